What follows belongs to an exercise in optimizing a design on an open flow for small area; a production flow would make more cautious choices. Where RTL was checked, it was by simulation tests only, not by an equivalence proof against the original. Order is by start time. A run may have started before the one above it ended, and the first run may already hold edits. Not every run is shown, and edits may drop behaviour that the tests do not exercise. No functional check of the RTL was part of runs 1 and 2.

--- design/flow/run.sh ---
#!/bin/bash
# synth_recipe.tcl (not shown) runs the flow's synth.tcl, then flattens the netlist and writes it again
# the make line also repeats each setting of config.mk as NAME=value (left out here)
make -C /OpenROAD-flow-scripts/flow DESIGN_CONFIG=/design/flow/config.mk WORK_HOME=/design/flow/orfs CLKGATE_MAP_FILE= SYNTH_SCRIPT=/design/flow/synth_recipe.tcl finish
--- design/flow/config.mk ---
export PLATFORM = sky130hd
export DESIGN_NAME = radix_4
export DESIGN_NICKNAME = radix_4
export VERILOG_FILES = /design/flow/design.v
export SDC_FILE = /design/flow/constraint.sdc
export NUM_CORES = 4
export LEC_CHECK = 0
export CAP_MARGIN = 20
export CORE_MARGIN = 2
export CORE_UTILIZATION = 40
export PLACE_DENSITY = 0.6
export SLEW_MARGIN = 20
--- design/flow/constraint.sdc ---
create_clock -name core_clock -period 13.0 [get_ports {clk}]
set_input_delay 2.6000 -clock core_clock [delete_from_list [all_inputs] [get_ports {clk}]]
set_output_delay 2.6000 -clock core_clock [all_outputs]
set_load 0.01 [all_outputs]
--- design/flow/design.v ---
module DW02_mult_2_stage #(
    parameter A_width = 8,
    parameter B_width = 8
)(
    input  [A_width-1:0] A,
    input  [B_width-1:0] B,
    input  TC,
    input  CLK,
    output reg [A_width+B_width-1:0] PRODUCT
);
wire signed [A_width+B_width-1:0] prod_s = $signed(A) * $signed(B);
wire        [A_width+B_width-1:0] prod_u = A * B;
always @(posedge CLK)
    PRODUCT <= TC ? prod_s : prod_u;
endmodule
module complex_mult #(
    parameter WIDTH_A=26
)(
input signed [WIDTH_A-1:0] A_r,A_i, 
input signed [15:0] B_r,B_i,
input clk,
output signed [WIDTH_A:0] I,Q);
wire signed [WIDTH_A:0] z0;
wire signed [16:0] z1,z2;
assign z0 = (A_r >>> 0) - (A_i >>> 0);
assign z1 = (B_r >>> 0) - (B_i >>> 0);
assign z2 = (B_r >>> 0) + (B_i >>> 0);
wire signed [WIDTH_A+16:0] y0,y1,y2;
wire signed [WIDTH_A+17:0] w1,w2;
mult #(16,WIDTH_A+1,WIDTH_A+17) A0(.A(B_i >>> 0) ,.B(z0 >>> 0) ,.clk(clk) ,.C(y0));
mult #(WIDTH_A,17,WIDTH_A+17) A1(.A(A_r >>> 0) ,.B(z1 >>> 0) ,.clk(clk) ,.C(y1));
mult #(WIDTH_A,17,WIDTH_A+17) A2(.A(A_i >>> 0) ,.B(z2 >>> 0) ,.clk(clk) ,.C(y2));
assign w1 = y0 + y1;
assign w2 = y0 + y2;
wire signed [WIDTH_A:0] I_tmp, Q_tmp;
wire signed [WIDTH_A+17:0] I_round = w1 + (1 << 13);
wire signed [WIDTH_A+17:0] Q_round = w2 + (1 << 13);
assign I_tmp = I_round[WIDTH_A+17 : 14];
assign Q_tmp = Q_round[WIDTH_A+17 : 14];
assign I = I_tmp;
assign Q = Q_tmp;
endmodule
module mult #(
    parameter WIDTH_A=26,
    parameter WIDTH_B=16,
    parameter WIDTH_C=26
)(
    input [WIDTH_A-1:0] A,
    input [WIDTH_B-1:0] B,
    input clk,
    output reg [WIDTH_C-1:0] C);
wire signed [WIDTH_A+WIDTH_B-1:0] Y0;
DW02_mult_2_stage #(WIDTH_A,WIDTH_B) U0 (.A(A) ,.B(B) ,.TC(1'b1), .CLK(clk) ,.PRODUCT(Y0));
always@(*)
begin
    C = Y0;
end
endmodule
module radix_4#(
    parameter WIDTH=26
)(
    input clk, start, rst_n,
    input signed [WIDTH-1:0] A_r, A_i, B_r, B_i, C_r, C_i, D_r, D_i,
    input signed [15:0] W0_r, W0_i, W1_r, W1_i, W2_r, W2_i,
    output reg done,
    output reg signed [WIDTH+1:0] Q0_r, Q0_i, Q1_r, Q1_i, Q2_r, Q2_i, Q3_r, Q3_i
);
reg [1:0] valid;
reg signed [WIDTH-1:0] A_r_d0,A_i_d0;
wire signed [WIDTH:0] z0_r, z0_i, z1_r, z1_i, z2_r, z2_i;
reg signed [WIDTH+1:0] pipe0, pipe1, pipe2, pipe3, pipe4, pipe5, pipe6, pipe7;
reg signed [WIDTH+1:0] pipe8, pipe9, pipe10, pipe11, pipe12, pipe13, pipe14, pipe15;
complex_mult #(WIDTH) U0(.clk(clk), .A_r(B_r), .A_i(B_i), .B_r(W0_r), .B_i(W0_i), .I(z0_r), .Q(z0_i));
complex_mult #(WIDTH) U1(.clk(clk), .A_r(C_r), .A_i(C_i), .B_r(W1_r), .B_i(W1_i), .I(z1_r), .Q(z1_i));
complex_mult #(WIDTH) U2(.clk(clk), .A_r(D_r), .A_i(D_i), .B_r(W2_r), .B_i(W2_i), .I(z2_r), .Q(z2_i));
always@(posedge clk or negedge rst_n)
begin
    if(!rst_n) begin
        done <= 0;
        valid <= 0;
    end
    else begin
        done <= valid[1];
        valid <= {valid[0], start};
    end
end
always@(posedge clk,negedge rst_n)
begin
    if(!rst_n) begin
        A_r_d0<=0;
        A_i_d0<=0;
    end
    else begin
        A_r_d0<=A_r;
        A_i_d0<=A_i;
    end
end
always@(posedge clk or negedge rst_n)
begin
    if(!rst_n) begin
        pipe0 <= 0; pipe1 <= 0; pipe2 <= 0; pipe3 <= 0;
        pipe4 <= 0; pipe5 <= 0; pipe6 <= 0; pipe7 <= 0;
        pipe8 <= 0; pipe9 <= 0; pipe10 <= 0; pipe11 <= 0;
        pipe12 <= 0; pipe13 <= 0; pipe14 <= 0; pipe15 <= 0;
    end
    else if(valid[0]) begin
        pipe0 <= A_r_d0 + z0_r;
        pipe1 <= z1_r + z2_r;
        pipe2 <= A_r_d0 - z0_r;
        pipe3 <= z2_r - z1_r;
        pipe4 <= A_i_d0  + z0_i ;
        pipe5 <= z1_i  + z2_i;
        pipe6 <= A_i_d0  - z0_i ;
        pipe7 <= z1_i - z2_i ;
        pipe8 <= A_r_d0 + z0_i;
        pipe9 <= z1_r + z2_i ;
        pipe10 <= A_i_d0  - z0_r ;
        pipe11 <= z2_r - z1_i;
        pipe12 <= A_r_d0  - z0_i;
        pipe13 <= z1_r - z2_i;
        pipe14 <= A_i_d0  + z0_r;
        pipe15 <= z2_r + z1_i;
    end
end
always@(posedge clk or negedge rst_n)
begin
    if(!rst_n) begin
        Q0_r <= 0; Q1_r <= 0; Q2_r <= 0; Q3_r <= 0;
        Q0_i <= 0; Q1_i <= 0; Q2_i <= 0; Q3_i <= 0;
    end
    else if(valid[1]) begin
        Q0_r <= ((pipe0 + pipe1) + 2) >>> 2;
        Q0_i <= ((pipe4 + pipe5) + 2) >>> 2;
        Q1_r <= ((pipe8 - pipe9) + 2) >>> 2;
        Q1_i <= ((pipe10 + pipe11) + 2) >>> 2;
        Q2_r <= ((pipe2 - pipe3) + 2) >>> 2;
        Q2_i <= ((pipe6 + pipe7) + 2) >>> 2;
        Q3_r <= ((pipe12 - pipe13) + 2) >>> 2;
        Q3_i <= ((pipe14 - pipe15) + 2) >>> 2;
    end
end
endmodule
==> results of run 1 <==
[worst max-delay path, delay by kind of cell]
kind	cells	cell delay (ps)
AO/OA/AOI/OAI	22	4960
adder cells (fa/ha/maj)	9	3850
buffers and inverters	6	810
AND/OR/NAND/NOR	1	220
multiplexers	1	160
XOR/XNOR	1	130
[cell families (layout without fill, tap and decap cells)]
logic type,Yosys count,in the layout,synth area share
multiplexers,312,312,0.0162
flip-flops,1088,1088,0.117
other,0,33,0
XOR/XNOR,1255,1255,0.0509
adder cells (fa/ha/maj),6147,6147,0.486
AND/OR/NAND/NOR,6466,6466,0.138
AO/OA/AOI/OAI,3080,3080,0.0907
buffers and inverters,5839,6353,0.101
[cell usage after synthesis, drive strengths merged (24+ instances only)]
master and n:
a21oi 1121, and2 988, o21a 168, and3 111, a31o 29, nand2b 211
a21o 339, o21bai 181, fa 3741, a31oi 110, o21ai 536, nor2 1391
nor2b 329, inv 5022, ha 2406, dfxtp 369, o211ai 61, or3 80
nand3 172, nand4 55, or2 55, nor3 231, xor2 260, a211oi 90
xnor2 994, o31ai 57, mux2 294, nand2 2727, a21boi 37, clkbuf 796
a211o 33, dfrtp 719, a2111oi 25, o31a 32, o2111ai 25, o41ai 24
[metrics by stage]
stage	instances	hold slack, ps	cell area, µm²	setup WS [ps]
2_1_floorplan	24200	352	216000	1540
3_3_place_gp	31600	465	233000	336
3_5_place_dp	31600	475	233000	285
4_1_cts	31900	488	238000	1220
5_1_grt	31900	501	238000	564
6_report	31900	483	238000	1030
[registers in the layout (all words and copies together), names as in the netlist, 41 cells and up]
signal            cells
U0.A0.U0.PRODUCT     41
U0.A1.U0.PRODUCT     41
U0.A2.U0.PRODUCT     41
U1.A0.U0.PRODUCT     41
U1.A1.U0.PRODUCT     41
U1.A2.U0.PRODUCT     41
U2.A0.U0.PRODUCT     41
U2.A1.U0.PRODUCT     41
U2.A2.U0.PRODUCT     41
[layout make-up]
| class | instances | area [µm²] | area share |
|---|---|---|---|
| Multi-Input combinational cell | 17300 | 170000 | 0.714 |
| Clock inverter | 71 | 1080 | 0.00452 |
| Clock buffer | 200 | 4290 | 0.0180 |
| Tap cell | 7208 | 9020 | 0.0379 |
| Inverter | 5025 | 18900 | 0.0792 |
| Sequential cell | 1088 | 25400 | 0.107 |
| Timing Repair Buffer | 1057 | 9370 | 0.0394 |
| Antenna cell | 33 | 82.6 | 0.000347 |
[how the worst max path moves through the flow]
stage	end	slack, ps	depth (start not counted)
2_1_floorplan	U1.A0.U0.PRODUCT[39]	1540	41
3_3_place_gp	U1.A0.U0.PRODUCT[39]	340	40
3_5_place_dp	U0.A0.U0.PRODUCT[37]	280	34
4_1_cts	U0.A0.U0.PRODUCT[37]	1220	34
5_1_grt	U0.A1.U0.PRODUCT[39]	560	36
6_report	U1.A0.U0.PRODUCT[39]	1030	40
[routing by layer]
| layer | vias up | GRT usage |
|---|---|---|
| met4 | 40 | 0.121 |
| met3 | 1158 | 0.0509 |
| met5 | - | 0 |
| met1 | 85600 | 0.370 |
| li1 | 75500 | - |
| met2 | 6102 | 0.408 |
==> impl_metrics.csv, run 1 <==
group,metric,value,unit
synthesis,synthArstFlopShare,0.661,
drt,met3WireLength,61.7,mm
clock_tree,clkTransAtPathRegs,60,ps
drt,ant_nets,0,
synthesis,syn_area_per_cell,8.94,µm²
worst_setup_path,max_stage_delay,520,ps
drt,drt-initial-drc-count,13400,
floorplanning,num_rows,270,
drt,wl_met1,316,mm
sta,maxSlewViolCount,0,
clock_tree,postCtsSetupRepairBufs,0,
clock_tree,cts_root_buf,"clkbuf_16",
synthesis,synth.top_cell.area_share,0.346,
cells_and_area,post-route-util,0.441,
placed_design,dp_hpwl,617,mm
synthesis,synthFlopType,"dfrtp_1",
cells_and_area,final_cell_mix,"inv_1, fa_1, nand2_1, ha_1, nor2_1",
sta,finClkSkew,83.7,ps
synthesis,synth_cells,24200,
global_route,grt_pass1_wl,1100,mm
cells_and_area,fillCellCount,53100,
placed_design,port-buffer-count,531,
worst_setup_path,worstPathMaxFanout,6,
min_path,worstHoldStart,"Q3_r[22]",
sta,slew_headroom,0.155,
min_path,hold_end,"Q3_r[22]",
clock_tree,cts_sinks,1088,
worst_setup_path,reg2reg_to,"pipe9[25]",
drt,routed_wl,733,mm
sta,period_share,0.921,
sta,period_needed,11970,ps
synthesis,synth_edf_count,0,
floorplanning,initial_core_util,0.401,
drt,avgRoutedWirePerCell,23.0,µm
cells_and_area,final_common_cell,"inv_1",
outcome,status,"finished clean",
cells_and_area,drive_gt1_frac,0.0545,
clock_tree,numCtsBuffers,151,
floorplanning,die_w,739,µm
synthesis,yosys_register_bits,1088,
drt,wl_met2,316,mm
synthesis,netlist_top_cells_area,"fa_1, ha_1, inv_1, dfrtp_1, nand2_1",
global_route,grt_max_degree,183,
clock_tree,cts_buffer_depth,4,
floorplanning,io_pins,532,
worst_setup_path,reg2reg_setup_slack,4420,ps
clock_tree,hold_buffers,0,
synthesis,synth.distinct_cells,109,
drt,drcViolationCount,0,
clock_tree,clk_latency,900,ps
floorplanning,core_area,540000,µm²
synthesis,yosys.area.top_type,"fa_1",
min_path,hold_path.class,"reg -> reg",
sta,tightest_slew,1260,ps
drt,vias,168000,
global_route,grt_pass1_vias,174000,
worst_setup_path,setup.worst_path.end_class,"register",
sta,grt_setup_unrepaired,"no",
drt,topRoutingLayerUsed,"met5",
worst_setup_path,r2r_start,"U1.A0.U0.PRODUCT[6]",
worst_setup_path,critical_path_required,13800,ps
worst_setup_path,critPathKind,"in -> reg",
synthesis,synth_area,216000,µm²
sta,max_freq,0.0835,GHz
worst_setup_path,reg2regPathDepth,28,
clock_tree,htreeDepth,4,
sta,finalHoldViolCount,0,
worst_setup_path,critPathLaunchType,"input port",
cells_and_area,nets,31000,
sta,finalSetupTns,0,ps
clock_tree,cts_resized,0,
worst_setup_path,worst_path_max_delay_cell,"a221oi_1",
sta,setup_viol,0,
global_route,antenna_found_initial,75,
drt,viasPerCell,5.27,
synthesis,yosys_warnings,5,
synthesis,ys_seq_area_frac,0.117,
flow_run,maxCapViolCount,0,
placed_design,place_congestion,0.978,
cells_and_area,area_delta_synth_final,10.1,%
floorplanning,die_area,547000,µm²
floorplanning,fp.dieH,739,µm
drt,first_pass_iters,8,
clock_tree,cts_tree,"built",
worst_setup_path,crit_start,"C_r[0]",
worst_setup_path,arrival,12770,ps
global_route,grt_overflow_total,0,
min_path,hold_depth,2,
global_route,grt_util_all_layers,0.268,
Power of run 1 is not shown: default switching activity piles up to over one toggle a cycle in this logic, so the estimate is an artifact.
## Run 2: large edit since run 1, in outline
design/flow/design.v: 142 -> 3276 lines; modules unchanged: 0
  benc: new, 7 lines
  bxor: new, 3 lines
  bsel: new, 3 lines
  bsgn: new, 3 lines
  fa1: new, 4 lines
  cmult: new, 2981 lines, shown in part
  radix_4: edited, 84 -> 65 lines
  inc2: new, 12 lines
  bf_add: new, 94 lines
  bf_addq: new, 96 lines
  fa: new, 4 lines
  ha: new, 4 lines
  removed: DW02_mult_2_stage, complex_mult, mult
==> module benc as of run 2 <==
module benc (input b1, input b0, input bm, output one, output two,
             output negp, output negn);
assign one = b0 ^ bm;
assign two = (b1 & ~b0 & ~bm) | (~b1 & b0 & bm);
assign negp = b1 & ~(b0 & bm);
assign negn = ~b1 & (b0 | bm);
endmodule
==> module bxor as of run 2 <==
module bxor (input a, input b, output y);
assign y = a ^ b;
endmodule
==> module bsel as of run 2 <==
module bsel (input one, input a, input two, input b, output y);
assign y = (one & a) | (two & b);
endmodule
==> module bsgn as of run 2 <==
module bsgn (input one, input two, input a, output yn);
assign yn = ~((one | two) & a);
endmodule
==> module fa1 as of run 2 <==
module fa1 (input a, input b, output s, output co);
assign s  = ~(a ^ b);
assign co = a | b;
endmodule
==> module cmult as of run 2, first 21 of 2981 lines <==
module cmult (
    input  [25:0] xr, xi,
    input  [15:0] wr, wi,
    output [26:0] zr, zi);
wire n1, n2, n3, n4, n5, n6, n7, n8, n9, n10, n11, n12, n13, n14, n15, n16;
wire n17, n18, n19, n20, n21, n22, n23, n24, n25, n26, n27, n28, n29, n30, n31, n32;
wire n33, n34, n35, n36, n37, n38, n39, n40, n41, n42, n43, n44, n45, n46, n47, n48;
wire n49, n50, n51, n52, n53, n54, n55, n56, n57, n58, n59, n60, n61, n62, n63, n64;
wire n65, n66, n67, n68, n69, n70, n71, n72, n73, n74, n75, n76, n77, n78, n79, n80;
wire n81, n82, n83, n84, n85, n86, n87, n88, n89, n90, n91, n92, n93, n94, n95, n96;
wire n97, n98, n99, n100, n101, n102, n103, n104, n105, n106, n107, n108, n109, n110, n111, n112;
wire n113, n114, n115, n116, n117, n118, n119, n120, n121, n122, n123, n124, n125, n126, n127, n128;
wire n129, n130, n131, n132, n133, n134, n135, n136, n137, n138, n139, n140, n141, n142, n143, n144;
wire n145, n146, n147, n148, n149, n150, n151, n152, n153, n154, n155, n156, n157, n158, n159, n160;
wire n161, n162, n163, n164, n165, n166, n167, n168, n169, n170, n171, n172, n173, n174, n175, n176;
wire n177, n178, n179, n180, n181, n182, n183, n184, n185, n186, n187, n188, n189, n190, n191, n192;
wire n193, n194, n195, n196, n197, n198, n199, n200, n201, n202, n203, n204, n205, n206, n207, n208;
wire n209, n210, n211, n212, n213, n214, n215, n216, n217, n218, n219, n220, n221, n222, n223, n224;
wire n225, n226, n227, n228, n229, n230, n231, n232, n233, n234, n235, n236, n237, n238, n239, n240;
wire n241, n242, n243, n244, n245, n246, n247, n248, n249, n250, n251, n252, n253, n254, n255, n256;
wire n257, n258, n259, n260, n261, n262, n263, n264, n265, n266, n267, n268, n269, n270, n271, n272;
==> module radix_4 as of run 2 <==
module radix_4#(
    parameter WIDTH=26
)(
    input clk, start, rst_n,
    input signed [WIDTH-1:0] A_r, A_i, B_r, B_i, C_r, C_i, D_r, D_i,
    input signed [15:0] W0_r, W0_i, W1_r, W1_i, W2_r, W2_i,
    output reg done,
    output signed [WIDTH+1:0] Q0_r, Q0_i, Q1_r, Q1_i, Q2_r, Q2_i, Q3_r, Q3_i
);
reg [1:0] valid;
always @(posedge clk or negedge rst_n)
    if (!rst_n) begin
        valid <= 2'b0;
        done  <= 1'b0;
    end else begin
        valid <= {valid[0], start};
        done  <= valid[1];
    end
wire [26:0] m0_r, m0_i, m1_r, m1_i, m2_r, m2_i;
cmult U0(.xr(B_r), .xi(B_i), .wr(W0_r), .wi(W0_i), .zr(m0_r), .zi(m0_i));
cmult U1(.xr(C_r), .xi(C_i), .wr(W1_r), .wi(W1_i), .zr(m1_r), .zi(m1_i));
cmult U2(.xr(D_r), .xi(D_i), .wr(W2_r), .wi(W2_i), .zr(m2_r), .zi(m2_i));
wire [26:0] a2_r, a2_i;
inc2 i0 (.a(A_r), .s(a2_r));
inc2 i1 (.a(A_i), .s(a2_i));
reg [26:0] z0_r, z0_i, z1_r, z1_i, z2_r, z2_i, ap_r, ap_i;
always @(posedge clk) begin
    z0_r <= m0_r; z0_i <= m0_i;
    z1_r <= m1_r; z1_i <= m1_i;
    z2_r <= m2_r; z2_i <= m2_i;
    ap_r <= a2_r; ap_i <= a2_i;
end
wire [27:0] t1_r, t1_i, t2_r, t2_i, t3_r, t3_i, t4_r, t4_i;
bf_add a0 (.a({ap_r[26], ap_r}), .b({z1_r[26], z1_r}),   .cin(1'b0), .s(t1_r));
bf_add a1 (.a({ap_i[26], ap_i}), .b({z1_i[26], z1_i}),   .cin(1'b0), .s(t1_i));
bf_add a2 (.a({ap_r[26], ap_r}), .b(~{z1_r[26], z1_r}),  .cin(1'b1), .s(t3_r));
bf_add a3 (.a({ap_i[26], ap_i}), .b(~{z1_i[26], z1_i}),  .cin(1'b1), .s(t3_i));
bf_add a4 (.a({z0_r[26], z0_r}), .b({z2_r[26], z2_r}),   .cin(1'b0), .s(t2_r));
bf_add a5 (.a({z0_i[26], z0_i}), .b({z2_i[26], z2_i}),   .cin(1'b0), .s(t2_i));
bf_add a6 (.a({z0_r[26], z0_r}), .b(~{z2_r[26], z2_r}),  .cin(1'b1), .s(t4_r));
bf_add a7 (.a({z0_i[26], z0_i}), .b(~{z2_i[26], z2_i}),  .cin(1'b1), .s(t4_i));
reg [27:0] u1_r, u1_i, u2_r, u2_i, u3_r, u3_i, u4_r, u4_i;
always @(posedge clk) begin
    u1_r <= t1_r; u1_i <= t1_i; u2_r <= t2_r; u2_i <= t2_i;
    u3_r <= t3_r; u3_i <= t3_i; u4_r <= t4_r; u4_i <= t4_i;
end
wire [26:0] q0_r, q0_i, q1_r, q1_i, q2_r, q2_i, q3_r, q3_i;
bf_addq b0 (.a({u1_r[27], u1_r}), .b({u2_r[27], u2_r}),   .cin(1'b0), .s(q0_r));
bf_addq b1 (.a({u1_i[27], u1_i}), .b({u2_i[27], u2_i}),   .cin(1'b0), .s(q0_i));
bf_addq b2 (.a({u1_r[27], u1_r}), .b(~{u2_r[27], u2_r}),  .cin(1'b1), .s(q2_r));
bf_addq b3 (.a({u1_i[27], u1_i}), .b(~{u2_i[27], u2_i}),  .cin(1'b1), .s(q2_i));
bf_addq b4 (.a({u3_r[27], u3_r}), .b({u4_i[27], u4_i}),   .cin(1'b0), .s(q1_r));
bf_addq b5 (.a({u3_i[27], u3_i}), .b(~{u4_r[27], u4_r}),  .cin(1'b1), .s(q1_i));
bf_addq b6 (.a({u3_r[27], u3_r}), .b(~{u4_i[27], u4_i}),  .cin(1'b1), .s(q3_r));
bf_addq b7 (.a({u3_i[27], u3_i}), .b({u4_r[27], u4_r}),   .cin(1'b0), .s(q3_i));
reg [26:0] r0_r, r0_i, r1_r, r1_i, r2_r, r2_i, r3_r, r3_i;
always @(posedge clk) begin
    r0_r <= q0_r; r0_i <= q0_i; r1_r <= q1_r; r1_i <= q1_i;
    r2_r <= q2_r; r2_i <= q2_i; r3_r <= q3_r; r3_i <= q3_i;
end
assign Q0_r = {r0_r[26], r0_r}; assign Q0_i = {r0_i[26], r0_i};
assign Q1_r = {r1_r[26], r1_r}; assign Q1_i = {r1_i[26], r1_i};
assign Q2_r = {r2_r[26], r2_r}; assign Q2_i = {r2_i[26], r2_i};
assign Q3_r = {r3_r[26], r3_r}; assign Q3_i = {r3_i[26], r3_i};
endmodule
==> module inc2 as of run 2 <==
module inc2 (input [25:0] a, output [26:0] s);
wire [26:0] c;
assign c[1] = 1'b1;
assign s[0] = a[0];
assign s[1] = ~a[1];
assign c[2] = a[1];
genvar i;
generate for (i = 2; i < 26; i = i + 1) begin : g
    ha h (.a(a[i]), .b(c[i]), .s(s[i]), .co(c[i+1]));
end endgenerate
assign s[26] = a[25] ^ c[26];
endmodule
==> module bf_add as of run 2 <==
module bf_add (input [27:0] a, input [27:0] b, input cin, output [27:0] s);
wire n1, n2, n3, n4, n5, n6, n7, n8, n9, n10, n11, n12, n13, n14, n15, n16;
wire n17, n18, n19, n20, n21, n22, n23, n24, n25, n26, n27, n28, n29, n30, n31, n32;
wire n33, n34, n35, n36, n37, n38, n39, n40, n41, n42, n43, n44, n45, n46, n47, n48;
wire n49, n50, n51, n52, n53, n54, n55, n56, n57, n58, n59, n60, n61, n62, n63, n64;
wire n65, n66, n67, n68, n69, n70, n71, n72, n73, n74, n75, n76, n77, n78, n79, n80;
wire n81, n82, n83, n84, n85, n86;
assign n1 = (a[0] & b[0]) | ((a[0] | b[0]) & 1'b0);
assign n2 = (a[0] | b[0]) & 1'b1;
assign n3 = (a[1] & b[1]) | ((a[1] | b[1]) & n1);
assign n4 = (a[1] | b[1]) & n2;
assign n5 = (a[2] & b[2]) | ((a[2] | b[2]) & n3);
assign n6 = (a[2] | b[2]) & n4;
assign n7 = (a[3] & b[3]) | ((a[3] | b[3]) & n5);
assign n8 = (a[3] | b[3]) & n6;
assign n9 = (a[4] & b[4]) | ((a[4] | b[4]) & n7);
assign n10 = (a[4] | b[4]) & n8;
assign n11 = (a[5] & b[5]) | ((a[5] | b[5]) & n9);
assign n12 = (a[5] | b[5]) & n10;
assign n13 = (a[6] & b[6]) | ((a[6] | b[6]) & n11);
assign n14 = (a[6] | b[6]) & n12;
assign n15 = (a[7] & b[7]) | ((a[7] | b[7]) & n13);
assign n16 = (a[7] | b[7]) & n14;
assign n17 = (a[8] & b[8]) | ((a[8] | b[8]) & n15);
assign n18 = (a[8] | b[8]) & n16;
assign n19 = (a[9] & b[9]) | ((a[9] | b[9]) & n17);
assign n20 = (a[9] | b[9]) & n18;
assign n21 = (a[10] & b[10]) | ((a[10] | b[10]) & n19);
assign n22 = (a[10] | b[10]) & n20;
assign n23 = (a[11] & b[11]) | ((a[11] | b[11]) & n21);
assign n24 = (a[11] | b[11]) & n22;
assign n25 = (a[12] & b[12]) | ((a[12] | b[12]) & n23);
assign n26 = (a[12] | b[12]) & n24;
assign n27 = (a[13] & b[13]) | ((a[13] | b[13]) & n25);
assign n28 = (a[13] | b[13]) & n26;
fa u1 (.a(a[0]), .b(b[0]), .c(cin), .s(s[0]), .co(n29));
fa u2 (.a(a[1]), .b(b[1]), .c(n29), .s(s[1]), .co(n30));
fa u3 (.a(a[2]), .b(b[2]), .c(n30), .s(s[2]), .co(n31));
fa u4 (.a(a[3]), .b(b[3]), .c(n31), .s(s[3]), .co(n32));
fa u5 (.a(a[4]), .b(b[4]), .c(n32), .s(s[4]), .co(n33));
fa u6 (.a(a[5]), .b(b[5]), .c(n33), .s(s[5]), .co(n34));
fa u7 (.a(a[6]), .b(b[6]), .c(n34), .s(s[6]), .co(n35));
fa u8 (.a(a[7]), .b(b[7]), .c(n35), .s(s[7]), .co(n36));
fa u9 (.a(a[8]), .b(b[8]), .c(n36), .s(s[8]), .co(n37));
fa u10 (.a(a[9]), .b(b[9]), .c(n37), .s(s[9]), .co(n38));
fa u11 (.a(a[10]), .b(b[10]), .c(n38), .s(s[10]), .co(n39));
fa u12 (.a(a[11]), .b(b[11]), .c(n39), .s(s[11]), .co(n40));
fa u13 (.a(a[12]), .b(b[12]), .c(n40), .s(s[12]), .co(n41));
fa u14 (.a(a[13]), .b(b[13]), .c(n41), .s(s[13]), .co(n42));
assign n43 = n27 | (n28 & cin);
assign n44 = (a[14] & b[14]) | ((a[14] | b[14]) & 1'b0);
assign n45 = (a[14] | b[14]) & 1'b1;
assign n46 = (a[15] & b[15]) | ((a[15] | b[15]) & n44);
assign n47 = (a[15] | b[15]) & n45;
assign n48 = (a[16] & b[16]) | ((a[16] | b[16]) & n46);
assign n49 = (a[16] | b[16]) & n47;
assign n50 = (a[17] & b[17]) | ((a[17] | b[17]) & n48);
assign n51 = (a[17] | b[17]) & n49;
assign n52 = (a[18] & b[18]) | ((a[18] | b[18]) & n50);
assign n53 = (a[18] | b[18]) & n51;
assign n54 = (a[19] & b[19]) | ((a[19] | b[19]) & n52);
assign n55 = (a[19] | b[19]) & n53;
assign n56 = (a[20] & b[20]) | ((a[20] | b[20]) & n54);
assign n57 = (a[20] | b[20]) & n55;
assign n58 = (a[21] & b[21]) | ((a[21] | b[21]) & n56);
assign n59 = (a[21] | b[21]) & n57;
assign n60 = (a[22] & b[22]) | ((a[22] | b[22]) & n58);
assign n61 = (a[22] | b[22]) & n59;
assign n62 = (a[23] & b[23]) | ((a[23] | b[23]) & n60);
assign n63 = (a[23] | b[23]) & n61;
assign n64 = (a[24] & b[24]) | ((a[24] | b[24]) & n62);
assign n65 = (a[24] | b[24]) & n63;
assign n66 = (a[25] & b[25]) | ((a[25] | b[25]) & n64);
assign n67 = (a[25] | b[25]) & n65;
assign n68 = (a[26] & b[26]) | ((a[26] | b[26]) & n66);
assign n69 = (a[26] | b[26]) & n67;
assign n70 = (a[27] & b[27]) | ((a[27] | b[27]) & n68);
assign n71 = (a[27] | b[27]) & n69;
fa u15 (.a(a[14]), .b(b[14]), .c(n43), .s(s[14]), .co(n72));
fa u16 (.a(a[15]), .b(b[15]), .c(n72), .s(s[15]), .co(n73));
fa u17 (.a(a[16]), .b(b[16]), .c(n73), .s(s[16]), .co(n74));
fa u18 (.a(a[17]), .b(b[17]), .c(n74), .s(s[17]), .co(n75));
fa u19 (.a(a[18]), .b(b[18]), .c(n75), .s(s[18]), .co(n76));
fa u20 (.a(a[19]), .b(b[19]), .c(n76), .s(s[19]), .co(n77));
fa u21 (.a(a[20]), .b(b[20]), .c(n77), .s(s[20]), .co(n78));
fa u22 (.a(a[21]), .b(b[21]), .c(n78), .s(s[21]), .co(n79));
fa u23 (.a(a[22]), .b(b[22]), .c(n79), .s(s[22]), .co(n80));
fa u24 (.a(a[23]), .b(b[23]), .c(n80), .s(s[23]), .co(n81));
fa u25 (.a(a[24]), .b(b[24]), .c(n81), .s(s[24]), .co(n82));
fa u26 (.a(a[25]), .b(b[25]), .c(n82), .s(s[25]), .co(n83));
fa u27 (.a(a[26]), .b(b[26]), .c(n83), .s(s[26]), .co(n84));
fa u28 (.a(a[27]), .b(b[27]), .c(n84), .s(s[27]), .co(n85));
assign n86 = n70 | (n71 & n43);
endmodule
==> module bf_addq as of run 2 <==
module bf_addq (input [28:0] a, input [28:0] b, input cin, output [26:0] s);
wire n1, n2, n3, n4, n5, n6, n7, n8, n9, n10, n11, n12, n13, n14, n15, n16;
wire n17, n18, n19, n20, n21, n22, n23, n24, n25, n26, n27, n28, n29, n30, n31, n32;
wire n33, n34, n35, n36, n37, n38, n39, n40, n41, n42, n43, n44, n45, n46, n47, n48;
wire n49, n50, n51, n52, n53, n54, n55, n56, n57, n58, n59, n60, n61, n62, n63, n64;
wire n65, n66, n67, n68, n69, n70, n71, n72, n73, n74, n75, n76, n77, n78, n79, n80;
wire n81, n82, n83, n84, n85, n86, n87, n88;
assign n1 = (a[0] & b[0]) | ((a[0] | b[0]) & 1'b0);
assign n2 = (a[0] | b[0]) & 1'b1;
assign n3 = (a[1] & b[1]) | ((a[1] | b[1]) & n1);
assign n4 = (a[1] | b[1]) & n2;
assign n5 = n3 | (n4 & cin);
assign n6 = (a[2] & b[2]) | ((a[2] | b[2]) & 1'b0);
assign n7 = (a[2] | b[2]) & 1'b1;
assign n8 = (a[3] & b[3]) | ((a[3] | b[3]) & n6);
assign n9 = (a[3] | b[3]) & n7;
assign n10 = (a[4] & b[4]) | ((a[4] | b[4]) & n8);
assign n11 = (a[4] | b[4]) & n9;
assign n12 = (a[5] & b[5]) | ((a[5] | b[5]) & n10);
assign n13 = (a[5] | b[5]) & n11;
assign n14 = (a[6] & b[6]) | ((a[6] | b[6]) & n12);
assign n15 = (a[6] | b[6]) & n13;
assign n16 = (a[7] & b[7]) | ((a[7] | b[7]) & n14);
assign n17 = (a[7] | b[7]) & n15;
assign n18 = (a[8] & b[8]) | ((a[8] | b[8]) & n16);
assign n19 = (a[8] | b[8]) & n17;
assign n20 = (a[9] & b[9]) | ((a[9] | b[9]) & n18);
assign n21 = (a[9] | b[9]) & n19;
assign n22 = (a[10] & b[10]) | ((a[10] | b[10]) & n20);
assign n23 = (a[10] | b[10]) & n21;
assign n24 = (a[11] & b[11]) | ((a[11] | b[11]) & n22);
assign n25 = (a[11] | b[11]) & n23;
assign n26 = (a[12] & b[12]) | ((a[12] | b[12]) & n24);
assign n27 = (a[12] | b[12]) & n25;
assign n28 = (a[13] & b[13]) | ((a[13] | b[13]) & n26);
assign n29 = (a[13] | b[13]) & n27;
assign n30 = (a[14] & b[14]) | ((a[14] | b[14]) & n28);
assign n31 = (a[14] | b[14]) & n29;
assign n32 = (a[15] & b[15]) | ((a[15] | b[15]) & n30);
assign n33 = (a[15] | b[15]) & n31;
fa u1 (.a(a[2]), .b(b[2]), .c(n5), .s(s[0]), .co(n34));
fa u2 (.a(a[3]), .b(b[3]), .c(n34), .s(s[1]), .co(n35));
fa u3 (.a(a[4]), .b(b[4]), .c(n35), .s(s[2]), .co(n36));
fa u4 (.a(a[5]), .b(b[5]), .c(n36), .s(s[3]), .co(n37));
fa u5 (.a(a[6]), .b(b[6]), .c(n37), .s(s[4]), .co(n38));
fa u6 (.a(a[7]), .b(b[7]), .c(n38), .s(s[5]), .co(n39));
fa u7 (.a(a[8]), .b(b[8]), .c(n39), .s(s[6]), .co(n40));
fa u8 (.a(a[9]), .b(b[9]), .c(n40), .s(s[7]), .co(n41));
fa u9 (.a(a[10]), .b(b[10]), .c(n41), .s(s[8]), .co(n42));
fa u10 (.a(a[11]), .b(b[11]), .c(n42), .s(s[9]), .co(n43));
fa u11 (.a(a[12]), .b(b[12]), .c(n43), .s(s[10]), .co(n44));
fa u12 (.a(a[13]), .b(b[13]), .c(n44), .s(s[11]), .co(n45));
fa u13 (.a(a[14]), .b(b[14]), .c(n45), .s(s[12]), .co(n46));
fa u14 (.a(a[15]), .b(b[15]), .c(n46), .s(s[13]), .co(n47));
assign n48 = n32 | (n33 & n5);
assign n49 = (a[16] & b[16]) | ((a[16] | b[16]) & 1'b0);
assign n50 = (a[16] | b[16]) & 1'b1;
assign n51 = (a[17] & b[17]) | ((a[17] | b[17]) & n49);
assign n52 = (a[17] | b[17]) & n50;
assign n53 = (a[18] & b[18]) | ((a[18] | b[18]) & n51);
assign n54 = (a[18] | b[18]) & n52;
assign n55 = (a[19] & b[19]) | ((a[19] | b[19]) & n53);
assign n56 = (a[19] | b[19]) & n54;
assign n57 = (a[20] & b[20]) | ((a[20] | b[20]) & n55);
assign n58 = (a[20] | b[20]) & n56;
assign n59 = (a[21] & b[21]) | ((a[21] | b[21]) & n57);
assign n60 = (a[21] | b[21]) & n58;
assign n61 = (a[22] & b[22]) | ((a[22] | b[22]) & n59);
assign n62 = (a[22] | b[22]) & n60;
assign n63 = (a[23] & b[23]) | ((a[23] | b[23]) & n61);
assign n64 = (a[23] | b[23]) & n62;
assign n65 = (a[24] & b[24]) | ((a[24] | b[24]) & n63);
assign n66 = (a[24] | b[24]) & n64;
assign n67 = (a[25] & b[25]) | ((a[25] | b[25]) & n65);
assign n68 = (a[25] | b[25]) & n66;
assign n69 = (a[26] & b[26]) | ((a[26] | b[26]) & n67);
assign n70 = (a[26] | b[26]) & n68;
assign n71 = (a[27] & b[27]) | ((a[27] | b[27]) & n69);
assign n72 = (a[27] | b[27]) & n70;
assign n73 = (a[28] & b[28]) | ((a[28] | b[28]) & n71);
assign n74 = (a[28] | b[28]) & n72;
fa u15 (.a(a[16]), .b(b[16]), .c(n48), .s(s[14]), .co(n75));
fa u16 (.a(a[17]), .b(b[17]), .c(n75), .s(s[15]), .co(n76));
fa u17 (.a(a[18]), .b(b[18]), .c(n76), .s(s[16]), .co(n77));
fa u18 (.a(a[19]), .b(b[19]), .c(n77), .s(s[17]), .co(n78));
fa u19 (.a(a[20]), .b(b[20]), .c(n78), .s(s[18]), .co(n79));
fa u20 (.a(a[21]), .b(b[21]), .c(n79), .s(s[19]), .co(n80));
fa u21 (.a(a[22]), .b(b[22]), .c(n80), .s(s[20]), .co(n81));
fa u22 (.a(a[23]), .b(b[23]), .c(n81), .s(s[21]), .co(n82));
fa u23 (.a(a[24]), .b(b[24]), .c(n82), .s(s[22]), .co(n83));
fa u24 (.a(a[25]), .b(b[25]), .c(n83), .s(s[23]), .co(n84));
fa u25 (.a(a[26]), .b(b[26]), .c(n84), .s(s[24]), .co(n85));
fa u26 (.a(a[27]), .b(b[27]), .c(n85), .s(s[25]), .co(n86));
fa u27 (.a(a[28]), .b(b[28]), .c(n86), .s(s[26]), .co(n87));
assign n88 = n73 | (n74 & n48);
endmodule
==> module fa as of run 2 <==
module fa (input a, input b, input c, output s, output co);
assign s  = a ^ b ^ c;
assign co = (a & b) | (a & c) | (b & c);
endmodule
==> module ha as of run 2 <==
module ha (input a, input b, output s, output co);
assign s  = a ^ b;
assign co = a & b;
endmodule
--- a/design/flow/config.mk
+++ b/design/flow/config.mk
@@ -10,3 +10,5 @@
 export CORE_UTILIZATION = 40
 export PLACE_DENSITY = 0.6
 export SLEW_MARGIN = 20
+export SYNTH_HIERARCHICAL = 1
+export SYNTH_MINIMUM_KEEP_SIZE = 0
==> run 2 against run 1 <==
Compared with the run above:
- still clean on timing, DRC and antenna
- core utilization increased by 1.6 points
- final cell count decreased by 49%
- critical path depth decreased by 15
- first-iteration DRC count decreased by 28%
- setup slack improved by 680 ps
- non-clock buffer count decreased by 101
- count of clock-buffer cells in the layout decreased by 112
- via count decreased by 40%
- wire length decreased by 30%
==> impl_metrics.csv, run 2 <==
group,metric,value,unit
outcome,status,"finished clean",
drt,drt-initial-drc-count,9706,
clock_tree,clkTransAtPathRegs,60,ps
drt,avgRoutedWirePerCell,31.6,µm
synthesis,yosys_warnings,7,
cells_and_area,nets,15300,
min_path,hold_path.class,"reg -> reg",
cells_and_area,post-route-util,0.457,
worst_setup_path,reg2reg_setup_slack,5160,ps
floorplanning,core_area,321000,µm²
clock_tree,cts_buffer_depth,3,
cells_and_area,final_common_cell,"fa_1",
cells_and_area,final_cell_mix,"fa_1, a22o_1, xor2_1, dfxtp_1, inv_1",
floorplanning,io_pins,532,
worst_setup_path,crit_end,"z1_i[20]",
drt,drcViolationCount,0,
sta,slew_headroom,0.172,
synthesis,synth_cells,10800,
drt,routed_wl,514,mm
sta,tightest_slew,1240,ps
sta,finClkSkew,82.1,ps
floorplanning,num_rows,208,
floorplanning,fp.dieH,572,µm
sta,period_share,0.868,
worst_setup_path,arrival,11860,ps
placed_design,place_congestion,1.01,
clock_tree,cts_tree,"built",
worst_setup_path,crit_start,"W1_i[5]",
placed_design,port-buffer-count,531,
global_route,grt_overflow_total,0,
clock_tree,clk_latency,750,ps
sta,maxSlewViolCount,0,
clock_tree,numCtsBuffers,74,
sta,setup_viol,0,
placed_design,dp_hpwl,423,mm
synthesis,syn_area_per_cell,11.9,µm²
sta,finalHoldViolCount,0,
clock_tree,hold_buffers,0,
clock_tree,cts_root_buf,"clkbuf_16",
clock_tree,postCtsSetupRepairBufs,0,
worst_setup_path,r2r_start,"z1_i[10]",
global_route,grt_util_all_layers,0.313,
drt,viasPerCell,6.25,
drt,vias,102000,
floorplanning,initial_core_util,0.402,
sta,grt_setup_unrepaired,"no",
drt,ant_nets,0,
worst_setup_path,setup.worst_path.end_class,"register",
cells_and_area,drive_gt1_frac,0.0719,
clock_tree,cts_resized,0,
flow_run,maxCapViolCount,0,
worst_setup_path,critPathKind,"in -> reg",
cells_and_area,fillCellCount,29500,
global_route,grt_pass1_wl,753,mm
global_route,grt_max_degree,57,
sta,period_needed,11290,ps
synthesis,synth_area,129000,µm²
floorplanning,die_area,327000,µm²
worst_setup_path,reg2regPathDepth,20,
floorplanning,die_w,572,µm
sta,max_freq,0.0886,GHz
clock_tree,cts_sinks,659,
drt,first_pass_iters,7,
global_route,grt_pass1_vias,110000,
worst_setup_path,critical_path_required,13580,ps
worst_setup_path,critPathLaunchType,"input port",
cells_and_area,area_delta_synth_final,13.8,%
worst_setup_path,worstPathMaxFanout,12,
clock_tree,htreeDepth,3,
global_route,antenna_found_initial,66,
worst_setup_path,reg2reg_to,"u3_i[27]",
run 2: worst max-delay path: stages:
cell             delay, ps
clkdlybuf4s50_1        540
ha_1                   280
nor2b_4                540
buf_4                  360
xor2_1                 130
a22o_1                 290
fa_1                   510
fa_1                   490
fa_1                   450
fa_1                   410
fa_1                   570
fa_1                   470
or2_2                  340
maj3_1                 350
a222oi_1               280
nand2_1                170
nand2_1                100
nand2_1                 60
fa_1                   380
fa_1                   420
fa_1                   420
fa_1                   410
fa_1                   410
fa_1                   400
fa_1                   460
run 2: worst min-delay path by stage:
stage                   from  endpoint  slack, ps  cells after the start
finish              valid[1]      done        360                      0
global route        valid[1]      done        360                      0
CTS                 valid[1]      done        360                      0
detailed placement  valid[1]      done        340                      0
global placement    valid[0]  valid[1]        340                      0
floorplan           valid[1]      done        330                      0
run 2: layer usage:
metal  global-route usage  up-vias  wire length, µm
met5                    0        -              374
met4                0.182       58            35300
met3               0.0812     1478            49100
met2                0.500     5628           235000
met1                0.383    53400           194000
li1                     -    41100                -
run 2: cell type report:
| cell class | count | area, µm² | area share |
|---|---|---|---|
| clock inverter | 49 | 624 | 0.00426 |
| sequential | 659 | 13200 | 0.0901 |
| inverter | 556 | 2090 | 0.0142 |
| clock buffer | 88 | 1950 | 0.0133 |
| multi-input combinational | 9615 | 115000 | 0.782 |
| tap | 4305 | 5390 | 0.0367 |
| timing repair buffer | 956 | 8640 | 0.0589 |
| antenna | 35 | 87.6 | 0.000597 |
run 2: per-stage QoR:
step           worst slack, ps  instance area (µm²)  hold slack, ps  cells  setup TNS [ps]
4_1_cts                   1800               147000             361  16200               0
3_5_place_dp               963               144000             339  16100               0
5_1_grt                   1450               147000             362  16200               0
2_1_floorplan            -52.5               129000             331  10800           -52.5
6_report                  1710               147000             358  16300               0
3_3_place_gp              1080               144000             343  16100               0
Power of run 2 is left out for the same reason.
==> run 3: changes to the inputs <==
==> design/flow/design.v (replaced) <==
module benc2 (input b1, input b0, input bm, output one, output two,
              output negp, output negn);
assign one = b0 ^ bm;
assign two = (b1 & ~b0 & ~bm) | (~b1 & b0 & bm);
assign negp = b1 & ~(b0 & bm);
assign negn = ~b1 & (b0 | bm);
endmodule
module benc (input b1, input b0, input bm, output one, output two, output negp);
assign one = b0 ^ bm;
assign two = (b1 & ~b0 & ~bm) | (~b1 & b0 & bm);
assign negp = b1 & ~(b0 & bm);
endmodule
module brow (input [25:0] x, input one, input two, input neg, output [26:0] p);
wire [25:0] xv;
bxorv ux (.a(x), .n({26{neg}}), .y(xv));
bselv us (.one({26{one}}), .a(xv[25:0]), .two({26{two}}), .b({xv[24:0], neg}), .y(p[25:0]));
bsgn ug (.one(one), .two(two), .a(xv[25]), .yn(p[26]));
endmodule
module bxorv (input [25:0] a, input [25:0] n, output [25:0] y);
assign y = a ^ n;
endmodule
module bselv (input [25:0] one, input [25:0] a, input [25:0] two, input [25:0] b, output [25:0] y);
assign y = (one & a) | (two & b);
endmodule
module bsgn (input one, input two, input a, output yn);
assign yn = ~((one | two) & a);
endmodule
module xnr (input a, input b, output y);
assign y = ~(a ^ b);
endmodule
module orr (input a, input b, output y);
assign y = a | b;
endmodule
module cmult (
    input  [25:0] xr, xi,
    input  [15:0] wr, wi,
    output [26:0] zr, zi);
wire [26:0] nv57;
wire [26:0] nv58;
wire [26:0] nv59;
wire [26:0] nv60;
wire [26:0] nv61;
wire [26:0] nv62;
wire [26:0] nv63;
wire [26:0] nv64;
wire [26:0] nv65;
wire [26:0] nv66;
wire [26:0] nv67;
wire [26:0] nv68;
wire [26:0] nv69;
wire [26:0] nv70;
wire [26:0] nv71;
wire [26:0] nv72;
wire [60:0] nv81;
wire [60:0] nv82;
wire [93:0] nv87;
wire [93:0] nv88;
wire [68:0] nv91;
wire [68:0] nv92;
wire [21:0] nv93;
wire [21:0] nv94;
wire [65:0] nv97;
wire [65:0] nv98;
wire [4:0] nv99;
wire [4:0] nv100;
wire [38:0] nv103;
wire [38:0] nv104;
wire [35:0] nv105;
wire [35:0] nv106;
wire [3:0] nv107;
wire [3:0] nv108;
wire [26:0] nv222;
wire [26:0] nv223;
wire [26:0] nv224;
wire [26:0] nv225;
wire [26:0] nv226;
wire [26:0] nv227;
wire [26:0] nv228;
wire [26:0] nv229;
wire [26:0] nv230;
wire [26:0] nv231;
wire [26:0] nv232;
wire [26:0] nv233;
wire [26:0] nv234;
wire [26:0] nv235;
wire [26:0] nv236;
wire [26:0] nv237;
wire [60:0] nv246;
wire [60:0] nv247;
wire [93:0] nv252;
wire [93:0] nv253;
wire [68:0] nv256;
wire [68:0] nv257;
wire [21:0] nv258;
wire [21:0] nv259;
wire [65:0] nv262;
wire [65:0] nv263;
wire [4:0] nv264;
wire [4:0] nv265;
wire [38:0] nv268;
wire [38:0] nv269;
wire [35:0] nv270;
wire [35:0] nv271;
wire [3:0] nv272;
wire [3:0] nv273;
wire n1, n2, n3, n4, n5, n6, n7, n8, n9, n10, n11, n12, n13, n14, n15, n16;
wire n17, n18, n19, n20, n21, n22, n23, n24, n25, n26, n27, n28, n29, n30, n31, n32;
wire n33, n34, n35, n36, n37, n38, n39, n40, n41, n42, n43, n44, n45, n46, n47, n48;
wire n49, n50, n51, n52, n53, n54, n55, n56, n73, n74, n75, n76, n77, n78, n79, n80;
wire n83, n84, n85, n86, n89, n90, n95, n96, n101, n102, n109, n110, n111, n112, n113, n114;
wire n115, n116, n117, n118, n119, n120, n121, n122, n123, n124, n125, n126, n127, n128, n129, n130;
wire n131, n132, n133, n134, n135, n136, n137, n138, n139, n140, n141, n142, n143, n144, n145, n146;
wire n147, n148, n149, n150, n151, n152, n153, n154, n155, n156, n157, n158, n159, n160, n161, n162;
wire n163, n164, n165, n166, n167, n168, n169, n170, n171, n172, n173, n174, n175, n176, n177, n178;
wire n179, n180, n181, n182, n183, n184, n185, n186, n187, n188, n189, n190, n191, n192, n193, n194;
wire n195, n196, n197, n198, n199, n200, n201, n202, n203, n204, n205, n206, n207, n208, n209, n210;
wire n211, n212, n213, n214, n215, n216, n217, n218, n219, n220, n221, n238, n239, n240, n241, n242;
wire n243, n244, n245, n248, n249, n250, n251, n254, n255, n260, n261, n266, n267, n274, n275, n276;
wire n277, n278, n279, n280, n281, n282, n283, n284, n285, n286, n287, n288, n289, n290, n291, n292;
wire n293, n294, n295, n296, n297, n298, n299, n300, n301, n302, n303, n304, n305, n306, n307, n308;
wire n309, n310, n311, n312, n313, n314, n315, n316, n317, n318, n319, n320, n321, n322, n323, n324;
wire n325, n326, n327, n328, n329, n330, n331, n332, n333, n334, n335, n336, n337, n338, n339, n340;
wire n341, n342, n343, n344, n345, n346, n347, n348, n349, n350, n351, n352, n353, n354, n355, n356;
wire n357, n358, n359, n360, n361, n362, n363, n364, n365, n366, n367, n368, n369, n370, n371, n372;
wire n373, n374, n375, n376, n377, n378, n379, n380, n381, n382, n383, n384, n385, n386;
benc u1 (.b1(wr[1]), .b0(wr[0]), .bm(1'b0), .one(n1), .two(n2), .negp(n3));
benc u2 (.b1(wr[3]), .b0(wr[2]), .bm(wr[1]), .one(n4), .two(n5), .negp(n6));
benc u3 (.b1(wr[5]), .b0(wr[4]), .bm(wr[3]), .one(n7), .two(n8), .negp(n9));
benc u4 (.b1(wr[7]), .b0(wr[6]), .bm(wr[5]), .one(n10), .two(n11), .negp(n12));
benc u5 (.b1(wr[9]), .b0(wr[8]), .bm(wr[7]), .one(n13), .two(n14), .negp(n15));
benc u6 (.b1(wr[11]), .b0(wr[10]), .bm(wr[9]), .one(n16), .two(n17), .negp(n18));
benc u7 (.b1(wr[13]), .b0(wr[12]), .bm(wr[11]), .one(n19), .two(n20), .negp(n21));
benc u8 (.b1(wr[15]), .b0(wr[14]), .bm(wr[13]), .one(n22), .two(n23), .negp(n24));
benc2 u9 (.b1(wi[1]), .b0(wi[0]), .bm(1'b0), .one(n25), .two(n26), .negp(n27), .negn(n28));
benc2 u10 (.b1(wi[3]), .b0(wi[2]), .bm(wi[1]), .one(n29), .two(n30), .negp(n31), .negn(n32));
benc2 u11 (.b1(wi[5]), .b0(wi[4]), .bm(wi[3]), .one(n33), .two(n34), .negp(n35), .negn(n36));
benc2 u12 (.b1(wi[7]), .b0(wi[6]), .bm(wi[5]), .one(n37), .two(n38), .negp(n39), .negn(n40));
benc2 u13 (.b1(wi[9]), .b0(wi[8]), .bm(wi[7]), .one(n41), .two(n42), .negp(n43), .negn(n44));
benc2 u14 (.b1(wi[11]), .b0(wi[10]), .bm(wi[9]), .one(n45), .two(n46), .negp(n47), .negn(n48));
benc2 u15 (.b1(wi[13]), .b0(wi[12]), .bm(wi[11]), .one(n49), .two(n50), .negp(n51), .negn(n52));
benc2 u16 (.b1(wi[15]), .b0(wi[14]), .bm(wi[13]), .one(n53), .two(n54), .negp(n55), .negn(n56));
brow u_rnv57 (.x(xr), .one(n1), .two(n2), .neg(n3), .p(nv57));
brow u_rnv58 (.x(xr), .one(n4), .two(n5), .neg(n6), .p(nv58));
brow u_rnv59 (.x(xr), .one(n7), .two(n8), .neg(n9), .p(nv59));
brow u_rnv60 (.x(xr), .one(n10), .two(n11), .neg(n12), .p(nv60));
brow u_rnv61 (.x(xr), .one(n13), .two(n14), .neg(n15), .p(nv61));
brow u_rnv62 (.x(xr), .one(n16), .two(n17), .neg(n18), .p(nv62));
brow u_rnv63 (.x(xr), .one(n19), .two(n20), .neg(n21), .p(nv63));
brow u_rnv64 (.x(xr), .one(n22), .two(n23), .neg(n24), .p(nv64));
brow u_rnv65 (.x(xi), .one(n25), .two(n26), .neg(n28), .p(nv65));
brow u_rnv66 (.x(xi), .one(n29), .two(n30), .neg(n32), .p(nv66));
brow u_rnv67 (.x(xi), .one(n33), .two(n34), .neg(n36), .p(nv67));
brow u_rnv68 (.x(xi), .one(n37), .two(n38), .neg(n40), .p(nv68));
brow u_rnv69 (.x(xi), .one(n41), .two(n42), .neg(n44), .p(nv69));
brow u_rnv70 (.x(xi), .one(n45), .two(n46), .neg(n48), .p(nv70));
brow u_rnv71 (.x(xi), .one(n49), .two(n50), .neg(n52), .p(nv71));
brow u_rnv72 (.x(xi), .one(n53), .two(n54), .neg(n56), .p(nv72));
xnr u17 (.a(nv57[13]), .b(nv58[11]), .y(n73));
orr u18 (.a(nv57[13]), .b(nv58[11]), .y(n74));
xnr u19 (.a(nv58[25]), .b(nv59[23]), .y(n75));
orr u20 (.a(nv58[25]), .b(nv59[23]), .y(n76));
xnr u21 (.a(nv58[26]), .b(nv59[24]), .y(n77));
orr u22 (.a(nv58[26]), .b(nv59[24]), .y(n78));
xnr u23 (.a(nv59[26]), .b(nv60[24]), .y(n79));
orr u24 (.a(nv59[26]), .b(nv60[24]), .y(n80));
fav #(61) u_fanv81 (.a({nv59[25], nv63[16], nv60[22], nv63[15], nv60[21], nv66[24], nv63[14], nv60[20], nv57[26], nv66[23], nv63[13], nv60[19], nv57[25], nv66[22], nv63[12], nv60[18], nv57[24], nv66[21], nv63[11], nv60[17], nv57[23], nv66[20], nv63[10], nv60[16], nv57[22], nv66[19], nv63[9], nv60[15], nv57[21], nv66[18], nv63[8], nv60[14], nv57[20], nv66[17], nv63[7], nv60[13], nv57[19], nv66[16], nv63[6], nv60[12], nv57[18], nv66[15], nv63[5], nv60[11], nv57[17], nv66[14], nv63[4], nv60[10], nv57[16], nv66[13], nv63[3], nv60[9], nv57[15], nv65[14], nv63[2], nv60[8], nv57[14], nv59[9], nv60[6], nv57[12], nv57[10]}), .b({nv60[23], nv64[14], nv61[20], nv64[13], nv61[19], nv67[22], nv64[12], nv61[18], nv58[24], nv67[21], nv64[11], nv61[17], nv58[23], nv67[20], nv64[10], nv61[16], nv58[22], nv67[19], nv64[9], nv61[15], nv58[21], nv67[18], nv64[8], nv61[14], nv58[20], nv67[17], nv64[7], nv61[13], nv58[19], nv67[16], nv64[6], nv61[12], nv58[18], nv67[15], nv64[5], nv61[11], nv58[17], nv67[14], nv64[4], nv61[10], nv58[16], nv67[13], nv64[3], nv61[9], nv58[15], nv67[12], nv64[2], nv61[8], nv58[14], nv67[11], nv64[1], nv61[7], nv58[13], nv66[12], nv64[0], nv61[6], nv58[12], nv60[7], nv61[4], nv58[10], nv58[8]}), .c({nv61[21], nv66[26], nv62[18], nv66[25], nv62[17], nv68[20], nv65[26], nv62[16], nv59[22], nv68[19], nv65[25], nv62[15], nv59[21], nv68[18], nv65[24], nv62[14], nv59[20], nv68[17], nv65[23], nv62[13], nv59[19], nv68[16], nv65[22], nv62[12], nv59[18], nv68[15], nv65[21], nv62[11], nv59[17], nv68[14], nv65[20], nv62[10], nv59[16], nv68[13], nv65[19], nv62[9], nv59[15], nv68[12], nv65[18], nv62[8], nv59[14], nv68[11], nv65[17], nv62[7], nv59[13], nv68[10], nv65[16], nv62[6], nv59[12], nv68[9], nv65[15], nv62[5], nv59[11], nv67[10], n24, nv62[4], nv59[10], nv61[5], nv62[2], nv59[8], nv59[6]}), .s(nv81), .co(nv82));
xnr u25 (.a(nv60[26]), .b(nv61[24]), .y(n83));
orr u26 (.a(nv60[26]), .b(nv61[24]), .y(n84));
xnr u27 (.a(nv61[26]), .b(nv62[24]), .y(n85));
orr u28 (.a(nv61[26]), .b(nv62[24]), .y(n86));
fav #(94) u_fanv87 (.a({nv61[25], nv68[26], nv62[22], nv69[23], nv63[19], nv60[25], nv72[16], nv69[22], nv64[16], nv61[22], n78, nv70[19], nv67[25], nv62[19], n77, n76, nv70[18], nv67[24], nv82[55], nv82[52], nv70[17], nv67[23], nv81[53], nv82[50], nv72[12], nv69[18], nv81[49], nv82[46], nv72[11], nv69[17], nv81[45], nv82[42], nv72[10], nv69[16], nv81[41], nv82[38], nv72[9], nv69[15], nv81[37], nv82[34], nv72[8], nv69[14], nv81[33], nv82[30], nv72[7], nv69[13], nv81[29], nv82[26], nv72[6], nv69[12], nv81[25], nv82[22], nv72[5], nv69[11], nv81[21], nv82[18], nv72[4], nv69[10], nv81[17], nv82[14], nv72[3], nv69[9], nv81[13], nv82[10], nv72[2], nv69[8], nv81[9], nv82[6], nv72[1], nv69[7], nv81[5], n74, nv71[2], nv68[8], nv82[1], nv69[5], nv66[11], nv62[3], n52, nv69[4], nv66[10], nv63[0], nv68[5], nv65[11], nv60[5], nv57[11], nv67[6], n18, nv60[4], nv60[3], nv57[9], nv60[2], nv57[8], nv57[6]}), .b({nv62[23], nv69[24], nv63[20], nv70[21], nv64[17], nv61[23], nv82[60], nv70[20], nv67[26], nv62[20], nv82[58], nv71[17], nv68[23], nv63[17], nv81[58], nv82[56], nv71[16], nv68[22], n75, nv82[53], nv71[15], nv68[21], nv81[54], nv82[51], nv82[48], nv70[16], nv81[50], nv82[47], nv82[44], nv70[15], nv81[46], nv82[43], nv82[40], nv70[14], nv81[42], nv82[39], nv82[36], nv70[13], nv81[38], nv82[35], nv82[32], nv70[12], nv81[34], nv82[31], nv82[28], nv70[11], nv81[30], nv82[27], nv82[24], nv70[10], nv81[26], nv82[23], nv82[20], nv70[9], nv81[22], nv82[19], nv82[16], nv70[8], nv81[18], nv82[15], nv82[12], nv70[7], nv81[14], nv82[11], nv82[8], nv70[6], nv81[10], nv82[7], nv82[4], nv70[5], nv81[6], nv82[3], nv72[0], nv69[6], nv82[2], nv70[3], nv67[9], nv63[1], nv81[1], nv70[2], nv67[8], n21, nv69[3], nv66[9], nv61[3], nv58[9], nv68[4], nv65[10], nv61[2], nv61[1], nv58[7], nv61[0], nv58[6], nv58[4]}), .c({nv63[21], nv70[22], nv64[18], nv71[19], nv68[25], nv62[21], n79, nv71[18], nv68[24], nv63[18], nv82[59], nv72[15], nv69[21], nv64[15], nv81[59], nv82[57], nv72[14], nv69[20], nv81[56], nv82[54], nv72[13], nv69[19], nv81[55], nv81[52], nv82[49], nv71[14], nv81[51], nv81[48], nv82[45], nv71[13], nv81[47], nv81[44], nv82[41], nv71[12], nv81[43], nv81[40], nv82[37], nv71[11], nv81[39], nv81[36], nv82[33], nv71[10], nv81[35], nv81[32], nv82[29], nv71[9], nv81[31], nv81[28], nv82[25], nv71[8], nv81[27], nv81[24], nv82[21], nv71[7], nv81[23], nv81[20], nv82[17], nv71[6], nv81[19], nv81[16], nv82[13], nv71[5], nv81[15], nv81[12], nv82[9], nv71[4], nv81[11], nv81[8], nv82[5], nv71[3], nv81[7], nv81[4], n56, nv70[4], n73, nv71[1], nv68[7], nv65[13], nv81[2], nv71[0], nv68[6], nv65[12], nv70[1], nv67[7], nv62[1], nv59[7], nv69[2], nv66[8], nv62[0], nv65[9], nv59[5], n15, nv59[4], nv59[2]}), .s(nv87), .co(nv88));
xnr u29 (.a(nv62[26]), .b(nv63[24]), .y(n89));
orr u30 (.a(nv62[26]), .b(nv63[24]), .y(n90));
fav #(69) u_fanv91 (.a({nv64[22], nv70[25], nv62[25], nv70[24], nv63[22], nv88[91], nv71[21], nv64[19], nv88[89], nv71[20], nv87[89], nv88[85], nv72[17], nv87[84], nv88[80], nv88[78], nv87[80], nv88[76], nv87[77], nv88[72], nv88[71], nv87[73], nv88[68], nv88[66], nv88[64], nv88[62], nv88[60], nv88[58], nv88[56], nv88[54], nv88[52], nv88[50], nv88[48], nv88[46], nv88[44], nv88[42], nv88[40], nv88[38], nv88[36], nv88[34], nv88[32], nv88[30], nv88[28], nv88[26], nv88[24], nv88[22], nv88[20], nv87[20], nv88[16], nv87[18], nv81[3], nv88[12], nv88[11], nv88[8], nv88[7], nv82[0], nv88[4], nv70[0], nv69[1], nv66[7], nv68[2], nv65[8], nv67[3], nv60[1], nv57[7], nv66[4], nv60[0], nv57[5], nv57[4]}), .b({nv70[26], nv71[23], nv63[23], nv71[22], nv64[20], nv88[92], nv72[19], nv69[25], nv88[90], nv72[18], nv87[90], nv88[86], n80, nv87[85], nv88[81], nv88[79], nv87[81], nv88[77], nv88[74], nv88[73], nv87[74], nv88[69], nv81[57], nv88[67], nv87[68], nv88[63], nv87[64], nv88[59], nv87[60], nv88[55], nv87[56], nv88[51], nv87[52], nv88[47], nv87[48], nv88[43], nv87[44], nv88[39], nv87[40], nv88[35], nv87[36], nv88[31], nv87[32], nv88[27], nv87[28], nv88[23], nv88[21], nv87[21], nv88[17], nv88[15], nv87[16], nv88[13], nv87[12], nv88[9], nv87[8], nv88[5], nv81[0], n48, nv88[1], nv67[5], nv69[0], nv66[6], nv68[1], nv65[7], nv58[5], nv67[2], n12, nv58[3], nv58[2]}), .c({nv71[24], nv72[21], nv64[21], nv72[20], nv69[26], nv87[93], n84, nv70[23], n83, nv88[88], nv88[87], nv87[88], nv88[84], nv87[86], nv88[82], nv87[83], nv87[82], nv81[60], nv88[75], nv87[76], nv87[75], nv88[70], nv87[72], nv87[69], nv88[65], nv87[65], nv88[61], nv87[61], nv88[57], nv87[57], nv88[53], nv87[53], nv88[49], nv87[49], nv88[45], nv87[45], nv88[41], nv87[41], nv88[37], nv87[37], nv88[33], nv87[33], nv88[29], nv87[29], nv88[25], nv87[25], nv87[24], nv88[19], nv88[18], nv87[19], nv87[17], nv88[14], nv87[13], nv88[10], nv87[9], nv88[6], nv87[5], nv88[3], nv88[2], nv68[3], n44, nv67[4], nv88[0], nv66[5], nv59[3], nv68[0], nv65[6], nv59[1], nv59[0]}), .s(nv91), .co(nv92));
hav #(22) u_hanv93 (.a({nv88[93], nv87[91], nv88[83], nv87[78], nv87[70], nv87[66], nv87[62], nv87[58], nv87[54], nv87[50], nv87[46], nv87[42], nv87[38], nv87[34], nv87[30], nv87[26], nv87[22], nv87[14], nv87[10], nv87[6], nv87[3], nv87[1]}), .b({n85, nv87[92], nv87[87], nv87[79], nv87[71], nv87[67], nv87[63], nv87[59], nv87[55], nv87[51], nv87[47], nv87[43], nv87[39], nv87[35], nv87[31], nv87[27], nv87[23], nv87[15], nv87[11], nv87[7], nv87[4], nv87[2]}), .s(nv93), .co(nv94));
xnr u31 (.a(nv63[26]), .b(nv64[24]), .y(n95));
orr u32 (.a(nv63[26]), .b(nv64[24]), .y(n96));
fav #(66) u_fanv97 (.a({nv72[23], nv63[25], nv72[22], nv91[66], n86, nv92[62], nv92[61], nv92[60], nv91[61], nv91[59], nv92[56], nv91[57], nv92[54], nv91[55], nv92[51], nv94[18], nv92[49], nv93[18], nv92[46], nv92[45], nv91[46], nv91[44], nv92[42], nv91[42], nv92[40], nv91[40], nv92[38], nv91[38], nv92[36], nv91[36], nv92[34], nv91[34], nv92[32], nv91[32], nv92[30], nv91[30], nv92[28], nv91[28], nv92[26], nv91[26], nv92[24], nv91[24], nv92[22], nv92[21], nv92[20], nv93[5], nv92[17], nv91[18], nv92[15], nv91[15], nv94[3], nv92[12], nv94[2], nv93[2], nv92[9], nv94[0], nv92[7], nv91[8], nv92[4], nv92[2], n40, nv65[5], nv67[0], n9, nv57[3], nv57[2]}), .b({n90, nv64[23], nv92[66], nv91[67], nv92[64], nv93[21], nv91[64], nv91[62], nv94[20], nv91[60], nv93[20], nv94[19], nv92[55], nv92[53], nv92[52], nv92[50], nv91[51], nv92[48], nv91[49], nv91[47], nv92[44], nv93[17], nv94[16], nv93[16], nv94[15], nv93[15], nv94[14], nv93[14], nv94[13], nv93[13], nv94[12], nv93[12], nv94[11], nv93[11], nv94[10], nv93[10], nv94[9], nv93[9], nv94[8], nv93[8], nv94[7], nv93[7], nv94[6], nv93[6], nv91[22], nv92[19], nv92[18], nv94[4], nv92[16], nv91[16], nv92[13], nv91[13], nv92[11], nv91[11], nv94[1], nv93[1], nv92[8], nv92[6], nv92[5], nv92[3], nv92[1], nv66[3], n36, nv65[4], nv58[1], nv58[0]}), .c({nv92[68], nv71[25], nv92[67], nv94[21], nv92[65], nv92[63], nv91[65], nv91[63], nv92[59], nv92[58], nv92[57], nv91[58], nv91[56], nv93[19], nv91[54], nv91[53], nv91[52], nv91[50], nv92[47], nv91[48], nv94[17], nv91[45], nv92[43], nv91[43], nv92[41], nv91[41], nv92[39], nv91[39], nv92[37], nv91[37], nv92[35], nv91[35], nv92[33], nv91[33], nv92[31], nv91[31], nv92[29], nv91[29], nv92[27], nv91[27], nv92[25], nv91[25], nv92[23], nv91[23], nv94[5], nv91[21], nv91[20], nv91[19], nv91[17], nv93[4], nv92[14], nv91[14], nv93[3], nv91[12], nv92[10], nv91[10], nv91[9], nv93[0], nv91[7], nv91[4], nv87[0], nv67[1], nv91[0], nv66[2], nv65[3], n6}), .s(nv97), .co(nv98));
hav #(5) u_hanv99 (.a({nv71[26], n89, nv91[5], nv91[2], nv92[0]}), .b({nv72[24], nv91[68], nv91[6], nv91[3], nv91[1]}), .s(nv99), .co(nv100));
xnr u33 (.a(nv64[26]), .b(nv72[26]), .y(n101));
orr u34 (.a(nv64[26]), .b(nv72[26]), .y(n102));
fav #(39) u_fanv103 (.a({nv64[25], nv99[4], nv97[64], nv98[61], nv98[59], nv97[59], nv98[55], nv98[53], nv98[51], nv98[49], nv97[49], nv98[45], nv98[43], nv98[41], nv98[39], nv98[37], nv98[35], nv98[33], nv98[31], nv98[29], nv98[27], nv98[25], nv98[23], nv98[21], nv98[19], nv98[17], nv98[15], nv98[13], nv98[11], nv98[9], nv98[7], nv98[6], nv100[1], nv98[4], nv98[2], nv98[1], nv66[1], nv65[2], nv57[0]}), .b({nv72[25], nv98[64], nv100[3], nv99[3], nv97[61], nv98[57], nv97[57], nv97[55], nv97[53], nv97[51], nv98[47], nv97[47], nv97[45], nv98[42], nv98[40], nv98[38], nv98[36], nv98[34], nv98[32], nv98[30], nv98[28], nv98[26], nv98[24], nv98[22], nv97[21], nv97[19], nv97[17], nv98[14], nv97[13], nv98[10], nv97[9], nv97[7], nv98[5], nv100[0], nv97[4], nv97[2], nv98[0], nv66[0], n3}), .c({nv100[4], n95, nv98[63], nv97[63], nv97[62], nv98[58], nv97[58], nv98[54], nv98[52], nv98[50], nv98[48], nv98[46], nv98[44], nv97[43], nv97[41], nv97[39], nv97[37], nv97[35], nv97[33], nv97[31], nv97[29], nv97[27], nv97[25], nv97[23], nv98[20], nv98[18], nv98[16], nv97[15], nv98[12], nv97[11], nv98[8], nv100[2], nv97[6], nv99[1], nv99[0], nv97[3], nv97[1], n32, nv65[0]}), .s(nv103), .co(nv104));
fav #(36) u_fanv105 (.a({n96, nv98[65], nv97[65], nv98[62], nv98[60], nv97[60], nv98[56], nv97[56], nv97[54], nv97[52], nv97[50], nv97[48], nv97[46], nv97[44], nv97[42], nv97[40], nv97[38], nv97[36], nv97[34], nv97[32], nv97[30], nv97[28], nv97[26], nv97[24], nv97[22], nv97[20], nv104[11], nv97[16], nv97[14], nv97[12], nv97[10], nv97[8], nv99[2], nv97[5], nv98[3], nv57[1]}), .b({nv103[38], nv103[37], nv104[35], nv103[35], nv103[34], nv104[32], nv103[32], nv104[30], nv104[29], nv104[28], nv103[28], nv104[26], nv104[25], nv104[24], nv104[23], nv104[22], nv104[21], nv104[20], nv104[19], nv104[18], nv104[17], nv104[16], nv104[15], nv104[14], nv103[14], nv104[12], nv97[18], nv104[10], nv104[9], nv104[8], nv104[7], nv104[6], nv104[5], nv104[4], nv103[4], nv65[1]}), .c({nv104[37], nv104[36], nv103[36], nv104[34], nv104[33], nv103[33], nv104[31], nv103[31], nv103[30], nv103[29], nv104[27], nv103[27], nv103[26], nv103[25], nv103[24], nv103[23], nv103[22], nv103[21], nv103[20], nv103[19], nv103[18], nv103[17], nv103[16], nv103[15], nv104[13], nv103[13], nv103[12], nv103[11], nv103[10], nv103[9], nv103[8], nv103[7], nv103[6], nv103[5], nv104[3], nv104[0]}), .s(nv105), .co(nv106));
hav #(4) u_hanv107 (.a({n101, nv104[2], nv104[1], nv97[0]}), .b({nv104[38], nv103[3], nv103[2], nv103[1]}), .s(nv107), .co(nv108));
assign n109 = (n28 & nv103[0]) | ((n28 | nv103[0]) & 1'b0);
assign n110 = (n28 | nv103[0]) & 1'b1;
assign n111 = (nv105[0] & 1'b0) | ((nv105[0] | 1'b0) & n109);
assign n112 = (nv105[0] | 1'b0) & n110;
assign n113 = (nv106[0] & nv107[0]) | ((nv106[0] | nv107[0]) & n111);
assign n114 = (nv106[0] | nv107[0]) & n112;
assign n115 = (nv108[0] & nv107[1]) | ((nv108[0] | nv107[1]) & n113);
assign n116 = (nv108[0] | nv107[1]) & n114;
assign n117 = (nv108[1] & nv107[2]) | ((nv108[1] | nv107[2]) & n115);
assign n118 = (nv108[1] | nv107[2]) & n116;
assign n119 = (nv105[1] & nv108[2]) | ((nv105[1] | nv108[2]) & n117);
assign n120 = (nv105[1] | nv108[2]) & n118;
assign n121 = (nv106[1] & nv105[2]) | ((nv106[1] | nv105[2]) & n119);
assign n122 = (nv106[1] | nv105[2]) & n120;
assign n123 = (nv106[2] & nv105[3]) | ((nv106[2] | nv105[3]) & n121);
assign n124 = (nv106[2] | nv105[3]) & n122;
assign n125 = (nv106[3] & nv105[4]) | ((nv106[3] | nv105[4]) & n123);
assign n126 = (nv106[3] | nv105[4]) & n124;
assign n127 = (nv106[4] & nv105[5]) | ((nv106[4] | nv105[5]) & n125);
assign n128 = (nv106[4] | nv105[5]) & n126;
assign n129 = (nv106[5] & nv105[6]) | ((nv106[5] | nv105[6]) & n127);
assign n130 = (nv106[5] | nv105[6]) & n128;
assign n131 = (nv106[6] & nv105[7]) | ((nv106[6] | nv105[7]) & n129);
assign n132 = (nv106[6] | nv105[7]) & n130;
assign n133 = (nv106[7] & nv105[8]) | ((nv106[7] | nv105[8]) & n131);
assign n134 = (nv106[7] | nv105[8]) & n132;
assign n135 = (nv106[8] & nv105[9]) | ((nv106[8] | nv105[9]) & n133);
assign n136 = (nv106[8] | nv105[9]) & n134;
assign n137 = n135 | (n136 & 1'b0);
assign n138 = (nv106[9] & nv105[10]) | ((nv106[9] | nv105[10]) & 1'b0);
assign n139 = (nv106[9] | nv105[10]) & 1'b1;
assign n140 = (nv106[10] & nv105[11]) | ((nv106[10] | nv105[11]) & n138);
assign n141 = (nv106[10] | nv105[11]) & n139;
assign n142 = (nv106[11] & nv105[12]) | ((nv106[11] | nv105[12]) & n140);
assign n143 = (nv106[11] | nv105[12]) & n141;
assign n144 = (nv106[12] & nv105[13]) | ((nv106[12] | nv105[13]) & n142);
assign n145 = (nv106[12] | nv105[13]) & n143;
assign n146 = (nv106[13] & nv105[14]) | ((nv106[13] | nv105[14]) & n144);
assign n147 = (nv106[13] | nv105[14]) & n145;
assign n148 = (nv106[14] & nv105[15]) | ((nv106[14] | nv105[15]) & n146);
assign n149 = (nv106[14] | nv105[15]) & n147;
assign n150 = (nv106[15] & nv105[16]) | ((nv106[15] | nv105[16]) & n148);
assign n151 = (nv106[15] | nv105[16]) & n149;
assign n152 = (nv106[16] & nv105[17]) | ((nv106[16] | nv105[17]) & n150);
assign n153 = (nv106[16] | nv105[17]) & n151;
assign n154 = (nv106[17] & nv105[18]) | ((nv106[17] | nv105[18]) & n152);
assign n155 = (nv106[17] | nv105[18]) & n153;
fa u35 (.a(nv106[9]), .b(nv105[10]), .c(n137), .s(zr[0]), .co(n156));
fa u36 (.a(nv106[10]), .b(nv105[11]), .c(n156), .s(zr[1]), .co(n157));
fa u37 (.a(nv106[11]), .b(nv105[12]), .c(n157), .s(zr[2]), .co(n158));
fa u38 (.a(nv106[12]), .b(nv105[13]), .c(n158), .s(zr[3]), .co(n159));
fa u39 (.a(nv106[13]), .b(nv105[14]), .c(n159), .s(zr[4]), .co(n160));
fa u40 (.a(nv106[14]), .b(nv105[15]), .c(n160), .s(zr[5]), .co(n161));
fa u41 (.a(nv106[15]), .b(nv105[16]), .c(n161), .s(zr[6]), .co(n162));
fa u42 (.a(nv106[16]), .b(nv105[17]), .c(n162), .s(zr[7]), .co(n163));
fa u43 (.a(nv106[17]), .b(nv105[18]), .c(n163), .s(zr[8]), .co(n164));
assign n165 = n154 | (n155 & n137);
assign n166 = (nv106[18] & nv105[19]) | ((nv106[18] | nv105[19]) & 1'b0);
assign n167 = (nv106[18] | nv105[19]) & 1'b1;
assign n168 = (nv106[19] & nv105[20]) | ((nv106[19] | nv105[20]) & n166);
assign n169 = (nv106[19] | nv105[20]) & n167;
assign n170 = (nv106[20] & nv105[21]) | ((nv106[20] | nv105[21]) & n168);
assign n171 = (nv106[20] | nv105[21]) & n169;
assign n172 = (nv106[21] & nv105[22]) | ((nv106[21] | nv105[22]) & n170);
assign n173 = (nv106[21] | nv105[22]) & n171;
assign n174 = (nv106[22] & nv105[23]) | ((nv106[22] | nv105[23]) & n172);
assign n175 = (nv106[22] | nv105[23]) & n173;
assign n176 = (nv106[23] & nv105[24]) | ((nv106[23] | nv105[24]) & n174);
assign n177 = (nv106[23] | nv105[24]) & n175;
assign n178 = (nv106[24] & nv105[25]) | ((nv106[24] | nv105[25]) & n176);
assign n179 = (nv106[24] | nv105[25]) & n177;
assign n180 = (nv106[25] & nv105[26]) | ((nv106[25] | nv105[26]) & n178);
assign n181 = (nv106[25] | nv105[26]) & n179;
assign n182 = (nv106[26] & nv105[27]) | ((nv106[26] | nv105[27]) & n180);
assign n183 = (nv106[26] | nv105[27]) & n181;
fa u44 (.a(nv106[18]), .b(nv105[19]), .c(n165), .s(zr[9]), .co(n184));
fa u45 (.a(nv106[19]), .b(nv105[20]), .c(n184), .s(zr[10]), .co(n185));
fa u46 (.a(nv106[20]), .b(nv105[21]), .c(n185), .s(zr[11]), .co(n186));
fa u47 (.a(nv106[21]), .b(nv105[22]), .c(n186), .s(zr[12]), .co(n187));
fa u48 (.a(nv106[22]), .b(nv105[23]), .c(n187), .s(zr[13]), .co(n188));
fa u49 (.a(nv106[23]), .b(nv105[24]), .c(n188), .s(zr[14]), .co(n189));
fa u50 (.a(nv106[24]), .b(nv105[25]), .c(n189), .s(zr[15]), .co(n190));
fa u51 (.a(nv106[25]), .b(nv105[26]), .c(n190), .s(zr[16]), .co(n191));
fa u52 (.a(nv106[26]), .b(nv105[27]), .c(n191), .s(zr[17]), .co(n192));
assign n193 = n182 | (n183 & n165);
assign n194 = (nv106[27] & nv105[28]) | ((nv106[27] | nv105[28]) & 1'b0);
assign n195 = (nv106[27] | nv105[28]) & 1'b1;
assign n196 = (nv106[28] & nv105[29]) | ((nv106[28] | nv105[29]) & n194);
assign n197 = (nv106[28] | nv105[29]) & n195;
assign n198 = (nv106[29] & nv105[30]) | ((nv106[29] | nv105[30]) & n196);
assign n199 = (nv106[29] | nv105[30]) & n197;
assign n200 = (nv106[30] & nv105[31]) | ((nv106[30] | nv105[31]) & n198);
assign n201 = (nv106[30] | nv105[31]) & n199;
assign n202 = (nv106[31] & nv105[32]) | ((nv106[31] | nv105[32]) & n200);
assign n203 = (nv106[31] | nv105[32]) & n201;
assign n204 = (nv106[32] & nv105[33]) | ((nv106[32] | nv105[33]) & n202);
assign n205 = (nv106[32] | nv105[33]) & n203;
assign n206 = (nv106[33] & nv105[34]) | ((nv106[33] | nv105[34]) & n204);
assign n207 = (nv106[33] | nv105[34]) & n205;
assign n208 = (nv106[34] & nv105[35]) | ((nv106[34] | nv105[35]) & n206);
assign n209 = (nv106[34] | nv105[35]) & n207;
assign n210 = (nv106[35] & nv107[3]) | ((nv106[35] | nv107[3]) & n208);
assign n211 = (nv106[35] | nv107[3]) & n209;
fa u53 (.a(nv106[27]), .b(nv105[28]), .c(n193), .s(zr[18]), .co(n212));
fa u54 (.a(nv106[28]), .b(nv105[29]), .c(n212), .s(zr[19]), .co(n213));
fa u55 (.a(nv106[29]), .b(nv105[30]), .c(n213), .s(zr[20]), .co(n214));
fa u56 (.a(nv106[30]), .b(nv105[31]), .c(n214), .s(zr[21]), .co(n215));
fa u57 (.a(nv106[31]), .b(nv105[32]), .c(n215), .s(zr[22]), .co(n216));
fa u58 (.a(nv106[32]), .b(nv105[33]), .c(n216), .s(zr[23]), .co(n217));
fa u59 (.a(nv106[33]), .b(nv105[34]), .c(n217), .s(zr[24]), .co(n218));
fa u60 (.a(nv106[34]), .b(nv105[35]), .c(n218), .s(zr[25]), .co(n219));
fa u61 (.a(nv106[35]), .b(nv107[3]), .c(n219), .s(zr[26]), .co(n220));
assign n221 = n210 | (n211 & n193);
brow u_rnv222 (.x(xr), .one(n25), .two(n26), .neg(n27), .p(nv222));
brow u_rnv223 (.x(xr), .one(n29), .two(n30), .neg(n31), .p(nv223));
brow u_rnv224 (.x(xr), .one(n33), .two(n34), .neg(n35), .p(nv224));
brow u_rnv225 (.x(xr), .one(n37), .two(n38), .neg(n39), .p(nv225));
brow u_rnv226 (.x(xr), .one(n41), .two(n42), .neg(n43), .p(nv226));
brow u_rnv227 (.x(xr), .one(n45), .two(n46), .neg(n47), .p(nv227));
brow u_rnv228 (.x(xr), .one(n49), .two(n50), .neg(n51), .p(nv228));
brow u_rnv229 (.x(xr), .one(n53), .two(n54), .neg(n55), .p(nv229));
brow u_rnv230 (.x(xi), .one(n1), .two(n2), .neg(n3), .p(nv230));
brow u_rnv231 (.x(xi), .one(n4), .two(n5), .neg(n6), .p(nv231));
brow u_rnv232 (.x(xi), .one(n7), .two(n8), .neg(n9), .p(nv232));
brow u_rnv233 (.x(xi), .one(n10), .two(n11), .neg(n12), .p(nv233));
brow u_rnv234 (.x(xi), .one(n13), .two(n14), .neg(n15), .p(nv234));
brow u_rnv235 (.x(xi), .one(n16), .two(n17), .neg(n18), .p(nv235));
brow u_rnv236 (.x(xi), .one(n19), .two(n20), .neg(n21), .p(nv236));
brow u_rnv237 (.x(xi), .one(n22), .two(n23), .neg(n24), .p(nv237));
xnr u62 (.a(nv222[13]), .b(nv223[11]), .y(n238));
orr u63 (.a(nv222[13]), .b(nv223[11]), .y(n239));
xnr u64 (.a(nv223[25]), .b(nv224[23]), .y(n240));
orr u65 (.a(nv223[25]), .b(nv224[23]), .y(n241));
xnr u66 (.a(nv223[26]), .b(nv224[24]), .y(n242));
orr u67 (.a(nv223[26]), .b(nv224[24]), .y(n243));
xnr u68 (.a(nv224[26]), .b(nv225[24]), .y(n244));
orr u69 (.a(nv224[26]), .b(nv225[24]), .y(n245));
fav #(61) u_fanv246 (.a({nv224[25], nv228[16], nv225[22], nv228[15], nv225[21], nv231[24], nv228[14], nv225[20], nv222[26], nv231[23], nv228[13], nv225[19], nv222[25], nv231[22], nv228[12], nv225[18], nv222[24], nv231[21], nv228[11], nv225[17], nv222[23], nv231[20], nv228[10], nv225[16], nv222[22], nv231[19], nv228[9], nv225[15], nv222[21], nv231[18], nv228[8], nv225[14], nv222[20], nv231[17], nv228[7], nv225[13], nv222[19], nv231[16], nv228[6], nv225[12], nv222[18], nv231[15], nv228[5], nv225[11], nv222[17], nv231[14], nv228[4], nv225[10], nv222[16], nv231[13], nv228[3], nv225[9], nv222[15], nv230[14], nv228[2], nv225[8], nv222[14], nv224[9], nv225[6], nv222[12], nv222[10]}), .b({nv225[23], nv229[14], nv226[20], nv229[13], nv226[19], nv232[22], nv229[12], nv226[18], nv223[24], nv232[21], nv229[11], nv226[17], nv223[23], nv232[20], nv229[10], nv226[16], nv223[22], nv232[19], nv229[9], nv226[15], nv223[21], nv232[18], nv229[8], nv226[14], nv223[20], nv232[17], nv229[7], nv226[13], nv223[19], nv232[16], nv229[6], nv226[12], nv223[18], nv232[15], nv229[5], nv226[11], nv223[17], nv232[14], nv229[4], nv226[10], nv223[16], nv232[13], nv229[3], nv226[9], nv223[15], nv232[12], nv229[2], nv226[8], nv223[14], nv232[11], nv229[1], nv226[7], nv223[13], nv231[12], nv229[0], nv226[6], nv223[12], nv225[7], nv226[4], nv223[10], nv223[8]}), .c({nv226[21], nv231[26], nv227[18], nv231[25], nv227[17], nv233[20], nv230[26], nv227[16], nv224[22], nv233[19], nv230[25], nv227[15], nv224[21], nv233[18], nv230[24], nv227[14], nv224[20], nv233[17], nv230[23], nv227[13], nv224[19], nv233[16], nv230[22], nv227[12], nv224[18], nv233[15], nv230[21], nv227[11], nv224[17], nv233[14], nv230[20], nv227[10], nv224[16], nv233[13], nv230[19], nv227[9], nv224[15], nv233[12], nv230[18], nv227[8], nv224[14], nv233[11], nv230[17], nv227[7], nv224[13], nv233[10], nv230[16], nv227[6], nv224[12], nv233[9], nv230[15], nv227[5], nv224[11], nv232[10], n55, nv227[4], nv224[10], nv226[5], nv227[2], nv224[8], nv224[6]}), .s(nv246), .co(nv247));
xnr u70 (.a(nv225[26]), .b(nv226[24]), .y(n248));
orr u71 (.a(nv225[26]), .b(nv226[24]), .y(n249));
xnr u72 (.a(nv226[26]), .b(nv227[24]), .y(n250));
orr u73 (.a(nv226[26]), .b(nv227[24]), .y(n251));
fav #(94) u_fanv252 (.a({nv226[25], nv233[26], nv227[22], nv234[23], nv228[19], nv225[25], nv237[16], nv234[22], nv229[16], nv226[22], n243, nv235[19], nv232[25], nv227[19], n242, n241, nv235[18], nv232[24], nv247[55], nv247[52], nv235[17], nv232[23], nv246[53], nv247[50], nv237[12], nv234[18], nv246[49], nv247[46], nv237[11], nv234[17], nv246[45], nv247[42], nv237[10], nv234[16], nv246[41], nv247[38], nv237[9], nv234[15], nv246[37], nv247[34], nv237[8], nv234[14], nv246[33], nv247[30], nv237[7], nv234[13], nv246[29], nv247[26], nv237[6], nv234[12], nv246[25], nv247[22], nv237[5], nv234[11], nv246[21], nv247[18], nv237[4], nv234[10], nv246[17], nv247[14], nv237[3], nv234[9], nv246[13], nv247[10], nv237[2], nv234[8], nv246[9], nv247[6], nv237[1], nv234[7], nv246[5], n239, nv236[2], nv233[8], nv247[1], nv234[5], nv231[11], nv227[3], n21, nv234[4], nv231[10], nv228[0], nv233[5], nv230[11], nv225[5], nv222[11], nv232[6], n47, nv225[4], nv225[3], nv222[9], nv225[2], nv222[8], nv222[6]}), .b({nv227[23], nv234[24], nv228[20], nv235[21], nv229[17], nv226[23], nv247[60], nv235[20], nv232[26], nv227[20], nv247[58], nv236[17], nv233[23], nv228[17], nv246[58], nv247[56], nv236[16], nv233[22], n240, nv247[53], nv236[15], nv233[21], nv246[54], nv247[51], nv247[48], nv235[16], nv246[50], nv247[47], nv247[44], nv235[15], nv246[46], nv247[43], nv247[40], nv235[14], nv246[42], nv247[39], nv247[36], nv235[13], nv246[38], nv247[35], nv247[32], nv235[12], nv246[34], nv247[31], nv247[28], nv235[11], nv246[30], nv247[27], nv247[24], nv235[10], nv246[26], nv247[23], nv247[20], nv235[9], nv246[22], nv247[19], nv247[16], nv235[8], nv246[18], nv247[15], nv247[12], nv235[7], nv246[14], nv247[11], nv247[8], nv235[6], nv246[10], nv247[7], nv247[4], nv235[5], nv246[6], nv247[3], nv237[0], nv234[6], nv247[2], nv235[3], nv232[9], nv228[1], nv246[1], nv235[2], nv232[8], n51, nv234[3], nv231[9], nv226[3], nv223[9], nv233[4], nv230[10], nv226[2], nv226[1], nv223[7], nv226[0], nv223[6], nv223[4]}), .c({nv228[21], nv235[22], nv229[18], nv236[19], nv233[25], nv227[21], n244, nv236[18], nv233[24], nv228[18], nv247[59], nv237[15], nv234[21], nv229[15], nv246[59], nv247[57], nv237[14], nv234[20], nv246[56], nv247[54], nv237[13], nv234[19], nv246[55], nv246[52], nv247[49], nv236[14], nv246[51], nv246[48], nv247[45], nv236[13], nv246[47], nv246[44], nv247[41], nv236[12], nv246[43], nv246[40], nv247[37], nv236[11], nv246[39], nv246[36], nv247[33], nv236[10], nv246[35], nv246[32], nv247[29], nv236[9], nv246[31], nv246[28], nv247[25], nv236[8], nv246[27], nv246[24], nv247[21], nv236[7], nv246[23], nv246[20], nv247[17], nv236[6], nv246[19], nv246[16], nv247[13], nv236[5], nv246[15], nv246[12], nv247[9], nv236[4], nv246[11], nv246[8], nv247[5], nv236[3], nv246[7], nv246[4], n24, nv235[4], n238, nv236[1], nv233[7], nv230[13], nv246[2], nv236[0], nv233[6], nv230[12], nv235[1], nv232[7], nv227[1], nv224[7], nv234[2], nv231[8], nv227[0], nv230[9], nv224[5], n43, nv224[4], nv224[2]}), .s(nv252), .co(nv253));
xnr u74 (.a(nv227[26]), .b(nv228[24]), .y(n254));
orr u75 (.a(nv227[26]), .b(nv228[24]), .y(n255));
fav #(69) u_fanv256 (.a({nv229[22], nv235[25], nv227[25], nv235[24], nv228[22], nv253[91], nv236[21], nv229[19], nv253[89], nv236[20], nv252[89], nv253[85], nv237[17], nv252[84], nv253[80], nv253[78], nv252[80], nv253[76], nv252[77], nv253[72], nv253[71], nv252[73], nv253[68], nv253[66], nv253[64], nv253[62], nv253[60], nv253[58], nv253[56], nv253[54], nv253[52], nv253[50], nv253[48], nv253[46], nv253[44], nv253[42], nv253[40], nv253[38], nv253[36], nv253[34], nv253[32], nv253[30], nv253[28], nv253[26], nv253[24], nv253[22], nv253[20], nv252[20], nv253[16], nv252[18], nv246[3], nv253[12], nv253[11], nv253[8], nv253[7], nv247[0], nv253[4], nv235[0], nv234[1], nv231[7], nv233[2], nv230[8], nv232[3], nv225[1], nv222[7], nv231[4], nv225[0], nv222[5], nv222[4]}), .b({nv235[26], nv236[23], nv228[23], nv236[22], nv229[20], nv253[92], nv237[19], nv234[25], nv253[90], nv237[18], nv252[90], nv253[86], n245, nv252[85], nv253[81], nv253[79], nv252[81], nv253[77], nv253[74], nv253[73], nv252[74], nv253[69], nv246[57], nv253[67], nv252[68], nv253[63], nv252[64], nv253[59], nv252[60], nv253[55], nv252[56], nv253[51], nv252[52], nv253[47], nv252[48], nv253[43], nv252[44], nv253[39], nv252[40], nv253[35], nv252[36], nv253[31], nv252[32], nv253[27], nv252[28], nv253[23], nv253[21], nv252[21], nv253[17], nv253[15], nv252[16], nv253[13], nv252[12], nv253[9], nv252[8], nv253[5], nv246[0], n18, nv253[1], nv232[5], nv234[0], nv231[6], nv233[1], nv230[7], nv223[5], nv232[2], n39, nv223[3], nv223[2]}), .c({nv236[24], nv237[21], nv229[21], nv237[20], nv234[26], nv252[93], n249, nv235[23], n248, nv253[88], nv253[87], nv252[88], nv253[84], nv252[86], nv253[82], nv252[83], nv252[82], nv246[60], nv253[75], nv252[76], nv252[75], nv253[70], nv252[72], nv252[69], nv253[65], nv252[65], nv253[61], nv252[61], nv253[57], nv252[57], nv253[53], nv252[53], nv253[49], nv252[49], nv253[45], nv252[45], nv253[41], nv252[41], nv253[37], nv252[37], nv253[33], nv252[33], nv253[29], nv252[29], nv253[25], nv252[25], nv252[24], nv253[19], nv253[18], nv252[19], nv252[17], nv253[14], nv252[13], nv253[10], nv252[9], nv253[6], nv252[5], nv253[3], nv253[2], nv233[3], n15, nv232[4], nv253[0], nv231[5], nv224[3], nv233[0], nv230[6], nv224[1], nv224[0]}), .s(nv256), .co(nv257));
hav #(22) u_hanv258 (.a({nv253[93], nv252[91], nv253[83], nv252[78], nv252[70], nv252[66], nv252[62], nv252[58], nv252[54], nv252[50], nv252[46], nv252[42], nv252[38], nv252[34], nv252[30], nv252[26], nv252[22], nv252[14], nv252[10], nv252[6], nv252[3], nv252[1]}), .b({n250, nv252[92], nv252[87], nv252[79], nv252[71], nv252[67], nv252[63], nv252[59], nv252[55], nv252[51], nv252[47], nv252[43], nv252[39], nv252[35], nv252[31], nv252[27], nv252[23], nv252[15], nv252[11], nv252[7], nv252[4], nv252[2]}), .s(nv258), .co(nv259));
xnr u76 (.a(nv228[26]), .b(nv229[24]), .y(n260));
orr u77 (.a(nv228[26]), .b(nv229[24]), .y(n261));
fav #(66) u_fanv262 (.a({nv237[23], nv228[25], nv237[22], nv256[66], n251, nv257[62], nv257[61], nv257[60], nv256[61], nv256[59], nv257[56], nv256[57], nv257[54], nv256[55], nv257[51], nv259[18], nv257[49], nv258[18], nv257[46], nv257[45], nv256[46], nv256[44], nv257[42], nv256[42], nv257[40], nv256[40], nv257[38], nv256[38], nv257[36], nv256[36], nv257[34], nv256[34], nv257[32], nv256[32], nv257[30], nv256[30], nv257[28], nv256[28], nv257[26], nv256[26], nv257[24], nv256[24], nv257[22], nv257[21], nv257[20], nv258[5], nv257[17], nv256[18], nv257[15], nv256[15], nv259[3], nv257[12], nv259[2], nv258[2], nv257[9], nv259[0], nv257[7], nv256[8], nv257[4], nv257[2], n12, nv230[5], nv232[0], n35, nv222[3], nv222[2]}), .b({n255, nv229[23], nv257[66], nv256[67], nv257[64], nv258[21], nv256[64], nv256[62], nv259[20], nv256[60], nv258[20], nv259[19], nv257[55], nv257[53], nv257[52], nv257[50], nv256[51], nv257[48], nv256[49], nv256[47], nv257[44], nv258[17], nv259[16], nv258[16], nv259[15], nv258[15], nv259[14], nv258[14], nv259[13], nv258[13], nv259[12], nv258[12], nv259[11], nv258[11], nv259[10], nv258[10], nv259[9], nv258[9], nv259[8], nv258[8], nv259[7], nv258[7], nv259[6], nv258[6], nv256[22], nv257[19], nv257[18], nv259[4], nv257[16], nv256[16], nv257[13], nv256[13], nv257[11], nv256[11], nv259[1], nv258[1], nv257[8], nv257[6], nv257[5], nv257[3], nv257[1], nv231[3], n9, nv230[4], nv223[1], nv223[0]}), .c({nv257[68], nv236[25], nv257[67], nv259[21], nv257[65], nv257[63], nv256[65], nv256[63], nv257[59], nv257[58], nv257[57], nv256[58], nv256[56], nv258[19], nv256[54], nv256[53], nv256[52], nv256[50], nv257[47], nv256[48], nv259[17], nv256[45], nv257[43], nv256[43], nv257[41], nv256[41], nv257[39], nv256[39], nv257[37], nv256[37], nv257[35], nv256[35], nv257[33], nv256[33], nv257[31], nv256[31], nv257[29], nv256[29], nv257[27], nv256[27], nv257[25], nv256[25], nv257[23], nv256[23], nv259[5], nv256[21], nv256[20], nv256[19], nv256[17], nv258[4], nv257[14], nv256[14], nv258[3], nv256[12], nv257[10], nv256[10], nv256[9], nv258[0], nv256[7], nv256[4], nv252[0], nv232[1], nv256[0], nv231[2], nv230[3], n31}), .s(nv262), .co(nv263));
hav #(5) u_hanv264 (.a({nv236[26], n254, nv256[5], nv256[2], nv257[0]}), .b({nv237[24], nv256[68], nv256[6], nv256[3], nv256[1]}), .s(nv264), .co(nv265));
xnr u78 (.a(nv229[26]), .b(nv237[26]), .y(n266));
orr u79 (.a(nv229[26]), .b(nv237[26]), .y(n267));
fav #(39) u_fanv268 (.a({nv229[25], nv264[4], nv262[64], nv263[61], nv263[59], nv262[59], nv263[55], nv263[53], nv263[51], nv263[49], nv262[49], nv263[45], nv263[43], nv263[41], nv263[39], nv263[37], nv263[35], nv263[33], nv263[31], nv263[29], nv263[27], nv263[25], nv263[23], nv263[21], nv263[19], nv263[17], nv263[15], nv263[13], nv263[11], nv263[9], nv263[7], nv263[6], nv265[1], nv263[4], nv263[2], nv263[1], nv231[1], nv230[2], nv222[0]}), .b({nv237[25], nv263[64], nv265[3], nv264[3], nv262[61], nv263[57], nv262[57], nv262[55], nv262[53], nv262[51], nv263[47], nv262[47], nv262[45], nv263[42], nv263[40], nv263[38], nv263[36], nv263[34], nv263[32], nv263[30], nv263[28], nv263[26], nv263[24], nv263[22], nv262[21], nv262[19], nv262[17], nv263[14], nv262[13], nv263[10], nv262[9], nv262[7], nv263[5], nv265[0], nv262[4], nv262[2], nv263[0], nv231[0], n27}), .c({nv265[4], n260, nv263[63], nv262[63], nv262[62], nv263[58], nv262[58], nv263[54], nv263[52], nv263[50], nv263[48], nv263[46], nv263[44], nv262[43], nv262[41], nv262[39], nv262[37], nv262[35], nv262[33], nv262[31], nv262[29], nv262[27], nv262[25], nv262[23], nv263[20], nv263[18], nv263[16], nv262[15], nv263[12], nv262[11], nv263[8], nv265[2], nv262[6], nv264[1], nv264[0], nv262[3], nv262[1], n6, nv230[0]}), .s(nv268), .co(nv269));
fav #(36) u_fanv270 (.a({n261, nv263[65], nv262[65], nv263[62], nv263[60], nv262[60], nv263[56], nv262[56], nv262[54], nv262[52], nv262[50], nv262[48], nv262[46], nv262[44], nv262[42], nv262[40], nv262[38], nv262[36], nv262[34], nv262[32], nv262[30], nv262[28], nv262[26], nv262[24], nv262[22], nv262[20], nv269[11], nv262[16], nv262[14], nv262[12], nv262[10], nv262[8], nv264[2], nv262[5], nv263[3], nv222[1]}), .b({nv268[38], nv268[37], nv269[35], nv268[35], nv268[34], nv269[32], nv268[32], nv269[30], nv269[29], nv269[28], nv268[28], nv269[26], nv269[25], nv269[24], nv269[23], nv269[22], nv269[21], nv269[20], nv269[19], nv269[18], nv269[17], nv269[16], nv269[15], nv269[14], nv268[14], nv269[12], nv262[18], nv269[10], nv269[9], nv269[8], nv269[7], nv269[6], nv269[5], nv269[4], nv268[4], nv230[1]}), .c({nv269[37], nv269[36], nv268[36], nv269[34], nv269[33], nv268[33], nv269[31], nv268[31], nv268[30], nv268[29], nv269[27], nv268[27], nv268[26], nv268[25], nv268[24], nv268[23], nv268[22], nv268[21], nv268[20], nv268[19], nv268[18], nv268[17], nv268[16], nv268[15], nv269[13], nv268[13], nv268[12], nv268[11], nv268[10], nv268[9], nv268[8], nv268[7], nv268[6], nv268[5], nv269[3], nv269[0]}), .s(nv270), .co(nv271));
hav #(4) u_hanv272 (.a({n266, nv269[2], nv269[1], nv262[0]}), .b({nv269[38], nv268[3], nv268[2], nv268[1]}), .s(nv272), .co(nv273));
assign n274 = (n3 & nv268[0]) | ((n3 | nv268[0]) & 1'b0);
assign n275 = (n3 | nv268[0]) & 1'b1;
assign n276 = (nv270[0] & 1'b0) | ((nv270[0] | 1'b0) & n274);
assign n277 = (nv270[0] | 1'b0) & n275;
assign n278 = (nv271[0] & nv272[0]) | ((nv271[0] | nv272[0]) & n276);
assign n279 = (nv271[0] | nv272[0]) & n277;
assign n280 = (nv273[0] & nv272[1]) | ((nv273[0] | nv272[1]) & n278);
assign n281 = (nv273[0] | nv272[1]) & n279;
assign n282 = (nv273[1] & nv272[2]) | ((nv273[1] | nv272[2]) & n280);
assign n283 = (nv273[1] | nv272[2]) & n281;
assign n284 = (nv270[1] & nv273[2]) | ((nv270[1] | nv273[2]) & n282);
assign n285 = (nv270[1] | nv273[2]) & n283;
assign n286 = (nv271[1] & nv270[2]) | ((nv271[1] | nv270[2]) & n284);
assign n287 = (nv271[1] | nv270[2]) & n285;
assign n288 = (nv271[2] & nv270[3]) | ((nv271[2] | nv270[3]) & n286);
assign n289 = (nv271[2] | nv270[3]) & n287;
assign n290 = (nv271[3] & nv270[4]) | ((nv271[3] | nv270[4]) & n288);
assign n291 = (nv271[3] | nv270[4]) & n289;
assign n292 = (nv271[4] & nv270[5]) | ((nv271[4] | nv270[5]) & n290);
assign n293 = (nv271[4] | nv270[5]) & n291;
assign n294 = (nv271[5] & nv270[6]) | ((nv271[5] | nv270[6]) & n292);
assign n295 = (nv271[5] | nv270[6]) & n293;
assign n296 = (nv271[6] & nv270[7]) | ((nv271[6] | nv270[7]) & n294);
assign n297 = (nv271[6] | nv270[7]) & n295;
assign n298 = (nv271[7] & nv270[8]) | ((nv271[7] | nv270[8]) & n296);
assign n299 = (nv271[7] | nv270[8]) & n297;
assign n300 = (nv271[8] & nv270[9]) | ((nv271[8] | nv270[9]) & n298);
assign n301 = (nv271[8] | nv270[9]) & n299;
assign n302 = n300 | (n301 & 1'b0);
assign n303 = (nv271[9] & nv270[10]) | ((nv271[9] | nv270[10]) & 1'b0);
assign n304 = (nv271[9] | nv270[10]) & 1'b1;
assign n305 = (nv271[10] & nv270[11]) | ((nv271[10] | nv270[11]) & n303);
assign n306 = (nv271[10] | nv270[11]) & n304;
assign n307 = (nv271[11] & nv270[12]) | ((nv271[11] | nv270[12]) & n305);
assign n308 = (nv271[11] | nv270[12]) & n306;
assign n309 = (nv271[12] & nv270[13]) | ((nv271[12] | nv270[13]) & n307);
assign n310 = (nv271[12] | nv270[13]) & n308;
assign n311 = (nv271[13] & nv270[14]) | ((nv271[13] | nv270[14]) & n309);
assign n312 = (nv271[13] | nv270[14]) & n310;
assign n313 = (nv271[14] & nv270[15]) | ((nv271[14] | nv270[15]) & n311);
assign n314 = (nv271[14] | nv270[15]) & n312;
assign n315 = (nv271[15] & nv270[16]) | ((nv271[15] | nv270[16]) & n313);
assign n316 = (nv271[15] | nv270[16]) & n314;
assign n317 = (nv271[16] & nv270[17]) | ((nv271[16] | nv270[17]) & n315);
assign n318 = (nv271[16] | nv270[17]) & n316;
assign n319 = (nv271[17] & nv270[18]) | ((nv271[17] | nv270[18]) & n317);
assign n320 = (nv271[17] | nv270[18]) & n318;
fa u80 (.a(nv271[9]), .b(nv270[10]), .c(n302), .s(zi[0]), .co(n321));
fa u81 (.a(nv271[10]), .b(nv270[11]), .c(n321), .s(zi[1]), .co(n322));
fa u82 (.a(nv271[11]), .b(nv270[12]), .c(n322), .s(zi[2]), .co(n323));
fa u83 (.a(nv271[12]), .b(nv270[13]), .c(n323), .s(zi[3]), .co(n324));
fa u84 (.a(nv271[13]), .b(nv270[14]), .c(n324), .s(zi[4]), .co(n325));
fa u85 (.a(nv271[14]), .b(nv270[15]), .c(n325), .s(zi[5]), .co(n326));
fa u86 (.a(nv271[15]), .b(nv270[16]), .c(n326), .s(zi[6]), .co(n327));
fa u87 (.a(nv271[16]), .b(nv270[17]), .c(n327), .s(zi[7]), .co(n328));
fa u88 (.a(nv271[17]), .b(nv270[18]), .c(n328), .s(zi[8]), .co(n329));
assign n330 = n319 | (n320 & n302);
assign n331 = (nv271[18] & nv270[19]) | ((nv271[18] | nv270[19]) & 1'b0);
assign n332 = (nv271[18] | nv270[19]) & 1'b1;
assign n333 = (nv271[19] & nv270[20]) | ((nv271[19] | nv270[20]) & n331);
assign n334 = (nv271[19] | nv270[20]) & n332;
assign n335 = (nv271[20] & nv270[21]) | ((nv271[20] | nv270[21]) & n333);
assign n336 = (nv271[20] | nv270[21]) & n334;
assign n337 = (nv271[21] & nv270[22]) | ((nv271[21] | nv270[22]) & n335);
assign n338 = (nv271[21] | nv270[22]) & n336;
assign n339 = (nv271[22] & nv270[23]) | ((nv271[22] | nv270[23]) & n337);
assign n340 = (nv271[22] | nv270[23]) & n338;
assign n341 = (nv271[23] & nv270[24]) | ((nv271[23] | nv270[24]) & n339);
assign n342 = (nv271[23] | nv270[24]) & n340;
assign n343 = (nv271[24] & nv270[25]) | ((nv271[24] | nv270[25]) & n341);
assign n344 = (nv271[24] | nv270[25]) & n342;
assign n345 = (nv271[25] & nv270[26]) | ((nv271[25] | nv270[26]) & n343);
assign n346 = (nv271[25] | nv270[26]) & n344;
assign n347 = (nv271[26] & nv270[27]) | ((nv271[26] | nv270[27]) & n345);
assign n348 = (nv271[26] | nv270[27]) & n346;
fa u89 (.a(nv271[18]), .b(nv270[19]), .c(n330), .s(zi[9]), .co(n349));
fa u90 (.a(nv271[19]), .b(nv270[20]), .c(n349), .s(zi[10]), .co(n350));
fa u91 (.a(nv271[20]), .b(nv270[21]), .c(n350), .s(zi[11]), .co(n351));
fa u92 (.a(nv271[21]), .b(nv270[22]), .c(n351), .s(zi[12]), .co(n352));
fa u93 (.a(nv271[22]), .b(nv270[23]), .c(n352), .s(zi[13]), .co(n353));
fa u94 (.a(nv271[23]), .b(nv270[24]), .c(n353), .s(zi[14]), .co(n354));
fa u95 (.a(nv271[24]), .b(nv270[25]), .c(n354), .s(zi[15]), .co(n355));
fa u96 (.a(nv271[25]), .b(nv270[26]), .c(n355), .s(zi[16]), .co(n356));
fa u97 (.a(nv271[26]), .b(nv270[27]), .c(n356), .s(zi[17]), .co(n357));
assign n358 = n347 | (n348 & n330);
assign n359 = (nv271[27] & nv270[28]) | ((nv271[27] | nv270[28]) & 1'b0);
assign n360 = (nv271[27] | nv270[28]) & 1'b1;
assign n361 = (nv271[28] & nv270[29]) | ((nv271[28] | nv270[29]) & n359);
assign n362 = (nv271[28] | nv270[29]) & n360;
assign n363 = (nv271[29] & nv270[30]) | ((nv271[29] | nv270[30]) & n361);
assign n364 = (nv271[29] | nv270[30]) & n362;
assign n365 = (nv271[30] & nv270[31]) | ((nv271[30] | nv270[31]) & n363);
assign n366 = (nv271[30] | nv270[31]) & n364;
assign n367 = (nv271[31] & nv270[32]) | ((nv271[31] | nv270[32]) & n365);
assign n368 = (nv271[31] | nv270[32]) & n366;
assign n369 = (nv271[32] & nv270[33]) | ((nv271[32] | nv270[33]) & n367);
assign n370 = (nv271[32] | nv270[33]) & n368;
assign n371 = (nv271[33] & nv270[34]) | ((nv271[33] | nv270[34]) & n369);
assign n372 = (nv271[33] | nv270[34]) & n370;
assign n373 = (nv271[34] & nv270[35]) | ((nv271[34] | nv270[35]) & n371);
assign n374 = (nv271[34] | nv270[35]) & n372;
assign n375 = (nv271[35] & nv272[3]) | ((nv271[35] | nv272[3]) & n373);
assign n376 = (nv271[35] | nv272[3]) & n374;
fa u98 (.a(nv271[27]), .b(nv270[28]), .c(n358), .s(zi[18]), .co(n377));
fa u99 (.a(nv271[28]), .b(nv270[29]), .c(n377), .s(zi[19]), .co(n378));
fa u100 (.a(nv271[29]), .b(nv270[30]), .c(n378), .s(zi[20]), .co(n379));
fa u101 (.a(nv271[30]), .b(nv270[31]), .c(n379), .s(zi[21]), .co(n380));
fa u102 (.a(nv271[31]), .b(nv270[32]), .c(n380), .s(zi[22]), .co(n381));
fa u103 (.a(nv271[32]), .b(nv270[33]), .c(n381), .s(zi[23]), .co(n382));
fa u104 (.a(nv271[33]), .b(nv270[34]), .c(n382), .s(zi[24]), .co(n383));
fa u105 (.a(nv271[34]), .b(nv270[35]), .c(n383), .s(zi[25]), .co(n384));
fa u106 (.a(nv271[35]), .b(nv272[3]), .c(n384), .s(zi[26]), .co(n385));
assign n386 = n375 | (n376 & n358);
endmodule
module radix_4#(
    parameter WIDTH=26
)(
    input clk, start, rst_n,
    input signed [WIDTH-1:0] A_r, A_i, B_r, B_i, C_r, C_i, D_r, D_i,
    input signed [15:0] W0_r, W0_i, W1_r, W1_i, W2_r, W2_i,
    output reg done,
    output signed [WIDTH+1:0] Q0_r, Q0_i, Q1_r, Q1_i, Q2_r, Q2_i, Q3_r, Q3_i
);
reg [1:0] valid;
always @(posedge clk or negedge rst_n)
    if (!rst_n) begin
        valid <= 2'b0;
        done  <= 1'b0;
    end else begin
        valid <= {valid[0], start};
        done  <= valid[1];
    end
wire [26:0] m0_r, m0_i, m1_r, m1_i, m2_r, m2_i;
cmult U0(.xr(B_r), .xi(B_i), .wr(W0_r), .wi(W0_i), .zr(m0_r), .zi(m0_i));
cmult U1(.xr(C_r), .xi(C_i), .wr(W1_r), .wi(W1_i), .zr(m1_r), .zi(m1_i));
cmult U2(.xr(D_r), .xi(D_i), .wr(W2_r), .wi(W2_i), .zr(m2_r), .zi(m2_i));
wire [26:1] a2_r, a2_i;
inc2 i0 (.a(A_r[25:1]), .s(a2_r));
inc2 i1 (.a(A_i[25:1]), .s(a2_i));
reg [26:0] z0_r, z0_i, z1_r, z1_i, z2_r, z2_i, ap_r, ap_i;
always @(posedge clk) begin
    z0_r <= m0_r; z0_i <= m0_i;
    z1_r <= m1_r; z1_i <= m1_i;
    z2_r <= m2_r; z2_i <= m2_i;
    ap_r <= {a2_r, A_r[0]}; ap_i <= {a2_i, A_i[0]};
end
wire [27:0] t1_r, t1_i, t2_r, t2_i, t3_r, t3_i, t4_r, t4_i;
bf_add a0 (.a({ap_r[26], ap_r}), .b({z1_r[26], z1_r}),   .cin(1'b0), .s(t1_r));
bf_add a1 (.a({ap_i[26], ap_i}), .b({z1_i[26], z1_i}),   .cin(1'b0), .s(t1_i));
bf_add a2 (.a({ap_r[26], ap_r}), .b(~{z1_r[26], z1_r}),  .cin(1'b1), .s(t3_r));
bf_add a3 (.a({ap_i[26], ap_i}), .b(~{z1_i[26], z1_i}),  .cin(1'b1), .s(t3_i));
bf_add a4 (.a({z0_r[26], z0_r}), .b({z2_r[26], z2_r}),   .cin(1'b0), .s(t2_r));
bf_add a5 (.a({z0_i[26], z0_i}), .b({z2_i[26], z2_i}),   .cin(1'b0), .s(t2_i));
bf_add a6 (.a({z0_r[26], z0_r}), .b(~{z2_r[26], z2_r}),  .cin(1'b1), .s(t4_r));
bf_add a7 (.a({z0_i[26], z0_i}), .b(~{z2_i[26], z2_i}),  .cin(1'b1), .s(t4_i));
reg [27:0] u1_r, u1_i, u2_r, u2_i, u3_r, u3_i, u4_r, u4_i;
always @(posedge clk) begin
    u1_r <= t1_r; u1_i <= t1_i; u2_r <= t2_r; u2_i <= t2_i;
    u3_r <= t3_r; u3_i <= t3_i; u4_r <= t4_r; u4_i <= t4_i;
end
wire [26:0] q0_r, q0_i, q1_r, q1_i, q2_r, q2_i, q3_r, q3_i;
bf_addq b0 (.a({u1_r[27], u1_r}), .b({u2_r[27], u2_r}),   .cin(1'b0), .s(q0_r));
bf_addq b1 (.a({u1_i[27], u1_i}), .b({u2_i[27], u2_i}),   .cin(1'b0), .s(q0_i));
bf_addq b2 (.a({u1_r[27], u1_r}), .b(~{u2_r[27], u2_r}),  .cin(1'b1), .s(q2_r));
bf_addq b3 (.a({u1_i[27], u1_i}), .b(~{u2_i[27], u2_i}),  .cin(1'b1), .s(q2_i));
bf_addq b4 (.a({u3_r[27], u3_r}), .b({u4_i[27], u4_i}),   .cin(1'b0), .s(q1_r));
bf_addq b5 (.a({u3_i[27], u3_i}), .b(~{u4_r[27], u4_r}),  .cin(1'b1), .s(q1_i));
bf_addq b6 (.a({u3_r[27], u3_r}), .b(~{u4_i[27], u4_i}),  .cin(1'b1), .s(q3_r));
bf_addq b7 (.a({u3_i[27], u3_i}), .b({u4_r[27], u4_r}),   .cin(1'b0), .s(q3_i));
reg [26:0] r0_r, r0_i, r1_r, r1_i, r2_r, r2_i, r3_r, r3_i;
always @(posedge clk) begin
    r0_r <= q0_r; r0_i <= q0_i; r1_r <= q1_r; r1_i <= q1_i;
    r2_r <= q2_r; r2_i <= q2_i; r3_r <= q3_r; r3_i <= q3_i;
end
assign Q0_r = {r0_r[26], r0_r}; assign Q0_i = {r0_i[26], r0_i};
assign Q1_r = {r1_r[26], r1_r}; assign Q1_i = {r1_i[26], r1_i};
assign Q2_r = {r2_r[26], r2_r}; assign Q2_i = {r2_i[26], r2_i};
assign Q3_r = {r3_r[26], r3_r}; assign Q3_i = {r3_i[26], r3_i};
endmodule
module inc2 (input [25:1] a, output [26:1] s);
wire [26:2] c;
assign s[1] = ~a[1];
assign c[2] = a[1];
genvar i;
generate for (i = 2; i < 26; i = i + 1) begin : g
    ha h (.a(a[i]), .b(c[i]), .s(s[i]), .co(c[i+1]));
end endgenerate
assign s[26] = a[25] ^ c[26];
endmodule
module bf_add (input [27:0] a, input [27:0] b, input cin, output [27:0] s);
wire n1, n2, n3, n4, n5, n6, n7, n8, n9, n10, n11, n12, n13, n14, n15, n16;
wire n17, n18, n19, n20, n21, n22, n23, n24, n25, n26, n27, n28, n29, n30, n31, n32;
wire n33, n34, n35, n36, n37, n38, n39, n40, n41, n42, n43, n44, n45, n46, n47, n48;
wire n49, n50, n51, n52, n53, n54, n55, n56, n57, n58, n59, n60, n61, n62, n63, n64;
wire n65, n66, n67, n68, n69, n70, n71, n72, n73, n74, n75, n76, n77, n78, n79, n80;
wire n81, n82, n83, n84, n85;
assign n1 = (a[0] & b[0]) | ((a[0] | b[0]) & 1'b0);
assign n2 = (a[0] | b[0]) & 1'b1;
assign n3 = (a[1] & b[1]) | ((a[1] | b[1]) & n1);
assign n4 = (a[1] | b[1]) & n2;
assign n5 = (a[2] & b[2]) | ((a[2] | b[2]) & n3);
assign n6 = (a[2] | b[2]) & n4;
assign n7 = (a[3] & b[3]) | ((a[3] | b[3]) & n5);
assign n8 = (a[3] | b[3]) & n6;
assign n9 = (a[4] & b[4]) | ((a[4] | b[4]) & n7);
assign n10 = (a[4] | b[4]) & n8;
assign n11 = (a[5] & b[5]) | ((a[5] | b[5]) & n9);
assign n12 = (a[5] | b[5]) & n10;
assign n13 = (a[6] & b[6]) | ((a[6] | b[6]) & n11);
assign n14 = (a[6] | b[6]) & n12;
assign n15 = (a[7] & b[7]) | ((a[7] | b[7]) & n13);
assign n16 = (a[7] | b[7]) & n14;
assign n17 = (a[8] & b[8]) | ((a[8] | b[8]) & n15);
assign n18 = (a[8] | b[8]) & n16;
assign n19 = (a[9] & b[9]) | ((a[9] | b[9]) & n17);
assign n20 = (a[9] | b[9]) & n18;
assign n21 = (a[10] & b[10]) | ((a[10] | b[10]) & n19);
assign n22 = (a[10] | b[10]) & n20;
assign n23 = (a[11] & b[11]) | ((a[11] | b[11]) & n21);
assign n24 = (a[11] | b[11]) & n22;
assign n25 = (a[12] & b[12]) | ((a[12] | b[12]) & n23);
assign n26 = (a[12] | b[12]) & n24;
assign n27 = (a[13] & b[13]) | ((a[13] | b[13]) & n25);
assign n28 = (a[13] | b[13]) & n26;
assign n29 = (a[14] & b[14]) | ((a[14] | b[14]) & n27);
assign n30 = (a[14] | b[14]) & n28;
assign n31 = (a[15] & b[15]) | ((a[15] | b[15]) & n29);
assign n32 = (a[15] | b[15]) & n30;
assign n33 = (a[16] & b[16]) | ((a[16] | b[16]) & n31);
assign n34 = (a[16] | b[16]) & n32;
assign n35 = (a[17] & b[17]) | ((a[17] | b[17]) & n33);
assign n36 = (a[17] | b[17]) & n34;
assign n37 = (a[18] & b[18]) | ((a[18] | b[18]) & n35);
assign n38 = (a[18] | b[18]) & n36;
assign n39 = (a[19] & b[19]) | ((a[19] | b[19]) & n37);
assign n40 = (a[19] | b[19]) & n38;
assign n41 = (a[20] & b[20]) | ((a[20] | b[20]) & n39);
assign n42 = (a[20] | b[20]) & n40;
assign n43 = (a[21] & b[21]) | ((a[21] | b[21]) & n41);
assign n44 = (a[21] | b[21]) & n42;
assign n45 = (a[22] & b[22]) | ((a[22] | b[22]) & n43);
assign n46 = (a[22] | b[22]) & n44;
assign n47 = (a[23] & b[23]) | ((a[23] | b[23]) & n45);
assign n48 = (a[23] | b[23]) & n46;
assign n49 = (a[24] & b[24]) | ((a[24] | b[24]) & n47);
assign n50 = (a[24] | b[24]) & n48;
assign n51 = (a[25] & b[25]) | ((a[25] | b[25]) & n49);
assign n52 = (a[25] | b[25]) & n50;
assign n53 = (a[26] & b[26]) | ((a[26] | b[26]) & n51);
assign n54 = (a[26] | b[26]) & n52;
assign n55 = (a[27] & b[27]) | ((a[27] | b[27]) & n53);
assign n56 = (a[27] | b[27]) & n54;
fa u1 (.a(a[0]), .b(b[0]), .c(cin), .s(s[0]), .co(n57));
fa u2 (.a(a[1]), .b(b[1]), .c(n57), .s(s[1]), .co(n58));
fa u3 (.a(a[2]), .b(b[2]), .c(n58), .s(s[2]), .co(n59));
fa u4 (.a(a[3]), .b(b[3]), .c(n59), .s(s[3]), .co(n60));
fa u5 (.a(a[4]), .b(b[4]), .c(n60), .s(s[4]), .co(n61));
fa u6 (.a(a[5]), .b(b[5]), .c(n61), .s(s[5]), .co(n62));
fa u7 (.a(a[6]), .b(b[6]), .c(n62), .s(s[6]), .co(n63));
fa u8 (.a(a[7]), .b(b[7]), .c(n63), .s(s[7]), .co(n64));
fa u9 (.a(a[8]), .b(b[8]), .c(n64), .s(s[8]), .co(n65));
fa u10 (.a(a[9]), .b(b[9]), .c(n65), .s(s[9]), .co(n66));
fa u11 (.a(a[10]), .b(b[10]), .c(n66), .s(s[10]), .co(n67));
fa u12 (.a(a[11]), .b(b[11]), .c(n67), .s(s[11]), .co(n68));
fa u13 (.a(a[12]), .b(b[12]), .c(n68), .s(s[12]), .co(n69));
fa u14 (.a(a[13]), .b(b[13]), .c(n69), .s(s[13]), .co(n70));
fa u15 (.a(a[14]), .b(b[14]), .c(n70), .s(s[14]), .co(n71));
fa u16 (.a(a[15]), .b(b[15]), .c(n71), .s(s[15]), .co(n72));
fa u17 (.a(a[16]), .b(b[16]), .c(n72), .s(s[16]), .co(n73));
fa u18 (.a(a[17]), .b(b[17]), .c(n73), .s(s[17]), .co(n74));
fa u19 (.a(a[18]), .b(b[18]), .c(n74), .s(s[18]), .co(n75));
fa u20 (.a(a[19]), .b(b[19]), .c(n75), .s(s[19]), .co(n76));
fa u21 (.a(a[20]), .b(b[20]), .c(n76), .s(s[20]), .co(n77));
fa u22 (.a(a[21]), .b(b[21]), .c(n77), .s(s[21]), .co(n78));
fa u23 (.a(a[22]), .b(b[22]), .c(n78), .s(s[22]), .co(n79));
fa u24 (.a(a[23]), .b(b[23]), .c(n79), .s(s[23]), .co(n80));
fa u25 (.a(a[24]), .b(b[24]), .c(n80), .s(s[24]), .co(n81));
fa u26 (.a(a[25]), .b(b[25]), .c(n81), .s(s[25]), .co(n82));
fa u27 (.a(a[26]), .b(b[26]), .c(n82), .s(s[26]), .co(n83));
fa u28 (.a(a[27]), .b(b[27]), .c(n83), .s(s[27]), .co(n84));
assign n85 = n55 | (n56 & cin);
endmodule
module bf_addq (input [28:0] a, input [28:0] b, input cin, output [26:0] s);
wire n1, n2, n3, n4, n5, n6, n7, n8, n9, n10, n11, n12, n13, n14, n15, n16;
wire n17, n18, n19, n20, n21, n22, n23, n24, n25, n26, n27, n28, n29, n30, n31, n32;
wire n33, n34, n35, n36, n37, n38, n39, n40, n41, n42, n43, n44, n45, n46, n47, n48;
wire n49, n50, n51, n52, n53, n54, n55, n56, n57, n58, n59, n60, n61, n62, n63, n64;
wire n65, n66, n67, n68, n69, n70, n71, n72, n73, n74, n75, n76, n77, n78, n79, n80;
wire n81, n82, n83, n84, n85, n86, n87;
assign n1 = (a[0] & b[0]) | ((a[0] | b[0]) & 1'b0);
assign n2 = (a[0] | b[0]) & 1'b1;
assign n3 = (a[1] & b[1]) | ((a[1] | b[1]) & n1);
assign n4 = (a[1] | b[1]) & n2;
assign n5 = n3 | (n4 & cin);
assign n6 = (a[2] & b[2]) | ((a[2] | b[2]) & 1'b0);
assign n7 = (a[2] | b[2]) & 1'b1;
assign n8 = (a[3] & b[3]) | ((a[3] | b[3]) & n6);
assign n9 = (a[3] | b[3]) & n7;
assign n10 = (a[4] & b[4]) | ((a[4] | b[4]) & n8);
assign n11 = (a[4] | b[4]) & n9;
assign n12 = (a[5] & b[5]) | ((a[5] | b[5]) & n10);
assign n13 = (a[5] | b[5]) & n11;
assign n14 = (a[6] & b[6]) | ((a[6] | b[6]) & n12);
assign n15 = (a[6] | b[6]) & n13;
assign n16 = (a[7] & b[7]) | ((a[7] | b[7]) & n14);
assign n17 = (a[7] | b[7]) & n15;
assign n18 = (a[8] & b[8]) | ((a[8] | b[8]) & n16);
assign n19 = (a[8] | b[8]) & n17;
assign n20 = (a[9] & b[9]) | ((a[9] | b[9]) & n18);
assign n21 = (a[9] | b[9]) & n19;
assign n22 = (a[10] & b[10]) | ((a[10] | b[10]) & n20);
assign n23 = (a[10] | b[10]) & n21;
assign n24 = (a[11] & b[11]) | ((a[11] | b[11]) & n22);
assign n25 = (a[11] | b[11]) & n23;
assign n26 = (a[12] & b[12]) | ((a[12] | b[12]) & n24);
assign n27 = (a[12] | b[12]) & n25;
assign n28 = (a[13] & b[13]) | ((a[13] | b[13]) & n26);
assign n29 = (a[13] | b[13]) & n27;
assign n30 = (a[14] & b[14]) | ((a[14] | b[14]) & n28);
assign n31 = (a[14] | b[14]) & n29;
assign n32 = (a[15] & b[15]) | ((a[15] | b[15]) & n30);
assign n33 = (a[15] | b[15]) & n31;
assign n34 = (a[16] & b[16]) | ((a[16] | b[16]) & n32);
assign n35 = (a[16] | b[16]) & n33;
assign n36 = (a[17] & b[17]) | ((a[17] | b[17]) & n34);
assign n37 = (a[17] | b[17]) & n35;
assign n38 = (a[18] & b[18]) | ((a[18] | b[18]) & n36);
assign n39 = (a[18] | b[18]) & n37;
assign n40 = (a[19] & b[19]) | ((a[19] | b[19]) & n38);
assign n41 = (a[19] | b[19]) & n39;
assign n42 = (a[20] & b[20]) | ((a[20] | b[20]) & n40);
assign n43 = (a[20] | b[20]) & n41;
assign n44 = (a[21] & b[21]) | ((a[21] | b[21]) & n42);
assign n45 = (a[21] | b[21]) & n43;
assign n46 = (a[22] & b[22]) | ((a[22] | b[22]) & n44);
assign n47 = (a[22] | b[22]) & n45;
assign n48 = (a[23] & b[23]) | ((a[23] | b[23]) & n46);
assign n49 = (a[23] | b[23]) & n47;
assign n50 = (a[24] & b[24]) | ((a[24] | b[24]) & n48);
assign n51 = (a[24] | b[24]) & n49;
assign n52 = (a[25] & b[25]) | ((a[25] | b[25]) & n50);
assign n53 = (a[25] | b[25]) & n51;
assign n54 = (a[26] & b[26]) | ((a[26] | b[26]) & n52);
assign n55 = (a[26] | b[26]) & n53;
assign n56 = (a[27] & b[27]) | ((a[27] | b[27]) & n54);
assign n57 = (a[27] | b[27]) & n55;
assign n58 = (a[28] & b[28]) | ((a[28] | b[28]) & n56);
assign n59 = (a[28] | b[28]) & n57;
fa u1 (.a(a[2]), .b(b[2]), .c(n5), .s(s[0]), .co(n60));
fa u2 (.a(a[3]), .b(b[3]), .c(n60), .s(s[1]), .co(n61));
fa u3 (.a(a[4]), .b(b[4]), .c(n61), .s(s[2]), .co(n62));
fa u4 (.a(a[5]), .b(b[5]), .c(n62), .s(s[3]), .co(n63));
fa u5 (.a(a[6]), .b(b[6]), .c(n63), .s(s[4]), .co(n64));
fa u6 (.a(a[7]), .b(b[7]), .c(n64), .s(s[5]), .co(n65));
fa u7 (.a(a[8]), .b(b[8]), .c(n65), .s(s[6]), .co(n66));
fa u8 (.a(a[9]), .b(b[9]), .c(n66), .s(s[7]), .co(n67));
fa u9 (.a(a[10]), .b(b[10]), .c(n67), .s(s[8]), .co(n68));
fa u10 (.a(a[11]), .b(b[11]), .c(n68), .s(s[9]), .co(n69));
fa u11 (.a(a[12]), .b(b[12]), .c(n69), .s(s[10]), .co(n70));
fa u12 (.a(a[13]), .b(b[13]), .c(n70), .s(s[11]), .co(n71));
fa u13 (.a(a[14]), .b(b[14]), .c(n71), .s(s[12]), .co(n72));
fa u14 (.a(a[15]), .b(b[15]), .c(n72), .s(s[13]), .co(n73));
fa u15 (.a(a[16]), .b(b[16]), .c(n73), .s(s[14]), .co(n74));
fa u16 (.a(a[17]), .b(b[17]), .c(n74), .s(s[15]), .co(n75));
fa u17 (.a(a[18]), .b(b[18]), .c(n75), .s(s[16]), .co(n76));
fa u18 (.a(a[19]), .b(b[19]), .c(n76), .s(s[17]), .co(n77));
fa u19 (.a(a[20]), .b(b[20]), .c(n77), .s(s[18]), .co(n78));
fa u20 (.a(a[21]), .b(b[21]), .c(n78), .s(s[19]), .co(n79));
fa u21 (.a(a[22]), .b(b[22]), .c(n79), .s(s[20]), .co(n80));
fa u22 (.a(a[23]), .b(b[23]), .c(n80), .s(s[21]), .co(n81));
fa u23 (.a(a[24]), .b(b[24]), .c(n81), .s(s[22]), .co(n82));
fa u24 (.a(a[25]), .b(b[25]), .c(n82), .s(s[23]), .co(n83));
fa u25 (.a(a[26]), .b(b[26]), .c(n83), .s(s[24]), .co(n84));
fa u26 (.a(a[27]), .b(b[27]), .c(n84), .s(s[25]), .co(n85));
fa u27 (.a(a[28]), .b(b[28]), .c(n85), .s(s[26]), .co(n86));
assign n87 = n58 | (n59 & n5);
endmodule
module fa (input a, input b, input c, output s, output co);
assign s  = a ^ b ^ c;
assign co = (a & b) | (a & c) | (b & c);
endmodule
module ha (input a, input b, output s, output co);
assign s  = a ^ b;
assign co = a & b;
endmodule
module fav #(parameter W = 1) (input [W-1:0] a, input [W-1:0] b, input [W-1:0] c,
                               output [W-1:0] s, output [W-1:0] co);
assign s  = a ^ b ^ c;
assign co = (a & b) | (a & c) | (b & c);
endmodule
module hav #(parameter W = 1) (input [W-1:0] a, input [W-1:0] b,
                               output [W-1:0] s, output [W-1:0] co);
assign s  = a ^ b;
assign co = a & b;
endmodule
--- a/design/flow/config.mk
+++ b/design/flow/config.mk
@@ -7,8 +7,9 @@
 export LEC_CHECK = 0
 export CAP_MARGIN = 20
 export CORE_MARGIN = 2
-export CORE_UTILIZATION = 40
-export PLACE_DENSITY = 0.6
+export CORE_UTILIZATION = 55
+export CTS_BUF_LIST = sky130_fd_sc_hd__clkbuf_4
+export PLACE_DENSITY = 0.7
 export SLEW_MARGIN = 20
 export SYNTH_HIERARCHICAL = 1
 export SYNTH_MINIMUM_KEEP_SIZE = 0
==> run 3 against run 2 <==
Compared with the run above:
- still clean
- count of clock-buffer cells in the layout increased by 146
- hold slack about the same
- synthesized area decreased by 4.2%
- core utilization increased by 18 points
- clock skew increased by 100 ps
- sequential share of layout area increased by 0.35 points
- setup slack got worse by 930 ps
- flip-flop and latch count unchanged
- critical endpoint is now u3_i[27]
==> impl_metrics.csv, run 3 <==
group,metric,value,unit
outcome,status,"finished clean",
synthesis,syn_area_per_cell,12.4,µm²
cells_and_area,drive_gt1_frac,0.0906,
synthesis,synth_common_cells,"fa_1, a22o_1, xor2_1",
global_route,grt_util_all_layers,0.409,
worst_setup_path,critical_path_required,14000,ps
global_route,grt_max_degree,57,
clock_tree,numCtsBuffers,167,
cells_and_area,area_delta_synth_final,14.3,%
synthesis,synthSimpleGateAreaFrac,0.0146,
clock_tree,clkTransAtPathRegs,70,ps
floorplanning,die_area,228000,µm²
synthesis,synth.top_cell.area_share,0.453,
clock_tree,cts_sinks,659,
worst_setup_path,reg2reg_setup_slack,780,ps
drt,vias,97000,
drt,avgRoutedWirePerCell,32.3,µm
drt,first_pass_iters,8,
clock_tree,hold_buffers,0,
cells_and_area,nets,14700,
floorplanning,initial_core_util,0.554,
drt,viasPerCell,6.74,
sta,tightest_slew,1160,ps
synthesis,synth_compound_area_frac,0.204,
clock_tree,postCtsSetupRepairBufs,0,
worst_setup_path,max_stage_delay,510,ps
synthesis,synth_cells,9936,
drt,routed_wl,465,mm
synthesis,yosys_warnings,7,
clock_tree,cts_resized,0,
flow_run,maxCapViolCount,0,
synthesis,synth.distinct_cells,45,
worst_setup_path,critPathLaunchType,"register",
synthesis,synthFlopType,"dfxtp_1",
drt,ant_nets,0,
clock_tree,cts_tree,"built",
global_route,grt_overflow_total,0,
synthesis,synth_area,123000,µm²
worst_setup_path,reg2regPathDepth,29,
synthesis,synthArstFlopShare,0.00455,
worst_setup_path,worst_path_max_delay_cell,"fa_1",
synthesis,netlist_top_cells_area,"fa_1, a22o_1, xor2_1, dfxtp_1, ha_1",
clock_tree,cts_buffer_depth,3,
synthesis,synthMuxAreaShare,0,
global_route,grt_pass1_vias,106000,
worst_setup_path,setup.worst_path.end_class,"register",
synthesis,synth_xor_area_frac,0.181,
worst_setup_path,timing.critical_path.mode_cell,"fa_1",
min_path,hold_path.class,"reg -> reg",
floorplanning,die_w,478,µm
sta,finalSetupTns,0,ps
drt,drt-initial-drc-count,10400,
worst_setup_path,crit_start,"z1_i[0]",
placed_design,port-buffer-count,531,
worst_setup_path,arrival,13220,ps
placed_design,place_congestion,1.02,
clock_tree,clk_latency,1220,ps
worst_setup_path,crit_end,"u3_i[27]",
synthesis,synth_adder_area_share,0.484,
sta,period_needed,12220,ps
sta,max_freq,0.0818,GHz
worst_setup_path,worstPathMaxFanout,2,
sta,period_share,0.940,
clock_tree,cts_root_buf,"clkbuf_4",
sta,maxSlewViolCount,0,
worst_setup_path,r2r_start,"z1_i[0]",
sta,finalHoldViolCount,0,
sta,slew_headroom,0.223,
synthesis,synth_edf_count,0,
global_route,antenna_found_initial,30,
synthesis,synth_top_family_by_area,"adder cells",
synthesis,yosys_register_bits,659,
clock_tree,htreeDepth,4,
worst_setup_path,critPathKind,"reg -> reg",
sta,setup_viol,0,
cells_and_area,final_cell_mix,"fa_1, a22o_1, xor2_1, dfxtp_1",
global_route,grt_pass1_wl,690,mm
synthesis,yosys.area.top_type,"fa_1",
floorplanning,io_pins,532,
floorplanning,core_area,223000,µm²
placed_design,dp_hpwl,379,mm
floorplanning,fp.dieH,478,µm
floorplanning,num_rows,173,
cells_and_area,final_common_cell,"fa_1",
worst_setup_path,reg2reg_to,"u3_i[27]",
sta,grt_setup_unrepaired,"no",
synthesis,synth_most_common_cell,"fa_1",
sta,finClkSkew,185,ps
synthesis,ys_seq_area_frac,0.107,
sta,whs,358,ps
drt,drcViolationCount,0,
-- run 3: changes by cell type in the layout (fill, tap and decap cells not counted), sizes merged, moves of 62 or more --
cell / before / now
clkbuf: 89 / 234
inv: 570 / 283
ha: 384 / 306
buf: 481 / 599
nor2: 190 / 63
a22oi: 90 / 21
a21oi: 121 / 59
-- run 3: cell type report --
type                            count  area, µm²
Timing Repair Buffer             1130      10700
Tap cell                         2975       3720
Antenna cell                       24       60.1
Multi-Input combinational cell   9025     110000
Inverter                          276       1040
Clock buffer                      234       1760
Clock inverter                     55        378
Sequential cell                   659      13200
Fill cell                       17600      81700
-- run 3: per-layer routing --
layer,GRT usage,part of all wire
met1,0.501,0.36
met2,0.632,0.45
met3,0.0829,0.093
met4,0.327,0.10
met5,0,0.00038
-- run 3: Yosys stat by module, one instance, submodules excluded, a selection --
module	times used	area (µm²)	cells inside	flip-flops and latches
xnr	54	8.76	1	0
benc	24	41.3	5	0
benc2	24	65.1	9	0
bxorv	96	228	26	0
bsgn	96	5.00	1	0
ha	48	12.5	1	0
orr	48	6.26	1	0
fa	602	20.0	1	0
bf_addq	8	20.0	4	0
radix_4	1	14100	889	659
inc2	2	12.5	2	0
bselv	96	228	26	0
cmult	3	925	153	0
-- run 3: kinds of logic (layout without fill, tap and decap cells) --
| kind of cell | after synthesis | in the layout |
|---|---|---|
| buffers and inverters | 284 | 1695 |
| flip-flops | 659 | 659 |
| adder cells (fa/ha/maj) | 3104 | 3104 |
| other | 5 | 61 |
| AO/OA/AOI/OAI | 2985 | 2985 |
| XOR/XNOR | 2552 | 2552 |
| AND/OR/NAND/NOR | 347 | 347 |
-- run 3: worst min path at each step --
stage / start / to / cells after the start
finish: valid[1] / done / 0
global route: valid[0] / valid[1] / 0
CTS: valid[0] / valid[1] / 0
detailed placement: valid[0] / valid[1] / 0
global placement: valid[1] / done / 0
floorplan: valid[1] / done / 0
-- run 3: critical path: cells and delay by family, from the launching register on --
kind                     cells  cell delay, ps
adder cells (fa/ha/maj)     28           11670
buffers and inverters        1              90
flip-flops                   1             400
-- run 3: through the flow --
step	cells	setup slack, ps	area (µm²)	util
global placement	14100	294	139000	0.623
CTS	14400	704	141000	0.633
finish	14400	780	141000	0.633
global route	14400	539	141000	0.633
floorplan	9968	223	124000	-
detailed placement	14100	132	139000	0.624
Power of run 3 is left out for the same reason.
==> run 4: changes to the inputs <==
==> design/flow/flow/run.sh (new file) <==
#!/bin/bash
# The standard layout (standard.sh, unchanged synthesis and steps),
# with the plain sky130_fd_sc_hd__buf_1 as the buffer on every input and
# output port instead of the cell buffer_ports picks by default.
set -e
cp standard.sh standard_sh_copy.log
export BUFFER_PORTS_ARGS="-buffer_cell sky130_fd_sc_hd__buf_1"
bash standard.sh > standard.log 2>&1
==> design/flow/standard.sh (new file) <==
#!/bin/bash
# synth_recipe.tcl (not shown) runs the flow's synth.tcl, then flattens the netlist and writes it again
# the make line also repeats each setting of config.mk as NAME=value (left out here)
make -C /OpenROAD-flow-scripts/flow DESIGN_CONFIG=/design/flow/config.mk WORK_HOME=/design/flow/orfs CLKGATE_MAP_FILE= SYNTH_SCRIPT=/design/flow/synth_recipe.tcl "${@:-finish}"
removed: design/flow/run.sh
==> run 4 against run 3 <==
Compared with the run above:
- still clean on timing, DRC and antenna
- synthesized area is the same
- non-clock buffer count is 82 lower
- critical path depth grew 1
- first-iteration DRC count shrank 3.1%
- final cell count down 0.43%
- design area is 3.0% lower
- synthesized cell count stayed put
- count of clock-buffer cells in the layout down 6
- setup slack worse by 21 ps
- die area unchanged
- maximum frequency decreased by 0.17%
- clock skew down 63 ps
- critical path type unchanged
- largest cell class unchanged
==> impl_metrics.csv, run 4 <==
group,metric,value,unit
outcome,status,"finished clean",
floorplanning,die_area,228000,µm²
sta,tightest_slew,1210,ps
cells_and_area,nets,14600,
worst_setup_path,setup.worst_path.end_class,"register",
sta,slew_headroom,0.196,
floorplanning,fp.dieH,478,µm
worst_setup_path,worstPathMaxFanout,3,
sta,finalSetupTns,0,ps
sta,setup_viol,0,
floorplanning,core_area,223000,µm²
drt,ant_nets,0,
sta,maxSlewViolCount,0,
flow_run,maxCapViolCount,0,
synthesis,synthArstFlopShare,0.00455,
synthesis,syn_area_per_cell,12.4,µm²
synthesis,synth_common_cells,"fa_1, a22o_1, xor2_1",
sta,finalHoldViolCount,0,
clock_tree,cts_resized,0,
cells_and_area,final_common_cell,"fa_1",
global_route,antenna_found_initial,21,
clock_tree,cts_sinks,659,
synthesis,synthFlopType,"dfxtp_1",
clock_tree,postCtsSetupRepairBufs,0,
synthesis,netlist_top_cells_area,"fa_1, a22o_1, xor2_1, dfxtp_1, ha_1",
synthesis,synth.distinct_cells,45,
placed_design,place_congestion,1.04,
sta,grt_setup_unrepaired,"no",
drt,avgRoutedWirePerCell,32.4,µm
global_route,grt_util_all_layers,0.407,
drt,drcViolationCount,0,
sta,max_freq,0.0817,GHz
clock_tree,htreeDepth,4,
clock_tree,cts_root_buf,"clkbuf_4",
clock_tree,clkTransAtPathRegs,70,ps
sta,period_share,0.942,
synthesis,yosys_warnings,7,
drt,drt-initial-drc-count,10100,
drt,vias,96300,
global_route,grt_overflow_total,0,
clock_tree,clk_latency,1120,ps
drt,routed_wl,463,mm
min_path,hold_path.class,"reg -> reg",
synthesis,synth_cells,9936,
worst_setup_path,arrival,13210,ps
synthesis,synth_most_common_cell,"fa_1",
drt,viasPerCell,6.73,
worst_setup_path,max_stage_delay,580,ps
clock_tree,numCtsBuffers,166,
worst_setup_path,critPathLaunchType,"register",
global_route,grt_max_degree,57,
cells_and_area,final_cell_mix,"fa_1, a22o_1, xor2_1, dfxtp_1, buf_1",
placed_design,dp_hpwl,379,mm
synthesis,yosys_register_bits,659,
floorplanning,initial_core_util,0.554,
worst_setup_path,worst_path_max_delay_cell,"fa_1",
cells_and_area,drive_gt1_frac,0.0840,
synthesis,synth.top_cell.area_share,0.453,
synthesis,yosys.area.top_type,"fa_1",
sta,period_needed,12240,ps
clock_tree,cts_tree,"built",
worst_setup_path,critical_path_required,13970,ps
drt,first_pass_iters,6,
floorplanning,num_rows,173,
floorplanning,die_w,478,µm
synthesis,ys_seq_area_frac,0.107,
worst_setup_path,critPathKind,"reg -> reg",
clock_tree,hold_buffers,0,
synthesis,synth_area,123000,µm²
global_route,grt_pass1_wl,688,mm
worst_setup_path,timing.critical_path.mode_cell,"fa_1",
sta,finClkSkew,122,ps
synthesis,synth_edf_count,0,
placed_design,port-buffer-count,531,
global_route,grt_pass1_vias,105000,
floorplanning,io_pins,532,
cells_and_area,area_delta_synth_final,10.9,%
clock_tree,cts_buffer_depth,3,
worst_setup_path,reg2reg_setup_slack,760,ps
-- run 4: cell counts after synthesis --
Identical to the previous run, type by type.
-- run 4: kinds of logic (layout without fill, tap and decap cells) --
kind of cell / after synthesis / count (layout) / synth area share
other cells: 5 / 82 / 0.000152
buf+inv: 284 / 1612 / 0.00888
flops: 659 / 659 / 0.107
xor+xnor: 2552 / 2552 / 0.181
compound gates: 2985 / 2985 / 0.204
simple gates: 347 / 347 / 0.0146
fa+ha+maj: 3104 / 3104 / 0.484
-- run 4: worst paths after layout --
kind	start	endpoint	cells past startpoint
setup / recovery	u4_r[1]	r1_i[26]	30
hold / removal	valid[0]	valid[1]	0
setup reg to reg	u4_r[1]	r1_i[26]	30
hold reg to reg	valid[0]	valid[1]	0
max in group asynchronous	rst_n	done	1
min in group asynchronous	rst_n	valid[1]	1
-- run 4: cell type report --
| type | count | area (µm²) |
|---|---|---|
| antenna | 45 | 113 |
| timing repair buffer | 1048 | 6390 |
| multi-input combinational | 9025 | 110000 |
| clock inverter | 60 | 413 |
| tap | 2975 | 3720 |
| fill | 17900 | 85900 |
| inverter | 276 | 1040 |
| clock buffer | 228 | 1710 |
| sequential | 659 | 13200 |
-- run 4: through the flow --
stage	hold slack (ps)	instance area, µm²	instances	worst slack [ps]	utilization
4_1_cts	373	137000	14300	780	0.614
2_1_floorplan	331	124000	9968	223	-
3_3_place_gp	346	135000	14000	299	0.604
3_5_place_dp	343	135000	14000	165	0.604
6_report	364	137000	14300	759	0.614
5_1_grt	384	137000	14300	547	0.614
-- run 4: metal layers --
layer | part of all wire | routed length [µm] | GRT usage
met1 | 0.37 | 170000 | 0.510
met2 | 0.45 | 208000 | 0.628
met3 | 0.088 | 40900 | 0.0731
met4 | 0.095 | 44100 | 0.315
met5 | 0.00079 | 365 | 0
-- run 4: worst max-delay path: cells and delay by family (launching register included) --
family,cells,cell delay [ps]
AO/OA/AOI/OAI,2,270
adder cells (fa/ha/maj),27,11410
buffers and inverters,1,70
flip-flops,1,380
-- run 4: Yosys stat by module, one instance, submodules excluded, a selection --
module   cell area (µm²)  flip-flops and latches  copies in the design
cmult                925                       0                     3
bselv                228                       0                    96
bf_addq             20.0                       0                     8
radix_4            14100                     659                     1
bsgn                5.00                       0                    96
ha                  12.5                       0                    48
benc2               65.1                       0                    24
inc2                12.5                       0                     2
orr                 6.26                       0                    48
xnr                 8.76                       0                    54
Power of run 4 is left out for the same reason.
==> run 5: changes to the inputs <==
==> design/flow/design.v (replaced) <==
module benc2 (input b1, input b0, input bm, output one, output two,
              output negp, output negn);
assign one = b0 ^ bm;
assign two = (b1 & ~b0 & ~bm) | (~b1 & b0 & bm);
assign negp = b1 & ~(b0 & bm);
assign negn = ~b1 & (b0 | bm);
endmodule
module benc0 (input b1, input b0, output two);
assign two = b1 & ~b0;
endmodule
module benc0n (input b1, input b0, output two, output negn);
assign two = b1 & ~b0;
assign negn = ~b1 & b0;
endmodule
module benc (input b1, input b0, input bm, output one, output two, output negp);
assign one = b0 ^ bm;
assign two = (b1 & ~b0 & ~bm) | (~b1 & b0 & bm);
assign negp = b1 & ~(b0 & bm);
endmodule
module brow (input [25:0] x, input one, input two, input neg, output [26:0] p);
wire [25:0] xv;
bxorv ux (.a(x), .n({26{neg}}), .y(xv));
bselv us (.one({26{one}}), .a(xv[25:0]), .two({26{two}}), .b({xv[24:0], neg}), .y(p[25:0]));
bsgn ug (.one(one), .two(two), .a(xv[25]), .yn(p[26]));
endmodule
module bxorv (input [25:0] a, input [25:0] n, output [25:0] y);
assign y = a ^ n;
endmodule
module bselv (input [25:0] one, input [25:0] a, input [25:0] two, input [25:0] b, output [25:0] y);
assign y = (one & a) | (two & b);
endmodule
module bsgn (input one, input two, input a, output yn);
assign yn = ~((one | two) & a);
endmodule
module xnr (input a, input b, output y);
assign y = ~(a ^ b);
endmodule
module orr (input a, input b, output y);
assign y = a | b;
endmodule
module cmult (
    input  [25:0] xr, xi,
    input  [15:0] wr, wi,
    output [26:0] zr, zi);
wire [26:0] nv53;
wire [26:0] nv54;
wire [26:0] nv55;
wire [26:0] nv56;
wire [26:0] nv57;
wire [26:0] nv58;
wire [26:0] nv59;
wire [26:0] nv60;
wire [26:0] nv61;
wire [26:0] nv62;
wire [26:0] nv63;
wire [26:0] nv64;
wire [26:0] nv65;
wire [26:0] nv66;
wire [26:0] nv67;
wire [26:0] nv68;
wire [130:0] nv87;
wire [130:0] nv88;
wire [86:0] nv89;
wire [86:0] nv90;
wire [59:0] nv91;
wire [59:0] nv92;
wire [9:0] nv93;
wire [9:0] nv94;
wire [43:0] nv95;
wire [43:0] nv96;
wire [2:0] nv97;
wire [2:0] nv98;
wire [27:0] nv99;
wire [27:0] nv100;
wire [20:0] nv101;
wire [20:0] nv102;
wire [11:0] nv103;
wire [11:0] nv104;
wire [26:0] nv218;
wire [26:0] nv219;
wire [26:0] nv220;
wire [26:0] nv221;
wire [26:0] nv222;
wire [26:0] nv223;
wire [26:0] nv224;
wire [26:0] nv225;
wire [26:0] nv226;
wire [26:0] nv227;
wire [26:0] nv228;
wire [26:0] nv229;
wire [26:0] nv230;
wire [26:0] nv231;
wire [26:0] nv232;
wire [26:0] nv233;
wire [130:0] nv252;
wire [130:0] nv253;
wire [86:0] nv254;
wire [86:0] nv255;
wire [59:0] nv256;
wire [59:0] nv257;
wire [9:0] nv258;
wire [9:0] nv259;
wire [43:0] nv260;
wire [43:0] nv261;
wire [2:0] nv262;
wire [2:0] nv263;
wire [27:0] nv264;
wire [27:0] nv265;
wire [20:0] nv266;
wire [20:0] nv267;
wire [11:0] nv268;
wire [11:0] nv269;
wire n1, n2, n3, n4, n5, n6, n7, n8, n9, n10, n11, n12, n13, n14, n15, n16;
wire n17, n18, n19, n20, n21, n22, n23, n24, n25, n26, n27, n28, n29, n30, n31, n32;
wire n33, n34, n35, n36, n37, n38, n39, n40, n41, n42, n43, n44, n45, n46, n47, n48;
wire n49, n50, n51, n52, n69, n70, n71, n72, n73, n74, n75, n76, n77, n78, n79, n80;
wire n81, n82, n83, n84, n85, n86, n105, n106, n107, n108, n109, n110, n111, n112, n113, n114;
wire n115, n116, n117, n118, n119, n120, n121, n122, n123, n124, n125, n126, n127, n128, n129, n130;
wire n131, n132, n133, n134, n135, n136, n137, n138, n139, n140, n141, n142, n143, n144, n145, n146;
wire n147, n148, n149, n150, n151, n152, n153, n154, n155, n156, n157, n158, n159, n160, n161, n162;
wire n163, n164, n165, n166, n167, n168, n169, n170, n171, n172, n173, n174, n175, n176, n177, n178;
wire n179, n180, n181, n182, n183, n184, n185, n186, n187, n188, n189, n190, n191, n192, n193, n194;
wire n195, n196, n197, n198, n199, n200, n201, n202, n203, n204, n205, n206, n207, n208, n209, n210;
wire n211, n212, n213, n214, n215, n216, n217, n234, n235, n236, n237, n238, n239, n240, n241, n242;
wire n243, n244, n245, n246, n247, n248, n249, n250, n251, n270, n271, n272, n273, n274, n275, n276;
wire n277, n278, n279, n280, n281, n282, n283, n284, n285, n286, n287, n288, n289, n290, n291, n292;
wire n293, n294, n295, n296, n297, n298, n299, n300, n301, n302, n303, n304, n305, n306, n307, n308;
wire n309, n310, n311, n312, n313, n314, n315, n316, n317, n318, n319, n320, n321, n322, n323, n324;
wire n325, n326, n327, n328, n329, n330, n331, n332, n333, n334, n335, n336, n337, n338, n339, n340;
wire n341, n342, n343, n344, n345, n346, n347, n348, n349, n350, n351, n352, n353, n354, n355, n356;
wire n357, n358, n359, n360, n361, n362, n363, n364, n365, n366, n367, n368, n369, n370, n371, n372;
wire n373, n374, n375, n376, n377, n378, n379, n380, n381, n382;
benc0 u1 (.b1(wr[1]), .b0(wr[0]), .two(n1));
benc u2 (.b1(wr[3]), .b0(wr[2]), .bm(wr[1]), .one(n2), .two(n3), .negp(n4));
benc u3 (.b1(wr[5]), .b0(wr[4]), .bm(wr[3]), .one(n5), .two(n6), .negp(n7));
benc u4 (.b1(wr[7]), .b0(wr[6]), .bm(wr[5]), .one(n8), .two(n9), .negp(n10));
benc u5 (.b1(wr[9]), .b0(wr[8]), .bm(wr[7]), .one(n11), .two(n12), .negp(n13));
benc u6 (.b1(wr[11]), .b0(wr[10]), .bm(wr[9]), .one(n14), .two(n15), .negp(n16));
benc u7 (.b1(wr[13]), .b0(wr[12]), .bm(wr[11]), .one(n17), .two(n18), .negp(n19));
benc u8 (.b1(wr[15]), .b0(wr[14]), .bm(wr[13]), .one(n20), .two(n21), .negp(n22));
benc0n u9 (.b1(wi[1]), .b0(wi[0]), .two(n23), .negn(n24));
benc2 u10 (.b1(wi[3]), .b0(wi[2]), .bm(wi[1]), .one(n25), .two(n26), .negp(n27), .negn(n28));
benc2 u11 (.b1(wi[5]), .b0(wi[4]), .bm(wi[3]), .one(n29), .two(n30), .negp(n31), .negn(n32));
benc2 u12 (.b1(wi[7]), .b0(wi[6]), .bm(wi[5]), .one(n33), .two(n34), .negp(n35), .negn(n36));
benc2 u13 (.b1(wi[9]), .b0(wi[8]), .bm(wi[7]), .one(n37), .two(n38), .negp(n39), .negn(n40));
benc2 u14 (.b1(wi[11]), .b0(wi[10]), .bm(wi[9]), .one(n41), .two(n42), .negp(n43), .negn(n44));
benc2 u15 (.b1(wi[13]), .b0(wi[12]), .bm(wi[11]), .one(n45), .two(n46), .negp(n47), .negn(n48));
benc2 u16 (.b1(wi[15]), .b0(wi[14]), .bm(wi[13]), .one(n49), .two(n50), .negp(n51), .negn(n52));
brow u_rnv53 (.x(xr), .one(wr[0]), .two(n1), .neg(wr[1]), .p(nv53));
brow u_rnv54 (.x(xr), .one(n2), .two(n3), .neg(n4), .p(nv54));
brow u_rnv55 (.x(xr), .one(n5), .two(n6), .neg(n7), .p(nv55));
brow u_rnv56 (.x(xr), .one(n8), .two(n9), .neg(n10), .p(nv56));
brow u_rnv57 (.x(xr), .one(n11), .two(n12), .neg(n13), .p(nv57));
brow u_rnv58 (.x(xr), .one(n14), .two(n15), .neg(n16), .p(nv58));
brow u_rnv59 (.x(xr), .one(n17), .two(n18), .neg(n19), .p(nv59));
brow u_rnv60 (.x(xr), .one(n20), .two(n21), .neg(n22), .p(nv60));
brow u_rnv61 (.x(xi), .one(wi[0]), .two(n23), .neg(n24), .p(nv61));
brow u_rnv62 (.x(xi), .one(n25), .two(n26), .neg(n28), .p(nv62));
brow u_rnv63 (.x(xi), .one(n29), .two(n30), .neg(n32), .p(nv63));
brow u_rnv64 (.x(xi), .one(n33), .two(n34), .neg(n36), .p(nv64));
brow u_rnv65 (.x(xi), .one(n37), .two(n38), .neg(n40), .p(nv65));
brow u_rnv66 (.x(xi), .one(n41), .two(n42), .neg(n44), .p(nv66));
brow u_rnv67 (.x(xi), .one(n45), .two(n46), .neg(n48), .p(nv67));
brow u_rnv68 (.x(xi), .one(n49), .two(n50), .neg(n52), .p(nv68));
xnr u17 (.a(nv53[13]), .b(nv54[11]), .y(n69));
orr u18 (.a(nv53[13]), .b(nv54[11]), .y(n70));
xnr u19 (.a(nv54[25]), .b(nv55[23]), .y(n71));
orr u20 (.a(nv54[25]), .b(nv55[23]), .y(n72));
xnr u21 (.a(nv54[26]), .b(nv55[24]), .y(n73));
orr u22 (.a(nv54[26]), .b(nv55[24]), .y(n74));
xnr u23 (.a(nv55[26]), .b(nv56[24]), .y(n75));
orr u24 (.a(nv55[26]), .b(nv56[24]), .y(n76));
xnr u25 (.a(nv56[26]), .b(nv57[24]), .y(n77));
orr u26 (.a(nv56[26]), .b(nv57[24]), .y(n78));
xnr u27 (.a(nv57[26]), .b(nv58[24]), .y(n79));
orr u28 (.a(nv57[26]), .b(nv58[24]), .y(n80));
xnr u29 (.a(nv58[26]), .b(nv59[24]), .y(n81));
orr u30 (.a(nv58[26]), .b(nv59[24]), .y(n82));
xnr u31 (.a(nv59[26]), .b(nv60[24]), .y(n83));
orr u32 (.a(nv59[26]), .b(nv60[24]), .y(n84));
xnr u33 (.a(nv60[26]), .b(nv68[26]), .y(n85));
orr u34 (.a(nv60[26]), .b(nv68[26]), .y(n86));
fav #(131) u_fanv87 (.a({nv59[25], nv60[22], nv66[25], nv58[25], nv66[24], nv59[22], nv60[19], nv57[25], nv64[26], nv58[22], nv65[23], nv59[19], nv56[25], nv65[22], nv60[16], nv57[22], nv66[19], nv63[25], nv58[19], nv55[25], nv66[18], nv63[24], nv59[16], nv56[22], nv66[17], nv63[23], nv59[15], nv56[21], nv65[18], nv62[24], nv59[14], nv56[20], nv53[26], nv65[17], nv62[23], nv59[13], nv56[19], nv53[25], nv65[16], nv62[22], nv59[12], nv56[18], nv53[24], nv65[15], nv62[21], nv59[11], nv56[17], nv53[23], nv65[14], nv62[20], nv59[10], nv56[16], nv53[22], nv65[13], nv62[19], nv59[9], nv56[15], nv53[21], nv65[12], nv62[18], nv59[8], nv56[14], nv53[20], nv65[11], nv62[17], nv59[7], nv56[13], nv53[19], nv65[10], nv62[16], nv59[6], nv56[12], nv53[18], nv65[9], nv62[15], nv59[5], nv56[11], nv53[17], nv65[8], nv62[14], nv59[4], nv56[10], nv53[16], nv65[7], nv62[13], nv59[3], nv56[9], nv53[15], nv67[2], nv64[8], nv61[14], nv59[2], nv56[8], nv53[14], nv65[5], nv62[11], nv58[3], nv55[9], nv65[4], nv62[10], nv59[0], nv56[6], nv53[12], nv64[5], nv61[11], nv56[5], nv53[11], nv63[6], n16, nv56[4], nv53[10], nv62[7], nv56[3], nv53[9], nv64[2], nv61[8], nv56[2], nv53[8], nv56[1], nv53[7], nv62[4], nv56[0], nv53[6], nv61[5], nv53[5], n7, nv53[4], nv53[3], nv61[2], nv53[2], nv53[0]}), .b({nv60[23], nv66[26], nv67[23], nv59[23], nv67[22], nv60[20], nv65[25], nv58[23], nv65[24], nv59[20], nv66[21], nv60[17], nv57[23], nv66[20], nv63[26], nv58[20], nv67[17], nv64[23], nv59[17], nv56[23], nv67[16], nv64[22], nv60[14], nv57[20], nv67[15], nv64[21], nv60[13], nv57[19], nv66[16], nv63[22], nv60[12], nv57[18], nv54[24], nv66[15], nv63[21], nv60[11], nv57[17], nv54[23], nv66[14], nv63[20], nv60[10], nv57[16], nv54[22], nv66[13], nv63[19], nv60[9], nv57[15], nv54[21], nv66[12], nv63[18], nv60[8], nv57[14], nv54[20], nv66[11], nv63[17], nv60[7], nv57[13], nv54[19], nv66[10], nv63[16], nv60[6], nv57[12], nv54[18], nv66[9], nv63[15], nv60[5], nv57[11], nv54[17], nv66[8], nv63[14], nv60[4], nv57[10], nv54[16], nv66[7], nv63[13], nv60[3], nv57[9], nv54[15], nv66[6], nv63[12], nv60[2], nv57[8], nv54[14], nv66[5], nv63[11], nv60[1], nv57[7], nv54[13], nv68[0], nv65[6], nv62[12], nv60[0], nv57[6], nv54[12], nv66[3], nv63[9], nv59[1], nv56[7], nv66[2], nv63[8], n19, nv57[4], nv54[10], nv65[3], nv62[9], nv57[3], nv54[9], nv64[4], nv61[10], nv57[2], nv54[8], nv63[5], nv57[1], nv54[7], nv65[0], nv62[6], nv57[0], nv54[6], nv61[7], nv54[5], nv63[2], n10, nv54[4], nv62[3], nv54[3], nv61[4], nv54[2], nv54[1], nv62[0], nv54[0], wr[1]}), .c({nv67[25], nv67[24], nv68[21], nv60[21], nv68[20], nv65[26], nv66[23], nv59[21], nv66[22], nv60[18], nv67[19], nv64[25], nv58[21], nv67[18], nv64[24], nv59[18], nv68[15], nv65[21], nv60[15], nv57[21], nv68[14], nv65[20], nv62[26], nv58[18], nv68[13], nv65[19], nv62[25], nv58[17], nv67[14], nv64[20], nv61[26], nv58[16], nv55[22], nv67[13], nv64[19], nv61[25], nv58[15], nv55[21], nv67[12], nv64[18], nv61[24], nv58[14], nv55[20], nv67[11], nv64[17], nv61[23], nv58[13], nv55[19], nv67[10], nv64[16], nv61[22], nv58[12], nv55[18], nv67[9], nv64[15], nv61[21], nv58[11], nv55[17], nv67[8], nv64[14], nv61[20], nv58[10], nv55[16], nv67[7], nv64[13], nv61[19], nv58[9], nv55[15], nv67[6], nv64[12], nv61[18], nv58[8], nv55[14], nv67[5], nv64[11], nv61[17], nv58[7], nv55[13], nv67[4], nv64[10], nv61[16], nv58[6], nv55[12], nv67[3], nv64[9], nv61[15], nv58[5], nv55[11], n52, nv66[4], nv63[10], n22, nv58[4], nv55[10], nv67[1], nv64[7], nv61[13], nv57[5], nv67[0], nv64[6], nv61[12], nv58[2], nv55[8], nv66[1], nv63[7], nv58[1], nv55[7], nv65[2], nv62[8], nv58[0], nv55[6], nv64[3], nv61[9], nv55[5], n40, nv63[4], n13, nv55[4], nv62[5], nv55[3], nv64[0], nv61[6], nv55[2], nv63[1], nv55[1], nv62[2], nv55[0], nv61[3], n28, n4, nv61[0]}), .s(nv87), .co(nv88));
fav #(87) u_fanv89 (.a({nv60[25], nv67[26], nv68[23], nv68[22], n80, nv88[123], nv88[121], nv67[21], nv88[119], nv67[20], nv88[116], nv68[17], nv87[115], nv88[113], nv68[16], nv87[112], nv88[109], n74, nv87[107], nv88[105], n72, nv87[103], nv88[101], nv88[98], nv87[98], nv88[95], nv68[12], nv87[93], nv88[90], nv68[11], nv87[88], nv88[85], nv68[10], nv87[83], nv88[80], nv68[9], nv87[78], nv88[75], nv68[8], nv87[73], nv88[70], nv68[7], nv87[68], nv88[65], nv68[6], nv87[63], nv88[60], nv68[5], nv87[58], nv88[55], nv68[4], nv87[53], nv88[50], nv68[3], nv87[48], nv88[45], nv68[2], nv87[45], nv88[42], nv88[39], nv68[1], nv87[38], nv88[35], n70, nv87[33], nv88[31], nv88[28], nv87[29], nv88[26], n48, nv88[23], nv88[20], nv87[21], nv88[18], nv66[0], nv88[15], nv65[1], nv87[14], nv88[11], nv88[9], nv63[3], nv87[8], n36, nv88[4], nv63[0], nv62[1], nv53[1]}), .b({nv68[25], nv68[24], n82, nv88[127], nv88[125], nv88[124], nv88[122], nv68[19], nv88[120], nv68[18], nv88[117], n76, nv87[116], nv88[114], nv88[111], nv87[113], nv88[110], nv88[107], nv87[108], nv88[106], nv88[103], nv87[104], nv88[102], nv88[99], nv87[99], nv88[96], nv88[93], nv87[94], nv88[91], nv88[88], nv87[89], nv88[86], nv88[83], nv87[84], nv88[81], nv88[78], nv87[79], nv88[76], nv88[73], nv87[74], nv88[71], nv88[68], nv87[69], nv88[66], nv88[63], nv87[64], nv88[61], nv88[58], nv87[59], nv88[56], nv88[53], nv87[54], nv88[51], nv88[48], nv87[49], nv88[46], nv88[43], nv87[46], nv87[43], nv88[40], nv88[37], nv87[39], nv88[36], nv88[33], nv87[34], nv88[32], nv88[29], nv87[30], nv88[27], nv88[24], nv87[24], nv88[21], nv87[22], nv88[19], n44, nv88[16], nv88[13], nv87[15], nv88[12], nv88[10], nv64[1], nv87[9], nv88[6], nv88[5], n32, nv88[1], nv61[1]}), .c({n84, nv88[130], nv88[129], nv88[128], nv88[126], n79, nv87[123], n78, n77, nv88[118], nv87[118], nv88[115], nv87[117], n75, nv88[112], nv87[114], nv87[111], nv88[108], nv87[109], n73, nv88[104], nv87[105], n71, nv88[100], nv87[100], nv88[97], nv88[94], nv87[95], nv88[92], nv88[89], nv87[90], nv88[87], nv88[84], nv87[85], nv88[82], nv88[79], nv87[80], nv88[77], nv88[74], nv87[75], nv88[72], nv88[69], nv87[70], nv88[67], nv88[64], nv87[65], nv88[62], nv88[59], nv87[60], nv88[57], nv88[54], nv87[55], nv88[52], nv88[49], nv87[50], nv88[47], nv88[44], nv87[47], nv87[44], nv88[41], nv88[38], nv87[40], nv87[37], nv88[34], nv87[35], n69, nv88[30], nv87[31], nv87[28], nv88[25], nv87[25], nv88[22], nv87[23], nv87[20], nv88[17], nv87[17], nv88[14], nv87[16], nv87[13], nv87[11], nv88[8], nv87[10], nv88[7], nv87[6], nv88[3], nv88[2], nv88[0]}), .s(nv89), .co(nv90));
fav #(60) u_fanv91 (.a({n83, nv87[130], n81, nv87[127], nv87[125], nv87[124], nv90[76], nv87[121], nv90[73], nv87[119], nv89[72], nv90[69], nv89[69], nv90[66], nv90[65], nv87[110], nv90[62], nv87[106], nv90[58], nv87[101], nv90[55], nv87[96], nv90[52], nv87[91], nv90[49], nv87[86], nv90[46], nv87[81], nv90[43], nv87[76], nv90[40], nv87[71], nv90[37], nv87[66], nv90[34], nv87[61], nv90[31], nv87[56], nv89[30], nv90[27], nv87[51], nv89[26], nv90[23], nv90[21], nv87[41], nv90[19], nv87[36], nv89[17], nv87[32], nv90[13], nv87[26], nv90[10], nv90[9], nv87[18], nv90[6], nv87[12], nv90[3], nv87[7], nv87[4], nv87[1]}), .b({nv90[84], nv90[83], nv87[129], nv87[128], nv87[126], nv90[77], nv89[77], nv87[122], nv90[74], nv87[120], nv89[73], nv90[70], nv89[70], nv90[67], nv89[66], nv90[63], nv89[63], nv90[60], nv90[59], nv87[102], nv90[56], nv87[97], nv90[53], nv87[92], nv90[50], nv87[87], nv90[47], nv87[82], nv90[44], nv87[77], nv90[41], nv87[72], nv90[38], nv87[67], nv90[35], nv87[62], nv90[32], nv87[57], nv89[31], nv90[28], nv87[52], nv89[27], nv90[24], nv90[22], nv87[42], nv89[20], nv90[17], nv89[18], nv90[15], nv90[14], nv87[27], nv90[11], nv89[10], nv87[19], nv90[7], nv90[4], nv89[4], nv90[2], nv87[5], nv87[2]}), .c({nv89[85], nv89[84], nv90[82], nv90[81], nv90[79], nv90[78], nv89[78], nv90[75], nv89[75], nv90[72], nv89[74], nv90[71], nv89[71], nv90[68], nv89[67], nv90[64], nv89[64], nv90[61], nv89[60], nv90[57], nv89[57], nv90[54], nv89[54], nv90[51], nv89[51], nv90[48], nv89[48], nv90[45], nv89[45], nv90[42], nv89[42], nv90[39], nv89[39], nv90[36], nv89[36], nv90[33], nv89[33], nv90[30], nv89[32], nv90[29], nv90[26], nv89[28], nv90[25], nv89[23], nv90[20], nv89[21], nv90[18], nv89[19], nv90[16], nv89[15], nv90[12], nv89[12], nv89[11], nv90[8], nv89[8], nv90[5], nv89[5], nv89[3], nv90[1], nv90[0]}), .s(nv91), .co(nv92));
hav #(10) u_hanv93 (.a({nv89[61], nv89[58], nv89[55], nv89[52], nv89[49], nv89[46], nv89[43], nv89[40], nv89[37], nv89[34]}), .b({nv89[62], nv89[59], nv89[56], nv89[53], nv89[50], nv89[47], nv89[44], nv89[41], nv89[38], nv89[35]}), .s(nv93), .co(nv94));
fav #(44) u_fanv95 (.a({nv90[85], nv89[83], nv89[82], nv90[80], nv89[79], nv92[50], nv89[76], nv92[46], nv92[44], nv89[68], nv92[41], nv89[65], nv91[40], nv92[38], nv91[38], nv92[36], nv91[36], nv92[34], nv91[34], nv92[32], nv91[32], nv92[30], nv91[30], nv92[28], nv91[28], nv92[26], nv91[26], nv92[24], nv91[24], nv92[22], nv93[0], nv92[19], nv92[17], nv89[29], nv91[15], nv89[24], nv89[22], nv92[9], nv89[16], nv89[13], nv92[5], nv89[9], nv89[6], nv87[3]}), .b({nv89[86], nv92[56], nv92[55], nv89[81], nv89[80], nv92[51], nv92[48], nv92[47], nv92[45], nv92[42], nv91[42], nv92[40], nv93[9], nv94[8], nv93[8], nv94[7], nv93[7], nv94[6], nv93[6], nv94[5], nv93[5], nv94[4], nv93[4], nv94[3], nv93[3], nv94[2], nv93[2], nv94[1], nv93[1], nv94[0], nv92[21], nv92[20], nv91[19], nv92[15], nv92[14], nv89[25], nv92[11], nv92[10], nv92[8], nv89[14], nv91[6], nv92[4], nv89[7], nv89[1]}), .c({nv92[59], nv91[57], nv91[56], nv92[54], nv92[52], nv91[52], nv91[50], nv91[48], nv91[46], nv92[43], nv91[43], nv94[9], nv91[41], nv92[39], nv91[39], nv92[37], nv91[37], nv92[35], nv91[35], nv92[33], nv91[33], nv92[31], nv91[31], nv92[29], nv91[29], nv92[27], nv91[27], nv92[25], nv91[25], nv92[23], nv91[23], nv91[22], nv92[18], nv92[16], nv91[16], nv92[13], nv92[12], nv91[11], nv91[9], nv92[6], nv91[7], nv91[5], nv92[3], nv92[0]}), .s(nv95), .co(nv96));
hav #(3) u_hanv97 (.a({nv91[44], nv91[20], nv91[17]}), .b({nv91[45], nv91[21], nv91[18]}), .s(nv97), .co(nv98));
fav #(28) u_fanv99 (.a({n85, nv92[57], nv91[55], nv92[53], nv91[53], nv92[49], nv91[49], nv91[47], nv96[32], nv96[30], nv96[28], nv96[26], nv96[24], nv96[22], nv96[20], nv96[18], nv96[16], nv96[14], nv96[12], nv98[1], nv96[10], nv96[8], nv96[7], nv91[13], nv91[12], nv91[10], nv92[7], nv89[2]}), .b({nv90[86], nv91[58], nv96[39], nv91[54], nv96[37], nv91[51], nv96[35], nv98[2], nv97[2], nv95[32], nv96[29], nv96[27], nv96[25], nv96[23], nv96[21], nv96[19], nv96[17], nv96[15], nv96[13], nv96[11], nv98[0], nv96[9], nv95[8], nv91[14], nv96[5], nv96[4], nv91[8], nv91[1]}), .c({nv96[43], nv96[42], nv95[40], nv96[38], nv95[38], nv96[36], nv95[36], nv96[34], nv96[33], nv96[31], nv95[30], nv95[28], nv95[26], nv95[24], nv95[22], nv95[20], nv95[18], nv95[16], nv95[14], nv95[12], nv97[1], nv95[10], nv95[9], nv96[6], nv95[6], nv95[5], nv95[4], nv96[0]}), .s(nv99), .co(nv100));
fav #(21) u_fanv101 (.a({nv92[58], nv96[40], nv95[39], nv95[37], nv95[35], nv95[34], nv95[33], nv95[31], nv95[29], nv95[27], nv95[25], nv95[23], nv95[21], nv95[19], nv95[17], nv95[15], nv95[13], nv95[11], nv97[0], nv95[7], nv92[1]}), .b({nv91[59], nv95[41], nv100[23], nv99[22], nv99[20], nv100[18], nv100[17], nv100[16], nv100[15], nv100[14], nv100[13], nv100[12], nv100[11], nv100[10], nv100[9], nv100[8], nv100[7], nv100[6], nv99[6], nv99[4], nv91[2]}), .c({nv100[26], nv100[25], nv99[24], nv100[21], nv100[19], nv99[19], nv99[18], nv99[17], nv99[16], nv99[15], nv99[14], nv99[13], nv99[12], nv99[11], nv99[10], nv99[9], nv99[8], nv99[7], nv100[5], nv100[3], nv100[0]}), .s(nv101), .co(nv102));
hav #(12) u_hanv103 (.a({nv96[41], nv100[24], nv100[22], nv100[20], nv100[4], nv100[2], nv100[1], nv96[3], nv96[2], nv96[1], nv91[4], nv92[2]}), .b({nv95[42], nv99[25], nv99[23], nv99[21], nv99[5], nv99[3], nv99[2], nv99[1], nv95[3], nv95[2], nv95[1], nv91[3]}), .s(nv103), .co(nv104));
assign n105 = (n24 & nv87[0]) | ((n24 | nv87[0]) & 1'b0);
assign n106 = (n24 | nv87[0]) & 1'b1;
assign n107 = (nv89[0] & 1'b0) | ((nv89[0] | 1'b0) & n105);
assign n108 = (nv89[0] | 1'b0) & n106;
assign n109 = (nv91[0] & 1'b0) | ((nv91[0] | 1'b0) & n107);
assign n110 = (nv91[0] | 1'b0) & n108;
assign n111 = (nv95[0] & 1'b0) | ((nv95[0] | 1'b0) & n109);
assign n112 = (nv95[0] | 1'b0) & n110;
assign n113 = (nv99[0] & 1'b0) | ((nv99[0] | 1'b0) & n111);
assign n114 = (nv99[0] | 1'b0) & n112;
assign n115 = (nv101[0] & 1'b0) | ((nv101[0] | 1'b0) & n113);
assign n116 = (nv101[0] | 1'b0) & n114;
assign n117 = (nv102[0] & nv103[0]) | ((nv102[0] | nv103[0]) & n115);
assign n118 = (nv102[0] | nv103[0]) & n116;
assign n119 = (nv104[0] & nv103[1]) | ((nv104[0] | nv103[1]) & n117);
assign n120 = (nv104[0] | nv103[1]) & n118;
assign n121 = (nv104[1] & nv103[2]) | ((nv104[1] | nv103[2]) & n119);
assign n122 = (nv104[1] | nv103[2]) & n120;
assign n123 = (nv104[2] & nv103[3]) | ((nv104[2] | nv103[3]) & n121);
assign n124 = (nv104[2] | nv103[3]) & n122;
assign n125 = (nv104[3] & nv103[4]) | ((nv104[3] | nv103[4]) & n123);
assign n126 = (nv104[3] | nv103[4]) & n124;
assign n127 = (nv104[4] & nv103[5]) | ((nv104[4] | nv103[5]) & n125);
assign n128 = (nv104[4] | nv103[5]) & n126;
assign n129 = (nv104[5] & nv103[6]) | ((nv104[5] | nv103[6]) & n127);
assign n130 = (nv104[5] | nv103[6]) & n128;
assign n131 = (nv101[1] & nv104[6]) | ((nv101[1] | nv104[6]) & n129);
assign n132 = (nv101[1] | nv104[6]) & n130;
assign n133 = n131 | (n132 & 1'b0);
assign n134 = (nv102[1] & nv103[7]) | ((nv102[1] | nv103[7]) & 1'b0);
assign n135 = (nv102[1] | nv103[7]) & 1'b1;
assign n136 = (nv101[2] & nv104[7]) | ((nv101[2] | nv104[7]) & n134);
assign n137 = (nv101[2] | nv104[7]) & n135;
assign n138 = (nv102[2] & nv101[3]) | ((nv102[2] | nv101[3]) & n136);
assign n139 = (nv102[2] | nv101[3]) & n137;
assign n140 = (nv102[3] & nv101[4]) | ((nv102[3] | nv101[4]) & n138);
assign n141 = (nv102[3] | nv101[4]) & n139;
assign n142 = (nv102[4] & nv101[5]) | ((nv102[4] | nv101[5]) & n140);
assign n143 = (nv102[4] | nv101[5]) & n141;
assign n144 = (nv102[5] & nv101[6]) | ((nv102[5] | nv101[6]) & n142);
assign n145 = (nv102[5] | nv101[6]) & n143;
assign n146 = (nv102[6] & nv101[7]) | ((nv102[6] | nv101[7]) & n144);
assign n147 = (nv102[6] | nv101[7]) & n145;
assign n148 = (nv102[7] & nv101[8]) | ((nv102[7] | nv101[8]) & n146);
assign n149 = (nv102[7] | nv101[8]) & n147;
assign n150 = (nv102[8] & nv101[9]) | ((nv102[8] | nv101[9]) & n148);
assign n151 = (nv102[8] | nv101[9]) & n149;
fa u35 (.a(nv102[1]), .b(nv103[7]), .c(n133), .s(zr[0]), .co(n152));
fa u36 (.a(nv101[2]), .b(nv104[7]), .c(n152), .s(zr[1]), .co(n153));
fa u37 (.a(nv102[2]), .b(nv101[3]), .c(n153), .s(zr[2]), .co(n154));
fa u38 (.a(nv102[3]), .b(nv101[4]), .c(n154), .s(zr[3]), .co(n155));
fa u39 (.a(nv102[4]), .b(nv101[5]), .c(n155), .s(zr[4]), .co(n156));
fa u40 (.a(nv102[5]), .b(nv101[6]), .c(n156), .s(zr[5]), .co(n157));
fa u41 (.a(nv102[6]), .b(nv101[7]), .c(n157), .s(zr[6]), .co(n158));
fa u42 (.a(nv102[7]), .b(nv101[8]), .c(n158), .s(zr[7]), .co(n159));
fa u43 (.a(nv102[8]), .b(nv101[9]), .c(n159), .s(zr[8]), .co(n160));
assign n161 = n150 | (n151 & n133);
assign n162 = (nv102[9] & nv101[10]) | ((nv102[9] | nv101[10]) & 1'b0);
assign n163 = (nv102[9] | nv101[10]) & 1'b1;
assign n164 = (nv102[10] & nv101[11]) | ((nv102[10] | nv101[11]) & n162);
assign n165 = (nv102[10] | nv101[11]) & n163;
assign n166 = (nv102[11] & nv101[12]) | ((nv102[11] | nv101[12]) & n164);
assign n167 = (nv102[11] | nv101[12]) & n165;
assign n168 = (nv102[12] & nv101[13]) | ((nv102[12] | nv101[13]) & n166);
assign n169 = (nv102[12] | nv101[13]) & n167;
assign n170 = (nv102[13] & nv101[14]) | ((nv102[13] | nv101[14]) & n168);
assign n171 = (nv102[13] | nv101[14]) & n169;
assign n172 = (nv102[14] & nv101[15]) | ((nv102[14] | nv101[15]) & n170);
assign n173 = (nv102[14] | nv101[15]) & n171;
assign n174 = (nv102[15] & nv101[16]) | ((nv102[15] | nv101[16]) & n172);
assign n175 = (nv102[15] | nv101[16]) & n173;
assign n176 = (nv102[16] & nv103[8]) | ((nv102[16] | nv103[8]) & n174);
assign n177 = (nv102[16] | nv103[8]) & n175;
assign n178 = (nv101[17] & nv104[8]) | ((nv101[17] | nv104[8]) & n176);
assign n179 = (nv101[17] | nv104[8]) & n177;
fa u44 (.a(nv102[9]), .b(nv101[10]), .c(n161), .s(zr[9]), .co(n180));
fa u45 (.a(nv102[10]), .b(nv101[11]), .c(n180), .s(zr[10]), .co(n181));
fa u46 (.a(nv102[11]), .b(nv101[12]), .c(n181), .s(zr[11]), .co(n182));
fa u47 (.a(nv102[12]), .b(nv101[13]), .c(n182), .s(zr[12]), .co(n183));
fa u48 (.a(nv102[13]), .b(nv101[14]), .c(n183), .s(zr[13]), .co(n184));
fa u49 (.a(nv102[14]), .b(nv101[15]), .c(n184), .s(zr[14]), .co(n185));
fa u50 (.a(nv102[15]), .b(nv101[16]), .c(n185), .s(zr[15]), .co(n186));
fa u51 (.a(nv102[16]), .b(nv103[8]), .c(n186), .s(zr[16]), .co(n187));
fa u52 (.a(nv101[17]), .b(nv104[8]), .c(n187), .s(zr[17]), .co(n188));
assign n189 = n178 | (n179 & n161);
assign n190 = (nv102[17] & nv103[9]) | ((nv102[17] | nv103[9]) & 1'b0);
assign n191 = (nv102[17] | nv103[9]) & 1'b1;
assign n192 = (nv101[18] & nv104[9]) | ((nv101[18] | nv104[9]) & n190);
assign n193 = (nv101[18] | nv104[9]) & n191;
assign n194 = (nv102[18] & nv103[10]) | ((nv102[18] | nv103[10]) & n192);
assign n195 = (nv102[18] | nv103[10]) & n193;
assign n196 = (nv101[19] & nv104[10]) | ((nv101[19] | nv104[10]) & n194);
assign n197 = (nv101[19] | nv104[10]) & n195;
assign n198 = (nv102[19] & nv103[11]) | ((nv102[19] | nv103[11]) & n196);
assign n199 = (nv102[19] | nv103[11]) & n197;
assign n200 = (nv99[26] & nv104[11]) | ((nv99[26] | nv104[11]) & n198);
assign n201 = (nv99[26] | nv104[11]) & n199;
assign n202 = (nv101[20] & 1'b0) | ((nv101[20] | 1'b0) & n200);
assign n203 = (nv101[20] | 1'b0) & n201;
assign n204 = (nv95[43] & nv102[20]) | ((nv95[43] | nv102[20]) & n202);
assign n205 = (nv95[43] | nv102[20]) & n203;
assign n206 = (nv99[27] & 1'b0) | ((nv99[27] | 1'b0) & n204);
assign n207 = (nv99[27] | 1'b0) & n205;
fa u53 (.a(nv102[17]), .b(nv103[9]), .c(n189), .s(zr[18]), .co(n208));
fa u54 (.a(nv101[18]), .b(nv104[9]), .c(n208), .s(zr[19]), .co(n209));
fa u55 (.a(nv102[18]), .b(nv103[10]), .c(n209), .s(zr[20]), .co(n210));
fa u56 (.a(nv101[19]), .b(nv104[10]), .c(n210), .s(zr[21]), .co(n211));
fa u57 (.a(nv102[19]), .b(nv103[11]), .c(n211), .s(zr[22]), .co(n212));
fa u58 (.a(nv99[26]), .b(nv104[11]), .c(n212), .s(zr[23]), .co(n213));
assign zr[24] = nv101[20] ^ 1'b0 ^ n213;
assign n214 = (nv101[20] & 1'b0) | (nv101[20] & n213) | (1'b0 & n213);
fa u59 (.a(nv95[43]), .b(nv102[20]), .c(n214), .s(zr[25]), .co(n215));
assign zr[26] = nv99[27] ^ 1'b0 ^ n215;
assign n216 = (nv99[27] & 1'b0) | (nv99[27] & n215) | (1'b0 & n215);
assign n217 = n206 | (n207 & n189);
brow u_rnv218 (.x(xr), .one(wi[0]), .two(n23), .neg(wi[1]), .p(nv218));
brow u_rnv219 (.x(xr), .one(n25), .two(n26), .neg(n27), .p(nv219));
brow u_rnv220 (.x(xr), .one(n29), .two(n30), .neg(n31), .p(nv220));
brow u_rnv221 (.x(xr), .one(n33), .two(n34), .neg(n35), .p(nv221));
brow u_rnv222 (.x(xr), .one(n37), .two(n38), .neg(n39), .p(nv222));
brow u_rnv223 (.x(xr), .one(n41), .two(n42), .neg(n43), .p(nv223));
brow u_rnv224 (.x(xr), .one(n45), .two(n46), .neg(n47), .p(nv224));
brow u_rnv225 (.x(xr), .one(n49), .two(n50), .neg(n51), .p(nv225));
brow u_rnv226 (.x(xi), .one(wr[0]), .two(n1), .neg(wr[1]), .p(nv226));
brow u_rnv227 (.x(xi), .one(n2), .two(n3), .neg(n4), .p(nv227));
brow u_rnv228 (.x(xi), .one(n5), .two(n6), .neg(n7), .p(nv228));
brow u_rnv229 (.x(xi), .one(n8), .two(n9), .neg(n10), .p(nv229));
brow u_rnv230 (.x(xi), .one(n11), .two(n12), .neg(n13), .p(nv230));
brow u_rnv231 (.x(xi), .one(n14), .two(n15), .neg(n16), .p(nv231));
brow u_rnv232 (.x(xi), .one(n17), .two(n18), .neg(n19), .p(nv232));
brow u_rnv233 (.x(xi), .one(n20), .two(n21), .neg(n22), .p(nv233));
xnr u60 (.a(nv218[13]), .b(nv219[11]), .y(n234));
orr u61 (.a(nv218[13]), .b(nv219[11]), .y(n235));
xnr u62 (.a(nv219[25]), .b(nv220[23]), .y(n236));
orr u63 (.a(nv219[25]), .b(nv220[23]), .y(n237));
xnr u64 (.a(nv219[26]), .b(nv220[24]), .y(n238));
orr u65 (.a(nv219[26]), .b(nv220[24]), .y(n239));
xnr u66 (.a(nv220[26]), .b(nv221[24]), .y(n240));
orr u67 (.a(nv220[26]), .b(nv221[24]), .y(n241));
xnr u68 (.a(nv221[26]), .b(nv222[24]), .y(n242));
orr u69 (.a(nv221[26]), .b(nv222[24]), .y(n243));
xnr u70 (.a(nv222[26]), .b(nv223[24]), .y(n244));
orr u71 (.a(nv222[26]), .b(nv223[24]), .y(n245));
xnr u72 (.a(nv223[26]), .b(nv224[24]), .y(n246));
orr u73 (.a(nv223[26]), .b(nv224[24]), .y(n247));
xnr u74 (.a(nv224[26]), .b(nv225[24]), .y(n248));
orr u75 (.a(nv224[26]), .b(nv225[24]), .y(n249));
xnr u76 (.a(nv225[26]), .b(nv233[26]), .y(n250));
orr u77 (.a(nv225[26]), .b(nv233[26]), .y(n251));
fav #(131) u_fanv252 (.a({nv224[25], nv225[22], nv231[25], nv223[25], nv231[24], nv224[22], nv225[19], nv222[25], nv229[26], nv223[22], nv230[23], nv224[19], nv221[25], nv230[22], nv225[16], nv222[22], nv231[19], nv228[25], nv223[19], nv220[25], nv231[18], nv228[24], nv224[16], nv221[22], nv231[17], nv228[23], nv224[15], nv221[21], nv230[18], nv227[24], nv224[14], nv221[20], nv218[26], nv230[17], nv227[23], nv224[13], nv221[19], nv218[25], nv230[16], nv227[22], nv224[12], nv221[18], nv218[24], nv230[15], nv227[21], nv224[11], nv221[17], nv218[23], nv230[14], nv227[20], nv224[10], nv221[16], nv218[22], nv230[13], nv227[19], nv224[9], nv221[15], nv218[21], nv230[12], nv227[18], nv224[8], nv221[14], nv218[20], nv230[11], nv227[17], nv224[7], nv221[13], nv218[19], nv230[10], nv227[16], nv224[6], nv221[12], nv218[18], nv230[9], nv227[15], nv224[5], nv221[11], nv218[17], nv230[8], nv227[14], nv224[4], nv221[10], nv218[16], nv230[7], nv227[13], nv224[3], nv221[9], nv218[15], nv232[2], nv229[8], nv226[14], nv224[2], nv221[8], nv218[14], nv230[5], nv227[11], nv223[3], nv220[9], nv230[4], nv227[10], nv224[0], nv221[6], nv218[12], nv229[5], nv226[11], nv221[5], nv218[11], nv228[6], n43, nv221[4], nv218[10], nv227[7], nv221[3], nv218[9], nv229[2], nv226[8], nv221[2], nv218[8], nv221[1], nv218[7], nv227[4], nv221[0], nv218[6], nv226[5], nv218[5], n31, nv218[4], nv218[3], nv226[2], nv218[2], nv218[0]}), .b({nv225[23], nv231[26], nv232[23], nv224[23], nv232[22], nv225[20], nv230[25], nv223[23], nv230[24], nv224[20], nv231[21], nv225[17], nv222[23], nv231[20], nv228[26], nv223[20], nv232[17], nv229[23], nv224[17], nv221[23], nv232[16], nv229[22], nv225[14], nv222[20], nv232[15], nv229[21], nv225[13], nv222[19], nv231[16], nv228[22], nv225[12], nv222[18], nv219[24], nv231[15], nv228[21], nv225[11], nv222[17], nv219[23], nv231[14], nv228[20], nv225[10], nv222[16], nv219[22], nv231[13], nv228[19], nv225[9], nv222[15], nv219[21], nv231[12], nv228[18], nv225[8], nv222[14], nv219[20], nv231[11], nv228[17], nv225[7], nv222[13], nv219[19], nv231[10], nv228[16], nv225[6], nv222[12], nv219[18], nv231[9], nv228[15], nv225[5], nv222[11], nv219[17], nv231[8], nv228[14], nv225[4], nv222[10], nv219[16], nv231[7], nv228[13], nv225[3], nv222[9], nv219[15], nv231[6], nv228[12], nv225[2], nv222[8], nv219[14], nv231[5], nv228[11], nv225[1], nv222[7], nv219[13], nv233[0], nv230[6], nv227[12], nv225[0], nv222[6], nv219[12], nv231[3], nv228[9], nv224[1], nv221[7], nv231[2], nv228[8], n47, nv222[4], nv219[10], nv230[3], nv227[9], nv222[3], nv219[9], nv229[4], nv226[10], nv222[2], nv219[8], nv228[5], nv222[1], nv219[7], nv230[0], nv227[6], nv222[0], nv219[6], nv226[7], nv219[5], nv228[2], n35, nv219[4], nv227[3], nv219[3], nv226[4], nv219[2], nv219[1], nv227[0], nv219[0], wi[1]}), .c({nv232[25], nv232[24], nv233[21], nv225[21], nv233[20], nv230[26], nv231[23], nv224[21], nv231[22], nv225[18], nv232[19], nv229[25], nv223[21], nv232[18], nv229[24], nv224[18], nv233[15], nv230[21], nv225[15], nv222[21], nv233[14], nv230[20], nv227[26], nv223[18], nv233[13], nv230[19], nv227[25], nv223[17], nv232[14], nv229[20], nv226[26], nv223[16], nv220[22], nv232[13], nv229[19], nv226[25], nv223[15], nv220[21], nv232[12], nv229[18], nv226[24], nv223[14], nv220[20], nv232[11], nv229[17], nv226[23], nv223[13], nv220[19], nv232[10], nv229[16], nv226[22], nv223[12], nv220[18], nv232[9], nv229[15], nv226[21], nv223[11], nv220[17], nv232[8], nv229[14], nv226[20], nv223[10], nv220[16], nv232[7], nv229[13], nv226[19], nv223[9], nv220[15], nv232[6], nv229[12], nv226[18], nv223[8], nv220[14], nv232[5], nv229[11], nv226[17], nv223[7], nv220[13], nv232[4], nv229[10], nv226[16], nv223[6], nv220[12], nv232[3], nv229[9], nv226[15], nv223[5], nv220[11], n22, nv231[4], nv228[10], n51, nv223[4], nv220[10], nv232[1], nv229[7], nv226[13], nv222[5], nv232[0], nv229[6], nv226[12], nv223[2], nv220[8], nv231[1], nv228[7], nv223[1], nv220[7], nv230[2], nv227[8], nv223[0], nv220[6], nv229[3], nv226[9], nv220[5], n13, nv228[4], n39, nv220[4], nv227[5], nv220[3], nv229[0], nv226[6], nv220[2], nv228[1], nv220[1], nv227[2], nv220[0], nv226[3], n4, n27, nv226[0]}), .s(nv252), .co(nv253));
fav #(87) u_fanv254 (.a({nv225[25], nv232[26], nv233[23], nv233[22], n245, nv253[123], nv253[121], nv232[21], nv253[119], nv232[20], nv253[116], nv233[17], nv252[115], nv253[113], nv233[16], nv252[112], nv253[109], n239, nv252[107], nv253[105], n237, nv252[103], nv253[101], nv253[98], nv252[98], nv253[95], nv233[12], nv252[93], nv253[90], nv233[11], nv252[88], nv253[85], nv233[10], nv252[83], nv253[80], nv233[9], nv252[78], nv253[75], nv233[8], nv252[73], nv253[70], nv233[7], nv252[68], nv253[65], nv233[6], nv252[63], nv253[60], nv233[5], nv252[58], nv253[55], nv233[4], nv252[53], nv253[50], nv233[3], nv252[48], nv253[45], nv233[2], nv252[45], nv253[42], nv253[39], nv233[1], nv252[38], nv253[35], n235, nv252[33], nv253[31], nv253[28], nv252[29], nv253[26], n19, nv253[23], nv253[20], nv252[21], nv253[18], nv231[0], nv253[15], nv230[1], nv252[14], nv253[11], nv253[9], nv228[3], nv252[8], n10, nv253[4], nv228[0], nv227[1], nv218[1]}), .b({nv233[25], nv233[24], n247, nv253[127], nv253[125], nv253[124], nv253[122], nv233[19], nv253[120], nv233[18], nv253[117], n241, nv252[116], nv253[114], nv253[111], nv252[113], nv253[110], nv253[107], nv252[108], nv253[106], nv253[103], nv252[104], nv253[102], nv253[99], nv252[99], nv253[96], nv253[93], nv252[94], nv253[91], nv253[88], nv252[89], nv253[86], nv253[83], nv252[84], nv253[81], nv253[78], nv252[79], nv253[76], nv253[73], nv252[74], nv253[71], nv253[68], nv252[69], nv253[66], nv253[63], nv252[64], nv253[61], nv253[58], nv252[59], nv253[56], nv253[53], nv252[54], nv253[51], nv253[48], nv252[49], nv253[46], nv253[43], nv252[46], nv252[43], nv253[40], nv253[37], nv252[39], nv253[36], nv253[33], nv252[34], nv253[32], nv253[29], nv252[30], nv253[27], nv253[24], nv252[24], nv253[21], nv252[22], nv253[19], n16, nv253[16], nv253[13], nv252[15], nv253[12], nv253[10], nv229[1], nv252[9], nv253[6], nv253[5], n7, nv253[1], nv226[1]}), .c({n249, nv253[130], nv253[129], nv253[128], nv253[126], n244, nv252[123], n243, n242, nv253[118], nv252[118], nv253[115], nv252[117], n240, nv253[112], nv252[114], nv252[111], nv253[108], nv252[109], n238, nv253[104], nv252[105], n236, nv253[100], nv252[100], nv253[97], nv253[94], nv252[95], nv253[92], nv253[89], nv252[90], nv253[87], nv253[84], nv252[85], nv253[82], nv253[79], nv252[80], nv253[77], nv253[74], nv252[75], nv253[72], nv253[69], nv252[70], nv253[67], nv253[64], nv252[65], nv253[62], nv253[59], nv252[60], nv253[57], nv253[54], nv252[55], nv253[52], nv253[49], nv252[50], nv253[47], nv253[44], nv252[47], nv252[44], nv253[41], nv253[38], nv252[40], nv252[37], nv253[34], nv252[35], n234, nv253[30], nv252[31], nv252[28], nv253[25], nv252[25], nv253[22], nv252[23], nv252[20], nv253[17], nv252[17], nv253[14], nv252[16], nv252[13], nv252[11], nv253[8], nv252[10], nv253[7], nv252[6], nv253[3], nv253[2], nv253[0]}), .s(nv254), .co(nv255));
fav #(60) u_fanv256 (.a({n248, nv252[130], n246, nv252[127], nv252[125], nv252[124], nv255[76], nv252[121], nv255[73], nv252[119], nv254[72], nv255[69], nv254[69], nv255[66], nv255[65], nv252[110], nv255[62], nv252[106], nv255[58], nv252[101], nv255[55], nv252[96], nv255[52], nv252[91], nv255[49], nv252[86], nv255[46], nv252[81], nv255[43], nv252[76], nv255[40], nv252[71], nv255[37], nv252[66], nv255[34], nv252[61], nv255[31], nv252[56], nv254[30], nv255[27], nv252[51], nv254[26], nv255[23], nv255[21], nv252[41], nv255[19], nv252[36], nv254[17], nv252[32], nv255[13], nv252[26], nv255[10], nv255[9], nv252[18], nv255[6], nv252[12], nv255[3], nv252[7], nv252[4], nv252[1]}), .b({nv255[84], nv255[83], nv252[129], nv252[128], nv252[126], nv255[77], nv254[77], nv252[122], nv255[74], nv252[120], nv254[73], nv255[70], nv254[70], nv255[67], nv254[66], nv255[63], nv254[63], nv255[60], nv255[59], nv252[102], nv255[56], nv252[97], nv255[53], nv252[92], nv255[50], nv252[87], nv255[47], nv252[82], nv255[44], nv252[77], nv255[41], nv252[72], nv255[38], nv252[67], nv255[35], nv252[62], nv255[32], nv252[57], nv254[31], nv255[28], nv252[52], nv254[27], nv255[24], nv255[22], nv252[42], nv254[20], nv255[17], nv254[18], nv255[15], nv255[14], nv252[27], nv255[11], nv254[10], nv252[19], nv255[7], nv255[4], nv254[4], nv255[2], nv252[5], nv252[2]}), .c({nv254[85], nv254[84], nv255[82], nv255[81], nv255[79], nv255[78], nv254[78], nv255[75], nv254[75], nv255[72], nv254[74], nv255[71], nv254[71], nv255[68], nv254[67], nv255[64], nv254[64], nv255[61], nv254[60], nv255[57], nv254[57], nv255[54], nv254[54], nv255[51], nv254[51], nv255[48], nv254[48], nv255[45], nv254[45], nv255[42], nv254[42], nv255[39], nv254[39], nv255[36], nv254[36], nv255[33], nv254[33], nv255[30], nv254[32], nv255[29], nv255[26], nv254[28], nv255[25], nv254[23], nv255[20], nv254[21], nv255[18], nv254[19], nv255[16], nv254[15], nv255[12], nv254[12], nv254[11], nv255[8], nv254[8], nv255[5], nv254[5], nv254[3], nv255[1], nv255[0]}), .s(nv256), .co(nv257));
hav #(10) u_hanv258 (.a({nv254[61], nv254[58], nv254[55], nv254[52], nv254[49], nv254[46], nv254[43], nv254[40], nv254[37], nv254[34]}), .b({nv254[62], nv254[59], nv254[56], nv254[53], nv254[50], nv254[47], nv254[44], nv254[41], nv254[38], nv254[35]}), .s(nv258), .co(nv259));
fav #(44) u_fanv260 (.a({nv255[85], nv254[83], nv254[82], nv255[80], nv254[79], nv257[50], nv254[76], nv257[46], nv257[44], nv254[68], nv257[41], nv254[65], nv256[40], nv257[38], nv256[38], nv257[36], nv256[36], nv257[34], nv256[34], nv257[32], nv256[32], nv257[30], nv256[30], nv257[28], nv256[28], nv257[26], nv256[26], nv257[24], nv256[24], nv257[22], nv258[0], nv257[19], nv257[17], nv254[29], nv256[15], nv254[24], nv254[22], nv257[9], nv254[16], nv254[13], nv257[5], nv254[9], nv254[6], nv252[3]}), .b({nv254[86], nv257[56], nv257[55], nv254[81], nv254[80], nv257[51], nv257[48], nv257[47], nv257[45], nv257[42], nv256[42], nv257[40], nv258[9], nv259[8], nv258[8], nv259[7], nv258[7], nv259[6], nv258[6], nv259[5], nv258[5], nv259[4], nv258[4], nv259[3], nv258[3], nv259[2], nv258[2], nv259[1], nv258[1], nv259[0], nv257[21], nv257[20], nv256[19], nv257[15], nv257[14], nv254[25], nv257[11], nv257[10], nv257[8], nv254[14], nv256[6], nv257[4], nv254[7], nv254[1]}), .c({nv257[59], nv256[57], nv256[56], nv257[54], nv257[52], nv256[52], nv256[50], nv256[48], nv256[46], nv257[43], nv256[43], nv259[9], nv256[41], nv257[39], nv256[39], nv257[37], nv256[37], nv257[35], nv256[35], nv257[33], nv256[33], nv257[31], nv256[31], nv257[29], nv256[29], nv257[27], nv256[27], nv257[25], nv256[25], nv257[23], nv256[23], nv256[22], nv257[18], nv257[16], nv256[16], nv257[13], nv257[12], nv256[11], nv256[9], nv257[6], nv256[7], nv256[5], nv257[3], nv257[0]}), .s(nv260), .co(nv261));
hav #(3) u_hanv262 (.a({nv256[44], nv256[20], nv256[17]}), .b({nv256[45], nv256[21], nv256[18]}), .s(nv262), .co(nv263));
fav #(28) u_fanv264 (.a({n250, nv257[57], nv256[55], nv257[53], nv256[53], nv257[49], nv256[49], nv256[47], nv261[32], nv261[30], nv261[28], nv261[26], nv261[24], nv261[22], nv261[20], nv261[18], nv261[16], nv261[14], nv261[12], nv263[1], nv261[10], nv261[8], nv261[7], nv256[13], nv256[12], nv256[10], nv257[7], nv254[2]}), .b({nv255[86], nv256[58], nv261[39], nv256[54], nv261[37], nv256[51], nv261[35], nv263[2], nv262[2], nv260[32], nv261[29], nv261[27], nv261[25], nv261[23], nv261[21], nv261[19], nv261[17], nv261[15], nv261[13], nv261[11], nv263[0], nv261[9], nv260[8], nv256[14], nv261[5], nv261[4], nv256[8], nv256[1]}), .c({nv261[43], nv261[42], nv260[40], nv261[38], nv260[38], nv261[36], nv260[36], nv261[34], nv261[33], nv261[31], nv260[30], nv260[28], nv260[26], nv260[24], nv260[22], nv260[20], nv260[18], nv260[16], nv260[14], nv260[12], nv262[1], nv260[10], nv260[9], nv261[6], nv260[6], nv260[5], nv260[4], nv261[0]}), .s(nv264), .co(nv265));
fav #(21) u_fanv266 (.a({nv257[58], nv261[40], nv260[39], nv260[37], nv260[35], nv260[34], nv260[33], nv260[31], nv260[29], nv260[27], nv260[25], nv260[23], nv260[21], nv260[19], nv260[17], nv260[15], nv260[13], nv260[11], nv262[0], nv260[7], nv257[1]}), .b({nv256[59], nv260[41], nv265[23], nv264[22], nv264[20], nv265[18], nv265[17], nv265[16], nv265[15], nv265[14], nv265[13], nv265[12], nv265[11], nv265[10], nv265[9], nv265[8], nv265[7], nv265[6], nv264[6], nv264[4], nv256[2]}), .c({nv265[26], nv265[25], nv264[24], nv265[21], nv265[19], nv264[19], nv264[18], nv264[17], nv264[16], nv264[15], nv264[14], nv264[13], nv264[12], nv264[11], nv264[10], nv264[9], nv264[8], nv264[7], nv265[5], nv265[3], nv265[0]}), .s(nv266), .co(nv267));
hav #(12) u_hanv268 (.a({nv261[41], nv265[24], nv265[22], nv265[20], nv265[4], nv265[2], nv265[1], nv261[3], nv261[2], nv261[1], nv256[4], nv257[2]}), .b({nv260[42], nv264[25], nv264[23], nv264[21], nv264[5], nv264[3], nv264[2], nv264[1], nv260[3], nv260[2], nv260[1], nv256[3]}), .s(nv268), .co(nv269));
assign n270 = (wr[1] & nv252[0]) | ((wr[1] | nv252[0]) & 1'b0);
assign n271 = (wr[1] | nv252[0]) & 1'b1;
assign n272 = (nv254[0] & 1'b0) | ((nv254[0] | 1'b0) & n270);
assign n273 = (nv254[0] | 1'b0) & n271;
assign n274 = (nv256[0] & 1'b0) | ((nv256[0] | 1'b0) & n272);
assign n275 = (nv256[0] | 1'b0) & n273;
assign n276 = (nv260[0] & 1'b0) | ((nv260[0] | 1'b0) & n274);
assign n277 = (nv260[0] | 1'b0) & n275;
assign n278 = (nv264[0] & 1'b0) | ((nv264[0] | 1'b0) & n276);
assign n279 = (nv264[0] | 1'b0) & n277;
assign n280 = (nv266[0] & 1'b0) | ((nv266[0] | 1'b0) & n278);
assign n281 = (nv266[0] | 1'b0) & n279;
assign n282 = (nv267[0] & nv268[0]) | ((nv267[0] | nv268[0]) & n280);
assign n283 = (nv267[0] | nv268[0]) & n281;
assign n284 = (nv269[0] & nv268[1]) | ((nv269[0] | nv268[1]) & n282);
assign n285 = (nv269[0] | nv268[1]) & n283;
assign n286 = (nv269[1] & nv268[2]) | ((nv269[1] | nv268[2]) & n284);
assign n287 = (nv269[1] | nv268[2]) & n285;
assign n288 = (nv269[2] & nv268[3]) | ((nv269[2] | nv268[3]) & n286);
assign n289 = (nv269[2] | nv268[3]) & n287;
assign n290 = (nv269[3] & nv268[4]) | ((nv269[3] | nv268[4]) & n288);
assign n291 = (nv269[3] | nv268[4]) & n289;
assign n292 = (nv269[4] & nv268[5]) | ((nv269[4] | nv268[5]) & n290);
assign n293 = (nv269[4] | nv268[5]) & n291;
assign n294 = (nv269[5] & nv268[6]) | ((nv269[5] | nv268[6]) & n292);
assign n295 = (nv269[5] | nv268[6]) & n293;
assign n296 = (nv266[1] & nv269[6]) | ((nv266[1] | nv269[6]) & n294);
assign n297 = (nv266[1] | nv269[6]) & n295;
assign n298 = n296 | (n297 & 1'b0);
assign n299 = (nv267[1] & nv268[7]) | ((nv267[1] | nv268[7]) & 1'b0);
assign n300 = (nv267[1] | nv268[7]) & 1'b1;
assign n301 = (nv266[2] & nv269[7]) | ((nv266[2] | nv269[7]) & n299);
assign n302 = (nv266[2] | nv269[7]) & n300;
assign n303 = (nv267[2] & nv266[3]) | ((nv267[2] | nv266[3]) & n301);
assign n304 = (nv267[2] | nv266[3]) & n302;
assign n305 = (nv267[3] & nv266[4]) | ((nv267[3] | nv266[4]) & n303);
assign n306 = (nv267[3] | nv266[4]) & n304;
assign n307 = (nv267[4] & nv266[5]) | ((nv267[4] | nv266[5]) & n305);
assign n308 = (nv267[4] | nv266[5]) & n306;
assign n309 = (nv267[5] & nv266[6]) | ((nv267[5] | nv266[6]) & n307);
assign n310 = (nv267[5] | nv266[6]) & n308;
assign n311 = (nv267[6] & nv266[7]) | ((nv267[6] | nv266[7]) & n309);
assign n312 = (nv267[6] | nv266[7]) & n310;
assign n313 = (nv267[7] & nv266[8]) | ((nv267[7] | nv266[8]) & n311);
assign n314 = (nv267[7] | nv266[8]) & n312;
assign n315 = (nv267[8] & nv266[9]) | ((nv267[8] | nv266[9]) & n313);
assign n316 = (nv267[8] | nv266[9]) & n314;
fa u78 (.a(nv267[1]), .b(nv268[7]), .c(n298), .s(zi[0]), .co(n317));
fa u79 (.a(nv266[2]), .b(nv269[7]), .c(n317), .s(zi[1]), .co(n318));
fa u80 (.a(nv267[2]), .b(nv266[3]), .c(n318), .s(zi[2]), .co(n319));
fa u81 (.a(nv267[3]), .b(nv266[4]), .c(n319), .s(zi[3]), .co(n320));
fa u82 (.a(nv267[4]), .b(nv266[5]), .c(n320), .s(zi[4]), .co(n321));
fa u83 (.a(nv267[5]), .b(nv266[6]), .c(n321), .s(zi[5]), .co(n322));
fa u84 (.a(nv267[6]), .b(nv266[7]), .c(n322), .s(zi[6]), .co(n323));
fa u85 (.a(nv267[7]), .b(nv266[8]), .c(n323), .s(zi[7]), .co(n324));
fa u86 (.a(nv267[8]), .b(nv266[9]), .c(n324), .s(zi[8]), .co(n325));
assign n326 = n315 | (n316 & n298);
assign n327 = (nv267[9] & nv266[10]) | ((nv267[9] | nv266[10]) & 1'b0);
assign n328 = (nv267[9] | nv266[10]) & 1'b1;
assign n329 = (nv267[10] & nv266[11]) | ((nv267[10] | nv266[11]) & n327);
assign n330 = (nv267[10] | nv266[11]) & n328;
assign n331 = (nv267[11] & nv266[12]) | ((nv267[11] | nv266[12]) & n329);
assign n332 = (nv267[11] | nv266[12]) & n330;
assign n333 = (nv267[12] & nv266[13]) | ((nv267[12] | nv266[13]) & n331);
assign n334 = (nv267[12] | nv266[13]) & n332;
assign n335 = (nv267[13] & nv266[14]) | ((nv267[13] | nv266[14]) & n333);
assign n336 = (nv267[13] | nv266[14]) & n334;
assign n337 = (nv267[14] & nv266[15]) | ((nv267[14] | nv266[15]) & n335);
assign n338 = (nv267[14] | nv266[15]) & n336;
assign n339 = (nv267[15] & nv266[16]) | ((nv267[15] | nv266[16]) & n337);
assign n340 = (nv267[15] | nv266[16]) & n338;
assign n341 = (nv267[16] & nv268[8]) | ((nv267[16] | nv268[8]) & n339);
assign n342 = (nv267[16] | nv268[8]) & n340;
assign n343 = (nv266[17] & nv269[8]) | ((nv266[17] | nv269[8]) & n341);
assign n344 = (nv266[17] | nv269[8]) & n342;
fa u87 (.a(nv267[9]), .b(nv266[10]), .c(n326), .s(zi[9]), .co(n345));
fa u88 (.a(nv267[10]), .b(nv266[11]), .c(n345), .s(zi[10]), .co(n346));
fa u89 (.a(nv267[11]), .b(nv266[12]), .c(n346), .s(zi[11]), .co(n347));
fa u90 (.a(nv267[12]), .b(nv266[13]), .c(n347), .s(zi[12]), .co(n348));
fa u91 (.a(nv267[13]), .b(nv266[14]), .c(n348), .s(zi[13]), .co(n349));
fa u92 (.a(nv267[14]), .b(nv266[15]), .c(n349), .s(zi[14]), .co(n350));
fa u93 (.a(nv267[15]), .b(nv266[16]), .c(n350), .s(zi[15]), .co(n351));
fa u94 (.a(nv267[16]), .b(nv268[8]), .c(n351), .s(zi[16]), .co(n352));
fa u95 (.a(nv266[17]), .b(nv269[8]), .c(n352), .s(zi[17]), .co(n353));
assign n354 = n343 | (n344 & n326);
assign n355 = (nv267[17] & nv268[9]) | ((nv267[17] | nv268[9]) & 1'b0);
assign n356 = (nv267[17] | nv268[9]) & 1'b1;
assign n357 = (nv266[18] & nv269[9]) | ((nv266[18] | nv269[9]) & n355);
assign n358 = (nv266[18] | nv269[9]) & n356;
assign n359 = (nv267[18] & nv268[10]) | ((nv267[18] | nv268[10]) & n357);
assign n360 = (nv267[18] | nv268[10]) & n358;
assign n361 = (nv266[19] & nv269[10]) | ((nv266[19] | nv269[10]) & n359);
assign n362 = (nv266[19] | nv269[10]) & n360;
assign n363 = (nv267[19] & nv268[11]) | ((nv267[19] | nv268[11]) & n361);
assign n364 = (nv267[19] | nv268[11]) & n362;
assign n365 = (nv264[26] & nv269[11]) | ((nv264[26] | nv269[11]) & n363);
assign n366 = (nv264[26] | nv269[11]) & n364;
assign n367 = (nv266[20] & 1'b0) | ((nv266[20] | 1'b0) & n365);
assign n368 = (nv266[20] | 1'b0) & n366;
assign n369 = (nv260[43] & nv267[20]) | ((nv260[43] | nv267[20]) & n367);
assign n370 = (nv260[43] | nv267[20]) & n368;
assign n371 = (nv264[27] & 1'b0) | ((nv264[27] | 1'b0) & n369);
assign n372 = (nv264[27] | 1'b0) & n370;
fa u96 (.a(nv267[17]), .b(nv268[9]), .c(n354), .s(zi[18]), .co(n373));
fa u97 (.a(nv266[18]), .b(nv269[9]), .c(n373), .s(zi[19]), .co(n374));
fa u98 (.a(nv267[18]), .b(nv268[10]), .c(n374), .s(zi[20]), .co(n375));
fa u99 (.a(nv266[19]), .b(nv269[10]), .c(n375), .s(zi[21]), .co(n376));
fa u100 (.a(nv267[19]), .b(nv268[11]), .c(n376), .s(zi[22]), .co(n377));
fa u101 (.a(nv264[26]), .b(nv269[11]), .c(n377), .s(zi[23]), .co(n378));
assign zi[24] = nv266[20] ^ 1'b0 ^ n378;
assign n379 = (nv266[20] & 1'b0) | (nv266[20] & n378) | (1'b0 & n378);
fa u102 (.a(nv260[43]), .b(nv267[20]), .c(n379), .s(zi[25]), .co(n380));
assign zi[26] = nv264[27] ^ 1'b0 ^ n380;
assign n381 = (nv264[27] & 1'b0) | (nv264[27] & n380) | (1'b0 & n380);
assign n382 = n371 | (n372 & n354);
endmodule
module radix_4#(
    parameter WIDTH=26
)(
    input clk, start, rst_n,
    input signed [WIDTH-1:0] A_r, A_i, B_r, B_i, C_r, C_i, D_r, D_i,
    input signed [15:0] W0_r, W0_i, W1_r, W1_i, W2_r, W2_i,
    output reg done,
    output signed [WIDTH+1:0] Q0_r, Q0_i, Q1_r, Q1_i, Q2_r, Q2_i, Q3_r, Q3_i
);
reg [1:0] valid;
always @(posedge clk or negedge rst_n)
    if (!rst_n) begin
        valid <= 2'b0;
        done  <= 1'b0;
    end else begin
        valid <= {valid[0], start};
        done  <= valid[1];
    end
wire [26:0] m0_r, m0_i, m1_r, m1_i, m2_r, m2_i;
cmult U0(.xr(B_r), .xi(B_i), .wr(W0_r), .wi(W0_i), .zr(m0_r), .zi(m0_i));
cmult U1(.xr(C_r), .xi(C_i), .wr(W1_r), .wi(W1_i), .zr(m1_r), .zi(m1_i));
cmult U2(.xr(D_r), .xi(D_i), .wr(W2_r), .wi(W2_i), .zr(m2_r), .zi(m2_i));
wire [26:1] a2_r, a2_i;
inc2 i0 (.a(A_r[25:1]), .s(a2_r));
inc2 i1 (.a(A_i[25:1]), .s(a2_i));
reg [26:0] z0_r, z0_i, z1_r, z1_i, z2_r, z2_i, ap_r, ap_i;
always @(posedge clk) begin
    z0_r <= m0_r; z0_i <= m0_i;
    z1_r <= m1_r; z1_i <= m1_i;
    z2_r <= m2_r; z2_i <= m2_i;
    ap_r <= {a2_r, A_r[0]}; ap_i <= {a2_i, A_i[0]};
end
wire [27:0] t1_r, t1_i, t2_r, t2_i, t3_r, t3_i, t4_r, t4_i;
bf_add0 a0 (.a({ap_r[26], ap_r}), .b({z1_r[26], z1_r}), .s(t1_r));
bf_add0 a1 (.a({ap_i[26], ap_i}), .b({z1_i[26], z1_i}), .s(t1_i));
bf_add1 a2 (.a({ap_r[26], ap_r}), .b(~{z1_r[26], z1_r}), .s(t3_r));
bf_add1 a3 (.a({ap_i[26], ap_i}), .b(~{z1_i[26], z1_i}), .s(t3_i));
bf_add0 a4 (.a({z0_r[26], z0_r}), .b({z2_r[26], z2_r}), .s(t2_r));
bf_add0 a5 (.a({z0_i[26], z0_i}), .b({z2_i[26], z2_i}), .s(t2_i));
bf_add1 a6 (.a({z0_r[26], z0_r}), .b(~{z2_r[26], z2_r}), .s(t4_r));
bf_add1 a7 (.a({z0_i[26], z0_i}), .b(~{z2_i[26], z2_i}), .s(t4_i));
reg [27:0] u1_r, u1_i, u2_r, u2_i, u3_r, u3_i, u4_r, u4_i;
always @(posedge clk) begin
    u1_r <= t1_r; u1_i <= t1_i; u2_r <= t2_r; u2_i <= t2_i;
    u3_r <= t3_r; u3_i <= t3_i; u4_r <= t4_r; u4_i <= t4_i;
end
wire [26:0] q0_r, q0_i, q1_r, q1_i, q2_r, q2_i, q3_r, q3_i;
bf_addq0 b0 (.a({u1_r[27], u1_r}), .b({u2_r[27], u2_r}), .s(q0_r));
bf_addq0 b1 (.a({u1_i[27], u1_i}), .b({u2_i[27], u2_i}), .s(q0_i));
bf_addq1 b2 (.a({u1_r[27], u1_r}), .b(~{u2_r[27], u2_r}), .s(q2_r));
bf_addq1 b3 (.a({u1_i[27], u1_i}), .b(~{u2_i[27], u2_i}), .s(q2_i));
bf_addq0 b4 (.a({u3_r[27], u3_r}), .b({u4_i[27], u4_i}), .s(q1_r));
bf_addq1 b5 (.a({u3_i[27], u3_i}), .b(~{u4_r[27], u4_r}), .s(q1_i));
bf_addq1 b6 (.a({u3_r[27], u3_r}), .b(~{u4_i[27], u4_i}), .s(q3_r));
bf_addq0 b7 (.a({u3_i[27], u3_i}), .b({u4_r[27], u4_r}), .s(q3_i));
reg [26:0] r0_r, r0_i, r1_r, r1_i, r2_r, r2_i, r3_r, r3_i;
always @(posedge clk) begin
    r0_r <= q0_r; r0_i <= q0_i; r1_r <= q1_r; r1_i <= q1_i;
    r2_r <= q2_r; r2_i <= q2_i; r3_r <= q3_r; r3_i <= q3_i;
end
assign Q0_r = {r0_r[26], r0_r}; assign Q0_i = {r0_i[26], r0_i};
assign Q1_r = {r1_r[26], r1_r}; assign Q1_i = {r1_i[26], r1_i};
assign Q2_r = {r2_r[26], r2_r}; assign Q2_i = {r2_i[26], r2_i};
assign Q3_r = {r3_r[26], r3_r}; assign Q3_i = {r3_i[26], r3_i};
endmodule
module inc2 (input [25:1] a, output [26:1] s);
wire [26:2] c;
assign s[1] = ~a[1];
assign c[2] = a[1];
genvar i;
generate for (i = 2; i < 26; i = i + 1) begin : g
    ha h (.a(a[i]), .b(c[i]), .s(s[i]), .co(c[i+1]));
end endgenerate
assign s[26] = a[25] ^ c[26];
endmodule
module bf_add0 (input [27:0] a, input [27:0] b, output [27:0] s);
wire n1, n2, n3, n4, n5, n6, n7, n8, n9, n10, n11, n12, n13, n14, n15, n16;
wire n17, n18, n19, n20, n21, n22, n23, n24, n25, n26, n27, n28, n29, n30, n31, n32;
wire n33, n34, n35, n36, n37, n38, n39, n40, n41, n42, n43, n44, n45, n46, n47, n48;
wire n49, n50, n51, n52, n53, n54, n55, n56, n57, n58, n59, n60, n61, n62, n63, n64;
wire n65, n66, n67, n68, n69, n70, n71, n72, n73, n74, n75, n76, n77, n78, n79, n80;
wire n81, n82, n83, n84, n85;
assign n1 = (a[0] & b[0]) | ((a[0] | b[0]) & 1'b0);
assign n2 = (a[0] | b[0]) & 1'b1;
assign n3 = (a[1] & b[1]) | ((a[1] | b[1]) & n1);
assign n4 = (a[1] | b[1]) & n2;
assign n5 = (a[2] & b[2]) | ((a[2] | b[2]) & n3);
assign n6 = (a[2] | b[2]) & n4;
assign n7 = (a[3] & b[3]) | ((a[3] | b[3]) & n5);
assign n8 = (a[3] | b[3]) & n6;
assign n9 = (a[4] & b[4]) | ((a[4] | b[4]) & n7);
assign n10 = (a[4] | b[4]) & n8;
assign n11 = (a[5] & b[5]) | ((a[5] | b[5]) & n9);
assign n12 = (a[5] | b[5]) & n10;
assign n13 = (a[6] & b[6]) | ((a[6] | b[6]) & n11);
assign n14 = (a[6] | b[6]) & n12;
assign n15 = (a[7] & b[7]) | ((a[7] | b[7]) & n13);
assign n16 = (a[7] | b[7]) & n14;
assign n17 = (a[8] & b[8]) | ((a[8] | b[8]) & n15);
assign n18 = (a[8] | b[8]) & n16;
assign n19 = (a[9] & b[9]) | ((a[9] | b[9]) & n17);
assign n20 = (a[9] | b[9]) & n18;
assign n21 = (a[10] & b[10]) | ((a[10] | b[10]) & n19);
assign n22 = (a[10] | b[10]) & n20;
assign n23 = (a[11] & b[11]) | ((a[11] | b[11]) & n21);
assign n24 = (a[11] | b[11]) & n22;
assign n25 = (a[12] & b[12]) | ((a[12] | b[12]) & n23);
assign n26 = (a[12] | b[12]) & n24;
assign n27 = (a[13] & b[13]) | ((a[13] | b[13]) & n25);
assign n28 = (a[13] | b[13]) & n26;
assign n29 = (a[14] & b[14]) | ((a[14] | b[14]) & n27);
assign n30 = (a[14] | b[14]) & n28;
assign n31 = (a[15] & b[15]) | ((a[15] | b[15]) & n29);
assign n32 = (a[15] | b[15]) & n30;
assign n33 = (a[16] & b[16]) | ((a[16] | b[16]) & n31);
assign n34 = (a[16] | b[16]) & n32;
assign n35 = (a[17] & b[17]) | ((a[17] | b[17]) & n33);
assign n36 = (a[17] | b[17]) & n34;
assign n37 = (a[18] & b[18]) | ((a[18] | b[18]) & n35);
assign n38 = (a[18] | b[18]) & n36;
assign n39 = (a[19] & b[19]) | ((a[19] | b[19]) & n37);
assign n40 = (a[19] | b[19]) & n38;
assign n41 = (a[20] & b[20]) | ((a[20] | b[20]) & n39);
assign n42 = (a[20] | b[20]) & n40;
assign n43 = (a[21] & b[21]) | ((a[21] | b[21]) & n41);
assign n44 = (a[21] | b[21]) & n42;
assign n45 = (a[22] & b[22]) | ((a[22] | b[22]) & n43);
assign n46 = (a[22] | b[22]) & n44;
assign n47 = (a[23] & b[23]) | ((a[23] | b[23]) & n45);
assign n48 = (a[23] | b[23]) & n46;
assign n49 = (a[24] & b[24]) | ((a[24] | b[24]) & n47);
assign n50 = (a[24] | b[24]) & n48;
assign n51 = (a[25] & b[25]) | ((a[25] | b[25]) & n49);
assign n52 = (a[25] | b[25]) & n50;
assign n53 = (a[26] & b[26]) | ((a[26] | b[26]) & n51);
assign n54 = (a[26] | b[26]) & n52;
assign n55 = (a[27] & b[27]) | ((a[27] | b[27]) & n53);
assign n56 = (a[27] | b[27]) & n54;
ha u1 (.a(a[0]), .b(b[0]), .s(s[0]), .co(n57));
fa u2 (.a(a[1]), .b(b[1]), .c(n57), .s(s[1]), .co(n58));
fa u3 (.a(a[2]), .b(b[2]), .c(n58), .s(s[2]), .co(n59));
fa u4 (.a(a[3]), .b(b[3]), .c(n59), .s(s[3]), .co(n60));
fa u5 (.a(a[4]), .b(b[4]), .c(n60), .s(s[4]), .co(n61));
fa u6 (.a(a[5]), .b(b[5]), .c(n61), .s(s[5]), .co(n62));
fa u7 (.a(a[6]), .b(b[6]), .c(n62), .s(s[6]), .co(n63));
fa u8 (.a(a[7]), .b(b[7]), .c(n63), .s(s[7]), .co(n64));
fa u9 (.a(a[8]), .b(b[8]), .c(n64), .s(s[8]), .co(n65));
fa u10 (.a(a[9]), .b(b[9]), .c(n65), .s(s[9]), .co(n66));
fa u11 (.a(a[10]), .b(b[10]), .c(n66), .s(s[10]), .co(n67));
fa u12 (.a(a[11]), .b(b[11]), .c(n67), .s(s[11]), .co(n68));
fa u13 (.a(a[12]), .b(b[12]), .c(n68), .s(s[12]), .co(n69));
fa u14 (.a(a[13]), .b(b[13]), .c(n69), .s(s[13]), .co(n70));
fa u15 (.a(a[14]), .b(b[14]), .c(n70), .s(s[14]), .co(n71));
fa u16 (.a(a[15]), .b(b[15]), .c(n71), .s(s[15]), .co(n72));
fa u17 (.a(a[16]), .b(b[16]), .c(n72), .s(s[16]), .co(n73));
fa u18 (.a(a[17]), .b(b[17]), .c(n73), .s(s[17]), .co(n74));
fa u19 (.a(a[18]), .b(b[18]), .c(n74), .s(s[18]), .co(n75));
fa u20 (.a(a[19]), .b(b[19]), .c(n75), .s(s[19]), .co(n76));
fa u21 (.a(a[20]), .b(b[20]), .c(n76), .s(s[20]), .co(n77));
fa u22 (.a(a[21]), .b(b[21]), .c(n77), .s(s[21]), .co(n78));
fa u23 (.a(a[22]), .b(b[22]), .c(n78), .s(s[22]), .co(n79));
fa u24 (.a(a[23]), .b(b[23]), .c(n79), .s(s[23]), .co(n80));
fa u25 (.a(a[24]), .b(b[24]), .c(n80), .s(s[24]), .co(n81));
fa u26 (.a(a[25]), .b(b[25]), .c(n81), .s(s[25]), .co(n82));
fa u27 (.a(a[26]), .b(b[26]), .c(n82), .s(s[26]), .co(n83));
fa u28 (.a(a[27]), .b(b[27]), .c(n83), .s(s[27]), .co(n84));
assign n85 = n55 | (n56 & 1'b0);
endmodule
module bf_add1 (input [27:0] a, input [27:0] b, output [27:0] s);
wire n1, n2, n3, n4, n5, n6, n7, n8, n9, n10, n11, n12, n13, n14, n15, n16;
wire n17, n18, n19, n20, n21, n22, n23, n24, n25, n26, n27, n28, n29, n30, n31, n32;
wire n33, n34, n35, n36, n37, n38, n39, n40, n41, n42, n43, n44, n45, n46, n47, n48;
wire n49, n50, n51, n52, n53, n54, n55, n56, n57, n58, n59, n60, n61, n62, n63, n64;
wire n65, n66, n67, n68, n69, n70, n71, n72, n73, n74, n75, n76, n77, n78, n79, n80;
wire n81, n82, n83, n84, n85;
assign n1 = (a[0] & b[0]) | ((a[0] | b[0]) & 1'b0);
assign n2 = (a[0] | b[0]) & 1'b1;
assign n3 = (a[1] & b[1]) | ((a[1] | b[1]) & n1);
assign n4 = (a[1] | b[1]) & n2;
assign n5 = (a[2] & b[2]) | ((a[2] | b[2]) & n3);
assign n6 = (a[2] | b[2]) & n4;
assign n7 = (a[3] & b[3]) | ((a[3] | b[3]) & n5);
assign n8 = (a[3] | b[3]) & n6;
assign n9 = (a[4] & b[4]) | ((a[4] | b[4]) & n7);
assign n10 = (a[4] | b[4]) & n8;
assign n11 = (a[5] & b[5]) | ((a[5] | b[5]) & n9);
assign n12 = (a[5] | b[5]) & n10;
assign n13 = (a[6] & b[6]) | ((a[6] | b[6]) & n11);
assign n14 = (a[6] | b[6]) & n12;
assign n15 = (a[7] & b[7]) | ((a[7] | b[7]) & n13);
assign n16 = (a[7] | b[7]) & n14;
assign n17 = (a[8] & b[8]) | ((a[8] | b[8]) & n15);
assign n18 = (a[8] | b[8]) & n16;
assign n19 = (a[9] & b[9]) | ((a[9] | b[9]) & n17);
assign n20 = (a[9] | b[9]) & n18;
assign n21 = (a[10] & b[10]) | ((a[10] | b[10]) & n19);
assign n22 = (a[10] | b[10]) & n20;
assign n23 = (a[11] & b[11]) | ((a[11] | b[11]) & n21);
assign n24 = (a[11] | b[11]) & n22;
assign n25 = (a[12] & b[12]) | ((a[12] | b[12]) & n23);
assign n26 = (a[12] | b[12]) & n24;
assign n27 = (a[13] & b[13]) | ((a[13] | b[13]) & n25);
assign n28 = (a[13] | b[13]) & n26;
assign n29 = (a[14] & b[14]) | ((a[14] | b[14]) & n27);
assign n30 = (a[14] | b[14]) & n28;
assign n31 = (a[15] & b[15]) | ((a[15] | b[15]) & n29);
assign n32 = (a[15] | b[15]) & n30;
assign n33 = (a[16] & b[16]) | ((a[16] | b[16]) & n31);
assign n34 = (a[16] | b[16]) & n32;
assign n35 = (a[17] & b[17]) | ((a[17] | b[17]) & n33);
assign n36 = (a[17] | b[17]) & n34;
assign n37 = (a[18] & b[18]) | ((a[18] | b[18]) & n35);
assign n38 = (a[18] | b[18]) & n36;
assign n39 = (a[19] & b[19]) | ((a[19] | b[19]) & n37);
assign n40 = (a[19] | b[19]) & n38;
assign n41 = (a[20] & b[20]) | ((a[20] | b[20]) & n39);
assign n42 = (a[20] | b[20]) & n40;
assign n43 = (a[21] & b[21]) | ((a[21] | b[21]) & n41);
assign n44 = (a[21] | b[21]) & n42;
assign n45 = (a[22] & b[22]) | ((a[22] | b[22]) & n43);
assign n46 = (a[22] | b[22]) & n44;
assign n47 = (a[23] & b[23]) | ((a[23] | b[23]) & n45);
assign n48 = (a[23] | b[23]) & n46;
assign n49 = (a[24] & b[24]) | ((a[24] | b[24]) & n47);
assign n50 = (a[24] | b[24]) & n48;
assign n51 = (a[25] & b[25]) | ((a[25] | b[25]) & n49);
assign n52 = (a[25] | b[25]) & n50;
assign n53 = (a[26] & b[26]) | ((a[26] | b[26]) & n51);
assign n54 = (a[26] | b[26]) & n52;
assign n55 = (a[27] & b[27]) | ((a[27] | b[27]) & n53);
assign n56 = (a[27] | b[27]) & n54;
xnr u1 (.a(a[0]), .b(b[0]), .y(s[0]));
orr u2 (.a(a[0]), .b(b[0]), .y(n57));
fa u3 (.a(a[1]), .b(b[1]), .c(n57), .s(s[1]), .co(n58));
fa u4 (.a(a[2]), .b(b[2]), .c(n58), .s(s[2]), .co(n59));
fa u5 (.a(a[3]), .b(b[3]), .c(n59), .s(s[3]), .co(n60));
fa u6 (.a(a[4]), .b(b[4]), .c(n60), .s(s[4]), .co(n61));
fa u7 (.a(a[5]), .b(b[5]), .c(n61), .s(s[5]), .co(n62));
fa u8 (.a(a[6]), .b(b[6]), .c(n62), .s(s[6]), .co(n63));
fa u9 (.a(a[7]), .b(b[7]), .c(n63), .s(s[7]), .co(n64));
fa u10 (.a(a[8]), .b(b[8]), .c(n64), .s(s[8]), .co(n65));
fa u11 (.a(a[9]), .b(b[9]), .c(n65), .s(s[9]), .co(n66));
fa u12 (.a(a[10]), .b(b[10]), .c(n66), .s(s[10]), .co(n67));
fa u13 (.a(a[11]), .b(b[11]), .c(n67), .s(s[11]), .co(n68));
fa u14 (.a(a[12]), .b(b[12]), .c(n68), .s(s[12]), .co(n69));
fa u15 (.a(a[13]), .b(b[13]), .c(n69), .s(s[13]), .co(n70));
fa u16 (.a(a[14]), .b(b[14]), .c(n70), .s(s[14]), .co(n71));
fa u17 (.a(a[15]), .b(b[15]), .c(n71), .s(s[15]), .co(n72));
fa u18 (.a(a[16]), .b(b[16]), .c(n72), .s(s[16]), .co(n73));
fa u19 (.a(a[17]), .b(b[17]), .c(n73), .s(s[17]), .co(n74));
fa u20 (.a(a[18]), .b(b[18]), .c(n74), .s(s[18]), .co(n75));
fa u21 (.a(a[19]), .b(b[19]), .c(n75), .s(s[19]), .co(n76));
fa u22 (.a(a[20]), .b(b[20]), .c(n76), .s(s[20]), .co(n77));
fa u23 (.a(a[21]), .b(b[21]), .c(n77), .s(s[21]), .co(n78));
fa u24 (.a(a[22]), .b(b[22]), .c(n78), .s(s[22]), .co(n79));
fa u25 (.a(a[23]), .b(b[23]), .c(n79), .s(s[23]), .co(n80));
fa u26 (.a(a[24]), .b(b[24]), .c(n80), .s(s[24]), .co(n81));
fa u27 (.a(a[25]), .b(b[25]), .c(n81), .s(s[25]), .co(n82));
fa u28 (.a(a[26]), .b(b[26]), .c(n82), .s(s[26]), .co(n83));
fa u29 (.a(a[27]), .b(b[27]), .c(n83), .s(s[27]), .co(n84));
assign n85 = n55 | (n56 & 1'b1);
endmodule
module bf_addq0 (input [28:0] a, input [28:0] b, output [26:0] s);
wire n1, n2, n3, n4, n5, n6, n7, n8, n9, n10, n11, n12, n13, n14, n15, n16;
wire n17, n18, n19, n20, n21, n22, n23, n24, n25, n26, n27, n28, n29, n30, n31, n32;
wire n33, n34, n35, n36, n37, n38, n39, n40, n41, n42, n43, n44, n45, n46, n47, n48;
wire n49, n50, n51, n52, n53, n54, n55, n56, n57, n58, n59, n60, n61, n62, n63, n64;
wire n65, n66, n67, n68, n69, n70, n71, n72, n73, n74, n75, n76, n77, n78, n79, n80;
wire n81, n82, n83, n84, n85, n86, n87;
assign n1 = (a[0] & b[0]) | ((a[0] | b[0]) & 1'b0);
assign n2 = (a[0] | b[0]) & 1'b1;
assign n3 = (a[1] & b[1]) | ((a[1] | b[1]) & n1);
assign n4 = (a[1] | b[1]) & n2;
assign n5 = n3 | (n4 & 1'b0);
assign n6 = (a[2] & b[2]) | ((a[2] | b[2]) & 1'b0);
assign n7 = (a[2] | b[2]) & 1'b1;
assign n8 = (a[3] & b[3]) | ((a[3] | b[3]) & n6);
assign n9 = (a[3] | b[3]) & n7;
assign n10 = (a[4] & b[4]) | ((a[4] | b[4]) & n8);
assign n11 = (a[4] | b[4]) & n9;
assign n12 = (a[5] & b[5]) | ((a[5] | b[5]) & n10);
assign n13 = (a[5] | b[5]) & n11;
assign n14 = (a[6] & b[6]) | ((a[6] | b[6]) & n12);
assign n15 = (a[6] | b[6]) & n13;
assign n16 = (a[7] & b[7]) | ((a[7] | b[7]) & n14);
assign n17 = (a[7] | b[7]) & n15;
assign n18 = (a[8] & b[8]) | ((a[8] | b[8]) & n16);
assign n19 = (a[8] | b[8]) & n17;
assign n20 = (a[9] & b[9]) | ((a[9] | b[9]) & n18);
assign n21 = (a[9] | b[9]) & n19;
assign n22 = (a[10] & b[10]) | ((a[10] | b[10]) & n20);
assign n23 = (a[10] | b[10]) & n21;
assign n24 = (a[11] & b[11]) | ((a[11] | b[11]) & n22);
assign n25 = (a[11] | b[11]) & n23;
assign n26 = (a[12] & b[12]) | ((a[12] | b[12]) & n24);
assign n27 = (a[12] | b[12]) & n25;
assign n28 = (a[13] & b[13]) | ((a[13] | b[13]) & n26);
assign n29 = (a[13] | b[13]) & n27;
assign n30 = (a[14] & b[14]) | ((a[14] | b[14]) & n28);
assign n31 = (a[14] | b[14]) & n29;
assign n32 = (a[15] & b[15]) | ((a[15] | b[15]) & n30);
assign n33 = (a[15] | b[15]) & n31;
assign n34 = (a[16] & b[16]) | ((a[16] | b[16]) & n32);
assign n35 = (a[16] | b[16]) & n33;
assign n36 = (a[17] & b[17]) | ((a[17] | b[17]) & n34);
assign n37 = (a[17] | b[17]) & n35;
assign n38 = (a[18] & b[18]) | ((a[18] | b[18]) & n36);
assign n39 = (a[18] | b[18]) & n37;
assign n40 = (a[19] & b[19]) | ((a[19] | b[19]) & n38);
assign n41 = (a[19] | b[19]) & n39;
assign n42 = (a[20] & b[20]) | ((a[20] | b[20]) & n40);
assign n43 = (a[20] | b[20]) & n41;
assign n44 = (a[21] & b[21]) | ((a[21] | b[21]) & n42);
assign n45 = (a[21] | b[21]) & n43;
assign n46 = (a[22] & b[22]) | ((a[22] | b[22]) & n44);
assign n47 = (a[22] | b[22]) & n45;
assign n48 = (a[23] & b[23]) | ((a[23] | b[23]) & n46);
assign n49 = (a[23] | b[23]) & n47;
assign n50 = (a[24] & b[24]) | ((a[24] | b[24]) & n48);
assign n51 = (a[24] | b[24]) & n49;
assign n52 = (a[25] & b[25]) | ((a[25] | b[25]) & n50);
assign n53 = (a[25] | b[25]) & n51;
assign n54 = (a[26] & b[26]) | ((a[26] | b[26]) & n52);
assign n55 = (a[26] | b[26]) & n53;
assign n56 = (a[27] & b[27]) | ((a[27] | b[27]) & n54);
assign n57 = (a[27] | b[27]) & n55;
assign n58 = (a[28] & b[28]) | ((a[28] | b[28]) & n56);
assign n59 = (a[28] | b[28]) & n57;
fa u1 (.a(a[2]), .b(b[2]), .c(n5), .s(s[0]), .co(n60));
fa u2 (.a(a[3]), .b(b[3]), .c(n60), .s(s[1]), .co(n61));
fa u3 (.a(a[4]), .b(b[4]), .c(n61), .s(s[2]), .co(n62));
fa u4 (.a(a[5]), .b(b[5]), .c(n62), .s(s[3]), .co(n63));
fa u5 (.a(a[6]), .b(b[6]), .c(n63), .s(s[4]), .co(n64));
fa u6 (.a(a[7]), .b(b[7]), .c(n64), .s(s[5]), .co(n65));
fa u7 (.a(a[8]), .b(b[8]), .c(n65), .s(s[6]), .co(n66));
fa u8 (.a(a[9]), .b(b[9]), .c(n66), .s(s[7]), .co(n67));
fa u9 (.a(a[10]), .b(b[10]), .c(n67), .s(s[8]), .co(n68));
fa u10 (.a(a[11]), .b(b[11]), .c(n68), .s(s[9]), .co(n69));
fa u11 (.a(a[12]), .b(b[12]), .c(n69), .s(s[10]), .co(n70));
fa u12 (.a(a[13]), .b(b[13]), .c(n70), .s(s[11]), .co(n71));
fa u13 (.a(a[14]), .b(b[14]), .c(n71), .s(s[12]), .co(n72));
fa u14 (.a(a[15]), .b(b[15]), .c(n72), .s(s[13]), .co(n73));
fa u15 (.a(a[16]), .b(b[16]), .c(n73), .s(s[14]), .co(n74));
fa u16 (.a(a[17]), .b(b[17]), .c(n74), .s(s[15]), .co(n75));
fa u17 (.a(a[18]), .b(b[18]), .c(n75), .s(s[16]), .co(n76));
fa u18 (.a(a[19]), .b(b[19]), .c(n76), .s(s[17]), .co(n77));
fa u19 (.a(a[20]), .b(b[20]), .c(n77), .s(s[18]), .co(n78));
fa u20 (.a(a[21]), .b(b[21]), .c(n78), .s(s[19]), .co(n79));
fa u21 (.a(a[22]), .b(b[22]), .c(n79), .s(s[20]), .co(n80));
fa u22 (.a(a[23]), .b(b[23]), .c(n80), .s(s[21]), .co(n81));
fa u23 (.a(a[24]), .b(b[24]), .c(n81), .s(s[22]), .co(n82));
fa u24 (.a(a[25]), .b(b[25]), .c(n82), .s(s[23]), .co(n83));
fa u25 (.a(a[26]), .b(b[26]), .c(n83), .s(s[24]), .co(n84));
fa u26 (.a(a[27]), .b(b[27]), .c(n84), .s(s[25]), .co(n85));
fa u27 (.a(a[28]), .b(b[28]), .c(n85), .s(s[26]), .co(n86));
assign n87 = n58 | (n59 & n5);
endmodule
module bf_addq1 (input [28:0] a, input [28:0] b, output [26:0] s);
wire n1, n2, n3, n4, n5, n6, n7, n8, n9, n10, n11, n12, n13, n14, n15, n16;
wire n17, n18, n19, n20, n21, n22, n23, n24, n25, n26, n27, n28, n29, n30, n31, n32;
wire n33, n34, n35, n36, n37, n38, n39, n40, n41, n42, n43, n44, n45, n46, n47, n48;
wire n49, n50, n51, n52, n53, n54, n55, n56, n57, n58, n59, n60, n61, n62, n63, n64;
wire n65, n66, n67, n68, n69, n70, n71, n72, n73, n74, n75, n76, n77, n78, n79, n80;
wire n81, n82, n83, n84, n85, n86, n87;
assign n1 = (a[0] & b[0]) | ((a[0] | b[0]) & 1'b0);
assign n2 = (a[0] | b[0]) & 1'b1;
assign n3 = (a[1] & b[1]) | ((a[1] | b[1]) & n1);
assign n4 = (a[1] | b[1]) & n2;
assign n5 = n3 | (n4 & 1'b1);
assign n6 = (a[2] & b[2]) | ((a[2] | b[2]) & 1'b0);
assign n7 = (a[2] | b[2]) & 1'b1;
assign n8 = (a[3] & b[3]) | ((a[3] | b[3]) & n6);
assign n9 = (a[3] | b[3]) & n7;
assign n10 = (a[4] & b[4]) | ((a[4] | b[4]) & n8);
assign n11 = (a[4] | b[4]) & n9;
assign n12 = (a[5] & b[5]) | ((a[5] | b[5]) & n10);
assign n13 = (a[5] | b[5]) & n11;
assign n14 = (a[6] & b[6]) | ((a[6] | b[6]) & n12);
assign n15 = (a[6] | b[6]) & n13;
assign n16 = (a[7] & b[7]) | ((a[7] | b[7]) & n14);
assign n17 = (a[7] | b[7]) & n15;
assign n18 = (a[8] & b[8]) | ((a[8] | b[8]) & n16);
assign n19 = (a[8] | b[8]) & n17;
assign n20 = (a[9] & b[9]) | ((a[9] | b[9]) & n18);
assign n21 = (a[9] | b[9]) & n19;
assign n22 = (a[10] & b[10]) | ((a[10] | b[10]) & n20);
assign n23 = (a[10] | b[10]) & n21;
assign n24 = (a[11] & b[11]) | ((a[11] | b[11]) & n22);
assign n25 = (a[11] | b[11]) & n23;
assign n26 = (a[12] & b[12]) | ((a[12] | b[12]) & n24);
assign n27 = (a[12] | b[12]) & n25;
assign n28 = (a[13] & b[13]) | ((a[13] | b[13]) & n26);
assign n29 = (a[13] | b[13]) & n27;
assign n30 = (a[14] & b[14]) | ((a[14] | b[14]) & n28);
assign n31 = (a[14] | b[14]) & n29;
assign n32 = (a[15] & b[15]) | ((a[15] | b[15]) & n30);
assign n33 = (a[15] | b[15]) & n31;
assign n34 = (a[16] & b[16]) | ((a[16] | b[16]) & n32);
assign n35 = (a[16] | b[16]) & n33;
assign n36 = (a[17] & b[17]) | ((a[17] | b[17]) & n34);
assign n37 = (a[17] | b[17]) & n35;
assign n38 = (a[18] & b[18]) | ((a[18] | b[18]) & n36);
assign n39 = (a[18] | b[18]) & n37;
assign n40 = (a[19] & b[19]) | ((a[19] | b[19]) & n38);
assign n41 = (a[19] | b[19]) & n39;
assign n42 = (a[20] & b[20]) | ((a[20] | b[20]) & n40);
assign n43 = (a[20] | b[20]) & n41;
assign n44 = (a[21] & b[21]) | ((a[21] | b[21]) & n42);
assign n45 = (a[21] | b[21]) & n43;
assign n46 = (a[22] & b[22]) | ((a[22] | b[22]) & n44);
assign n47 = (a[22] | b[22]) & n45;
assign n48 = (a[23] & b[23]) | ((a[23] | b[23]) & n46);
assign n49 = (a[23] | b[23]) & n47;
assign n50 = (a[24] & b[24]) | ((a[24] | b[24]) & n48);
assign n51 = (a[24] | b[24]) & n49;
assign n52 = (a[25] & b[25]) | ((a[25] | b[25]) & n50);
assign n53 = (a[25] | b[25]) & n51;
assign n54 = (a[26] & b[26]) | ((a[26] | b[26]) & n52);
assign n55 = (a[26] | b[26]) & n53;
assign n56 = (a[27] & b[27]) | ((a[27] | b[27]) & n54);
assign n57 = (a[27] | b[27]) & n55;
assign n58 = (a[28] & b[28]) | ((a[28] | b[28]) & n56);
assign n59 = (a[28] | b[28]) & n57;
fa u1 (.a(a[2]), .b(b[2]), .c(n5), .s(s[0]), .co(n60));
fa u2 (.a(a[3]), .b(b[3]), .c(n60), .s(s[1]), .co(n61));
fa u3 (.a(a[4]), .b(b[4]), .c(n61), .s(s[2]), .co(n62));
fa u4 (.a(a[5]), .b(b[5]), .c(n62), .s(s[3]), .co(n63));
fa u5 (.a(a[6]), .b(b[6]), .c(n63), .s(s[4]), .co(n64));
fa u6 (.a(a[7]), .b(b[7]), .c(n64), .s(s[5]), .co(n65));
fa u7 (.a(a[8]), .b(b[8]), .c(n65), .s(s[6]), .co(n66));
fa u8 (.a(a[9]), .b(b[9]), .c(n66), .s(s[7]), .co(n67));
fa u9 (.a(a[10]), .b(b[10]), .c(n67), .s(s[8]), .co(n68));
fa u10 (.a(a[11]), .b(b[11]), .c(n68), .s(s[9]), .co(n69));
fa u11 (.a(a[12]), .b(b[12]), .c(n69), .s(s[10]), .co(n70));
fa u12 (.a(a[13]), .b(b[13]), .c(n70), .s(s[11]), .co(n71));
fa u13 (.a(a[14]), .b(b[14]), .c(n71), .s(s[12]), .co(n72));
fa u14 (.a(a[15]), .b(b[15]), .c(n72), .s(s[13]), .co(n73));
fa u15 (.a(a[16]), .b(b[16]), .c(n73), .s(s[14]), .co(n74));
fa u16 (.a(a[17]), .b(b[17]), .c(n74), .s(s[15]), .co(n75));
fa u17 (.a(a[18]), .b(b[18]), .c(n75), .s(s[16]), .co(n76));
fa u18 (.a(a[19]), .b(b[19]), .c(n76), .s(s[17]), .co(n77));
fa u19 (.a(a[20]), .b(b[20]), .c(n77), .s(s[18]), .co(n78));
fa u20 (.a(a[21]), .b(b[21]), .c(n78), .s(s[19]), .co(n79));
fa u21 (.a(a[22]), .b(b[22]), .c(n79), .s(s[20]), .co(n80));
fa u22 (.a(a[23]), .b(b[23]), .c(n80), .s(s[21]), .co(n81));
fa u23 (.a(a[24]), .b(b[24]), .c(n81), .s(s[22]), .co(n82));
fa u24 (.a(a[25]), .b(b[25]), .c(n82), .s(s[23]), .co(n83));
fa u25 (.a(a[26]), .b(b[26]), .c(n83), .s(s[24]), .co(n84));
fa u26 (.a(a[27]), .b(b[27]), .c(n84), .s(s[25]), .co(n85));
fa u27 (.a(a[28]), .b(b[28]), .c(n85), .s(s[26]), .co(n86));
assign n87 = n58 | (n59 & n5);
endmodule
module fa (input a, input b, input c, output s, output co);
assign s  = a ^ b ^ c;
assign co = (a & b) | (a & c) | (b & c);
endmodule
module ha (input a, input b, output s, output co);
assign s  = a ^ b;
assign co = a & b;
endmodule
module fav #(parameter W = 1) (input [W-1:0] a, input [W-1:0] b, input [W-1:0] c,
                               output [W-1:0] s, output [W-1:0] co);
assign s  = a ^ b ^ c;
assign co = (a & b) | (a & c) | (b & c);
endmodule
module hav #(parameter W = 1) (input [W-1:0] a, input [W-1:0] b,
                               output [W-1:0] s, output [W-1:0] co);
assign s  = a ^ b;
assign co = a & b;
endmodule
==> design/flow/flow/run.sh (replaced) <==
#!/bin/bash
# The standard layout (standard.sh: unchanged synthesis and steps),
# with the plain sky130_fd_sc_hd__buf_1 as the buffer on every input and
# output port instead of the cell buffer_ports picks by default.
set -e
export BUFFER_PORTS_ARGS="-buffer_cell sky130_fd_sc_hd__buf_1"
bash standard.sh > standard.log 2>&1
--- a/design/flow/config.mk
+++ b/design/flow/config.mk
@@ -7,9 +7,11 @@
 export LEC_CHECK = 0
 export CAP_MARGIN = 20
 export CORE_MARGIN = 2
-export CORE_UTILIZATION = 55
-export CTS_BUF_LIST = sky130_fd_sc_hd__clkbuf_4
-export PLACE_DENSITY = 0.7
+export CORE_UTILIZATION = 70
+export CTS_BUF_LIST = sky130_fd_sc_hd__clkbuf_8
+export CTS_CLUSTER_DIAMETER = 60
+export CTS_CLUSTER_SIZE = 16
+export PLACE_DENSITY = 0.8
 export SLEW_MARGIN = 20
 export SYNTH_HIERARCHICAL = 1
 export SYNTH_MINIMUM_KEEP_SIZE = 0
==> run 5 against run 4 <==
Compared with the run above:
- critical path depth fell by 3
- the layout now fails its checks (negative setup slack)
- die area fell by 22%
- design area fell by 1.7%
- wire length rose by 15%
- global-route usage rose by 20 points
- critical endpoint is now z1_i[26]
- synthesized area fell by 0.31%
- synthesized cell count fell by 0.60%
- count of clock-buffer cells in the layout fell by 168
==> impl_metrics.csv, run 5 <==
group,metric,value,unit
floorplanning,core_area,174000,µm²
synthesis,yosys.area.top_type,"fa_1",
drt,viasPerCell,8.05,
sta,maxSlewViolCount,0,
drt,routed_wl,535,mm
synthesis,synthFlopType,"dfxtp_1",
drt,drcViolationCount,0,
worst_setup_path,critical_path_required,13740,ps
placed_design,dp_hpwl,393,mm
sta,grt_setup_unrepaired,"no",
cells_and_area,final_common_cell,"fa_1",
sta,finalHoldViolCount,0,
worst_setup_path,critPathLaunchType,"input port",
synthesis,ys_seq_area_frac,0.107,
sta,slew_headroom,0.133,
placed_design,port-buffer-count,531,
floorplanning,initial_core_util,0.706,
sta,period_share,1.00,
cells_and_area,area_delta_synth_final,9.33,%
global_route,grt_pass1_vias,116000,
outcome,check-failures,"negative setup slack",
synthesis,synth_cells,9876,
sta,finClkSkew,187,ps
drt,avgRoutedWirePerCell,40.0,µm
floorplanning,die_area,179000,µm²
sta,period_needed,13040,ps
clock_tree,clkTransAtPathRegs,100,ps
worst_setup_path,crit_start,"W1_r[3]",
outcome,status,"failed layout checks",
drt,ant_nets,0,
global_route,grt_util_all_layers,0.604,
clock_tree,numCtsBuffers,58,
synthesis,netlist_top_cells_area,"fa_1, xor2_1, a22o_1, dfxtp_1, ha_1",
global_route,grt_overflow_total,0,
clock_tree,cts_sinks,659,
synthesis,synth_common_cells,"fa_1, xor2_1, a22o_1",
cells_and_area,final_cell_mix,"fa_1, xor2_1, a22o_1, dfxtp_1, buf_1",
global_route,grt_max_degree,55,
synthesis,synthArstFlopShare,0.00455,
global_route,antenna_found_initial,52,
placed_design,pre_cts_ws,57.9,ps
floorplanning,num_rows,153,
clock_tree,postCtsSetupRepairBufs,0,
synthesis,synth.distinct_cells,47,
synthesis,synth_most_common_cell,"fa_1",
clock_tree,cts_root_buf,"clkbuf_8",
synthesis,synth_area,123000,µm²
clock_tree,cts_resized,0,
worst_setup_path,arrival,13780,ps
synthesis,syn_area_per_cell,12.5,µm²
cells_and_area,drive_gt1_frac,0.0707,
placed_design,place_congestion,1.10,
sta,max_freq,0.0767,GHz
worst_setup_path,worstPathMaxFanout,13,
global_route,grt_pass1_wl,780,mm
drt,first_pass_iters,20,
min_path,hold_path.class,"reg -> reg",
worst_setup_path,setup.worst_path.end_class,"register",
sta,setup_viol,1,
floorplanning,fp.dieH,423,µm
synthesis,synth.top_cell.area_share,0.457,
flow_run,maxCapViolCount,0,
min_path,worstHoldStart,"u2_i[12]",
clock_tree,hold_buffers,0,
cells_and_area,post-route-util,0.772,
cells_and_area,nets,14300,
floorplanning,io_pins,532,
clock_tree,clk_latency,940,ps
clock_tree,htreeDepth,2,
clock_tree,cts_tree,"built",
cells_and_area,fillCellCount,10600,
synthesis,yosys_warnings,7,
worst_setup_path,critPathKind,"in -> reg",
synthesis,yosys_register_bits,659,
drt,vias,108000,
clock_tree,cts_buffer_depth,3,
sta,setup_ws,-42.2,ps
worst_setup_path,r2r_start,"z1_i[1]",
sta,tightest_slew,1300,ps
drt,drt-initial-drc-count,18800,
synthesis,synth_edf_count,0,
floorplanning,die_w,423,µm
-- run 5: through the flow --
step	hold slack [ps]	TNS [ps]	area (µm²)	instances
2_1_floorplan	331	0	123000	9876
3_3_place_gp	344	0	133000	13200
3_5_place_dp	375	0	133000	13200
4_1_cts	406	0	134000	13300
5_1_grt	410	0	134000	13300
6_report	387	-42.2	135000	13400
-- run 5: final timing paths --
path	cells past startpoint	endpoint	slack [ps]
worst max register to register	28	u3_i[27]	160
min in group asynchronous	1	valid[1]	1580
worst min register to register	1	r0_i[10]	390
max in group asynchronous	1	done	11220
worst min-delay path	1	r0_i[10]	390
worst max-delay path	27	z1_i[26]	-40
-- run 5: kinds of logic (layout without fill, tap and decap cells) --
family | count (synthesis) | in the layout | share of synthesized area
adders and majority gates | 3094 | 3094 | 0.486
AOI/OAI and AO/OA | 2890 | 2890 | 0.199
xor gates and xnor gates | 2562 | 2562 | 0.182
DFF | 659 | 659 | 0.107
and+or+nand+nor | 384 | 384 | 0.0166
buffers and inverters | 287 | 1393 | 0.00900
other | 0 | 55 | 0
-- run 5: final cells by class --
cell class | count | area, µm² | share of cell area
multi-input cells | 8930 | 110000 | 0.815
flip-flops and latches | 659 | 13200 | 0.0982
repair buffers | 1031 | 6430 | 0.0478
well taps | 2325 | 2910 | 0.0216
inverters | 279 | 1050 | 0.00779
clock buffers | 60 | 826 | 0.00614
clock inverters | 23 | 303 | 0.00225
diodes | 55 | 138 | 0.00102
-- run 5: Yosys stat by module, one instance, submodules excluded, a selection --
module	cell area (µm²)	times used
benc0	13.8	3
xnr	8.76	58
benc	41.3	21
bsgn	5.00	96
orr	6.26	52
ha	12.5	52
bselv	228	96
bf_addq1	16.3	4
bf_addq0	15.0	4
benc0n	15.0	3
-- run 5: critical path, cell delays in order --
cell	delay [ps]
buf_1	190
ha_2	240
nor2b_4	520
buf_4	420
xor2_1	160
a22o_1	310
fa_1	710
fa_1	930
fa_1	520
fa_1	410
fa_1	400
fa_1	500
or2_2	340
maj3_1	400
a21oi_1	160
o31ai_1	90
a21oi_1	160
nand3_1	620
fa_1	820
fa_1	440
fa_1	390
fa_1	620
fa_1	520
fa_1	440
ha_1	230
fa_1	390
xor2_1	190
-- run 5: layer usage --
| metal | routed length [µm] | global-route usage |
|---|---|---|
| met5 | 1090 | 0.0774 |
| met4 | 67700 | 0.549 |
| met1 | 160000 | 0.662 |
| met3 | 91800 | 0.338 |
| met2 | 215000 | 0.820 |
Power of run 5 is left out for the same reason.
==> run 6: changes to the inputs <==
==> design/flow/run.sh (new file) <==
#!/bin/bash
# synth_recipe.tcl (not shown) runs the flow's synth.tcl, then flattens the netlist and writes it again
# the make line also repeats each setting of config.mk as NAME=value (left out here)
make -C /OpenROAD-flow-scripts/flow DESIGN_CONFIG=/design/flow/config.mk WORK_HOME=/design/flow/orfs CLKGATE_MAP_FILE= SYNTH_SCRIPT=/design/flow/synth_recipe.tcl finish
--- a/design/flow/config.mk
+++ b/design/flow/config.mk
@@ -9,8 +9,6 @@
 export CORE_MARGIN = 2
 export CORE_UTILIZATION = 70
 export CTS_BUF_LIST = sky130_fd_sc_hd__clkbuf_8
-export CTS_CLUSTER_DIAMETER = 60
-export CTS_CLUSTER_SIZE = 16
 export PLACE_DENSITY = 0.8
 export SLEW_MARGIN = 20
 export SYNTH_HIERARCHICAL = 1
removed: design/flow/flow/run.sh
removed: design/flow/standard.sh
==> run 6 against run 5 <==
Compared with the run above:
- the run now finishes clean
- critical path depth increased by 3
- setup slack improved by 190 ps
- largest cell class unchanged
- via count decreased by 2.4%
- register-to-register slack got worse by 20 ps
- final cell count increased by 0.95%
- critical endpoint is now r1_i[26]
==> impl_metrics.csv, run 6 <==
group,metric,value,unit
floorplanning,core_area,174000,µm²
clock_tree,cts_tree,"built",
floorplanning,initial_core_util,0.706,
drt,first_pass_iters,14,
synthesis,yosys_warnings,7,
synthesis,synthFlopType,"dfxtp_1",
synthesis,synthArstFlopShare,0.00455,
worst_setup_path,critical_path_required,13730,ps
floorplanning,io_pins,532,
cells_and_area,multi_input_area,110000,µm²
cells_and_area,area_delta_synth_final,13.1,%
cells_and_area,fillCellCount,10200,
global_route,grt_util_all_layers,0.576,
worst_setup_path,critPathLaunchType,"register",
sta,maxSlewViolCount,0,
sta,grt_setup_unrepaired,"no",
outcome,status,"finished clean",
flow_run,maxCapViolCount,0,
clock_tree,clk_latency,910,ps
global_route,grt_pass1_wl,753,mm
sta,finalHoldViolCount,0,
floorplanning,die_w,423,µm
clock_tree,hold_buffers,0,
drt,vias,105000,
worst_setup_path,worstPathMaxFanout,3,
cells_and_area,seq_area,13200,µm²
sta,period_share,0.989,
drt,drt-initial-drc-count,16900,
sta,finalSetupTns,0,ps
clock_tree,numCtsBuffers,100,
worst_setup_path,setup.worst_path.end_class,"register",
drt,drcViolationCount,0,
synthesis,synth_area,123000,µm²
clock_tree,cts_sinks,659,
placed_design,dp_hpwl,383,mm
synthesis,synth.top_cell.area_share,0.457,
worst_setup_path,arrival,13580,ps
synthesis,netlist_top_cells_area,"fa_1, xor2_1, a22o_1, dfxtp_1, ha_1",
drt,viasPerCell,7.79,
synthesis,synth_most_common_cell,"fa_1",
min_path,hold_path.class,"reg -> reg",
sta,max_freq,0.0778,GHz
sta,finClkSkew,109,ps
synthesis,yosys.area.top_type,"fa_1",
drt,avgRoutedWirePerCell,37.8,µm
clock_tree,htreeDepth,3,
synthesis,synth.distinct_cells,47,
clock_tree,clkTransAtPathRegs,80,ps
synthesis,ys_seq_area_frac,0.107,
synthesis,synth_cells,9876,
drt,ant_nets,0,
cells_and_area,final_cell_mix,"fa_1, xor2_1, a22o_1, dfxtp_1, clkdlybuf4s50_1",
sta,tightest_slew,1360,ps
worst_setup_path,max_stage_delay,580,ps
cells_and_area,drive_gt1_frac,0.0812,
sta,setup_viol,0,
worst_setup_path,critPathKind,"reg -> reg",
worst_setup_path,worst_path_max_delay_cell,"fa_1",
worst_setup_path,timing.critical_path.mode_cell,"fa_1",
placed_design,port-buffer-count,531,
floorplanning,fp.dieH,423,µm
synthesis,syn_area_per_cell,12.5,µm²
clock_tree,cts_buffer_depth,3,
cells_and_area,nets,14400,
clock_tree,postCtsSetupRepairBufs,0,
sta,period_needed,12860,ps
sta,slew_headroom,0.0919,
placed_design,place_congestion,1.07,
synthesis,synth_common_cells,"fa_1, xor2_1, a22o_1",
clock_tree,cts_resized,0,
synthesis,synth_edf_count,0,
clock_tree,cts_root_buf,"clkbuf_8",
global_route,grt_max_degree,57,
floorplanning,die_area,179000,µm²
global_route,antenna_found_initial,44,
cells_and_area,final_common_cell,"fa_1",
global_route,grt_overflow_total,0,
synthesis,yosys_register_bits,659,
floorplanning,num_rows,153,
drt,routed_wl,510,mm
global_route,grt_pass1_vias,115000,
run 6: cell counts after synthesis:
No cell type changed its count.
run 6: kinds of logic after synthesis:
logic type,Yosys count,share of synthesized area
buf+inv,287,0.00900
xor+xnor,2562,0.182
flops,659,0.107
simple gates,384,0.0166
compound gates,2890,0.199
fa+ha+maj,3094,0.486
run 6: area by class of cell:
| class | count | share of cell area |
|---|---|---|
| repair buffers | 1087 | 0.0730 |
| clock buffers | 119 | 0.0118 |
| inverters | 279 | 0.00753 |
| flip-flops and latches | 659 | 0.0949 |
| clock inverters | 60 | 0.00356 |
| diodes | 30 | 0.000539 |
| well taps | 2325 | 0.0209 |
| multi-input cells | 8930 | 0.788 |
run 6: path summary, 6_finish.rpt:
kind                       cells after the start  slack [ps]     start        to
max                                           30         140   u4_r[0]  r1_i[26]
min                                            0         380  valid[1]      done
max reg2reg                                   30         140   u4_r[0]  r1_i[26]
min reg2reg                                    0         380  valid[1]      done
max in group asynchronous                      1       10860     rst_n      done
min in group asynchronous                      1        1970     rst_n  valid[0]
run 6: routing by layer:
metal | GRT usage | routed length, µm
met1 | 0.621 | 150000
met2 | 0.808 | 211000
met4 | 0.547 | 65500
met3 | 0.292 | 82700
met5 | 0.0581 | 1440
run 6: worst max-delay path, delay by kind of cell, from the launching register on:
kind                       cells  cell delay (ps)
DFF                            1              410
AOI/OAI and AO/OA              1              320
buffers and inverters          1               90
and+or+nand+nor                1              170
adders and majority gates     27            11750
run 6: metrics by stage:
| step | util | setup slack, ps | hold slack (ps) | instances | area [µm²] |
|---|---|---|---|---|---|
| after CTS | 0.799 | 235 | 371 | 13500 | 139000 |
| final | 0.799 | 145 | 375 | 13500 | 139000 |
| after floorplan | - | 316 | 331 | 9876 | 123000 |
| after detailed placement | 0.786 | 99.4 | 344 | 13300 | 137000 |
| after global routing | 0.799 | 153 | 383 | 13500 | 139000 |
| after global placement | 0.786 | 281 | 343 | 13300 | 137000 |
run 6: modules after synthesis (local to each module, per instance), excerpt:
module,copies in the design,flip-flops and latches,area (µm²),cells inside
benc0n,3,0,15.0,2
xnr,58,0,8.76,1
cmult,3,0,896,150
bselv,96,0,228,26
fa,582,0,20.0,1
bsgn,96,0,5.00,1
Power of run 6 is left out for the same reason.
==> run 7: changes to the inputs <==
==> design/flow/flow/run.sh (new file) <==
#!/bin/bash
# The standard layout (standard.sh: unchanged synthesis and steps),
# with the plain sky130_fd_sc_hd__buf_1 as the buffer on every input and
# output port instead of the cell buffer_ports picks by default.
set -e
export BUFFER_PORTS_ARGS="-buffer_cell sky130_fd_sc_hd__buf_1"
bash standard.sh > standard.log 2>&1
==> design/flow/standard.sh (new file) <==
#!/bin/bash
# synth_recipe.tcl (not shown) runs the flow's synth.tcl, then flattens the netlist and writes it again
# the make line also repeats each setting of config.mk as NAME=value (left out here)
make -C /OpenROAD-flow-scripts/flow DESIGN_CONFIG=/design/flow/config.mk WORK_HOME=/design/flow/orfs CLKGATE_MAP_FILE= SYNTH_SCRIPT=/design/flow/synth_recipe.tcl "${@:-finish}"
--- a/design/flow/config.mk
+++ b/design/flow/config.mk
@@ -7,9 +7,9 @@
 export LEC_CHECK = 0
 export CAP_MARGIN = 20
 export CORE_MARGIN = 2
-export CORE_UTILIZATION = 70
-export CTS_BUF_LIST = sky130_fd_sc_hd__clkbuf_8
-export PLACE_DENSITY = 0.8
+export CORE_UTILIZATION = 55
+export CTS_BUF_LIST = sky130_fd_sc_hd__clkbuf_4
+export PLACE_DENSITY = 0.7
 export SLEW_MARGIN = 20
 export SYNTH_HIERARCHICAL = 1
 export SYNTH_MINIMUM_KEEP_SIZE = 0
removed: design/flow/run.sh
==> run 7 against run 6 <==
Compared with the run above:
- first-iteration DRC count shrank 38%
- design area decreased by 1.8%
- setup slack better by 610 ps
- flip-flop and latch count stayed put
- synthesized area stayed put
- largest cell class unchanged
==> impl_metrics.csv, run 7 <==
group,metric,value,unit
outcome,status,"finished clean",
synthesis,synth_edf_count,0,
synthesis,synthFlopType,"dfxtp_1",
sta,tightest_slew,1220,ps
worst_setup_path,r2r_start,"u2_r[0]",
global_route,grt_pass1_wl,687,mm
worst_setup_path,reg2reg_setup_slack,750,ps
floorplanning,die_area,227000,µm²
drt,ant_nets,0,
worst_setup_path,crit_family,"adder cells",
cells_and_area,area_delta_synth_final,11.0,%
placed_design,port-buffer-count,531,
synthesis,synthArstFlopShare,0.00455,
clock_tree,htreeDepth,4,
clock_tree,clk_latency,1230,ps
min_path,hold_end,"valid[1]",
sta,grt_setup_unrepaired,"no",
clock_tree,clkTransAtPathRegs,60,ps
worst_setup_path,reg2reg_to,"r2_r[26]",
sta,finClkSkew,128,ps
worst_setup_path,timing.critical_path.mode_cell,"fa_1",
placed_design,place_congestion,1.06,
worst_setup_path,worstPathMaxFanout,3,
synthesis,ys_seq_area_frac,0.107,
worst_setup_path,critical_path_required,14020,ps
worst_setup_path,crit_buf_inv,1,
clock_tree,cts_root_buf,"clkbuf_4",
clock_tree,postCtsSetupRepairBufs,0,
floorplanning,io_pins,532,
clock_tree,cts_sinks,659,
sta,maxSlewViolCount,0,
drt,avgRoutedWirePerCell,32.8,µm
drt,routed_wl,468,mm
cells_and_area,nets,14500,
global_route,grt_max_degree,57,
synthesis,yosys_register_bits,659,
worst_setup_path,worst_path_max_delay_cell,"fa_1",
drt,viasPerCell,6.77,
floorplanning,num_rows,173,
sta,setup_viol,0,
floorplanning,die_w,477,µm
clock_tree,numCtsBuffers,167,
floorplanning,core_area,222000,µm²
sta,period_share,0.942,
synthesis,yosys_warnings,7,
synthesis,synth.distinct_cells,47,
worst_setup_path,reg2regPathDepth,30,
min_path,hold_path.class,"reg -> reg",
cells_and_area,drive_gt1_frac,0.0890,
cells_and_area,fillCellCount,18100,
synthesis,synth_common_cells,"fa_1, xor2_1, a22o_1",
drt,vias,96600,
global_route,grt_util_all_layers,0.409,
synthesis,netlist_top_cells_area,"fa_1, xor2_1, a22o_1, dfxtp_1, ha_1",
synthesis,synth_cells,9876,
synthesis,synth.top_cell.area_share,0.457,
min_path,worstHoldStart,"valid[0]",
clock_tree,cts_buffer_depth,3,
placed_design,placed_area,134000,µm²
clock_tree,hold_buffers,0,
worst_setup_path,max_stage_delay,550,ps
sta,finalHoldViolCount,0,
drt,drcViolationCount,0,
clock_tree,cts_tree,"built",
global_route,grt_pass1_vias,104000,
global_route,antenna_found_initial,39,
worst_setup_path,setup.worst_path.end_class,"register",
cells_and_area,finalInstanceArea,137000,µm²
cells_and_area,final_cell_mix,"fa_1, xor2_1, a22o_1, dfxtp_1, buf_4",
flow_run,maxCapViolCount,0,
cells_and_area,final_common_cell,"fa_1",
floorplanning,initial_core_util,0.553,
sta,finalSetupTns,0,ps
worst_setup_path,arrival,13270,ps
drt,first_pass_iters,9,
synthesis,synth_area,123000,µm²
sta,period_needed,12250,ps
synthesis,yosys.area.top_type,"fa_1",
sta,max_freq,0.0816,GHz
clock_tree,cts_resized,0,
global_route,grt_overflow_total,0,
worst_setup_path,critPathLaunchType,"register",
synthesis,syn_area_per_cell,12.5,µm²
placed_design,dp_hpwl,387,mm
min_path,hold_depth,0,
drt,drt-initial-drc-count,10500,
synthesis,synth_most_common_cell,"fa_1",
floorplanning,fp.dieH,477,µm
worst_setup_path,critPathKind,"reg -> reg",
sta,slew_headroom,0.184,
==> run 7: worst max-delay path by stage <==
stage	startpoint	end	slack [ps]	cells after the start
final	u2_r[0]	r2_r[26]	750	30
after global routing	u2_r[0]	r2_r[26]	490	30
after CTS	u2_r[0]	r2_r[26]	790	30
after detailed placement	W2_r[9]	z2_i[26]	50	27
after global placement	W2_r[9]	z2_i[26]	240	27
after floorplan	W0_r[12]	z0_i[17]	320	24
==> run 7: final cells by class <==
class,count,area [µm²],area share
Clock inverter,72,497,0.00364
Antenna cell,51,128,0.000934
Clock buffer,225,1690,0.0124
Sequential cell,659,13200,0.0967
Timing Repair Buffer,1082,6670,0.0488
Inverter,279,1050,0.00767
Tap cell,2975,3720,0.0273
Multi-Input combinational cell,8930,110000,0.803
==> run 7: worst reg2reg max path: cells and delay by family, from the launching register on <==
| family | cells | cell delay, ps |
|---|---|---|
| compound gates | 1 | 210 |
| fa+ha+maj | 27 | 11420 |
| buf+inv | 1 | 60 |
| flops | 1 | 350 |
| simple gates | 1 | 140 |
==> run 7: cell families after synthesis <==
| logic type | after synthesis | share of synthesized area |
|---|---|---|
| xor gates and xnor gates | 2562 | 0.182 |
| AOI/OAI and AO/OA | 2890 | 0.199 |
| and+or+nand+nor | 384 | 0.0166 |
| adders and majority gates | 3094 | 0.486 |
| DFF | 659 | 0.107 |
| buffers and inverters | 287 | 0.00900 |
==> run 7: stage by stage <==
| stage | setup slack (ps) | util | std cells | hold slack, ps |
|---|---|---|---|---|
| detailed placement | 47.7 | 0.604 | 13900 | 345 |
| global route | 485 | 0.614 | 14300 | 371 |
| finish | 750 | 0.614 | 14300 | 357 |
| floorplan | 316 | - | 9876 | 331 |
| CTS | 789 | 0.614 | 14200 | 363 |
| global placement | 239 | 0.604 | 13900 | 343 |
==> run 7: per-layer routing <==
layer  vias to the layer above  wire [µm]  track usage
met5                         -         80            0
met4                        12      42600        0.301
met3                      1668      48300       0.0991
met2                      6593     207000        0.620
met1                     50100     170000        0.512
li1                      38200          -            -
==> run 7: modules after synthesis, one instance, submodules excluded, a selection <==
| module | copies in the design | cell area, µm² | flip-flops and latches |
|---|---|---|---|
| fa | 582 | 20.0 | 0 |
| bf_addq0 | 4 | 15.0 | 0 |
| inc2 | 2 | 12.5 | 0 |
| ha | 52 | 12.5 | 0 |
| xnr | 58 | 8.76 | 0 |
| bsgn | 96 | 5.00 | 0 |
Power of run 7 is left out for the same reason.

[what the ideal ports hide]
The flow's constraints put no driver on any port. The routed layouts listed below were extracted and timed again, unchanged, in two steps.
Step 1, drivers: a clkbuf_16 drives clk and a buf_2 each remaining input, both assumed.
Step 2 also shifts input and output timing later by t, the mid clock arrival at the registers, as if the neighbouring blocks saw the same clock.
Slacks: ideal / step 1 / step 2; pairs: ideal / step 1.
run | t, ns | slack for setup (ns) | worst hold slack (ns) | worst data-port slew with drivers (ns) | cell pins on the clock port's net
run 1 | 0.976 | 1.029 / 1.125 / 0.149 | 0.483 / 0.483 / 0.483 | 0.16 | 1
run 2 | 0.806 | 1.712 / 1.786 / 0.980 | 0.358 / 0.358 / 0.358 | 0.17 | 1
run 3 | 1.206 | 0.780 / 0.780 / 0.078 | 0.358 / 0.358 / 0.358 | 0.16 | 1
run 4 | 1.143 | 0.759 / 0.759 / 0.162 | 0.364 / 0.364 / 0.364 | 0.19 | 1
run 5 | 0.932 | -0.042 / 0.026 / -0.906 | 0.387 / 0.387 / 0.387 | 0.31 | 1
run 6 | 0.941 | 0.145 / 0.145 / -0.700 | 0.375 / 0.375 / 0.375 | 0.22 | 1
run 7 | 1.238 | 0.750 / 0.750 / -0.199 | 0.357 / 0.357 / 0.357 | 0.25 | 1
With both steps, setup timing fails in run 6 and run 7, where it was met with ideal ports. For run 7, which loses most, drivers alone change the setup slack by 0.000 ns; drivers and shift together by -0.949 ns.
